Source: an optimization exercise on an open RTL-to-GDS flow (aim: small area). Production flows keep margins and buffers that such runs may drop.
Only simulation tests tie the RTL to the original design; equivalence was not proved.
The runs stand in the order in which they began. Some may have run side by side, so a run need not build on the results above it, and the first need not be the original design.
The series may have gaps, and a smaller design here may also do less where the tests do not look.
Power and IR drop assume default switching activity.

==> flow/design.v <==
module param_register #(
	parameter BITNESS = 16,
	parameter synch_RESET = 1
)(
	input  wire 		  		CLK,
	input  wire 		  		EN,
	input  wire 		  		RST,
	input  wire	[BITNESS-1:0]	i_DATA,
	output reg	[BITNESS-1:0]	o_DATA
);
	if (synch_RESET == 0) begin
		always @(posedge CLK or posedge RST) begin
			if(RST) begin
				o_DATA <= 0;
			end else begin 
				if (EN) begin 
					o_DATA <= i_DATA;
				end
			end
		end
	end else begin 
		always @(posedge CLK) begin
			if(RST) begin
				o_DATA <= 0;
			end else begin 
				if (EN) begin 
					o_DATA <= i_DATA;
				end
			end
		end
	end
endmodule
module delay_unit #(
	parameter BITNESS = 16,
	parameter delay = 3,
	parameter synch_RESET = 1
)(
	input  wire 		  		CLK,
	input  wire 		  		EN,
	input  wire 		  		RST,
	input  wire	[BITNESS-1:0]	i_DATA,
	output wire	[BITNESS-1:0]	o_DATA
);
	wire [BITNESS-1:0] conections [delay:0];
	assign conections[0] 	= i_DATA;
	assign o_DATA 			= conections[delay];
	genvar i;
	generate
		for (i = 0; i < delay; i = i + 1) begin 
			param_register #(
			.BITNESS	(BITNESS		),
			.synch_RESET(synch_RESET	))
		param (
			.CLK		(CLK			),
			.EN			(EN				),
			.RST		(RST			),
			.i_DATA		(conections[i]	),
			.o_DATA		(conections[i+1])
		);
		end
	endgenerate
endmodule
module ring_shift_register #(
	parameter BITNESS = 16,
	parameter shLeft = 1,
	parameter RESET_VALUE = 1,
	parameter synch_RESET = 1
)(
	input  	wire 						CLK,
	input  	wire 						EN,
	input  	wire 						RST,
	output 	wire		[BITNESS-1:0]	o_DATA
);
	reg [BITNESS-1:0]	Q;
	assign o_DATA 	= Q;
	if (synch_RESET == 0) begin
		if (shLeft == 0) begin 
			always @(posedge CLK or posedge RST) begin
				if (RST) begin
					Q <= RESET_VALUE; 
				end else begin 
					if (EN)  begin
						Q <= { Q[0], Q[BITNESS-1:1]};
					end
				end
			end
		end else begin 
			always @(posedge CLK or posedge RST) begin
				if (RST) begin
					Q <= RESET_VALUE; 
				end else begin 
					if (EN)  begin
						Q <= {Q[BITNESS-2:0], Q[BITNESS-1]};
					end
				end
			end
		end
	end else begin 
		if (shLeft == 0) begin 
			always @(posedge CLK) begin
				if (RST) begin
					Q <= RESET_VALUE; 
				end else begin 
					if (EN)  begin
						Q <= { Q[0], Q[BITNESS-1:1]};
					end
				end
			end
		end else begin 
			always @(posedge CLK) begin
				if (RST) begin
					Q <= RESET_VALUE; 
				end else begin 
					if (EN)  begin
						Q <= {Q[BITNESS-2:0], Q[BITNESS-1]};
					end
				end
			end
		end
	end
endmodule
module dual_port_RAM_unit #(
	parameter DWL = 16,
	parameter AWL = 8,
	parameter INIT_FILE = "",
	parameter RAM_PERFORMANCE = "LOW_LATENCY"
)(
	input  wire 		  	CLK_A,
	input  wire 		  	WrE_A,
	input  wire 		  	EN_A,
	input  wire 		  	RST_A,
	input  wire	[DWL-1:0]	i_DATA_A,
	input  wire	[AWL-1:0]	i_ADDR_A,
	output wire	[DWL-1:0]	o_DATA_A,
	input  wire 		  	CLK_B,
	input  wire 		  	WrE_B,
	input  wire 		  	EN_B,
	input  wire 		  	RST_B,
	input  wire	[DWL-1:0]	i_DATA_B,
	input  wire	[AWL-1:0]	i_ADDR_B,
	output wire	[DWL-1:0]	o_DATA_B
);
	localparam RAM_DEPTH = 2**AWL;
	reg [DWL-1:0] RAM [RAM_DEPTH-1:0];
	reg [DWL-1:0] RAM_data_a;   
	reg [DWL-1:0] RAM_data_b;   
	always @(posedge CLK_A) begin
		if (EN_A) begin 
			if (WrE_A) begin
				RAM[i_ADDR_A] 	<=  i_DATA_A;
			end else begin 
				RAM_data_a 		<= RAM[i_ADDR_A];
			end
		end
	end
	always @(posedge CLK_B) begin
		if (EN_B) begin 
			if (WrE_B) begin
				RAM[i_ADDR_B] 	<=  i_DATA_B;
			end else begin 
				RAM_data_b 		<= RAM[i_ADDR_B];
			end
		end
	end
	generate 
		if (RAM_PERFORMANCE == "LOW_LATENCY") begin : no_output_register
			assign o_DATA_A =  RAM_data_a;
			assign o_DATA_B =  RAM_data_b;
		end else begin : output_register
			reg [DWL-1:0] dout_a_reg;  
			reg [DWL-1:0] dout_b_reg;  
			always @(posedge CLK_A) begin
				if (RST_A) begin 
					dout_a_reg <= {DWL{1'b0}};
				end else begin 
					dout_a_reg <= RAM_data_a;
				end 
			end
			always @(posedge CLK_B) begin
				if (RST_B) begin 
					dout_b_reg <= {DWL{1'b0}};
				end else begin 
					dout_b_reg <= RAM_data_b;
				end 
			end
			assign o_DATA_A =  dout_a_reg;
			assign o_DATA_B =  dout_b_reg;
		end
	endgenerate
endmodule
module in_fft_FIFO_unit #(
	parameter DWL 					= 16,
	parameter AWL 					= 8,
	parameter BIT_REVERS_WRITE 		= 1
)(
	input  wire 		  	CLK,
	input  wire 		  	RST,
	input  wire 		  	BLOCK,
	input  wire				R_INC,
	input  wire				WR_INC,
	output wire	[DWL-1:0]	R_DATA_1_R,
	output wire	[DWL-1:0]	R_DATA_1_I,
	output wire	[DWL-1:0]	R_DATA_2_R,
	output wire	[DWL-1:0]	R_DATA_2_I,
	input wire	[DWL-1:0]	WR_DATA_R,
	input wire	[DWL-1:0]	WR_DATA_I,
	output wire 			R_EMPTY,
	output wire 			WR_FULL
);
	wire 				WrE_A;	
	wire 				EN_A;
	wire 				EN_B;
	wire 	[AWL-1:0]	i_ADDR_A;
	wire 	[AWL-1:0] 	r_addr;
	wire 	[AWL-1:0] 	r_addr_2;
	reg 	[AWL-1:0] 	wr_addr;
	wire 	[AWL-1:0] 	normal_wr_addr;
	wire 	[AWL:0] 	r_ptr;
	wire 	[AWL:0] 	wr_ptr;
	wire         		full;
	wire         		empty;
	wire 		 		en_r;
	wire 		 		en_wr;
	assign en_r 	= R_INC & !empty;
	assign en_wr 	= WR_INC & !full;
	assign WrE_A 	= (BLOCK)?	1'b0 		: 1'b1;
	assign EN_A 	= (BLOCK)? 	en_r 		: en_wr;
	assign i_ADDR_A = (BLOCK)? 	r_addr_2 	: wr_addr;
	assign R_EMPTY 	= empty;
	assign WR_FULL 	= full;
	assign EN_B 	= en_r;
	generate
		if (BIT_REVERS_WRITE) begin 
			always @(normal_wr_addr) 
				wr_addr = BIT_REV(normal_wr_addr);
		end else begin 
			always @(normal_wr_addr) 
				wr_addr = normal_wr_addr;
		end
	endgenerate
	in_fft_FIFO_wptr_full #(
		.AWL		(AWL			)) 
	write_pointer_full_flag (
		.WR_CLK		(CLK			),
		.WR_RST		(RST			),
		.WR_INC		(WR_INC			),
		.BLOCK		(BLOCK			),
		.R_PTR_2	(r_ptr			),
		.WR_FULL	(full			),
		.WR_ADDR	(normal_wr_addr	),
		.WR_PTR		(wr_ptr			)
	);
	in_fft_FIFO_rptr_empty #(
		.AWL		(AWL			))
	read_pointer_empty_flagg(
		.R_CLK		(CLK			),
		.R_RST		(RST			),
		.R_INC		(R_INC			),
		.BLOCK		(BLOCK			),
		.WR_PTR_2	(wr_ptr			),
		.R_EMPTY	(empty			),
		.R_ADDR_2	(r_addr_2		),
		.R_ADDR		(r_addr			),
		.R_PTR		(r_ptr			)
	);
	in_fft_FIFO_dual_port_RAM_MEM_unit #(
		.DWL		(DWL			),
		.AWL		(AWL			)) 
	ram_unit_r (
		.CLK_A		(CLK			),
		.WrE_A		(WrE_A			),
		.EN_A		(EN_A			),
		.RST_A		(RST			),
		.i_DATA_A	(WR_DATA_R		),
		.i_ADDR_A	(i_ADDR_A		),
		.o_DATA_A	(R_DATA_2_R		),
		.CLK_B		(CLK			),
		.WrE_B		(1'b0			),
		.EN_B		(EN_B			),
		.RST_B		(RST			),
		.i_DATA_B	({DWL{1'b0}}	),
		.i_ADDR_B	(r_addr			),
		.o_DATA_B	(R_DATA_1_R		)
	);
	in_fft_FIFO_dual_port_RAM_MEM_unit #(
		.DWL		(DWL			),
		.AWL		(AWL			)) 
	ram_unit_i (
		.CLK_A		(CLK			),
		.WrE_A		(WrE_A			),
		.EN_A		(EN_A			),
		.RST_A		(RST			),
		.i_DATA_A	(WR_DATA_I		),
		.i_ADDR_A	(i_ADDR_A		),
		.o_DATA_A	(R_DATA_2_I		),
		.CLK_B		(CLK			),
		.WrE_B		(1'b0			),
		.EN_B		(EN_B			),
		.RST_B		(RST			),
		.i_DATA_B	({DWL{1'b0}}	),
		.i_ADDR_B	(r_addr			),
		.o_DATA_B	(R_DATA_1_I		)
	);
	function [AWL-1:0] BIT_REV(input [AWL-1:0] A);
		integer i;
		for (i = 0; i < AWL; i = i + 1) begin
			BIT_REV[i] = A[AWL-i-1];
		end 
	endfunction
endmodule
module in_fft_FIFO_wptr_full #(
	parameter AWL = 8
) (
	input 	wire 				WR_CLK,
	input 	wire 				WR_RST,
	input 	wire 				WR_INC,
	input 	wire 				BLOCK,
	input 	wire	[AWL:0]		R_PTR_2,
	output 	reg					WR_FULL,
	output 	wire	[AWL-1:0]	WR_ADDR,
	output 	wire	[AWL:0]		WR_PTR
);
	reg [AWL:0] wr_bin, wr_b_next;
	always @(posedge WR_CLK) begin
		if (WR_RST)begin 
			wr_bin <= 0;
		end else begin 
			wr_bin <= wr_b_next;
		end
	end
	always @(*) begin
		wr_b_next = (!WR_FULL & !BLOCK)? (wr_bin + WR_INC) : wr_bin;
	end
	assign WR_ADDR 	= wr_bin[AWL-1:0];
	assign WR_PTR 	= wr_b_next;
	always @(posedge WR_CLK) begin
		if (WR_RST) begin 
			WR_FULL <= 1'b0;
		end else begin 
			WR_FULL <= ((wr_b_next[AWL]     != R_PTR_2[AWL]  ) &&
						(wr_b_next[AWL-1:0] == R_PTR_2[AWL-1:0]));
		end
	end
endmodule
module in_fft_FIFO_rptr_empty #(
	parameter AWL = 8
) (
	input 	wire 				R_CLK,
	input 	wire 				R_RST,
	input 	wire 				BLOCK,
	input 	wire 				R_INC,
	input 	wire	[AWL:0]		WR_PTR_2,
	output 	reg					R_EMPTY,
	output 	wire	[AWL-1:0]	R_ADDR,
	output 	wire	[AWL-1:0]	R_ADDR_2,
	output 	wire	[AWL:0]		R_PTR
);
	reg [AWL:0] r_bin, r_b_next;
	always @(posedge R_CLK) begin
		if (R_RST)begin 
			r_bin <= 0;
		end else begin 
			if (R_INC) begin 
				r_bin <= r_b_next;
			end
		end
	end
	always @(*) begin
		r_b_next = (!R_EMPTY & BLOCK)? (r_bin + {R_INC, 1'b0}) : r_bin;
	end
	assign R_ADDR 		= r_bin[AWL-1:0];
	assign R_ADDR_2 	= r_bin[AWL-1:0] | 1;
	assign R_PTR 		= r_bin;
	always @(posedge R_CLK) begin
		if (R_RST) begin 
			R_EMPTY <= 1'b1;
		end else begin 
			R_EMPTY <= (r_b_next == WR_PTR_2);
		end
	end
endmodule
module in_fft_FIFO_dual_port_RAM_MEM_unit #(
	parameter DWL = 16,
	parameter AWL = 8,
	parameter INIT_FILE = "",
	parameter RAM_PERFORMANCE = "LOW_LATENCY"
)(
	input  wire 		  	CLK_A,
	input  wire 		  	WrE_A,
	input  wire 		  	EN_A,
	input  wire 		  	RST_A,
	input  wire	[DWL-1:0]	i_DATA_A,
	input  wire	[AWL-1:0]	i_ADDR_A,
	output wire	[DWL-1:0]	o_DATA_A,
	input  wire 		  	CLK_B,
	input  wire 		  	WrE_B,
	input  wire 		  	EN_B,
	input  wire 		  	RST_B,
	input  wire	[DWL-1:0]	i_DATA_B,
	input  wire	[AWL-1:0]	i_ADDR_B,
	output wire	[DWL-1:0]	o_DATA_B
);
	localparam RAM_DEPTH = 2**AWL;
	reg [DWL-1:0] RAM [RAM_DEPTH-1:0];
	reg [DWL-1:0] RAM_data_a;
	reg [DWL-1:0] RAM_data_b;
	always @(posedge CLK_A) begin
		if (EN_A) begin 
			if (WrE_A) begin
				RAM[i_ADDR_A] <=  i_DATA_A;
			end else begin 
				RAM_data_a <= RAM[i_ADDR_A];
			end
		end
	end
	always @(posedge CLK_B) begin
		if (EN_B) begin 
			if (WrE_B) begin
				RAM[i_ADDR_B] <=  i_DATA_B;
			end else begin 
				RAM_data_b <= RAM[i_ADDR_B];
			end
		end
	end
	generate 
		if (RAM_PERFORMANCE == "LOW_LATENCY") begin : no_output_register
			assign o_DATA_A =  RAM_data_a;
			assign o_DATA_B =  RAM_data_b;
		end else begin : output_register
			reg [DWL-1:0] dout_a_reg;
			reg [DWL-1:0] dout_b_reg;
			always @(posedge CLK_A) begin
				if (RST_A) begin 
					dout_a_reg <= {DWL{1'b0}};
				end else begin 
					dout_a_reg <= RAM_data_a;
				end 
			end
			always @(posedge CLK_B) begin
				if (RST_B) begin 
					dout_b_reg <= {DWL{1'b0}};
				end else begin 
					dout_b_reg <= RAM_data_b;
				end 
			end
			assign o_DATA_A =  dout_a_reg;
			assign o_DATA_B =  dout_b_reg;
		end
	endgenerate
endmodule
module out_fft_FIFO_unit #(
	parameter DWL 					= 16,
	parameter AWL 					= 8,
	parameter BIT_REVERS_RIDE 		= 1
)(
	input  wire 		  	CLK,
	input  wire 		  	RST,
	input  wire 		  	BLOCK,
	input  wire				R_INC,
	input  wire				WR_INC,
	output wire	[DWL-1:0]	R_DATA_R,
	output wire	[DWL-1:0]	R_DATA_I,
	input wire	[DWL-1:0]	WR_DATA_1_R,
	input wire	[DWL-1:0]	WR_DATA_1_I,
	input wire	[DWL-1:0]	WR_DATA_2_R,
	input wire	[DWL-1:0]	WR_DATA_2_I,
	output wire 			R_EMPTY,
	output wire 			WR_FULL
);
	wire 				WrE_A;	
	wire 				EN_A;
	wire 				EN_B;
	wire 	[AWL-1:0]	i_ADDR_B;
	reg 	[AWL-1:0] 	r_addr;
	wire 	[AWL-1:0] 	normal_r_addr;
	wire 	[AWL-1:0]	wr_addr;
	wire 	[AWL-1:0]	wr_addr_2;	
	wire	[AWL:0] 	r_ptr;
	wire 	[AWL:0] 	wr_ptr;
	wire         		full;
	wire         		empty;
	wire 		 		en_r;
	wire 		 		en_wr;
	assign en_r 	= R_INC & !empty;
	assign en_wr 	= WR_INC & !full;
	assign WrE_B 	= (BLOCK)?	1'b0 		: 1'b1;
	assign EN_B 	= (BLOCK)? 	en_r 		: en_wr;
	assign i_ADDR_B = (BLOCK)? 	r_addr 		: wr_addr_2;
	assign R_EMPTY 	= empty;
	assign WR_FULL 	= full;
	assign EN_A 	= en_wr;
	generate
		if (BIT_REVERS_RIDE) begin 
			always @(normal_r_addr) 
				r_addr = BIT_REV(normal_r_addr);
		end else begin 
			always @(normal_r_addr) 
				r_addr = normal_r_addr;
		end
	endgenerate
	out_fft_FIFO_wptr_full #(
		.AWL		(AWL			)) 
	write_pointer_full_flag (
		.WR_CLK		(CLK			),
		.WR_RST		(RST			),
		.WR_INC		(WR_INC			),
		.BLOCK		(BLOCK			),
		.R_PTR_2	(r_ptr			),
		.WR_FULL	(full			),
		.WR_ADDR	(wr_addr		),
		.WR_ADDR_2	(wr_addr_2		),
		.WR_PTR		(wr_ptr			)
	);
	out_fft_FIFO_rptr_empty #(
		.AWL		(AWL			))
	read_pointer_empty_flagg(
		.R_CLK		(CLK			),
		.R_RST		(RST			),
		.R_INC		(R_INC			),
		.BLOCK		(BLOCK			),
		.WR_PTR_2	(wr_ptr			),
		.R_EMPTY	(empty			),
		.R_ADDR		(normal_r_addr	),
		.R_PTR		(r_ptr			)
	);
	out_fft_FIFO_dual_port_RAM_MEM_unit #(
		.DWL		(DWL			),
		.AWL		(AWL			)) 
	ram_unit_r (
		.CLK_A		(CLK			),
		.WrE_A		(1'b1			),
		.EN_A		(EN_A			),
		.RST_A		(RST			),
		.i_DATA_A	(WR_DATA_1_R	),
		.i_ADDR_A	(wr_addr		),
		.CLK_B		(CLK			),
		.WrE_B		(WrE_B			),
		.EN_B		(EN_B			),
		.RST_B		(RST			),
		.i_DATA_B	(WR_DATA_2_R	),
		.i_ADDR_B	(i_ADDR_B		),
		.o_DATA_B	(R_DATA_R		)
	);
	out_fft_FIFO_dual_port_RAM_MEM_unit #(
		.DWL		(DWL			),
		.AWL		(AWL			)) 
	ram_unit_i (
		.CLK_A		(CLK			),
		.WrE_A		(1'b1			),
		.EN_A		(EN_A			),
		.RST_A		(RST			),
		.i_DATA_A	(WR_DATA_1_I	),
		.i_ADDR_A	(wr_addr		),
		.CLK_B		(CLK			),
		.WrE_B		(WrE_B			),
		.EN_B		(EN_B			),
		.RST_B		(RST			),
		.i_DATA_B	(WR_DATA_2_I	),
		.i_ADDR_B	(i_ADDR_B		),
		.o_DATA_B	(R_DATA_I		)
	);
	function [AWL-1:0] BIT_REV(input [AWL-1:0] A);
		integer i;
		for (i = 0; i < AWL; i = i + 1) begin
			BIT_REV[i] = A[AWL-i-1];
		end 
	endfunction
endmodule
module out_fft_FIFO_wptr_full #(
	parameter AWL = 8
) (
	input 	wire 				WR_CLK,
	input 	wire 				WR_RST,
	input 	wire 				WR_INC,
	input 	wire 				BLOCK,
	input 	wire	[AWL:0]		R_PTR_2,
	output 	reg					WR_FULL,
	output 	wire	[AWL-1:0]	WR_ADDR,
	output 	wire	[AWL-1:0]	WR_ADDR_2,
	output 	wire	[AWL:0]		WR_PTR
);
	reg [AWL-1:0] wr_bin, wr_b_next;
	always @(posedge WR_CLK) begin
		if (WR_RST)begin 
			wr_bin <= 0;
		end else begin 
			wr_bin <= wr_b_next;
		end
	end
	always @(*) begin
		wr_b_next = (!WR_FULL & !BLOCK)? (wr_bin + WR_INC) : wr_bin;
	end
	assign WR_ADDR = { 1'b0 , wr_bin[AWL-2:0]};
	assign WR_ADDR_2 = { 1'b1 ,wr_bin[AWL-2:0]};
	assign WR_PTR = {wr_b_next[AWL-1], 1'b0, wr_b_next[AWL-2:0]};
	always @(posedge WR_CLK) begin
		if (WR_RST) begin 
			WR_FULL <= 1'b0;
		end else begin 
			WR_FULL <= ((WR_PTR[AWL]     != R_PTR_2[AWL]  ) &&
						(WR_PTR[AWL-1:0] == R_PTR_2[AWL-1:0]));
		end
	end
endmodule
module out_fft_FIFO_rptr_empty #(
	parameter AWL = 8
) (
	input 	wire 				R_CLK,
	input 	wire 				R_RST,
	input 	wire 				BLOCK,
	input 	wire 				R_INC,
	input 	wire	[AWL:0]		WR_PTR_2,
	output 	reg					R_EMPTY,
	output 	wire	[AWL-1:0]	R_ADDR,
	output 	wire	[AWL:0]		R_PTR
);
	reg [AWL:0] r_bin, r_b_next;
	always @(posedge R_CLK) begin
		if (R_RST)begin 
			r_bin <= 0;
		end else begin 
			if (R_INC) begin 
				r_bin <= r_b_next;
			end
		end
	end
	always @(*) begin
		r_b_next = (!R_EMPTY & BLOCK)? (r_bin + R_INC) : r_bin;
	end
	assign R_ADDR = r_bin[AWL-1:0];
	assign R_PTR = r_bin;
	always @(posedge R_CLK) begin
		if (R_RST) begin 
			R_EMPTY <= 1'b1;
		end else begin 
			R_EMPTY <= (r_b_next == WR_PTR_2);
		end
	end
endmodule
module out_fft_FIFO_dual_port_RAM_MEM_unit #(
	parameter DWL = 16,
	parameter AWL = 8,
	parameter INIT_FILE = "",
	parameter RAM_PERFORMANCE = "LOW_LATENCY"
)(
	input  wire 		  	CLK_A,
	input  wire 		  	WrE_A,
	input  wire 		  	EN_A,
	input  wire 		  	RST_A,
	input  wire	[DWL-1:0]	i_DATA_A,
	input  wire	[AWL-1:0]	i_ADDR_A,
	output wire	[DWL-1:0]	o_DATA_A,
	input  wire 		  	CLK_B,
	input  wire 		  	WrE_B,
	input  wire 		  	EN_B,
	input  wire 		  	RST_B,
	input  wire	[DWL-1:0]	i_DATA_B,
	input  wire	[AWL-1:0]	i_ADDR_B,
	output wire	[DWL-1:0]	o_DATA_B
);
	localparam RAM_DEPTH = 2**AWL;
	reg [DWL-1:0] RAM [RAM_DEPTH-1:0];
	reg [DWL-1:0] RAM_data_a;
	reg [DWL-1:0] RAM_data_b;
	always @(posedge CLK_A) begin
		if (EN_A) begin 
			if (WrE_A) begin
				RAM[i_ADDR_A] <=  i_DATA_A;
			end else begin 
				RAM_data_a <= RAM[i_ADDR_A];
			end
		end
	end
	always @(posedge CLK_B) begin
		if (EN_B) begin 
			if (WrE_B) begin
				RAM[i_ADDR_B] <=  i_DATA_B;
			end else begin 
				RAM_data_b <= RAM[i_ADDR_B];
			end
		end
	end
	generate 
		if (RAM_PERFORMANCE == "LOW_LATENCY") begin : no_output_register
			assign o_DATA_A =  RAM_data_a;
			assign o_DATA_B =  RAM_data_b;
		end else begin : output_register
			reg [DWL-1:0] dout_a_reg;
			reg [DWL-1:0] dout_b_reg;
			always @(posedge CLK_A) begin
				if (RST_A) begin 
					dout_a_reg <= {DWL{1'b0}};
				end else begin 
					dout_a_reg <= RAM_data_a;
				end 
			end
			always @(posedge CLK_B) begin
				if (RST_B) begin 
					dout_b_reg <= {DWL{1'b0}};
				end else begin 
					dout_b_reg <= RAM_data_b;
				end 
			end
			assign o_DATA_A =  dout_a_reg;
			assign o_DATA_B =  dout_b_reg;
		end
	endgenerate
endmodule
module sin_table_unit #(
	parameter DWL = 16,
	parameter AWL = 4,
	parameter table_division = 2,
	parameter COS  =  0
)(
	input  wire	[AWL-1:0]	i_ADDR,
	output reg	[DWL-1:0]	o_DATA
);
	always @(*) begin
		if (COS) begin
			case (i_ADDR)
				4'd0:	o_DATA = 16'h7fff;
				4'd1:	o_DATA = 16'h7d8a;
				4'd2:	o_DATA = 16'h7641;
				4'd3:	o_DATA = 16'h6a6d;
				4'd4:	o_DATA = 16'h5a82;
				4'd5:	o_DATA = 16'h471c;
				4'd6:	o_DATA = 16'h30fb;
				4'd7:	o_DATA = 16'h18f8;
				4'd8:	o_DATA = 16'h0000;
				4'd9:	o_DATA = 16'he707;
				4'd10:	o_DATA = 16'hcf04;
				4'd11:	o_DATA = 16'hb8e3;
				4'd12:	o_DATA = 16'ha57d;
				4'd13:	o_DATA = 16'h9592;
				4'd14:	o_DATA = 16'h89be;
				4'd15:	o_DATA = 16'h8275;
				default: o_DATA = 16'h0000;
			endcase
		end else begin
			case (i_ADDR)
				4'd0:	o_DATA = 16'h0000;
				4'd1:	o_DATA = 16'h18f8;
				4'd2:	o_DATA = 16'h30fb;
				4'd3:	o_DATA = 16'h471c;
				4'd4:	o_DATA = 16'h5a82;
				4'd5:	o_DATA = 16'h6a6d;
				4'd6:	o_DATA = 16'h7641;
				4'd7:	o_DATA = 16'h7d8a;
				4'd8:	o_DATA = 16'h7fff;
				4'd9:	o_DATA = 16'h7d8a;
				4'd10:	o_DATA = 16'h7641;
				4'd11:	o_DATA = 16'h6a6d;
				4'd12:	o_DATA = 16'h5a82;
				4'd13:	o_DATA = 16'h471c;
				4'd14:	o_DATA = 16'h30fb;
				4'd15:	o_DATA = 16'h18f8;
				default: o_DATA = 16'h0000;
			endcase
		end
	end
endmodule
module butterfly_address_gen_unit #(
	parameter AWL = 5,
	parameter synch_RESET = 1
)(
	input wire 					CLK,
	input wire 					RST,
	input wire 					EN,
	input wire 					LAY_EN,
	output wire 	[AWL-1:0] 	A_ADDR,
	output wire 	[AWL-1:0]	B_ADDR
);
	localparam shLeft		= 1;
	localparam RESET_VALUE	= 1;
	wire 	[AWL-1:0] addr;
	reg 	[AWL-1:0] next_addr;
	wire 	[AWL-1:0] lay;
	reg 	[AWL-1:0] a;
	reg 	[AWL-1:0] b;
	assign A_ADDR = a;
	assign B_ADDR = b;	
	always @(*) begin
		a <= addr;
		b <= addr | lay;
	end
	always @(*) begin
		next_addr <= ~(lay) & (b + 1);
	end
	param_register #(
		.BITNESS		(AWL			),
		.synch_RESET	(synch_RESET	))
	addr_reg(
		.CLK			(CLK			),
		.EN				(EN				),
		.RST			(RST			),
		.i_DATA			(next_addr		),
		.o_DATA			(addr			)
	);
	ring_shift_register #(
		.BITNESS 		(AWL			),
		.shLeft			(shLeft			),
		.RESET_VALUE	(RESET_VALUE	),
		.synch_RESET	(synch_RESET	))
	ring_reg(
		.CLK			(CLK			),
		.EN				(LAY_EN			),
		.RST			(RST			),	
		.o_DATA			(lay			)
	);
endmodule
module w_address_gen_unit #(
	parameter AWL = 5,
	parameter synch_RESET = 1
)(
	input wire 					CLK,
	input wire 					RST,
	input wire 					EN,
	input wire 					LAY_EN,
	output wire 	[AWL-1:0] 	W_ADDR
);
	localparam shLeft		= 0;
	localparam RESET_VALUE	= {1'b1, {(AWL-1){1'b0}}};
	wire [AWL-1:0] addr;
	wire [AWL-1:0] next_addr;
	wire [AWL-1:0] lay;
	wire [AWL-1:0] mask;
	assign mask = {1'b0, {(AWL-1){1'b1}}};
	assign W_ADDR = addr & mask;
	assign next_addr = addr + lay;
	param_register #(
		.BITNESS		(AWL			),
		.synch_RESET	(synch_RESET	))
	addr_reg(
		.CLK			(CLK			),
		.EN				(EN				),
		.RST			(RST			),
		.i_DATA			(next_addr		),
		.o_DATA			(addr			)
	);
	ring_shift_register #(
		.BITNESS 		(AWL			),
		.shLeft			(shLeft			),
		.synch_RESET	(synch_RESET	),
		.RESET_VALUE	(RESET_VALUE	))
	ring_reg(
		.CLK			(CLK			),
		.EN				(LAY_EN			),
		.RST			(RST			),	
		.o_DATA			(lay			)
	);
endmodule
module complex_butterfly_pipe_3_clk_cycles #(
	parameter IWL1 				= 16,
	parameter IWL2 				= 16,
	parameter OWL 				= 16,
	parameter CONSTANT_SHIFT	= 1,
	parameter synch_RESET		= 1
)(
	input 	wire 				clk,
	input 	wire 				rst,
	input 	wire 				strb_in,
	input 	wire 	[IWL1-1:0]	din1_re,
	input 	wire 	[IWL1-1:0]	din1_im,
	input 	wire 	[IWL2-1:0]	din2_re,
	input 	wire 	[IWL2-1:0]	din2_im,
	input 	wire 	[IWL1-1:0]	din3_re,
	input 	wire 	[IWL1-1:0]	din3_im,
	output 	wire  	[OWL-1:0]	dout1_re,
	output 	wire  	[OWL-1:0]	dout1_im,
	output 	wire  	[OWL-1:0]	dout2_re,
	output 	wire  	[OWL-1:0]	dout2_im,
	output 	wire				strb_out
);
	localparam PROD_WL 	= IWL1 + IWL2;
	localparam AWL 		= OWL + 1 ;
	wire	signed	[IWL2-1:0]			MUL_1_din1;
	wire	signed	[IWL2-1:0]			MUL_1_din2;
	wire	signed	[IWL1-1:0]			MUL_2_din1;
	wire	signed	[IWL2-1:0]			MUL_2_din2;
	wire	signed	[IWL1-1:0]			MUL_3_din1;
	wire	signed	[IWL2-1:0]			MUL_3_din2;
	wire	signed	[IWL1-1:0]			MUL_4_din1;
	wire	signed	[IWL2-1:0]			MUL_4_din2;
	reg		signed	[PROD_WL-1:0]		tmp_mult_1;
	reg		signed	[PROD_WL-1:0]		tmp_mult_2;
	reg		signed	[PROD_WL-1:0]		tmp_mult_3;
	reg		signed	[PROD_WL-1:0]		tmp_mult_4;
	reg		signed	[AWL:0]				tmp_mult_out_1;
	reg		signed	[AWL:0]				tmp_mult_out_2;
	reg		signed	[AWL:0]				tmp_mult_out_3;
	reg		signed	[AWL:0]				tmp_mult_out_4;
	wire			[AWL:0]				mult_out_1;
	wire			[AWL:0]				mult_out_2;
	wire			[AWL:0]				mult_out_3;
	wire			[AWL:0]				mult_out_4;
	reg				[AWL:0]				mult_out_reg_1;
	reg				[AWL:0]				mult_out_reg_2;
	reg				[AWL:0]				mult_out_reg_3;
	reg				[AWL:0]				mult_out_reg_4;
	wire 			[AWL:0]				pre_sum_din3_re;
	wire 			[AWL:0]				pre_sum_din3_im;
	wire	signed	[AWL:0]				ADD_0_din1;
	wire	signed	[AWL:0]				ADD_0_din2;
	wire	signed	[AWL:0]				SUB_0_din1; 
	wire	signed	[AWL:0]				SUB_0_din2;
	reg				[AWL:0]				add_0_out;
	reg				[AWL:0]				sub_0_out;
	wire	signed	[AWL:0]				ADD_1_din1;
	wire	signed	[AWL:0]				ADD_1_din2;
	wire	signed	[AWL:0]				SUB_1_din1; 
	wire	signed	[AWL:0]				SUB_1_din2;
	reg		signed	[AWL:0]				tmp_add_1;
	reg		signed	[AWL:0]				tmp_sub_1;
	reg				[OWL-1:0]			add_1_out;
	reg				[OWL-1:0]			sub_1_out;
	wire	signed	[AWL:0]				ADD_2_din1;
	wire	signed	[AWL:0]				ADD_2_din2;
	wire	signed	[AWL:0]				SUB_2_din1;
	wire	signed	[AWL:0]				SUB_2_din2;
	reg		signed	[AWL:0]				tmp_add_2;
	reg		signed	[AWL:0]				tmp_sub_2;
	reg				[OWL-1:0]			add_2_out;
	reg				[OWL-1:0]			sub_2_out;
	reg				[AWL:0]				re_reg;
	reg				[AWL:0]				im_reg;
	assign strb_out		= 	strb_in;
	assign MUL_1_din1	=	din1_re;
	assign MUL_1_din2	=	din2_re;	
	assign MUL_2_din1	=	din1_im;
	assign MUL_2_din2	=	din2_im;	
	assign MUL_3_din1	=	din1_re;
	assign MUL_3_din2	=	din2_im;	
	assign MUL_4_din1	=	din1_im;
	assign MUL_4_din2	=	din2_re;
	always @(*) begin : mult_alw_1
		tmp_mult_1 = MUL_1_din1 * MUL_1_din2;
		tmp_mult_out_1 = tmp_mult_1[PROD_WL-1:PROD_WL-AWL-1];
	end
	always @(*) begin : mult_alw_2
		tmp_mult_2 = MUL_2_din1 * MUL_2_din2;
		tmp_mult_out_2 = tmp_mult_2[PROD_WL-1:PROD_WL-AWL-1];
	end
	always @(*) begin : mult_alw_3
		tmp_mult_3 = MUL_3_din1 * MUL_3_din2;
		tmp_mult_out_3 = tmp_mult_3[PROD_WL-1:PROD_WL-AWL-1];
	end
	always @(*) begin : mult_alw_4
		tmp_mult_4 = MUL_4_din1 * MUL_4_din2;
		tmp_mult_out_4 = tmp_mult_4[PROD_WL-1:PROD_WL-AWL-1];
	end
	assign mult_out_1 		= (CONSTANT_SHIFT == 0)? tmp_mult_out_1 :  tmp_mult_out_1 >>> 1;
	assign mult_out_2 		= (CONSTANT_SHIFT == 0)? tmp_mult_out_2 :  tmp_mult_out_2 >>> 1;
	assign mult_out_3 		= (CONSTANT_SHIFT == 0)? tmp_mult_out_3 :  tmp_mult_out_3 >>> 1;
	assign mult_out_4 		= (CONSTANT_SHIFT == 0)? tmp_mult_out_4 :  tmp_mult_out_4 >>> 1;
	assign pre_sum_din3_re 	= (CONSTANT_SHIFT == 0)? {din3_re[IWL1-1], din3_re, 1'b0}: {din3_re[IWL1-1], din3_re[IWL1-1], din3_re};
	assign pre_sum_din3_im 	= (CONSTANT_SHIFT == 0)? {din3_im[IWL1-1], din3_im, 1'b0}: {din3_im[IWL1-1], din3_im[IWL1-1], din3_im};
	assign ADD_0_din1 =	mult_out_reg_3;
	assign ADD_0_din2 =	mult_out_reg_4;
	always @* begin : add_0_alw
		add_0_out = ADD_0_din1 + ADD_0_din2; 
	end
	assign SUB_0_din1 =	mult_out_reg_1;
	assign SUB_0_din2 =	mult_out_reg_2;
	always @* begin : sub_0_alw
		sub_0_out = SUB_0_din1 - SUB_0_din2;
	end
	assign ADD_1_din1 =	pre_sum_din3_re;
	assign ADD_1_din2 =	re_reg;
	always @* begin : add_1_alw
		tmp_add_1 = ADD_1_din1 + ADD_1_din2 + 2'b01;
		if (tmp_add_1[AWL] == tmp_add_1[AWL-1]) begin 
			add_1_out = tmp_add_1[AWL-1: AWL-OWL];
		end else begin 
			add_1_out[OWL-1] = tmp_add_1[AWL];
			add_1_out[OWL-2:0] = {OWL-1{tmp_add_1[AWL-1]}};
		end 
	end
	assign SUB_1_din1 =	pre_sum_din3_re;
	assign SUB_1_din2 =	re_reg;
	always @* begin : sub_1_alw
		tmp_sub_1 = SUB_1_din1 - SUB_1_din2 + 2'b01;
		if (tmp_sub_1[AWL] == tmp_sub_1[AWL-1]) begin 
			sub_1_out = tmp_sub_1[AWL-1: AWL-OWL];
		end else begin 
			sub_1_out[OWL-1] = tmp_sub_1[AWL];
			sub_1_out[OWL-2:0] = {OWL-1{tmp_sub_1[AWL-1]}};
		end 
	end
	assign ADD_2_din1 = pre_sum_din3_im;
	assign ADD_2_din2 = im_reg; 
	always @* begin : add_2_alw
		tmp_add_2 = ADD_2_din1 + ADD_2_din2 + 2'b01;
		if (tmp_add_2[AWL] == tmp_add_2[AWL-1]) begin 
			add_2_out = tmp_add_2[AWL-1: AWL-OWL];
		end else begin 
			add_2_out[OWL-1] = tmp_add_2[AWL];
			add_2_out[OWL-2:0] = {OWL-1{tmp_add_2[AWL-1]}};
		end 
	end
	assign SUB_2_din1 = pre_sum_din3_im; 
	assign SUB_2_din2 = im_reg; 
	always @* begin : sub_2_alw
		tmp_sub_2 = SUB_2_din1 - SUB_2_din2 + 2'b01;
		if (tmp_sub_2[AWL] == tmp_sub_2[AWL-1]) begin 
			sub_2_out = tmp_sub_2[AWL-1: AWL-OWL];
		end else begin 
			sub_2_out[OWL-1] = tmp_sub_2[AWL];
			sub_2_out[OWL-2:0] = {OWL-1{tmp_sub_2[AWL-1]}};
		end 
	end
	always @(posedge clk) begin : pipe
		mult_out_reg_1 <= mult_out_1;
		mult_out_reg_2 <= mult_out_2;
		mult_out_reg_3 <= mult_out_3;
		mult_out_reg_4 <= mult_out_4;
	end
	always @(posedge clk) begin
		re_reg <= sub_0_out;
		im_reg <= add_0_out;
	end
	param_register #(
		.BITNESS		(OWL			),
		.synch_RESET	(synch_RESET	))
	reg_dout1_re(
		.CLK			(clk			),
		.EN				(strb_in		),
		.RST			(rst			),
		.i_DATA			(add_1_out		),
		.o_DATA			(dout1_re		)
	);
	param_register #(
		.BITNESS		(OWL			),
		.synch_RESET	(synch_RESET	))
	reg_dout1_im(
		.CLK			(clk			),
		.EN				(strb_in		),
		.RST			(rst			),
		.i_DATA			(add_2_out		),
		.o_DATA			(dout1_im		)
	);
	param_register #(
		.BITNESS		(OWL			),
		.synch_RESET	(synch_RESET	))
	reg_dout2_re(
		.CLK			(clk			),
		.EN				(strb_in		),
		.RST			(rst			),
		.i_DATA			(sub_1_out		),
		.o_DATA			(dout2_re		)
	);
	param_register #(
		.BITNESS		(OWL			),
		.synch_RESET	(synch_RESET	))
	reg_dout2_im(
		.CLK			(clk			),
		.EN				(strb_in		),
		.RST			(rst			),
		.i_DATA			(sub_2_out		),
		.o_DATA			(dout2_im		)
	);
endmodule 
module complex_butterfly_selection #(
	parameter IWL1 				= 16,
	parameter IWL2 				= 16,
	parameter OWL 				= 16,
	parameter CONSTANT_SHIFT	= 1,
	parameter BUT_CLK_CYCLE 	= 5,
	parameter synch_RESET		= 1
)(
	input 	wire 				clk,
	input 	wire 				rst,
	input 	wire 				strb_in,
	input 	wire 	[IWL1-1:0]	din1_re,
	input 	wire 	[IWL1-1:0]	din1_im,
	input 	wire 	[IWL2-1:0]	din2_re,
	input 	wire 	[IWL2-1:0]	din2_im,
	input 	wire 	[IWL1-1:0]	din3_re,
	input 	wire 	[IWL1-1:0]	din3_im,
	output 	wire  	[OWL-1:0]	dout1_re,
	output 	wire  	[OWL-1:0]	dout1_im,
	output 	wire  	[OWL-1:0]	dout2_re,
	output 	wire  	[OWL-1:0]	dout2_im,
	output 	wire				strb_out
);
	generate 
		if (BUT_CLK_CYCLE == 3) begin
			complex_butterfly_pipe_3_clk_cycles #(
				.IWL1			(IWL1			),
				.IWL2			(IWL2			),
				.OWL			(OWL			),
				.synch_RESET	(synch_RESET	),
				.CONSTANT_SHIFT	(CONSTANT_SHIFT	))
			cplx_but_4MUL_3ADD_3SUB(
				.clk 			(clk 			),	        
				.rst         	(rst         	),
				.strb_in 		(strb_in 		),	    
				.din1_re 		(din1_re 		),	 
				.din1_im     	(din1_im     	),
				.din2_re     	(din2_re     	),   
				.din2_im     	(din2_im     	),
				.din3_re		(din3_re		),   
				.din3_im		(din3_im		),
				.dout1_re     	(dout1_re     	),
				.dout1_im     	(dout1_im     	),
				.dout2_re     	(dout2_re     	),
				.dout2_im     	(dout2_im     	),
				.strb_out    	(strb_out    	)
			);
		end
	endgenerate
endmodule	
module control_unit_fft_iter_3_cyc_but #(
	parameter LAYERS 		= 5,
	parameter BUTTERFLYES 	= 16,
	parameter LayWL 		= 3,
	parameter ButtWL 		= 4
)(
	input 	wire					CLK,
	input 	wire					RST,
	input 	wire					EN,
	input 	wire					START,	
	output	wire					BUSY,
	output 	wire					BUT_STROB,
	output 	wire					LAY_EN,
	output 	wire					ADDR_EN,
	output 	wire					ADDR_RST,
	output 	wire					RAM_EN_R,
	output 	wire					RAM_EN_WR,
	output 	wire					Wr,
	output 	wire					LAST_LAY	
);
	localparam FSM_BITNESS = 2;
	localparam FSM_STATE_WAIT 		= 0;  
	localparam FSM_STATE_R_STROB 	= 1;  
	localparam FSM_STATE_DELAY	 	= 3;  
	localparam FSM_STATE_ADDRgen_WR = 2;  
	reg 	[FSM_BITNESS-1:0]	state;
	reg 	[FSM_BITNESS-1:0]	next_state;
	reg 	[ButtWL+LayWL-1:0] 	counter;
	wire 	[ButtWL-1:0]		butt_count;
	wire 	[LayWL-1:0]			lay_count;
	wire						tmp_last_lay_en;
	reg							tmp_last_lay;
	wire 						tmp_but_strob;
	wire 						tmp_addr_en;
	wire						tmp_end;
	wire						tmp_busy;
	wire						tmp_count_rst;
	wire						tmp_addr_rst;
	wire						tmp_lay_en;
	wire 						tmp_wr;
	wire 						tmp_ram_en_r;
	wire 						tmp_ram_en_wr;
	assign tmp_busy 		= 	(state != FSM_STATE_WAIT)		? 1'b1 : 1'b0;
	assign tmp_but_strob 	= 	(state == FSM_STATE_R_STROB)	? 1'b1 : 1'b0;
	assign tmp_addr_en 		=	(state == FSM_STATE_ADDRgen_WR)	? 1'b1 : 1'b0; 
	assign tmp_wr 			= 	(state == FSM_STATE_ADDRgen_WR)	? 1'b1 : 1'b0;
	assign tmp_addr_rst 	= 	(state == FSM_STATE_WAIT)		? 1'b1 : 1'b0;
	assign tmp_count_rst 	= 	(state == FSM_STATE_WAIT)		? 1'b1 : 1'b0;
	assign tmp_ram_en_r 	= 	(state == FSM_STATE_R_STROB) 	? 1'b1 : 1'b0;
	assign tmp_ram_en_wr 	= 	(state == FSM_STATE_ADDRgen_WR) ? 1'b1 : 1'b0;
	assign tmp_end		 	= 	((butt_count == 2)				&& 
								(lay_count == LAYERS))			? 1'b1 : 1'b0;
	assign tmp_last_lay_en	= 	((butt_count == 3)				&&  
								(lay_count == LAYERS-1))		? 1'b1 : 1'b0;
	assign tmp_lay_en 		= 	((butt_count == {ButtWL{1'b0}}) && 
								(state == FSM_STATE_ADDRgen_WR) && 
								(lay_count != {LayWL{1'b0}}))	? 1'b1 : 1'b0;
	assign butt_count 		= 	counter[ButtWL-1:0];
	assign lay_count		= 	counter[ButtWL+LayWL-1:ButtWL];
	assign LAY_EN			= 	tmp_lay_en;
	assign Wr				= 	tmp_wr;
	assign LAST_LAY			= 	tmp_last_lay;
	assign BUT_STROB 		= 	tmp_but_strob;
	assign ADDR_EN 			= 	tmp_addr_en;
	assign RAM_EN_R			=	tmp_ram_en_r ;
	assign RAM_EN_WR		=	tmp_ram_en_wr;
	assign ADDR_RST			=	tmp_addr_rst;
	assign BUSY 			=	tmp_busy;
	always @(*) begin
		case (state)
			FSM_STATE_WAIT:
				if(START == 1) begin
					next_state = FSM_STATE_R_STROB;
				end else begin
					next_state = state;
				end
			FSM_STATE_R_STROB:
				next_state = FSM_STATE_DELAY;
			FSM_STATE_DELAY:
				next_state = FSM_STATE_ADDRgen_WR;
			FSM_STATE_ADDRgen_WR:
				if(tmp_end == 1) begin
					next_state = FSM_STATE_WAIT;
				end else begin
					next_state = FSM_STATE_R_STROB;
				end
		endcase
	end
	always @(posedge CLK) begin
		if(tmp_count_rst) begin 
			counter <= 0;
		end else begin 
			if (tmp_but_strob) begin
				counter <= counter + 1;
			end
		end
	end
	always @(posedge CLK) begin
		if(tmp_count_rst) begin 
			tmp_last_lay <= 0;
		end else begin 
			if (tmp_last_lay_en) begin
				tmp_last_lay <= 1;
			end
		end
	end
	always @(posedge CLK) begin
		if(RST) begin 
			state <= FSM_STATE_WAIT;
		end else begin 
			if (EN) begin
				state <= next_state;
			end
		end
	end
endmodule
module control_unit_fft_iter_selection #(
	parameter LAYERS 		= 5,
	parameter BUTTERFLYES 	= 16,
	parameter LayWL 		= 3,
	parameter ButtWL 		= 4,
	parameter BUT_CLK_CYCLE = 5
)(
	input 	wire					CLK,
	input 	wire					RST,
	input 	wire					EN,
	input 	wire					START,	
	output	wire					BUSY,
	output 	wire					BUT_STROB,
	output 	wire					LAY_EN,
	output 	wire					ADDR_EN,
	output 	wire					ADDR_RST,
	output 	wire					RAM_EN_R,
	output 	wire					RAM_EN_WR,
	output 	wire					Wr,
	output 	wire					LAST_LAY
);
	generate
		if ((BUT_CLK_CYCLE == 3) || (BUT_CLK_CYCLE == 33)) begin
			control_unit_fft_iter_3_cyc_but #(
				.LAYERS 	(LAYERS			),
				.BUTTERFLYES(BUTTERFLYES	),
				.LayWL 		(LayWL			),
				.ButtWL 	(ButtWL			))	
			control_unit(
				.CLK		(CLK			),
				.RST		(RST			),
				.EN			(EN				),
				.START		(START			),
				.BUSY		(BUSY			),
				.BUT_STROB	(BUT_STROB		),
				.LAY_EN		(LAY_EN			),
				.ADDR_EN	(ADDR_EN		),
				.ADDR_RST	(ADDR_RST		),
				.RAM_EN_R	(RAM_EN_R		),
				.RAM_EN_WR	(RAM_EN_WR		),
				.Wr			(Wr				),
				.LAST_LAY	(LAST_LAY		));
		end
	endgenerate
endmodule
module top_fft_iter #(
	parameter DWL 					= 16,
	parameter W_DWL					= 16,
	parameter AWL 					= 5,
	parameter BIT_REVERS_WRITE 		= 1,
	parameter LayWL 				= 4,
	parameter INVERSE 				= 0,
	parameter BUT_CLK_CYCLE 		= 3,
	parameter synch_RESET			= 1
)(	
	input 	wire					CLK,
	input 	wire					RST,
	input 	wire					EN,
	input 	wire 		[DWL-1:0] 	i_DATA_R,
	input 	wire 		[DWL-1:0] 	i_DATA_I,
	input 	wire					i_WR_DATA,
	input	wire 					IN_FIFO_RST,		
	output 	wire					FULL,
	output 	wire 		[DWL-1:0] 	o_DATA_R,
	output 	wire 		[DWL-1:0] 	o_DATA_I,
	output 	wire					VALID
);
	localparam BUT_NUM 	= 2^(AWL-1);
	localparam a_b_address_delay 	= (BUT_CLK_CYCLE == 33) || (BUT_CLK_CYCLE == 3) || (BUT_CLK_CYCLE == 2) ? 3	: 2;
	localparam w_value_delay 		= (BUT_CLK_CYCLE == 33) || (BUT_CLK_CYCLE == 3) || (BUT_CLK_CYCLE == 2) ? 2	: 1;
	localparam butterfly_constant_shift = (INVERSE == 0)? 1'b1 : 1'b0;
	wire 	[DWL-1:0] 		a_value_r_mux;
	wire 	[DWL-1:0] 		b_value_r_mux;
	wire 	[DWL-1:0] 		a_value_i_mux;
	wire 	[DWL-1:0] 		b_value_i_mux;
	wire  	[DWL-1:0] 		reg_a_value_r;
	wire  	[DWL-1:0] 		reg_b_value_r;
	wire  	[DWL-1:0] 		reg_a_value_i;
	wire  	[DWL-1:0] 		reg_b_value_i;
	wire 	[DWL-1:0] 		x_value_r;
	wire 	[DWL-1:0] 		y_value_r;
	wire 	[DWL-1:0] 		x_value_i;
	wire 	[DWL-1:0] 		y_value_i;
	wire 	[AWL-1:0] 		a_addr_mux;
	wire 	[AWL-1:0] 		b_addr_mux;
	wire  	[AWL-1:0] 		wr_a_addr;
	wire  	[AWL-1:0] 		wr_b_addr;
	wire 	[AWL-1:0] 		r_a_addr;
	wire 	[AWL-1:0] 		r_b_addr;
	wire 	[DWL-1:0] 		RAM_a_value_r;
	wire 	[DWL-1:0] 		RAM_b_value_r;
	wire 	[DWL-1:0] 		RAM_a_value_i;
	wire 	[DWL-1:0] 		RAM_b_value_i;
	wire 	[DWL-1:0] 		in_FIFO_a_value_r;
	wire 	[DWL-1:0] 		in_FIFO_b_value_r;
	wire 	[DWL-1:0] 		in_FIFO_a_value_i;
	wire 	[DWL-1:0] 		in_FIFO_b_value_i;
	wire 					tmp_in_fifo_empty;
	wire 					tmp_in_fifo_full;
	wire					tmp_in_fifo_rst;
	wire					in_fifo_r_en;
	wire 					tmp_out_fifo_empty;
	wire 					tmp_out_fifo_full;
	wire 					tmp_out_fifo_block;
	wire					out_fifo_wr_en;
	wire 	[AWL-1:0] 		w_addr;
	wire 	[W_DWL-1:0] 	cos_value;
	wire 	[W_DWL-1:0] 	sin_value;
	wire 	[W_DWL-1:0] 	w_value_i;
	wire 	[W_DWL-1:0] 	w_value_r;
	wire 	[W_DWL-1:0] 	reg_w_value_i;
	wire 	[W_DWL-1:0] 	reg_w_value_r;
	wire					tmp_full;
	wire 					tmp_valid;
	wire 					first_lay;
	wire					first_reg;
	wire					first_reg_en;
	wire 					tmp_block_reg;
	wire 					tmp_block_rst;
	wire 					last_lay;
	wire					tmp_start;
	wire 					busy;
	wire 					addr_en;
	wire 					addr_rst;
	wire 					lay_en;
	wire 					wr;
	wire 					ram_en;
	wire 					ram_en_r;
	wire 					ram_en_wr;
	wire 					but_strob;
	wire 					strb_out;
	assign a_value_r_mux		= (first_lay )	? in_FIFO_a_value_r	: RAM_a_value_r;
	assign a_value_i_mux		= (first_lay )	? in_FIFO_a_value_i	: RAM_a_value_i;
	assign b_value_r_mux		= (first_lay )	? in_FIFO_b_value_r	: RAM_b_value_r;
	assign b_value_i_mux		= (first_lay )	? in_FIFO_b_value_i	: RAM_b_value_i;
	assign a_addr_mux			= (wr		)	? wr_a_addr			: r_a_addr;
	assign b_addr_mux			= (wr		)	? wr_b_addr			: r_b_addr;
	assign w_value_i 			= (INVERSE	)	? sin_value			: -sin_value;
	assign w_value_r 			= 				cos_value;
	assign ram_en 				= (last_lay )	? ram_en_r			: ram_en_r | ram_en_wr;
	assign in_fifo_r_en			= (first_lay	)	? ram_en_r			:	0;
	assign out_fifo_wr_en		= (last_lay	)	? ram_en_wr			:	0;
	assign tmp_start			= tmp_in_fifo_full & (~busy);
	assign tmp_in_fifo_rst		= RST || (IN_FIFO_RST && !tmp_block_reg);
	assign tmp_block_rst		= RST | (tmp_in_fifo_empty & addr_en);
	assign first_reg_en			= ((BUT_CLK_CYCLE == 4) || (BUT_CLK_CYCLE == 5) || (BUT_CLK_CYCLE == 6)) ? ram_en_r : but_strob;
	assign first_lay				= first_reg || tmp_block_reg;
	assign tmp_full				= first_lay || tmp_in_fifo_full;
	assign FULL					= tmp_full;
	assign VALID				= tmp_out_fifo_block & tmp_valid;
	in_fft_FIFO_unit #(
		.DWL			(DWL						),
		.AWL			(AWL						),
		.BIT_REVERS_WRITE(BIT_REVERS_WRITE			))
	in_fifo(
		.CLK			(CLK						),
		.RST			(tmp_in_fifo_rst			),
		.BLOCK			(tmp_full					),
		.R_INC			(in_fifo_r_en				),
		.WR_INC			(i_WR_DATA					),
		.R_DATA_1_R		(in_FIFO_a_value_r			),
		.R_DATA_1_I		(in_FIFO_a_value_i			),
		.R_DATA_2_R		(in_FIFO_b_value_r			),
		.R_DATA_2_I		(in_FIFO_b_value_i			),
		.WR_DATA_R		(i_DATA_R					),
		.WR_DATA_I		(i_DATA_I					),
		.R_EMPTY		(tmp_in_fifo_empty			),
		.WR_FULL		(tmp_in_fifo_full			)
	);
	param_register #(
		.BITNESS		(1							),
		.synch_RESET	(synch_RESET				))
	block_reg(
		.CLK			(CLK						),
		.EN				(tmp_start					),
		.RST			(tmp_block_rst				),
		.i_DATA			(1'b1						),
		.o_DATA			(tmp_block_reg				)
	);
	param_register #(
		.BITNESS		(1							),
		.synch_RESET	(synch_RESET				))
	firstss_reg(
		.CLK			(CLK						),
		.EN				(first_reg_en				),
		.RST			(RST						),
		.i_DATA			(tmp_block_reg				),
		.o_DATA			(first_reg					)
	);
	butterfly_address_gen_unit #(
		.AWL			(AWL						),
		.synch_RESET	(synch_RESET				))
	butterfly_address_gen(
		.CLK			(CLK						),
		.RST			(addr_rst					),
		.EN				(addr_en					),
		.LAY_EN			(lay_en						),
		.A_ADDR			(r_a_addr					),
		.B_ADDR			(r_b_addr					)
	);
	delay_unit #(
		.BITNESS		(AWL						),
		.delay			(a_b_address_delay			),
		.synch_RESET	(synch_RESET				))
	delay_address_A(
		.CLK			(CLK						),
		.EN				(but_strob					),
		.RST			(RST						),
		.i_DATA			(r_a_addr					),
		.o_DATA			(wr_a_addr					)
	);
	delay_unit #(
		.BITNESS		(AWL						),
		.delay			(a_b_address_delay			),
		.synch_RESET	(synch_RESET				))
	delay_address_B(
		.CLK			(CLK						),
		.EN				(but_strob					),
		.RST			(RST						),
		.i_DATA			(r_b_addr					),
		.o_DATA			(wr_b_addr					)
	);
	w_address_gen_unit #(
		.AWL 			(AWL						),
		.synch_RESET	(synch_RESET				))
	w_address_gen(
		.CLK			(CLK						),
		.RST			(addr_rst					),
		.EN				(addr_en					),
		.LAY_EN			(lay_en						),
		.W_ADDR			(w_addr						)
	);
	sin_table_unit #(
		.DWL			(DWL						),
		.AWL			(AWL-1						),
		.table_division	(2							)) 
	sin_table (
		.i_ADDR			(w_addr[AWL-2:0]			),
		.o_DATA			(sin_value					)
	);
	sin_table_unit #(
		.DWL			(DWL						),
		.AWL			(AWL-1						),
		.COS			(1							),
		.table_division	(2							)) 
	cos_table (
		.i_ADDR			(w_addr[AWL-2:0]			),
		.o_DATA			(cos_value					)
	);
	delay_unit #(
		.BITNESS		(W_DWL						),
		.delay			(w_value_delay				),
		.synch_RESET	(synch_RESET				))
	delay_value_w_r(
		.CLK			(CLK						),
		.EN				(but_strob					),
		.RST			(RST						),
		.i_DATA			(w_value_r					),
		.o_DATA			(reg_w_value_r				)
	);
	delay_unit #(
		.BITNESS		(W_DWL						),
		.delay			(w_value_delay				),
		.synch_RESET	(synch_RESET				))
	delay_value_w_i(
		.CLK			(CLK						),
		.EN				(but_strob					),
		.RST			(RST						),
		.i_DATA			(w_value_i					),
		.o_DATA			(reg_w_value_i				)
	);
	param_register #(
		.BITNESS		(DWL						),
		.synch_RESET	(synch_RESET				))
	a_r_reg(
		.CLK			(CLK						),
		.EN				(but_strob					),
		.RST			(RST						),
		.i_DATA			(a_value_r_mux				),
		.o_DATA			(reg_a_value_r				)
	);
	param_register #(
		.BITNESS		(DWL						),
		.synch_RESET	(synch_RESET				))
	a_i_reg(
		.CLK			(CLK						),
		.EN				(but_strob					),
		.RST			(RST						),
		.i_DATA			(a_value_i_mux				),
		.o_DATA			(reg_a_value_i				)
	);
	param_register #(
		.BITNESS		(DWL						),
		.synch_RESET	(synch_RESET				))
	b_r_reg(
		.CLK			(CLK						),
		.EN				(but_strob					),
		.RST			(RST						),
		.i_DATA			(b_value_r_mux				),
		.o_DATA			(reg_b_value_r				)
	);
	param_register #(
		.BITNESS		(DWL						),
		.synch_RESET	(synch_RESET				))
	b_i_reg(
		.CLK			(CLK						),
		.EN				(but_strob					),
		.RST			(RST						),
		.i_DATA			(b_value_i_mux				),
		.o_DATA			(reg_b_value_i				)
	);
	complex_butterfly_selection #(
		.IWL1			(DWL						),
		.IWL2			(W_DWL						),
		.OWL			(DWL						),
		.CONSTANT_SHIFT	(butterfly_constant_shift	),
		.synch_RESET	(synch_RESET				),
		.BUT_CLK_CYCLE	(BUT_CLK_CYCLE				)) 
	butterfly(
		.clk 			(CLK 						),	        
		.rst         	(RST         				),
		.strb_in 		(but_strob 					),	  
		.din1_re 		(reg_b_value_r				),	
		.din1_im     	(reg_b_value_i	   			),
		.din2_re     	(reg_w_value_r				),  
		.din2_im     	(reg_w_value_i				),
		.din3_re		(reg_a_value_r				),  
		.din3_im		(reg_a_value_i				),
		.dout1_re     	(x_value_r					),
		.dout1_im     	(x_value_i		   			),
		.dout2_re     	(y_value_r		 			),
		.dout2_im     	(y_value_i		   			),
		.strb_out    	(strb_out    				)
	);
	(* DONT_TOUCH = "yes" *) dual_port_RAM_unit #(
		.DWL			(DWL						),
		.AWL			(AWL						),
		.RAM_PERFORMANCE("NO"						)) 
	workt_ram_unit_r (
		.CLK_A			(CLK						),
		.WrE_A			(wr							),
		.EN_A			(ram_en						),
		.RST_A			(RST						),
		.i_DATA_A		(x_value_r					),
		.i_ADDR_A		(a_addr_mux					),
		.o_DATA_A		(RAM_a_value_r				),
		.CLK_B			(CLK						),
		.WrE_B			(wr							),
		.EN_B			(ram_en						),
		.RST_B			(RST						),
		.i_DATA_B		(y_value_r					),
		.i_ADDR_B		(b_addr_mux					),
		.o_DATA_B		(RAM_b_value_r				)
	);
	(* DONT_TOUCH = "yes" *) dual_port_RAM_unit #(
		.DWL			(DWL						),
		.AWL			(AWL						),
		.RAM_PERFORMANCE("NO"						)) 
	workt_ram_unit_i (
		.CLK_A			(CLK						),
		.WrE_A			(wr							),
		.EN_A			(ram_en						),
		.RST_A			(RST						),
		.i_DATA_A		(x_value_i					),
		.i_ADDR_A		(a_addr_mux					),
		.o_DATA_A		(RAM_a_value_i				),
		.CLK_B			(CLK						),
		.WrE_B			(wr							),
		.EN_B			(ram_en						),
		.RST_B			(RST						),
		.i_DATA_B		(y_value_i					),
		.i_ADDR_B		(b_addr_mux					),
		.o_DATA_B		(RAM_b_value_i				)
	);
	out_fft_FIFO_unit #(
		.DWL			(DWL						),
		.AWL			(AWL						),
		.BIT_REVERS_RIDE(0							))
	out_fifo(
		.CLK			(CLK						),
		.RST			(RST						),
		.BLOCK			(tmp_out_fifo_block			),
		.R_INC			(tmp_out_fifo_block			),
		.WR_INC			(out_fifo_wr_en				),
		.R_DATA_R		(o_DATA_R					),
		.R_DATA_I		(o_DATA_I					),
		.WR_DATA_1_R	(x_value_r					),
		.WR_DATA_1_I	(x_value_i					),
		.WR_DATA_2_R	(y_value_r					),
		.WR_DATA_2_I	(y_value_i					),
		.R_EMPTY		(tmp_out_fifo_empty			),
		.WR_FULL		(tmp_out_fifo_full			)
	);
	param_register #(
		.BITNESS		(1							),
		.synch_RESET	(synch_RESET				))
	out_fifo_block_reg(
		.CLK			(CLK						),
		.EN				(tmp_out_fifo_full			),
		.RST			(tmp_out_fifo_empty			),
		.i_DATA			(1'b1						),
		.o_DATA			(tmp_out_fifo_block			)
	);
	param_register #(
		.BITNESS		(1							),
		.synch_RESET	(synch_RESET				))
	valid_reg(
		.CLK			(CLK						),
		.EN				(EN							),
		.RST			(RST						),
		.i_DATA			(tmp_out_fifo_block			),
		.o_DATA			(tmp_valid					)
	);
	control_unit_fft_iter_selection #(
		.LAYERS 		(AWL						),
		.BUTTERFLYES	(BUT_NUM					),
		.LayWL 			(LayWL						),
		.ButtWL 		(AWL-1						),
		.BUT_CLK_CYCLE	(BUT_CLK_CYCLE				))	
	control_unit_selection(
		.CLK			(CLK						),
		.RST			(RST						),
		.EN				(EN							),
		.START			(first_lay					),
		.BUSY			(busy						),
		.BUT_STROB		(but_strob					),
		.LAY_EN			(lay_en						),
		.ADDR_EN		(addr_en					),
		.ADDR_RST		(addr_rst					),
		.RAM_EN_R		(ram_en_r					),
		.RAM_EN_WR		(ram_en_wr					),
		.Wr				(wr							),
		.LAST_LAY		(last_lay					)
	);
endmodule
==> flow/run.sh <==
#!/bin/bash
# synth_recipe.tcl (not shown) runs the flow's synth.tcl, then flattens the netlist and writes it again
# the make line also repeats each setting of config.mk as NAME=value (left out here)
make -C /OpenROAD-flow-scripts/flow DESIGN_CONFIG=/design/flow/config.mk WORK_HOME=/design/flow/orfs CLKGATE_MAP_FILE= SYNTH_SCRIPT=/design/flow/synth_recipe.tcl finish
==> flow/config.mk <==
export PLATFORM = sky130hd
export DESIGN_NAME = top_fft_iter
export DESIGN_NICKNAME = top_fft_iter
export VERILOG_FILES = /design/flow/design.v
export SDC_FILE = /design/flow/constraint.sdc
export NUM_CORES = 4
export LEC_CHECK = 0
export CAP_MARGIN = 20
export CORE_MARGIN = 2
export CORE_UTILIZATION = 40
export SLEW_MARGIN = 20
==> flow/constraint.sdc <==
create_clock -name core_clock -period 9.0 [get_ports {CLK}]
set_input_delay 1.8000 -clock core_clock [delete_from_list [all_inputs] [get_ports {CLK}]]
set_output_delay 1.8000 -clock core_clock [all_outputs]
set_load 0.01 [all_outputs]
==> impl_metrics.toml, run 1 <==
[status]
outcome = "finished clean"

[critical_path]
cp_common_cell = "fa_1"
slowest_stage = "fa_1"
critPathKind = "reg -> reg"
arrival_ns = 8.04
worst_ep_required_time_ns = 9.84
crit_family = "adder cells"
cp.buffers_inverters = 4
start_kind = "flip-flop"
endpoint_kind = "flip-flop"
worstPathMaxFanout = 17
max_stage_delay_ns = 0.89
crit_chain = "buf_4 -> nand2_1 -> inv_1 -> fa_1 -> fa_1 -> fa_1 -> fa_1 -> fa_1 -> inv_1 -> fa_1 -> inv_1 -> ha_1 -> a21o_1 -> a21o_1 -> a21o_1 -> a21o_1 -> nor3_1 -> a21oi_1 -> and2_1 -> a311o_1 -> xnor2_1"

[die]
start_util_pct = 40.13
rows = 265
die-area_um2 = 528100
core_um2 = 520600
die-width_um = 726.7
io_pins = 71
fp.dieH_um = 726.7

[drt]
route.detailed.drc = 0
first_pass_iters = 8
routed_wl_mm = 688.9
viasPerCell = 6.060
dr_total_vias = 134200
wl_per_cell_um = 31.10
drt_iter0_drc = 16650
ant_nets = 0

[global_route]
grt_antenna_before_repair = 47
grtUsageTotal_pct = 25.55
grt_max_degree = 143
grt_pass1_vias = 132900
grt_overflow_total = 0
grt_pass1_wl_mm = 986.1

[final_layout]
n_fill_cell = 46540
drive_above_1_share_pct = 22.92
fin_cells = 22150
areaGrowthSynthToFinish_pct = 10.73
nNetsFinal = 16400
finalInstanceArea_um2 = 231300

[sta]
setup_viol = 0
final.period_utilization_pct = 79.94
final_hold_viol_count = 0
setup_tns_ns = 0
skew_ns = 0.1203
drv_slew = 0
worst_pin_slew_ns = 1.282
rsz0062_at_grt = "no"
fmax_mhz = 139.0
finalCriticalPeriod_ns = 7.195
relSlewSlack_pct = 14.35

[clock_network]
postCtsSetupRepairBufs = 0
numCtsBuffers = 402
clkTransAtPathRegs_ns = 0.06
numClockSinks = 3697
htreeDepth = 5
clockRootBuffer = "clkbuf_16"
cts_tree = "built"
clk_latency_ns = 1.05
ctsResizeCount = 0
ctsHoldBuffers = 0
clock_path_buffers = 4

[logic_synthesis]
yosysSeqAreaShare_pct = 50.91
synth_most_common_cell = "edfxtp_1"
netlist_instances = 15200
synth_edf_count = 3232
ys_async_sr_fraction_pct = 0
synth_nets = 16780
synth_area_um2 = 208900
yosysTopAreaCell = "edfxtp_1"
syn_area_per_cell_um2 = 13.74
synth.distinct_cells = 89
ys_ff_latch = 3697
yosys_warnings = 22
synthDominantCellAreaShare_pct = 46.45
netlist_top_cells_count = "edfxtp_1 (3,232), nand2_1 (1,561), mux2_2 (1,282), inv_1 (1,264), fa_1 (1,051)"
ys_top_cells_by_area = "edfxtp_1 (46%), fa_1 (10%), mux4_2 (10%)"
synth_flop_cell = "edfxtp_1"

[placed_design]
io_buffer_count = 70
dp_hpwl_mm = 417.6
place_inst = 21360
place.gp.congestion = 0.8718
placed_area_um2 = 217900

[worst_hold_path]
hold_path.class = "reg -> reg"

[run]
cap_violations = 0
==> metal layers <==
metal / part of all wire (%) / wire length (um) / track usage (%) / vias up
met3: 10 / 69480 / 5.053 / 1497
li1: - / - / - / 54970
met1: 39 / 269000 / 34.61 / 69790
met2: 46 / 315100 / 40.05 / 7964
met4: 5.1 / 35260 / 11.25 / 14
met5: 0.012 / 86 / 0 / -
==> final timing paths <==
| kind | start | endpoint | slack, ns | depth (start not counted) |
|---|---|---|---|---|
| min | workt_ram_unit_r.RAM_data_b[6] | workt_ram_unit_r.output_register.dout_b_reg[6] | 0.40 | 1 |
| max reg2reg | delay_value_w_r.genblk1[1].param.o_DATA[2] | flip-flop | 1.81 | 21 |
| min reg2reg | workt_ram_unit_r.RAM_data_b[6] | workt_ram_unit_r.output_register.dout_b_reg[6] | 0.40 | 1 |
| max | delay_value_w_r.genblk1[1].param.o_DATA[2] | flip-flop | 1.81 | 21 |
==> per-stage QoR <==
stage               hold slack (ns)  util (%)  setup WS [ns]
floorplan                    0.3932         -          2.768
global placement             0.4372     41.85          1.602
detailed placement           0.4419     41.87          1.632
CTS                          0.4073     44.40          1.551
global route                 0.4235     44.43          1.350
finish                       0.4027     44.44          1.805
==> cell usage in the layout (no fill, tap or decap), types with 79 or more instances in the layout <==
| cell type | count |
|---|---|
| fa_1 | 1051 |
| mux2_2 | 1282 |
| and2_1 | 497 |
| mux2i_1 | 127 |
| buf_4 | 378 |
| clkbuf_1 | 112 |
| a221oi_1 | 227 |
| a21oi_1 | 150 |
| xnor2_1 | 157 |
| nand3_1 | 107 |
| edfxtp_1 | 3232 |
| dfxtp_1 | 394 |
| nor2_1 | 466 |
| mux4_2 | 928 |
| ha_1 | 487 |
| nand4_1 | 94 |
| a311oi_1 | 79 |
| inv_1 | 1256 |
| nor2b_1 | 96 |
| nand2_1 | 1537 |
| o21ai_0 | 158 |
| a22oi_1 | 402 |
| clkbuf_16 | 408 |
| o22ai_1 | 119 |
| a22o_1 | 252 |
==> worst reg2reg max path, delay by kind of cell, from the launching register on <==
| kind | cells | cell delay, ns |
|---|---|---|
| AO/OA/AOI/OAI | 6 | 1.18 |
| XOR/XNOR | 1 | 0.13 |
| adder cells (fa/ha/maj) | 7 | 3.81 |
| buffers and inverters | 4 | 0.62 |
| flip-flops | 1 | 0.86 |
| AND/OR/NAND/NOR | 3 | 0.46 |
==> cell type report <==
cell class              count  area, um^2  area share, %
diodes                     36       90.09        0.03894
clock buffers             549       11030          4.768
clock inverters           203        2177         0.9411
inverters                1269        4763          2.059
multi-input cells        8989       94200          40.72
flip-flops and latches   3697      106500          46.03
well taps                6942        8686          3.755
repair buffers            466        3916          1.693
==> cells by family after synthesis <==
group,Yosys count,share of synthesized area (%)
flip-flops,3697,50.91
adder cells (fa/ha/maj),1541,13.01
AND/OR/NAND/NOR,3165,6.917
multiplexers,2340,17.54
buffers and inverters,2517,4.597
XOR/XNOR,223,0.9349
AO/OA/AOI/OAI,1720,6.099
Power of run 1 is not shown: the default activity estimate is doubtful for this run.
==> run 2, diff against run 1 <==
==> flow/design.v (replaced) <==
module top_fft_iter (
	input  wire        CLK,
	input  wire        RST,
	input  wire        EN,
	input  wire [15:0] i_DATA_R,
	input  wire [15:0] i_DATA_I,
	input  wire        i_WR_DATA,
	input  wire        IN_FIFO_RST,
	output wire        FULL,
	output wire [15:0] o_DATA_R,
	output wire [15:0] o_DATA_I,
	output wire        VALID
);
	localparam S_WAIT = 2'd0, S_RD = 2'd1, S_DLY = 2'd3, S_WR = 2'd2;
	reg  [1:0] state;
	reg  [6:0] counter;
	reg        last_lay;
	wire       busy     = (state != S_WAIT);
	wire       st_rd    = (state == S_RD);
	wire       st_dly   = (state == S_DLY);
	wire       st_wr    = (state == S_WR);
	wire       first_lay;
	always @(posedge CLK) begin
		if (RST)
			state <= S_WAIT;
		else if (EN) begin
			case (state)
				S_WAIT: if (first_lay) state <= S_RD;
				S_RD:   state <= S_DLY;
				S_DLY:  state <= S_WR;
				default: state <= (counter == 7'd82) ? S_WAIT : S_RD;
			endcase
		end
	end
	always @(posedge CLK) begin
		if (!busy)
			counter <= 7'd0;
		else if (st_rd)
			counter <= counter + 7'd1;
	end
	always @(posedge CLK) begin
		if (!busy)
			last_lay <= 1'b0;
		else if (counter == 7'd67)
			last_lay <= 1'b1;
	end
	reg  [5:0] iw, ir;
	reg        ifull, iempty;
	reg        block_reg, first_reg;
	assign first_lay = first_reg | block_reg;
	wire   tmp_full  = first_lay | ifull;
	wire   in_rst    = RST | (IN_FIFO_RST & ~block_reg);
	wire   in_we     = i_WR_DATA & ~tmp_full;
	wire [5:0] iw_next = in_we ? iw + 6'd1 : iw;
	wire   ir_inc    = first_lay & st_rd & ~iempty;
	wire [5:0] ir_next = ir_inc ? ir + 6'd2 : ir;
	always @(posedge CLK) begin
		if (in_rst) begin
			iw     <= 6'd0;
			ir     <= 6'd0;
			ifull  <= 1'b0;
			iempty <= 1'b1;
		end else begin
			iw     <= iw_next;
			ir     <= ir_next;
			ifull  <= (iw_next[5] != ir[5]) && (iw_next[4:0] == ir[4:0]);
			iempty <= (ir_next == iw_next);
		end
	end
	always @(posedge CLK) begin
		if (RST | (iempty & st_wr))
			block_reg <= 1'b0;
		else if (ifull & ~busy)
			block_reg <= 1'b1;
	end
	always @(posedge CLK) begin
		if (RST)
			first_reg <= 1'b0;
		else if (st_rd)
			first_reg <= block_reg;
	end
	assign FULL = tmp_full;
	reg  [4:0] ow;
	reg  [5:0] orp;
	reg        ofull, oempty, oblock, valid_reg;
	wire       ow_inc   = last_lay & st_wr & ~ofull & ~oblock;
	wire [4:0] ow_next  = ow + {4'd0, ow_inc};
	wire [5:0] ow_ptr   = {ow_next[4], 1'b0, ow_next[3:0]};
	wire       o_rd     = oblock & ~oempty;
	wire [5:0] or_next  = orp + {5'd0, o_rd};
	always @(posedge CLK) begin
		if (RST) begin
			ow     <= 5'd0;
			orp    <= 6'd0;
			ofull  <= 1'b0;
			oempty <= 1'b1;
		end else begin
			ow     <= ow_next;
			orp    <= or_next;
			ofull  <= (ow_ptr[5] != orp[5]) && (ow_ptr[4:0] == orp[4:0]);
			oempty <= (or_next == ow_ptr);
		end
	end
	always @(posedge CLK) begin
		if (oempty)
			oblock <= 1'b0;
		else if (ofull)
			oblock <= 1'b1;
	end
	always @(posedge CLK) begin
		if (RST)
			valid_reg <= 1'b0;
		else if (EN)
			valid_reg <= oblock;
	end
	assign VALID = oblock & valid_reg;
	function [4:0] addr_a(input [6:0] s);
		begin
			case (s[6:4])
				3'd1:    addr_a = {s[3:1], 1'b0, s[0]};
				3'd2:    addr_a = {s[3:2], 1'b0, s[1:0]};
				3'd3:    addr_a = {s[3], 1'b0, s[2:0]};
				3'd4:    addr_a = {1'b0, s[3:0]};
				default: addr_a = {s[3:0], 1'b0};
			endcase
		end
	endfunction
	function [4:0] addr_b(input [6:0] s);
		begin
			case (s[6:4])
				3'd1:    addr_b = {s[3:1], 1'b1, s[0]};
				3'd2:    addr_b = {s[3:2], 1'b1, s[1:0]};
				3'd3:    addr_b = {s[3], 1'b1, s[2:0]};
				3'd4:    addr_b = {1'b1, s[3:0]};
				default: addr_b = {s[3:0], 1'b1};
			endcase
		end
	endfunction
	function [3:0] tw_idx(input [6:0] s);
		begin
			case (s[6:4])
				3'd1:    tw_idx = {s[0], 3'd0};
				3'd2:    tw_idx = {s[1:0], 2'd0};
				3'd3:    tw_idx = {s[2:0], 1'b0};
				3'd4:    tw_idx = s[3:0];
				default: tw_idx = 4'd0;
			endcase
		end
	endfunction
	function [15:0] cos_tab(input [3:0] i);
		begin
			case (i)
				4'd0:  cos_tab = 16'h7fff;
				4'd1:  cos_tab = 16'h7d8a;
				4'd2:  cos_tab = 16'h7641;
				4'd3:  cos_tab = 16'h6a6d;
				4'd4:  cos_tab = 16'h5a82;
				4'd5:  cos_tab = 16'h471c;
				4'd6:  cos_tab = 16'h30fb;
				4'd7:  cos_tab = 16'h18f8;
				4'd8:  cos_tab = 16'h0000;
				4'd9:  cos_tab = 16'he707;
				4'd10: cos_tab = 16'hcf04;
				4'd11: cos_tab = 16'hb8e3;
				4'd12: cos_tab = 16'ha57d;
				4'd13: cos_tab = 16'h9592;
				4'd14: cos_tab = 16'h89be;
				default: cos_tab = 16'h8275;
			endcase
		end
	endfunction
	function [15:0] nsin_tab(input [3:0] i);
		begin
			case (i)
				4'd0:  nsin_tab = 16'h0000;
				4'd1:  nsin_tab = 16'he708;
				4'd2:  nsin_tab = 16'hcf05;
				4'd3:  nsin_tab = 16'hb8e4;
				4'd4:  nsin_tab = 16'ha57e;
				4'd5:  nsin_tab = 16'h9593;
				4'd6:  nsin_tab = 16'h89bf;
				4'd7:  nsin_tab = 16'h8276;
				4'd8:  nsin_tab = 16'h8001;
				4'd9:  nsin_tab = 16'h8276;
				4'd10: nsin_tab = 16'h89bf;
				4'd11: nsin_tab = 16'h9593;
				4'd12: nsin_tab = 16'ha57e;
				4'd13: nsin_tab = 16'hb8e4;
				4'd14: nsin_tab = 16'hcf05;
				default: nsin_tab = 16'he708;
			endcase
		end
	endfunction
	function [15:0] sat_half(input [17:0] t);
		begin
			if (t[17] == t[16])
				sat_half = t[16:1];
			else
				sat_half = {t[17], {15{t[16]}}};
		end
	endfunction
	reg  [6:0]  h1, h2, h3;
	reg         selq;         
	reg         f0;           
	reg  [3:0]  irq;          
	reg  [31:0] ha, hb;       
	reg  [31:0] rb, ra;       
	reg  [16:0] rre, rim;     
	reg  [31:0] xr, yr;       
	wire        if_rd_now = st_rd & first_lay & ~iempty;
	always @(posedge CLK) begin
		if (RST) begin
			h1 <= 7'd127;
			h2 <= 7'd127;
			h3 <= 7'd127;
		end else if (st_rd) begin
			h1 <= counter;
			h2 <= h1;
			h3 <= h2;
		end
	end
	always @(posedge CLK) begin
		f0 <= if_rd_now;
		if (st_rd) begin
			selq <= block_reg | (counter == 7'd81);
			irq  <= ir[4:1];
		end
	end
	wire [4:0]  if_addr = f0 ? {irq, 1'b1} : ir[4:0];
	wire [4:0]  wr_addr = st_dly ? addr_b(h1) : addr_a(h1);
	wire [31:0] if_rd, wr_rd;
	wire [31:0] hb_d = f0 ? if_rd : hb;
	always @(posedge CLK) begin
		if (if_rd_now) ha <= if_rd;
		if (f0)        hb <= if_rd;
		if (st_dly)    rb <= selq ? hb_d : wr_rd;
		if (st_wr)     ra <= selq ? ha : wr_rd;
	end
	wire [3:0]  ti   = tw_idx(h1);
	wire [15:0] wre  = cos_tab(ti);
	wire [15:0] wim  = nsin_tab(ti);
	wire [15:0] m1w  = st_wr ? wre : wim;
	wire [15:0] m2w  = st_wr ? wim : wre;
	wire signed [15:0] b_re = rb[31:16];
	wire signed [15:0] b_im = rb[15:0];
	wire signed [15:0] w1   = m1w;
	wire signed [15:0] w2   = m2w;
	wire signed [31:0] p1 = b_re * w1;
	wire signed [31:0] p2 = b_im * w2;
	wire [16:0] q1 = p1[31:15];
	wire [16:0] q2 = p2[31:15];
	wire [16:0] pr = st_wr ? (q1 - q2) : (q1 + q2);
	always @(posedge CLK) begin
		if (st_wr) rre <= pr;
		if (st_rd) rim <= pr;
	end
	wire        ysel  = st_dly;
	wire [17:0] op_re = ysel ? ~{rre[16], rre} : {rre[16], rre};
	wire [17:0] op_im = ysel ? ~{rim[16], rim} : {rim[16], rim};
	wire [17:0] k12   = {16'd0, ysel, ~ysel};
	wire [17:0] s_re  = {{2{ra[31]}}, ra[31:16]} + op_re + k12;
	wire [17:0] s_im  = {{2{ra[15]}}, ra[15:0]}  + op_im + k12;
	wire [31:0] bf_o  = {sat_half(s_re), sat_half(s_im)};
	always @(posedge CLK) begin
		if (st_dly) yr <= bf_o;
		if (st_wr)  xr <= bf_o;
	end
	wire        h3_wr  = (h3 < 7'd64) | (h3 == 7'd81);
	wire        h3_out = (h3[6:4] == 3'd4);
	wire        wr_we  = h3_wr & ((st_dly & ~RST) | st_wr);
	wire [4:0]  wr_wa  = st_dly ? addr_b(h3) : addr_a(h3);
	wire [31:0] bf_wd  = st_dly ? yr : xr;
	wire [4:0]  in_wa = {iw[0], iw[1], iw[2], iw[3], iw[4]};
	reg  [31:0] ifm [0:31];
	reg  [31:0] wrm [0:31];
	always @(posedge CLK) if (in_we) ifm[in_wa] <= {i_DATA_R, i_DATA_I};
	always @(posedge CLK) if (wr_we) wrm[wr_wa] <= bf_wd;
	assign if_rd = ifm[if_addr];
	assign wr_rd = wrm[wr_addr];
	reg  [31:0] sx [0:15];
	reg  [31:0] sy [0:15];
	reg  [31:0] odata;
	wire        push_x = h3_out & st_wr;
	wire        push_y = h3_out & st_dly & ~RST;
	integer k;
	always @(posedge CLK) begin
		if (push_x | o_rd) begin
			odata <= sx[15];
			for (k = 15; k > 0; k = k - 1)
				sx[k] <= sx[k-1];
			sx[0] <= o_rd ? sy[15] : bf_wd;
		end
		if (push_y | o_rd) begin
			for (k = 15; k > 0; k = k - 1)
				sy[k] <= sy[k-1];
			sy[0] <= bf_wd;
		end
	end
	assign o_DATA_R = odata[31:16];
	assign o_DATA_I = odata[15:0];
endmodule
==> run 2 against run 1 <==
The layout now fails its checks (setup timing). Critical path depth grew 25. Sequential cell count shrank 300. Clock skew shrank 0.016 ns. Utilization grew 2.5 points. Register-to-register slack lost 2.9 ns. Count of clock-buffer cells in the layout shrank 124. Critical path type unchanged. Highest routed layer unchanged.
==> impl_metrics.toml, run 2 <==
[status]
outcome = "finished with violations"
so_faults = "setup timing"

[final_layout]
areaGrowthSynthToFinish_pct = 16.84
final_common_cell = "edfxtp_1"
largest_registers = "ifm x1024, wrm x1024"
nNetsFinal = 9823
drive_above_1_share_pct = 23.26
finalInstanceArea_um2 = 170100
n_fill_cell = 30540
final_cell_mix = "edfxtp_1 (3,303), inv_1 (653), buf_4 (615)"

[placed_design]
io_buffer_count = 70
dp_hpwl_mm = 203.0
placed_area_um2 = 156700
place.gp.congestion = 0.8571

[die]
core_um2 = 362200
fp.dieH_um = 607.4
rows = 221
die-width_um = 607.4
die-area_um2 = 368900
start_util_pct = 40.20
io_pins = 71

[critical_path]
start_kind = "flip-flop"
arrival_ns = 10.70
max_stage_delay_ns = 0.57
slowest_stage = "or4bb_4"
cp_common_cell = "fa_1"
worstPathMaxFanout = 9
cp.buffers_inverters = 12
endpoint_kind = "flip-flop"
worst_ep_required_time_ns = 9.63
crit_family = "adder cells"
critPathKind = "reg -> reg"

[sta]
final.period_utilization_pct = 111.9
fmax_mhz = 99.31
setup_viol = 22
finalWorstSetupSlack_ns = -1.069
relSlewSlack_pct = 25.92
finalCriticalPeriod_ns = 10.07
final_hold_viol_count = 0
skew_ns = 0.1045
rsz0062_at_grt = "yes"
worst_pin_slew_ns = 1.101
drv_slew = 0

[global_route]
grt_max_degree = 127
top_usage_layer = "met2"
grtUsageTotal_pct = 18.31
gr-usage-met3_pct = 2.380
grt_pass1_vias = 76990
grt.met2_usage_pct = 29.83
met1_usage_pct = 26.02
grt_overflow_total = 0
grt_antenna_before_repair = 26
grt_pass1_wl_mm = 504.1

[clock_network]
clk_latency_ns = 0.96
htreeDepth = 5
clockRootBuffer = "clkbuf_16"
clock_path_buffers = 4
ctsHoldBuffers = 0
numClockSinks = 3397
numCtsBuffers = 345
clkTransAtPathRegs_ns = 0.07
cts_tree = "built"

[drt]
route.detailed.drc = 0
routed_wl_mm = 341.9
viasPerCell = 5.272
first_pass_iters = 5
drt_iter0_drc = 7364
wl_per_cell_um = 24.28
dr_total_vias = 74240
ant_nets = 0

[logic_synthesis]
ys_top_cells_by_area = "edfxtp_1 (68%), mux4_2 (7.9%), fa_1 (7.2%)"
syn_area_per_cell_um2 = 17.68
synth_edf_count = 3303
netlist_instances = 8235
ys_async_sr_fraction_pct = 0
synth_nets = 9062
synth.distinct_cells = 82
synthDominantCellAreaShare_pct = 68.11
ys_ff_latch = 3397
netlist_top_cells_count = "edfxtp_1 (3,303), inv_1 (680), nand2_1 (618), fa_1 (525), mux4_2 (512)"
synth_area_um2 = 145600
synth_flop_cell = "edfxtp_1"
yosysTopAreaCell = "edfxtp_1"
yosys_warnings = 3
yosysSeqAreaShare_pct = 69.41
synth_most_common_cell = "edfxtp_1"

[worst_hold_path]
hold_path.class = "reg -> reg"

[run]
cap_violations = 0
==> run 2: through the flow <==
stage               setup TNS, ns  setup WS, ns  utilization (%)  hold WS, ns  std cells
finish                     -13.51        -1.069            46.97       0.3930      14080
global route               -22.40        -1.455            46.97       0.3972      14080
CTS                        -13.90        -1.057            46.70       0.3939      14050
detailed placement         -31.05        -1.755            43.25       0.3981      13380
global placement           -31.38        -1.785            43.24       0.3976      13380
floorplan                -3776.37        -6.066                -       0.3835       8235
==> run 2: cell families (layout without fill, tap and decap cells) <==
kind of cell	count (synthesis)	in the layout	synth area share, %
xor gates and xnor gates	167	167	1.004
other	0	10	0
adders and majority gates	790	790	9.495
buffers and inverters	1029	2071	2.677
muxes	697	697	9.277
DFF	3397	3397	69.41
and+or+nand+nor	1401	1401	4.559
AOI/OAI and AO/OA	754	754	3.581
==> run 2: routing by layer <==
metal / vias up / part of all wire [%]
met5: - / 0.0038
met1: 39250 / 44
met4: 2 / 2.5
met3: 486 / 5.7
met2: 2162 / 48
li1: 32340 / -
==> run 2: path summary, 6_finish.rpt <==
path         startpoint        end  slack [ns]  depth (start not counted)
max               h1[4]    rre[16]       -1.07                         46
min           sx[13][3]  sx[14][3]        0.39                          0
max reg2reg       h1[4]    rre[16]       -1.07                         46
min reg2reg   sx[13][3]  sx[14][3]        0.39                          0
==> run 2: area by class of cell <==
cell class,count,area [um^2],share of cell area [%]
well taps,4794,5998,3.525
multi-input cells,3809,42740,25.12
inverters,682,2567,1.509
clock inverters,203,2237,1.315
flip-flops and latches,3397,101100,59.41
clock buffers,425,8994,5.286
diodes,10,25.02,0.01471
repair buffers,761,6497,3.819
==> run 2: what timing repair did <==
action                     in CTS  in global routing
pin swaps                      75                119
setup endpoints to repair      31                 28
resized for setup             198                191
cloned                          4                  1
setup buffers                  41                 31
Power of run 2 is not shown: the default activity estimate is doubtful for this run.
==> run 3, diff against run 2 <==
--- a/flow/config.mk
+++ b/flow/config.mk
@@ -7,2 +7,3 @@
 export LEC_CHECK = 0
+export ABC_AREA = 1
 export CAP_MARGIN = 20
==> run 3 against run 2 <==
The layout still fails its checks (setup timing). Cell count increased by 21%. Clock skew increased by 0.020 ns. Routed wire length grew 14%. Worst hold slack gained 0.018 ns. Count of clock-buffer cells in the layout grew 17. Via count is 22% higher. Setup slack better by 0.82 ns. Global-route usage grew 2.2 points.
==> impl_metrics.toml, run 3 <==
[status]
outcome = "finished with violations"
so_faults = "setup timing"

[placed_design]
dp_hpwl_mm = 229.5
place.gp.congestion = 0.8930
io_buffer_count = 70
place_inst = 16220
post-place-ws_ns = -0.6912

[logic_synthesis]
synthXorXnorAreaFrac_pct = 0.8060
yosysSeqAreaShare_pct = 68.03
synth_flop_cell = "edfxtp_1"
ys_top_cells_by_area = "edfxtp_1 (67%), fa_1 (7.1%), nand2_1 (5.1%)"
synthMuxAreaShare_pct = 1.563
synth.distinct_cells = 61
synth_most_common_cell = "edfxtp_1"
synth-adder-area-share_pct = 9.307
synth_simple_gate_area_share_pct = 8.839
netlist_top_cells_count = "edfxtp_1 (3,303), nand2_1 (2,007), inv_1 (927), nor2_1 (879), fa_1 (525)"
synthDominantCellAreaShare_pct = 66.76
yosys_warnings = 3
ys_ff_latch = 3397
yosysTopAreaCell = "edfxtp_1"
synth_nets = 11900
netlist_instances = 11070
syn_area_per_cell_um2 = 13.42
ys_async_sr_fraction_pct = 0
synth_top_family_by_area = "adder cells"
synth_compound_area_share_pct = 7.576
synth_area_um2 = 148600
synth_edf_count = 3303

[sta]
finalCriticalPeriod_ns = 9.253
skew_ns = 0.1240
final_hold_viol_count = 0
drv_slew = 0
rsz0062_at_grt = "yes"
setup_viol = 11
fmax_mhz = 108.1
finalWorstSetupSlack_ns = -0.2532
worst_pin_slew_ns = 1.170
relSlewSlack_pct = 21.80
hold_slack_ns = 0.4105
final.period_utilization_pct = 102.8

[global_route]
grtUsageTotal_pct = 20.48
grt_max_degree = 197
grt_pass1_vias = 90480
grt_overflow_total = 0
grt_pass1_wl_mm = 578.9
grt_antenna_before_repair = 23

[critical_path]
timing.rr.end = "rre[16]"
crit-reg2reg-launch = "h1[4]"
ff2ff_setup_slack_ns = -0.25
worst_ep_required_time_ns = 9.73
endpoint_kind = "flip-flop"
slowest_stage = "fa_1"
critPathKind = "reg -> reg"
arrival_ns = 9.98
worstPathMaxFanout = 7
max_stage_delay_ns = 0.54
ff2ff_path_depth = 58
start_kind = "flip-flop"

[die]
rows = 223
core_um2 = 369400
die-area_um2 = 376300
fp.dieH_um = 613.4
start_util_pct = 40.21
io_pins = 71
die-width_um = 613.4

[drt]
highest_layer = "met5"
first_pass_iters = 6
viasPerCell = 5.328
drt_iter0_drc = 9677
dr_total_vias = 90700
route.detailed.drc = 0
drt-met1-wl_mm = 165.2
ant_nets = 0
dr_wl_met2_mm = 182.9
wl_met3_mm = 26.44
routed_wl_mm = 391.3
wl_per_cell_um = 22.98

[worst_hold_path]
hold_path.class = "reg -> reg"
min-delay-start = "sy[2][25]"
holdPathStages = 0
min_to = "sy[3][25]"

[clock_network]
ctsHoldBuffers = 0
clockRootBuffer = "clkbuf_16"
htreeDepth = 5
numClockSinks = 3397
clock_path_buffers = 4
clkTransAtPathRegs_ns = 0.06
numCtsBuffers = 352
cts_tree = "built"
clk_latency_ns = 0.98

[final_layout]
final_cell_mix = "edfxtp_1 (3,303), nand2_1 (1,914), inv_1 (861)"
nNetsFinal = 12620
areaGrowthSynthToFinish_pct = 17.45
fin_cells = 17020
drive_above_1_share_pct = 16.51
final_common_cell = "edfxtp_1"
largest_registers = "ifm x1024, wrm x1024"

[run]
cap_violations = 0
[run 3: cells by family after synthesis]
family,after synthesis
xor+xnor,135
fa+ha+maj,790
flops,3397
compound gates,1723
simple gates,3308
mux,216
buf+inv,1504
[run 3: layout make-up]
cell class	count	area, um^2
diodes	4	10.01
multi-input cells	6172	44540
repair buffers	921	7923
inverters	945	3608
clock inverters	192	1836
flip-flops and latches	3397	101100
fillers	32100	194900
well taps	4950	6193
clock buffers	442	9294
[run 3: repair_timing]
item,in CTS,in global routing
gates cloned,1,1
setup endpoints to repair,23,58
setup buffers,121,53
endpoints found under the hold margin,0,0
resized for setup,337,239
pin swaps,123,141
[run 3: critical path, delay by kind of cell (launching register included)]
kind / cells / cell delay, ns
AO/OA/AOI/OAI: 2 / 0.17
XOR/XNOR: 1 / 0.07
adder cells (fa/ha/maj): 9 / 3.77
buffers and inverters: 17 / 1.59
flip-flops: 1 / 0.36
AND/OR/NAND/NOR: 29 / 3.03
[run 3: metal layers]
metal  global-route usage (%)  vias up
met5                        0        -
met4                    8.257       20
met3                    2.862      801
met2                    32.94     3414
met1                    28.09    45630
li1                         -    40830
[run 3: metrics by stage]
step / util [%] / instance area [um^2] / TNS, ns
finish: 47.23 / 174500 / -1.385
global route: 47.23 / 174500 / -7.819
CTS: 46.86 / 173100 / -0.9206
detailed placement: 43.24 / 159700 / -9.497
global placement: 43.20 / 159600 / -8.921
floorplan: - / 148700 / -1520.84
[run 3: how the worst max path moves through the flow]
stage | startpoint | endpoint
after floorplan | RST | sy[0][0]
final | h1[4] | rre[16]
after detailed placement | h1[4] | rim[14]
after global placement | h1[4] | rre[15]
after CTS | h1[5] | rim[15]
after global routing | h1[4] | rre[16]
Power of run 3 is not shown: the default activity estimate is doubtful for this run.
==> run 4, diff against run 3 <==
--- a/flow/design.v
+++ b/flow/design.v
@@ -193,2 +193,24 @@
 	endfunction
+	function [31:0] bmul(input [15:0] x, input [15:0] y);
+		integer i;
+		reg b0, b1, b2, ng, one, two;
+		reg [17:0] xs, pp;
+		reg [31:0] acc;
+		begin
+			xs  = {{2{x[15]}}, x};
+			acc = 32'h55560000;    
+			for (i = 0; i < 8; i = i + 1) begin
+				b2  = y[2*i+1];
+				b1  = y[2*i];
+				b0  = (i == 0) ? 1'b0 : y[2*i-1];
+				ng  = b2 & ~(b1 & b0);
+				one = b1 ^ b0;
+				two = (b2 & ~b1 & ~b0) | (~b2 & b1 & b0);
+				pp  = ({18{one}} & xs) | ({18{two}} & {xs[16:0], 1'b0});
+				pp  = pp ^ {18{ng}};
+				acc = acc + ({{14{1'b0}}, ~pp[17], pp[16:0]} << (2*i)) + ({31'd0, ng} << (2*i));
+			end
+			bmul = acc;
+		end
+	endfunction
 	function [15:0] sat_half(input [17:0] t);
@@ -241,10 +263,14 @@
 	wire [15:0] wim  = nsin_tab(ti);
-	wire [15:0] m1w  = st_wr ? wre : wim;
-	wire [15:0] m2w  = st_wr ? wim : wre;
-	wire signed [15:0] b_re = rb[31:16];
-	wire signed [15:0] b_im = rb[15:0];
-	wire signed [15:0] w1   = m1w;
-	wire signed [15:0] w2   = m2w;
-	wire signed [31:0] p1 = b_re * w1;
-	wire signed [31:0] p2 = b_im * w2;
+	reg  [15:0] m1w, m2w;     
+	always @(posedge CLK) begin
+		if (st_dly) begin
+			m1w <= wre;
+			m2w <= wim;
+		end else if (st_wr) begin
+			m1w <= wim;
+			m2w <= wre;
+		end
+	end
+	wire [31:0] p1 = bmul(rb[31:16], m1w);
+	wire [31:0] p2 = bmul(rb[15:0], m2w);
 	wire [16:0] q1 = p1[31:15];
@@ -277,18 +303,29 @@
 	always @(posedge CLK) if (wr_we) wrm[wr_wa] <= bf_wd;
-	assign if_rd = ifm[if_addr];
-	assign wr_rd = wrm[wr_addr];
+	wire [31:0] if_sel = 32'd1 << if_addr;
+	wire [31:0] wr_sel = 32'd1 << wr_addr;
+	reg  [31:0] if_rd_r, wr_rd_r;
+	integer n;
+	always @(*) begin
+		if_rd_r = 32'd0;
+		wr_rd_r = 32'd0;
+		for (n = 0; n < 32; n = n + 1) begin
+			if_rd_r = if_rd_r | ({32{if_sel[n]}} & ifm[n]);
+			wr_rd_r = wr_rd_r | ({32{wr_sel[n]}} & wrm[n]);
+		end
+	end
+	assign if_rd = if_rd_r;
+	assign wr_rd = wr_rd_r;
 	reg  [31:0] sx [0:15];
 	reg  [31:0] sy [0:15];
-	reg  [31:0] odata;
 	wire        push_x = h3_out & st_wr;
 	wire        push_y = h3_out & st_dly & ~RST;
+	wire        pop    = o_rd & (orp[4:0] != 5'd0);
 	integer k;
 	always @(posedge CLK) begin
-		if (push_x | o_rd) begin
-			odata <= sx[15];
+		if (push_x | pop) begin
 			for (k = 15; k > 0; k = k - 1)
 				sx[k] <= sx[k-1];
-			sx[0] <= o_rd ? sy[15] : bf_wd;
+			sx[0] <= pop ? sy[15] : bf_wd;
 		end
-		if (push_y | o_rd) begin
+		if (push_y | pop) begin
 			for (k = 15; k > 0; k = k - 1)
@@ -298,4 +335,4 @@
 	end
-	assign o_DATA_R = odata[31:16];
-	assign o_DATA_I = odata[15:0];
+	assign o_DATA_R = sx[15][31:16];
+	assign o_DATA_I = sx[15][15:0];
 endmodule
--- a/flow/config.mk
+++ b/flow/config.mk
@@ -7,3 +7,2 @@
 export LEC_CHECK = 0
-export ABC_AREA = 1
 export CAP_MARGIN = 20
@@ -11,2 +10,3 @@
 export CORE_UTILIZATION = 40
+export CTS_BUF_LIST = sky130_fd_sc_hd__clkbuf_8
 export SLEW_MARGIN = 20
==> run 4 against run 3 <==
The run now finishes clean. Die area down 9.3%. Worst hold slack got worse by 0.025 ns. Register-to-register slack improved by 0.78 ns. Non-clock buffer count down 531. Utilization fell by 1.8 points. Area after synthesis fell by 9.4%.
==> impl_metrics.toml, run 4 <==
[status]
outcome = "finished clean"

[global_route]
grt_pass1_vias = 76790
grtUsageTotal_pct = 22.35
grt_overflow_total = 0
grt_antenna_before_repair = 31
grt_pass1_wl_mm = 550.6
grt_max_degree = 180

[sta]
relSlewSlack_pct = 20.02
final.period_utilization_pct = 94.16
setup_viol = 0
drv_slew = 0
finalCriticalPeriod_ns = 8.474
fmax_mhz = 118.0
skew_ns = 0.08936
worst_pin_slew_ns = 1.193
final_hold_viol_count = 0
rsz0062_at_grt = "no"

[critical_path]
critPathKind = "reg -> reg"
arrival_ns = 9.29
slowest_stage = "fa_1"
worstPathMaxFanout = 14
worst_ep_required_time_ns = 9.82
cp_common_cell = "xnor2_1"
max_stage_delay_ns = 0.55
start_kind = "flip-flop"
endpoint_kind = "flip-flop"
ff2ff_setup_slack_ns = 0.53

[drt]
dr_wl_met2_mm = 176.7
highest_layer = "met5"
viasPerCell = 5.859
first_pass_iters = 7
drt_iter0_drc = 10840
routed_wl_mm = 390.2
drt-met1-wl_mm = 155.3
dr_total_vias = 78350
route.detailed.drc = 0
wl_met3_mm = 42.84
ant_nets = 0
wl_per_cell_um = 29.18

[logic_synthesis]
netlist_instances = 8023
synthDominantCellAreaShare_pct = 73.67
netlist_top_cells_count = "edfxtp_1 (3,303), a22oi_1 (621), nand2_1 (367), clkbuf_1 (334), nor2_1 (302)"
ys_async_sr_fraction_pct = 0
ys_top_cells_by_area = "edfxtp_1 (74%), a22oi_1 (3.5%), fa_1 (2.7%)"
yosysTopAreaCell = "edfxtp_1"
ys_ff_latch = 3397
synth_nets = 8512
yosysSeqAreaShare_pct = 75.07
yosys_warnings = 3
synth_flop_cell = "edfxtp_1"
synth.distinct_cells = 87
syn_area_per_cell_um2 = 16.78
synth_most_common_cell = "edfxtp_1"
synth_edf_count = 3303
synth_area_um2 = 134600

[clock_network]
clockRootBuffer = "clkbuf_8"
clock_path_buffers = 4
cts_tree = "built"
htreeDepth = 6
clkTransAtPathRegs_ns = 0.06
numClockSinks = 3397
numCtsBuffers = 554
clk_latency_ns = 1.15

[die]
rows = 213
die-area_um2 = 341200
die-width_um = 584.1
io_pins = 71
start_util_pct = 40.09
fp.dieH_um = 584.1
core_um2 = 335800

[final_layout]
utilization_pct = 45.43
drive_above_1_share_pct = 14.04
final_cell_mix = "edfxtp_1 (3,303), a22oi_1 (621), clkbuf_8 (573)"
finalInstanceArea_um2 = 152500
areaGrowthSynthToFinish_pct = 13.31
nNetsFinal = 9031
largest_registers = "ifm x1024, wrm x1024"
final_common_cell = "edfxtp_1"

[placed_design]
io_buffer_count = 70
dp_hpwl_mm = 221.5
place.gp.congestion = 0.8552
placed_area_um2 = 142600

[run]
cap_violations = 0

[worst_hold_path]
hold_path.class = "reg -> reg"
## run 4: cell count changes after synthesis, sizes merged, moves of 200 or more
cell,before,now
a31oi,265,13
nand2,2017,367
inv,934,255
o21ai,377,177
a22oi,5,621
fa,525,183
a22o,0,224
a21oi,385,143
nor2,885,302
## run 4: cell type report
| class | count | area [um^2] |
|---|---|---|
| well taps | 4407 | 5514 |
| multi-input cells | 3941 | 31850 |
| fillers | 28880 | 183300 |
| flip-flops and latches | 3397 | 101100 |
| clock inverters | 391 | 2029 |
| diodes | 16 | 40.04 |
| inverters | 258 | 987.2 |
| clock buffers | 573 | 7886 |
| repair buffers | 390 | 3159 |
## run 4: final timing paths
check                  start          to  depth (start not counted)
setup / recovery      m2w[3]     rre[16]                         33
hold / removal    sy[12][28]  sy[13][28]                          0
setup reg to reg      m2w[3]     rre[16]                         33
hold reg to reg   sy[12][28]  sy[13][28]                          0
## run 4: what timing repair did
| action | 4_1_cts | 5_1_grt |
|---|---|---|
| hold buffers | 0 | 0 |
| gates resized for setup | 0 | 9 |
| setup endpoints to repair | 0 | 6 |
| buffers inserted | 0 | 0 |
## run 4: cell families after synthesis
logic type | count (synthesis) | synth area share (%)
XOR/XNOR | 386 | 2.511
AO/OA/AOI/OAI | 1772 | 9.897
AND/OR/NAND/NOR | 1170 | 4.075
buffers and inverters | 685 | 1.941
flip-flops | 3397 | 75.07
adder cells (fa/ha/maj) | 452 | 5.221
multiplexers | 161 | 1.283
## run 4: per-layer routing
metal	up-vias	track usage, %
met2	4753	34.85
met3	883	4.715
li1	32770	-
met5	-	0
met1	39940	30.87
met4	6	8.238
## run 4: through the flow
stage / instances / hold slack, ns / setup TNS, ns / setup WS [ns]
6_report: 13370 / 0.3854 / 0 / 0.5259
5_1_grt: 13360 / 0.3850 / 0 / 0.02179
4_1_cts: 13360 / 0.3862 / 0 / 0.3059
3_5_place_dp: 12390 / 0.4045 / 0 / 0.3436
3_3_place_gp: 12390 / 0.4004 / 0 / 0.4108
2_1_floorplan: 8023 / 0.3932 / -3268.70 / -6.063
## run 4: critical path: cells and delay by family (launching register included)
kind	cells	cell delay, ns
AOI/OAI and AO/OA	10	1.94
xor gates and xnor gates	6	1.01
adders and majority gates	7	2.90
buffers and inverters	4	0.52
DFF	1	0.48
and+or+nand+nor	6	1.36
Power of run 4 is not shown: the default activity estimate is doubtful for this run.
==> run 5, diff against run 4 <==
--- a/flow/config.mk
+++ b/flow/config.mk
@@ -10,3 +10,3 @@
 export CORE_UTILIZATION = 40
-export CTS_BUF_LIST = sky130_fd_sc_hd__clkbuf_8
+export CTS_BUF_LIST = sky130_fd_sc_hd__clkbuf_4
 export SLEW_MARGIN = 20
==> run 5 against run 4 <==
Still clean on timing, DRC and antenna. Count of clock-buffer cells in the layout grew 619. Non-clock buffer count is the same. Sequential cell count is the same. Setup slack lost 0.015 ns. Clock skew grew 0.13 ns. Register-to-register slack lost 0.02 ns. Routed wire length is essentially flat. Cell area grew 0.21%. Cell count grew 3.3%. Critical path type unchanged. Highest routed layer unchanged.
==> impl_metrics.toml, run 5 <==
[logic_synthesis]
netlist_top_cells_count = "edfxtp_1 (3,303), a22oi_1 (621), nand2_1 (367), clkbuf_1 (334), nor2_1 (302)"
ys_async_sr_fraction_pct = 0
ys_top_cells_by_area = "edfxtp_1 (74%), a22oi_1 (3.5%), fa_1 (2.7%)"
ys_ff_latch = 3397
synth_flop_cell = "edfxtp_1"
yosys_warnings = 3
netlist_instances = 8023
yosysSeqAreaShare_pct = 75.07
synthDominantCellAreaShare_pct = 73.67
synth.distinct_cells = 87
yosysTopAreaCell = "edfxtp_1"
synth_area_um2 = 134600
synth_edf_count = 3303
synth_most_common_cell = "edfxtp_1"
syn_area_per_cell_um2 = 16.78
synth_nets = 8512

[drt]
ant_nets = 0
dr_total_vias = 80130
routed_wl_mm = 390.2
route.detailed.drc = 0
first_pass_iters = 7
wl_per_cell_um = 28.24
drt_iter0_drc = 10720
viasPerCell = 5.799

[sta]
skew_ns = 0.2162
finalWorstSetupSlack_ns = 0.5107
final.period_utilization_pct = 94.33
hold_slack_ns = 0.3736
final_hold_viol_count = 0
relSlewSlack_pct = 20.47
finalCriticalPeriod_ns = 8.489
setup_viol = 0
worst_pin_slew_ns = 1.191
setup_tns_ns = 0
fmax_mhz = 117.8
drv_slew = 0
rsz0062_at_grt = "no"

[clock_network]
clkTransAtPathRegs_ns = 0.06
clk_latency_ns = 1.60
clockRootBuffer = "clkbuf_4"
numClockSinks = 3397
cts_tree = "built"
htreeDepth = 6
numCtsBuffers = 826
clock_path_buffers = 4

[critical_path]
ff2ff_path_depth = 31
max_stage_delay_ns = 0.55
worstPathMaxFanout = 14
start_kind = "flip-flop"
crit-reg2reg-launch = "m2w[3]"
worst_ep_required_time_ns = 10.13
slowest_stage = "fa_1"
timing.rr.end = "rre[16]"
arrival_ns = 9.62
critPathKind = "reg -> reg"
ff2ff_setup_slack_ns = 0.51
cp_common_cell = "xnor2_1"
endpoint_kind = "flip-flop"

[worst_hold_path]
holdPathStages = 0
min-delay-start = "sx[9][20]"
min_to = "sx[10][20]"
hold_path.class = "reg -> reg"

[final_layout]
final_cell_mix = "edfxtp_1 (3,303), clkbuf_4 (1,192), a22oi_1 (621)"
fin_cells = 13820
final_common_cell = "edfxtp_1"
nNetsFinal = 9303
drive_above_1_share_pct = 19.74
largest_registers = "ifm x1024, wrm x1024"
areaGrowthSynthToFinish_pct = 13.54

[placed_design]
post-place-ws_ns = 0.3436
place.gp.congestion = 0.8552
io_buffer_count = 70
place_inst = 12390
dp_hpwl_mm = 221.5

[global_route]
grt_antenna_before_repair = 36
grt_overflow_total = 0
grt_pass1_vias = 78820
grt_pass1_wl_mm = 552.4
grt_max_degree = 180
grtUsageTotal_pct = 22.39

[die]
core_um2 = 335800
die-width_um = 584.1
io_pins = 71
die-area_um2 = 341200
fp.dieH_um = 584.1
start_util_pct = 40.09
rows = 213

[status]
outcome = "finished clean"

[run]
cap_violations = 0
run 5: changes by cell type in the layout (fill, tap and decap cells not counted), sizes merged:
cell / change
buf: +1
bufinv: +6
clkbuf: +619
clkdlybuf4s50: -1
clkinv: +28
clkinvlp: -3
diode: +4
inv: -209
run 5: cell families (layout without fill, tap and decap cells):
kind of cell,after synthesis,count (layout),share of synthesized area [%]
compound gates,1772,1772,9.897
xor+xnor,386,386,2.511
fa+ha+maj,452,452,5.221
buf+inv,685,2053,1.941
flops,3397,3397,75.07
mux,161,161,1.283
other cells,0,20,0
simple gates,1170,1170,4.075
run 5: worst max-delay path by stage:
stage                     startpoint       end  slack [ns]  depth (start not counted)
final                         m2w[3]   rre[16]        0.51                         31
after global routing          m2w[5]   rre[16]       0.009                         36
after CTS                     m1w[7]   rre[15]        0.27                         31
after detailed placement      m1w[7]   rim[15]        0.34                         31
after global placement        m2w[7]   rim[16]        0.41                         36
after floorplan                  RST  sy[0][0]       -6.06                          2
run 5: cell type report:
cell class | instances | area, um^2
diodes | 20 | 50.05
clock buffers | 1192 | 8949
clock inverters | 213 | 1265
fillers | 29110 | 182900
inverters | 258 | 987.2
multi-input cells | 3941 | 31870
flip-flops and latches | 3397 | 101100
well taps | 4407 | 5514
repair buffers | 390 | 3154
run 5: critical path, delay by kind of cell (launching register included):
family	cells	cell delay, ns
adder cells (fa/ha/maj)	7	2.80
flip-flops	1	0.48
AO/OA/AOI/OAI	9	2.52
AND/OR/NAND/NOR	5	1.11
XOR/XNOR	6	0.80
buffers and inverters	4	0.45
run 5: routing by layer:
metal / vias up / routed length (um) / track usage [%]
li1: 33800 / - / -
met1: 40620 / 153600 / 30.46
met2: 4859 / 177700 / 34.90
met3: 848 / 43830 / 5.249
met4: 10 / 15040 / 8.576
met5: - / 53 / 0
run 5: per-stage QoR:
stage | area, um^2 | util, %
floorplan | 134700 | -
global placement | 142500 | 42.45
detailed placement | 142600 | 42.46
CTS | 152800 | 45.50
global route | 152800 | 45.51
finish | 152900 | 45.52
run 5: what timing repair did:
item / CTS / global route
setup buffers: 0 / 0
setup endpoints to repair: 0 / 6
gates resized for setup: 0 / 11
hold buffers: 0 / 0
Power of run 5 is not shown: the default activity estimate is doubtful for this run.
==> run 6, diff against run 5 <==
==> flow/flow/run.sh (new file) <==
#!/bin/bash
# The standard layout (standard.sh: the standard flow's synthesis, floorplan, placement,
# CTS, routing), with one change: clock tree synthesis inserts no dummy
# loads. Its arguments are otherwise ORFS's defaults for this design
# (sink clustering, clock net repair, clkbuf_4 as in config.mk).
set -euo pipefail
export CTS_ARGS="-sink_clustering_enable -repair_clock_nets -dont_use_dummy_load -buf_list sky130_fd_sc_hd__clkbuf_4"
bash standard.sh > standard.log 2>&1
==> flow/standard.sh (new file) <==
#!/bin/bash
# synth_recipe.tcl (not shown) runs the flow's synth.tcl, then flattens the netlist and writes it again
# the make line also repeats each setting of config.mk as NAME=value (left out here)
make -C /OpenROAD-flow-scripts/flow DESIGN_CONFIG=/design/flow/config.mk WORK_HOME=/design/flow/orfs CLKGATE_MAP_FILE= SYNTH_SCRIPT=/design/flow/synth_recipe.tcl "${@:-finish}"
removed: flow/run.sh
==> run 6 against run 5 <==
Non-clock buffer count unchanged. Setup slack worse by 0.028 ns. Critical path type unchanged. Register-to-register slack worse by 0.03 ns. Cell count shrank 4.2%. Via count is 1.6% lower. Area after synthesis unchanged. Sequential cell count stayed put. Count of clock-buffer cells in the layout shrank 366. Global-route usage fell by 0.089 points. Largest cell class unchanged. Worst hold slack worse by 0.020 ns.
==> impl_metrics.toml, run 6 <==
[status]
outcome = "finished clean"

[logic_synthesis]
synth_flop_cell = "edfxtp_1"
ys_ff_latch = 3397
yosysTopAreaCell = "edfxtp_1"
synthDominantCellAreaShare_pct = 73.67
yosysSeqAreaShare_pct = 75.07
yosys_warnings = 3
ys_top_cells_by_area = "edfxtp_1 (74%), a22oi_1 (3.5%), fa_1 (2.7%)"
ys_async_sr_fraction_pct = 0
synth_nets = 8512
netlist_instances = 8023
synth.distinct_cells = 87
syn_area_per_cell_um2 = 16.78
synth_most_common_cell = "edfxtp_1"
synth_edf_count = 3303
netlist_top_cells_count = "edfxtp_1 (3,303), a22oi_1 (621), nand2_1 (367), clkbuf_1 (334), nor2_1 (302)"
synth_area_um2 = 134600

[drt]
wl_per_cell_um = 29.33
viasPerCell = 5.959
first_pass_iters = 6
dr_total_vias = 78870
drt_iter0_drc = 10460
ant_nets = 0
route.detailed.drc = 0
routed_wl_mm = 388.1

[clock_network]
numCtsBuffers = 826
htreeDepth = 6
clk_latency_ns = 1.58
clock_path_buffers = 4
cts_tree = "built"
clockRootBuffer = "clkbuf_4"
clkTransAtPathRegs_ns = 0.06
numClockSinks = 3397
ctsHoldBuffers = 0

[sta]
final.period_utilization_pct = 94.64
skew_ns = 0.2273
finalWorstSetupSlack_ns = 0.4828
rsz0062_at_grt = "no"
fmax_mhz = 117.4
setup_viol = 0
final_hold_viol_count = 0
worst_pin_slew_ns = 1.250
drv_slew = 0
hold_slack_ns = 0.3532
finalCriticalPeriod_ns = 8.517
relSlewSlack_pct = 16.54

[run]
cap_violations = 0

[final_layout]
final_common_cell = "edfxtp_1"
drive_above_1_share_pct = 16.17
n_fill_cell = 29340
nNetsFinal = 9303
final_cell_mix = "edfxtp_1 (3,303), clkbuf_4 (826), a22oi_1 (621)"
largest_registers = "ifm x1024, wrm x1024"
areaGrowthSynthToFinish_pct = 10.56

[critical_path]
start_kind = "flip-flop"
worstPathMaxFanout = 14
endpoint_kind = "flip-flop"
critPathKind = "reg -> reg"
worst_ep_required_time_ns = 10.09
max_stage_delay_ns = 0.55
cp_common_cell = "xnor2_1"
slowest_stage = "fa_1"
arrival_ns = 9.61

[worst_hold_path]
hold_path.class = "reg -> reg"

[die]
die-area_um2 = 341200
rows = 213
fp.dieH_um = 584.1
start_util_pct = 40.09
io_pins = 71
die-width_um = 584.1
core_um2 = 335800

[global_route]
grtUsageTotal_pct = 22.30
grt_pass1_vias = 78020
grt_pass1_wl_mm = 549.2
grt_overflow_total = 0
grt_antenna_before_repair = 35
grt_max_degree = 180

[placed_design]
dp_hpwl_mm = 221.5
place.gp.congestion = 0.8552
post-place-ws_ns = 0.3436
io_buffer_count = 70
## run 6: cell counts after synthesis
No cell type changed its count.
## run 6: repair_timing
action,CTS,global route
gates resized for setup,0,12
buffers inserted,0,0
endpoints found under the setup margin,0,5
hold endpoints to repair,0,0
## run 6: critical path, delay by kind of cell (launching register included)
family	cells	cell delay [ns]
XOR/XNOR	6	0.91
adder cells (fa/ha/maj)	7	2.87
AO/OA/AOI/OAI	9	2.17
flip-flops	1	0.47
buffers and inverters	4	0.45
AND/OR/NAND/NOR	6	0.93
multiplexers	1	0.37
## run 6: final cells by class
class	instances	area [um^2]	area share [%]
multi-input combinational	3941	31870	21.41
antenna	17	42.54	0.02858
sequential	3397	101100	67.91
timing repair buffer	390	3159	2.122
clock buffer	826	6201	4.166
tap	4407	5514	3.704
inverter	258	987.2	0.6632
## run 6: per-stage QoR
stage / setup TNS, ns / cell area, um^2 / util (%) / cells
after detailed placement: 0 / 142600 / 42.46 / 12390
after global routing: 0 / 148800 / 44.32 / 13220
final: 0 / 148800 / 44.33 / 13240
after global placement: 0 / 142500 / 42.45 / 12390
after floorplan: -3268.70 / 134700 / - / 8023
after CTS: 0 / 148800 / 44.31 / 13220
## run 6: worst paths after layout
check	startpoint	to	slack (ns)	depth (start not counted)
setup / recovery	m2w[3]	rre[16]	0.48	33
hold / removal	sx[6][5]	sx[7][5]	0.35	0
setup reg to reg	m2w[3]	rre[16]	0.48	33
hold reg to reg	sx[6][5]	sx[7][5]	0.35	0
## run 6: cell families after synthesis
family / Yosys count / share of synthesized area, %
mux: 161 / 1.283
fa+ha+maj: 452 / 5.221
flops: 3397 / 75.07
simple gates: 1170 / 4.075
xor+xnor: 386 / 2.511
buf+inv: 685 / 1.941
compound gates: 1772 / 9.897
## run 6: per-layer routing
metal | part of all wire, % | wire (um) | global-route usage (%)
met5 | 0.011 | 41 | 0
met3 | 11 | 42560 | 5.189
met4 | 3.9 | 15210 | 8.604
met2 | 45 | 176400 | 34.66
met1 | 40 | 153900 | 30.43
Power of run 6 is not shown: the default activity estimate is doubtful for this run.
==> run 7, diff against run 6 <==
==> flow/run.sh (new file) <==
#!/bin/bash
# synth_recipe.tcl (not shown) runs the flow's synth.tcl, then flattens the netlist and writes it again
# the make line also repeats each setting of config.mk as NAME=value (left out here)
make -C /OpenROAD-flow-scripts/flow DESIGN_CONFIG=/design/flow/config.mk WORK_HOME=/design/flow/orfs CLKGATE_MAP_FILE= SYNTH_SCRIPT=/design/flow/synth_recipe.tcl finish
--- a/flow/config.mk
+++ b/flow/config.mk
@@ -10,3 +10,5 @@
 export CORE_UTILIZATION = 40
-export CTS_BUF_LIST = sky130_fd_sc_hd__clkbuf_4
+export CTS_BUF_LIST = sky130_fd_sc_hd__clkbuf_8
+export CTS_CLUSTER_DIAMETER = 60
+export CTS_CLUSTER_SIZE = 16
 export SLEW_MARGIN = 20
removed: flow/flow/run.sh
removed: flow/standard.sh
==> run 7 against run 6 <==
Worst hold slack better by 0.053 ns. Clock skew down 0.13 ns. First-iteration DRC count down 0.17%. Synthesized cell count unchanged.
==> impl_metrics.toml, run 7 <==
[status]
outcome = "finished clean"

[placed_design]
place.gp.congestion = 0.8552
io_buffer_count = 70
dp_hpwl_mm = 221.5

[drt]
routed_wl_mm = 384.4
viasPerCell = 5.950
route.detailed.drc = 0
first_pass_iters = 6
dr_total_vias = 76410
ant_nets = 0
drt_iter0_drc = 10440
wl_per_cell_um = 29.93

[critical_path]
cp_common_cell = "xnor2_1"
worst_ep_required_time_ns = 9.72
critPathKind = "reg -> reg"
slowest_stage = "fa_1"
max_stage_delay_ns = 0.55
endpoint_kind = "flip-flop"
start_kind = "flip-flop"
worstPathMaxFanout = 14
arrival_ns = 9.19

[clock_network]
htreeDepth = 5
ctsHoldBuffers = 0
clkTransAtPathRegs_ns = 0.09
numCtsBuffers = 279
cts_tree = "built"
clockRootBuffer = "clkbuf_8"
clk_latency_ns = 1.07
clock_path_buffers = 4
numClockSinks = 3397

[worst_hold_path]
hold_path.class = "reg -> reg"

[sta]
finalCriticalPeriod_ns = 8.472
worst_pin_slew_ns = 1.181
setup_viol = 0
relSlewSlack_pct = 21.14
final_hold_viol_count = 0
drv_slew = 0
rsz0062_at_grt = "no"
fmax_mhz = 118.0
final.period_utilization_pct = 94.14
skew_ns = 0.1011

[logic_synthesis]
synth_nets = 8512
synth_edf_count = 3303
yosysTopAreaCell = "edfxtp_1"
syn_area_per_cell_um2 = 16.78
synth_flop_cell = "edfxtp_1"
netlist_top_cells_count = "edfxtp_1 (3,303), a22oi_1 (621), nand2_1 (367), clkbuf_1 (334), nor2_1 (302)"
ys_async_sr_fraction_pct = 0
ys_ff_latch = 3397
synth.distinct_cells = 87
netlist_instances = 8023
synthDominantCellAreaShare_pct = 73.67
synth_most_common_cell = "edfxtp_1"
yosysSeqAreaShare_pct = 75.07
yosys_warnings = 3
synth_area_um2 = 134600
ys_top_cells_by_area = "edfxtp_1 (74%), a22oi_1 (3.5%), fa_1 (2.7%)"

[global_route]
grt_pass1_vias = 73960
grt_antenna_before_repair = 30
grtUsageTotal_pct = 22.02
grt_overflow_total = 0
grt_pass1_wl_mm = 541.0
grt_max_degree = 180

[final_layout]
final_common_cell = "edfxtp_1"
nNetsFinal = 8756
drive_above_1_share_pct = 11.63
utilization_pct = 44.05
areaGrowthSynthToFinish_pct = 9.872
final_cell_mix = "edfxtp_1 (3,303), a22oi_1 (621), nand2_1 (361)"
largest_registers = "ifm x1024, wrm x1024"

[die]
fp.dieH_um = 584.1
io_pins = 71
rows = 213
core_um2 = 335800
die-area_um2 = 341200
start_util_pct = 40.09
die-width_um = 584.1

[run]
cap_violations = 0
[run 7: timing repair]
action / in CTS / in global routing
gates resized for setup: 0 / 9
buffers inserted: 0 / 0
endpoints found under the setup margin: 0 / 6
[run 7: cell families after synthesis]
group | Yosys count | share of synthesized area [%]
XOR/XNOR | 386 | 2.511
buffers and inverters | 685 | 1.941
flip-flops | 3397 | 75.07
AO/OA/AOI/OAI | 1772 | 9.897
adder cells (fa/ha/maj) | 452 | 5.221
AND/OR/NAND/NOR | 1170 | 4.075
multiplexers | 161 | 1.283
[run 7: critical path, delay by kind of cell, from the launching register on]
kind            cells  cell delay (ns)
fa+ha+maj           7             2.91
compound gates     10             1.93
simple gates        6             1.34
xor+xnor            6             1.01
buf+inv             4             0.51
flops               1             0.49
[run 7: cell type report]
type / instances / area (um^2)
fill: 29100 / 187900
sequential: 3397 / 101100
multi-input combinational: 3941 / 31850
tap: 4407 / 5514
clock buffer: 295 / 4060
timing repair buffer: 390 / 3154
clock inverter: 130 / 1217
inverter: 258 / 987.2
antenna: 24 / 60.06
[run 7: per-layer routing]
layer	vias to the layer above	global-route usage, %	share of wire, %
met5	-	0	0.0044
met4	4	7.765	3.9
met3	787	4.309	11
met2	4348	34.28	45
met1	39330	30.86	40
li1	31940	-	-
[run 7: per-stage QoR]
stage                     hold WS, ns  cells  cell area, um^2  TNS (ns)  setup WS, ns
after global placement         0.4004  12390           142500         0        0.4108
after CTS                      0.4048  12820           147900         0        0.3140
final                          0.4061  12840           147900         0        0.5277
after global routing           0.4056  12820           147900         0      0.007450
after floorplan                0.3932   8023           134700  -3268.70        -6.063
after detailed placement       0.4045  12390           142600         0        0.3436
[run 7: path summary, 6_finish.rpt]
kind,from,to,slack [ns],cells past startpoint
setup / recovery,m2w[3],rre[16],0.53,33
hold / removal,sx[8][27],sx[9][27],0.41,0
setup reg to reg,m2w[3],rre[16],0.53,33
hold reg to reg,sx[8][27],sx[9][27],0.41,0
Power of run 7 is not shown: the default activity estimate is doubtful for this run.
==> run 8, diff against run 7 <==
==> flow/flow/run.sh (new file) <==
#!/bin/bash
# The standard layout (standard.sh: the standard flow's synthesis, floorplan, placement,
# CTS, routing), with one change: clock tree synthesis inserts no dummy
# loads and uses the clustering given here.
set -euo pipefail
export CTS_ARGS="-sink_clustering_enable -repair_clock_nets -dont_use_dummy_load -sink_clustering_size 16 -sink_clustering_max_diameter 60 -buf_list sky130_fd_sc_hd__clkbuf_8"
bash standard.sh > standard.log 2>&1
==> flow/standard.sh (new file) <==
#!/bin/bash
# synth_recipe.tcl (not shown) runs the flow's synth.tcl, then flattens the netlist and writes it again
# the make line also repeats each setting of config.mk as NAME=value (left out here)
make -C /OpenROAD-flow-scripts/flow DESIGN_CONFIG=/design/flow/config.mk WORK_HOME=/design/flow/orfs CLKGATE_MAP_FILE= SYNTH_SCRIPT=/design/flow/synth_recipe.tcl "${@:-finish}"
removed: flow/run.sh
==> run 8 against run 7 <==
Clock skew increased by 0.044 ns. Register-to-register slack lost 0.03 ns. Count of clock-buffer cells in the layout fell by 16. Die area stayed put. Global-route usage about the same. Routed wire length about the same. Still clean. Area after synthesis unchanged. First-iteration DRC count grew 0.53%. Via count about the same.
==> impl_metrics.toml, run 8 <==
[logic_synthesis]
ys_top_cells_by_area = "edfxtp_1 (74%), a22oi_1 (3.5%), fa_1 (2.7%)"
synth_flop_cell = "edfxtp_1"
netlist_instances = 8023
yosysSeqAreaShare_pct = 75.07
synthDominantCellAreaShare_pct = 73.67
yosysTopAreaCell = "edfxtp_1"
syn_area_per_cell_um2 = 16.78
ys_ff_latch = 3397
ys_async_sr_fraction_pct = 0
synth_area_um2 = 134600
netlist_top_cells_count = "edfxtp_1 (3,303), a22oi_1 (621), nand2_1 (367), clkbuf_1 (334), nor2_1 (302)"
synth_nets = 8512
synth.distinct_cells = 87
synth_most_common_cell = "edfxtp_1"
yosys_warnings = 3
synth_edf_count = 3303

[drt]
wl_per_cell_um = 30.26
dr_total_vias = 76390
viasPerCell = 6.018
first_pass_iters = 6
ant_nets = 0
route.detailed.drc = 0
routed_wl_mm = 384.1
drt_iter0_drc = 10500

[global_route]
grt_max_degree = 180
grt_pass1_wl_mm = 539.8
grt_antenna_before_repair = 31
grt_pass1_vias = 73670
grtUsageTotal_pct = 21.99
grt_overflow_total = 0

[clock_network]
clock_path_buffers = 4
clockRootBuffer = "clkbuf_8"
cts_tree = "built"
clk_latency_ns = 1.08
clkTransAtPathRegs_ns = 0.09
numCtsBuffers = 279
htreeDepth = 5
numClockSinks = 3397

[final_layout]
n_fill_cell = 29200
largest_registers = "ifm x1024, wrm x1024"
drive_above_1_share_pct = 10.60
fin_cells = 12690
final_common_cell = "edfxtp_1"
areaGrowthSynthToFinish_pct = 8.799
nNetsFinal = 8756
final_cell_mix = "edfxtp_1 (3,303), a22oi_1 (621), nand2_1 (361)"

[die]
die-area_um2 = 341200
rows = 213
core_um2 = 335800
io_pins = 71
die-width_um = 584.1
start_util_pct = 40.09
fp.dieH_um = 584.1

[sta]
finalCriticalPeriod_ns = 8.506
skew_ns = 0.1451
setup_tns_ns = 0
drv_slew = 0
final_hold_viol_count = 0
rsz0062_at_grt = "no"
fmax_mhz = 117.6
setup_viol = 0
finalWorstSetupSlack_ns = 0.4938
relSlewSlack_pct = 20.00
final.period_utilization_pct = 94.51
worst_pin_slew_ns = 1.198

[run]
cap_violations = 0

[status]
outcome = "finished clean"

[placed_design]
place_inst = 12390
io_buffer_count = 70
dp_hpwl_mm = 221.5
place.gp.congestion = 0.8552
post-place-ws_ns = 0.3436

[worst_hold_path]
hold_path.class = "reg -> reg"

[critical_path]
worst_ep_required_time_ns = 9.76
slowest_stage = "fa_1"
arrival_ns = 9.26
max_stage_delay_ns = 0.53
start_kind = "flip-flop"
critPathKind = "reg -> reg"
cp_common_cell = "o21ai_0"
endpoint_kind = "flip-flop"
worstPathMaxFanout = 7
## run 8: cell counts after synthesis
No cell type changed its count.
## run 8: worst max-delay path, delay by kind of cell (launching register included)
family / cells / cell delay (ns)
adder cells (fa/ha/maj): 8 / 3.11
AO/OA/AOI/OAI: 10 / 2.43
buffers and inverters: 6 / 0.79
AND/OR/NAND/NOR: 7 / 0.87
flip-flops: 1 / 0.47
XOR/XNOR: 3 / 0.57
## run 8: metal layers
metal	vias to the layer above	part of all wire (%)	routed length (um)	global-route usage [%]
met2	4350	45	173800	34.26
met4	4	4.0	15190	7.626
met1	39450	40	154000	30.71
met3	801	11	40980	4.478
li1	31780	-	-	-
met5	-	0.0044	17	0
## run 8: layout make-up
type / count / area, um^2 / share of cell area [%]
clock buffers: 279 / 3840 / 2.622
well taps: 4407 / 5514 / 3.765
inverters: 258 / 987.2 / 0.6740
repair buffers: 390 / 3154 / 2.154
diodes: 21 / 52.55 / 0.03588
flip-flops and latches: 3397 / 101100 / 69.01
multi-input cells: 3941 / 31850 / 21.74
## run 8: metrics by stage
step | hold WS [ns] | util, % | cell area (um^2)
floorplan | 0.3932 | - | 134700
global placement | 0.4004 | 42.45 | 142500
detailed placement | 0.4045 | 42.46 | 142600
CTS | 0.3692 | 43.60 | 146400
global route | 0.3650 | 43.61 | 146400
finish | 0.3676 | 43.62 | 146500
## run 8: path summary, 6_finish.rpt
| check | endpoint | cells after the start | from | slack [ns] |
|---|---|---|---|---|
| max | rre[15] | 34 | m2w[7] | 0.49 |
| min | sx[9][27] | 0 | sx[8][27] | 0.37 |
| max reg2reg | rre[15] | 34 | m2w[7] | 0.49 |
| min reg2reg | sx[9][27] | 0 | sx[8][27] | 0.37 |
## run 8: logic make-up after synthesis
| kind of cell | count (synthesis) | synth area share (%) |
|---|---|---|
| DFF | 3397 | 75.07 |
| AOI/OAI and AO/OA | 1772 | 9.897 |
| and+or+nand+nor | 1170 | 4.075 |
| buffers and inverters | 685 | 1.941 |
| adders and majority gates | 452 | 5.221 |
| xor gates and xnor gates | 386 | 2.511 |
| muxes | 161 | 1.283 |
## run 8: what timing repair did
action / 4_1_cts / 5_1_grt
gates resized for setup: 0 / 8
setup buffers: 0 / 0
setup endpoints to repair: 0 / 6
hold buffers: 0 / 0
Power of run 8 is not shown: the default activity estimate is doubtful for this run.
==> run 9, diff against run 8 <==
--- a/flow/config.mk
+++ b/flow/config.mk
@@ -7,5 +7,5 @@
 export LEC_CHECK = 0
-export CAP_MARGIN = 20
+export CAP_MARGIN = 10
 export CORE_MARGIN = 2
-export CORE_UTILIZATION = 40
+export CORE_UTILIZATION = 50
 export CTS_BUF_LIST = sky130_fd_sc_hd__clkbuf_8
@@ -13,2 +13,2 @@
 export CTS_CLUSTER_SIZE = 16
-export SLEW_MARGIN = 20
+export SLEW_MARGIN = 10
==> run 9 against run 8 <==
Via count is 0.23% lower. Non-clock buffer count fell by 3. Sequential cell count is the same. Worst hold slack lost 0.013 ns. Maximum frequency grew 0.59%. First-iteration DRC count increased by 15%. Sequential share of layout area is 0.60 points higher. Area after synthesis is the same.
==> impl_metrics.toml, run 9 <==
[drt]
routed_wl_mm = 384.8
wl_per_cell_um = 32.57
dr_total_vias = 76210
first_pass_iters = 6
drt_iter0_drc = 12050
viasPerCell = 6.452
ant_nets = 0
route.detailed.drc = 0

[final_layout]
utilization_pct = 54.20
register_area_um2 = 101100
drive_above_1_share_pct = 10.30
final_common_cell = "edfxtp_1"
areaGrowthSynthToFinish_pct = 7.867
n_fill_cell = 21080
nNetsFinal = 8742
largest_registers = "ifm x1024, wrm x1024"
final_cell_mix = "edfxtp_1 (3,303), a22oi_1 (621), nand2_1 (363)"
multi_input_area_um2 = 31880

[global_route]
grtUsageTotal_pct = 27.70
grt.met2_usage_pct = 41.44
grt_pass1_vias = 72280
gr-usage-met3_pct = 5.573
grt_max_degree = 195
met1_usage_pct = 41.19
top_usage_layer = "met2"
grt_pass1_wl_mm = 537.2
grt_overflow_total = 0
grt_antenna_before_repair = 31

[critical_path]
slowest_stage = "fa_1"
cp_common_cell = "xnor2_1"
crit-reg2reg-launch = "m2w[5]"
worstPathMaxFanout = 9
worst_ep_required_time_ns = 9.73
arrival_ns = 9.18
endpoint_kind = "flip-flop"
ff2ff_setup_slack_ns = 0.54
max_stage_delay_ns = 0.58
critPathKind = "reg -> reg"
start_kind = "flip-flop"
timing.rr.end = "rre[16]"
ff2ff_path_depth = 30

[sta]
relSlewSlack_pct = 14.36
skew_ns = 0.1582
fmax_mhz = 118.3
setup_tns_ns = 0
setup_viol = 0
hold_slack_ns = 0.3550
drv_slew = 0
final_hold_viol_count = 0
final.period_utilization_pct = 93.96
finalCriticalPeriod_ns = 8.456
worst_pin_slew_ns = 1.281

[die]
io_pins = 71
start_util_pct = 50.25
die-width_um = 522.9
die-area_um2 = 273400
core_um2 = 267900
fp.dieH_um = 522.9
rows = 190

[logic_synthesis]
ys_ff_latch = 3397
synth.distinct_cells = 87
synth_most_common_cell = "edfxtp_1"
yosysTopAreaCell = "edfxtp_1"
ys_async_sr_fraction_pct = 0
yosys_warnings = 3
synth_edf_count = 3303
ys_top_cells_by_area = "edfxtp_1 (74%), a22oi_1 (3.5%), fa_1 (2.7%)"
synth_nets = 8512
netlist_top_cells_count = "edfxtp_1 (3,303), a22oi_1 (621), nand2_1 (367), clkbuf_1 (334), nor2_1 (302)"
syn_area_per_cell_um2 = 16.78
synth_area_um2 = 134600
netlist_instances = 8023
synth_flop_cell = "edfxtp_1"
synthDominantCellAreaShare_pct = 73.67
yosysSeqAreaShare_pct = 75.07

[worst_hold_path]
min_to = "sy[1][30]"
hold_path.class = "reg -> reg"
min-delay-start = "sy[0][30]"
holdPathStages = 0

[placed_design]
io_buffer_count = 70
dp_hpwl_mm = 225.2
place.gp.congestion = 0.8570

[clock_network]
clk_latency_ns = 1.10
clock_path_buffers = 4
clockRootBuffer = "clkbuf_8"
numClockSinks = 3397
clkTransAtPathRegs_ns = 0.09
numCtsBuffers = 268
htreeDepth = 5
cts_tree = "built"

[run]
cap_violations = 0

[status]
outcome = "finished clean"
run 9: cell count changes in the layout (fill, tap and decap cells not counted), moves of 4 or more:
cell             delta
buf_2               -9
clkbuf_8           -11
clkdlybuf4s50_1     +9
diode_2            -12
nor2_2              -4
run 9: cell families (layout without fill, tap and decap cells):
group           Yosys count  count (layout)  synth area share (%)
flops                  3397            3397                 75.07
compound gates         1772            1772                 9.897
simple gates           1170            1170                 4.075
buf+inv                 685             913                 1.941
fa+ha+maj               452             452                 5.221
xor+xnor                386             386                 2.511
mux                     161             161                 1.283
other cells               0               9                     0
run 9: layout make-up:
class                   count  area share, %
flip-flops and latches   3397          69.60
clock buffers             268          2.540
multi-input cells        3941          21.95
repair buffers            387          2.154
diodes                      9        0.01551
well taps                3552          3.060
inverters                 258         0.6738
run 9: worst max-delay path: cells and delay by family, from the launching register on:
| family | cells | cell delay, ns |
|---|---|---|
| AND/OR/NAND/NOR | 6 | 1.39 |
| buffers and inverters | 3 | 0.46 |
| AO/OA/AOI/OAI | 8 | 1.97 |
| XOR/XNOR | 6 | 0.91 |
| flip-flops | 1 | 0.47 |
| adder cells (fa/ha/maj) | 7 | 3.00 |
run 9: worst max-delay path by stage:
| stage | startpoint | endpoint | slack, ns |
|---|---|---|---|
| 3_5_place_dp | m2w[5] | rre[16] | 0.33 |
| 5_1_grt | m2w[3] | rre[16] | -0.005 |
| 6_report | m2w[5] | rre[16] | 0.54 |
| 2_1_floorplan | RST | sy[0][0] | -6.06 |
| 3_3_place_gp | m2w[5] | rim[16] | 0.34 |
| 4_1_cts | m2w[5] | rre[16] | 0.29 |
run 9: layer usage:
| layer | vias to the layer above | wire length, um |
|---|---|---|
| met5 | - | 57 |
| met4 | 10 | 13350 |
| met3 | 804 | 45190 |
| met2 | 4608 | 170200 |
| met1 | 39040 | 156000 |
| li1 | 31750 | - |
run 9: what timing repair did:
item / CTS / global route
setup buffers: 0 / 2
resized for setup: 0 / 11
setup endpoints to repair: 0 / 9
hold buffers: 0 / 0
run 9: metrics by stage:
stage               setup slack [ns]  std cells  area, um^2
floorplan                     -6.063       8023      134700
global placement              0.3449      11530      141400
detailed placement            0.3256      11530      141400
CTS                           0.2892      11800      145100
global route               -0.004820      11810      145200
finish                        0.5436      11810      145200
Power of run 9 is not shown: the default activity estimate is doubtful for this run.
==> run 10, diff against run 9 <==
--- a/flow/design.v
+++ b/flow/design.v
@@ -298,8 +298,15 @@
 	wire [31:0] bf_wd  = st_dly ? yr : xr;
-	wire [4:0]  in_wa = {iw[0], iw[1], iw[2], iw[3], iw[4]};
 	reg  [31:0] ifm [0:31];
+	integer m;
 	reg  [31:0] wrm [0:31];
-	always @(posedge CLK) if (in_we) ifm[in_wa] <= {i_DATA_R, i_DATA_I};
+	always @(posedge CLK) begin
+		if (in_we) begin
+			for (m = 31; m > 0; m = m - 1)
+				ifm[m] <= ifm[m-1];
+			ifm[0] <= {i_DATA_R, i_DATA_I};
+		end
+	end
 	always @(posedge CLK) if (wr_we) wrm[wr_wa] <= bf_wd;
-	wire [31:0] if_sel = 32'd1 << if_addr;
+	wire [4:0]  if_pos = ~{if_addr[0], if_addr[1], if_addr[2], if_addr[3], if_addr[4]};
+	wire [31:0] if_sel = 32'd1 << if_pos;
 	wire [31:0] wr_sel = 32'd1 << wr_addr;
--- a/flow/config.mk
+++ b/flow/config.mk
@@ -7,5 +7,5 @@
 export LEC_CHECK = 0
-export CAP_MARGIN = 10
+export CAP_MARGIN = 20
 export CORE_MARGIN = 2
-export CORE_UTILIZATION = 50
+export CORE_UTILIZATION = 40
 export CTS_BUF_LIST = sky130_fd_sc_hd__clkbuf_8
@@ -13,2 +13,2 @@
 export CTS_CLUSTER_SIZE = 16
-export SLEW_MARGIN = 10
+export SLEW_MARGIN = 20
==> run 10 against run 9 <==
Global-route usage down 6.6 points. Synthesized cell count decreased by 1.3%. Count of clock-buffer cells in the layout decreased by 2. Utilization is 11 points lower. Still clean on timing, DRC and antenna. Via count down 2.1%. Setup slack worse by 0.037 ns. Sequential share of layout area fell by 0.27 points. Non-clock buffer count up 7. Die area up 25%. Routed wire length shrank 4.0%. Sequential cell count stayed put.
==> impl_metrics.toml, run 10 <==
[status]
outcome = "finished clean"

[critical_path]
worstPathMaxFanout = 9
slowest_stage = "fa_1"
max_stage_delay_ns = 0.55
worst_ep_required_time_ns = 9.67
start_kind = "flip-flop"
endpoint_kind = "flip-flop"
critPathKind = "reg -> reg"
crit_start = "m2w[4]"
arrival_ns = 9.16
crit-reg2reg-launch = "m2w[4]"

[power]
irDropWorstVdd_uv = 123.8
switching_share_pct = 19.77
p_leak_uw = 0.04766
powerDensity_nw_per_um2 = 172.5
power_switching_uw = 4970
p_comb_share_pct = 0.7
p_clk_share_pct = 29.2
p_seq_share_pct = 70.1
intPower_uw = 20170

[global_route]
gr-usage-met3_pct = 3.943
grt.met2_usage_pct = 32.29
grt_pass1_vias = 71940
top_usage_layer = "met2"
grt_antenna_before_repair = 18
grt_overflow_total = 0
grt_max_degree = 201
grtUsageTotal_pct = 21.06
met1_usage_pct = 30.25
grt_pass1_wl_mm = 520.1

[die]
die-area_um2 = 340400
die-width_um = 583.5
core_um2 = 334000
fp.dieH_um = 583.5
start_util_pct = 40.22
rows = 212
io_pins = 71

[clock_network]
numClockSinks = 3397
numCtsBuffers = 266
clk_latency_ns = 1.04
htreeDepth = 5
clock_path_buffers = 4
clockRootBuffer = "clkbuf_8"
cts_tree = "built"
clkTransAtPathRegs_ns = 0.09
ctsHoldBuffers = 0

[worst_hold_path]
hold_path.class = "reg -> reg"
min-delay-start = "sx[6][4]"

[sta]
final_hold_viol_count = 0
finalCriticalPeriod_ns = 8.494
setup_tns_ns = 0
setup_viol = 0
rsz0062_at_grt = "no"
relSlewSlack_pct = 14.95
final.period_utilization_pct = 94.37
skew_ns = 0.1764
worst_pin_slew_ns = 1.266
fmax_mhz = 117.7
drv_slew = 0

[logic_synthesis]
synth_edf_count = 3303
netlist_instances = 7915
synth_nets = 8399
ys_async_sr_fraction_pct = 0
synth-adder-area-share_pct = 5.187
synth_most_common_cell = "edfxtp_1"
synth_simple_gate_area_share_pct = 3.981
synth_flop_cell = "edfxtp_1"
yosysSeqAreaShare_pct = 75.25
yosys_warnings = 4
yosysTopAreaCell = "edfxtp_1"
syn_area_per_cell_um2 = 16.97
ys_ff_latch = 3397
synth_compound_area_share_pct = 10.01
synth_top_family_by_area = "compound AO/OA/AOI/OAI gates"
synth_area_um2 = 134300
synthDominantCellAreaShare_pct = 73.85
synthMuxAreaShare_pct = 0.9130
synth.distinct_cells = 103
netlist_top_cells_count = "edfxtp_1 (3,303), a22oi_1 (636), nand2_1 (381), clkbuf_1 (321), ha_1 (264)"
synthXorXnorAreaFrac_pct = 2.641
ys_top_cells_by_area = "edfxtp_1 (74%), a22oi_1 (3.6%), fa_1 (2.7%)"

[placed_design]
io_buffer_count = 70
dp_hpwl_mm = 220.2
place.gp.congestion = 0.8744

[drt]
ant_nets = 0
first_pass_iters = 9
routed_wl_mm = 369.3
drt_iter0_drc = 11750
route.detailed.drc = 0
viasPerCell = 5.946
wl_per_cell_um = 29.43
dr_total_vias = 74630

[final_layout]
final_cell_mix = "edfxtp_1 (3,303), a22oi_1 (636), nand2_1 (380)"
utilization_pct = 43.65
largest_registers = "ifm x1024, wrm x1024"
areaGrowthSynthToFinish_pct = 8.531
final_common_cell = "edfxtp_1"
nNetsFinal = 8636
drive_above_1_share_pct = 10.52

[run]
cap_violations = 0
[run 10: changes by cell type after synthesis, sizes merged, moves of 15 or more]
cell / before / now
nand3: 142 / 81
a222oi: 45 / 95
mux2i: 90 / 41
nor2: 302 / 271
o21ai: 177 / 154
o21a: 81 / 59
a22o: 224 / 204
nand3b: 12 / 30
or3: 14 / 32
a22oi: 621 / 637
nand2: 367 / 383
nor3: 61 / 46
[run 10: through the flow]
stage | total power, uW | worst slack, ns | cells | instance area [um^2] | hold WS [ns]
floorplan | 18110 | -10.12 | 7915 | 134400 | 0.3932
global placement | 18140 | 0.1074 | 12260 | 141900 | 0.4002
detailed placement | 18160 | 0.1450 | 12260 | 141900 | 0.4045
CTS | 25360 | 0.1142 | 12530 | 145600 | 0.3678
global route | 25890 | 0.005164 | 12540 | 145700 | 0.3754
finish | 25140 | 0.5064 | 12550 | 145800 | 0.3796
[run 10: layout make-up]
| cell class | instances | area, um^2 |
|---|---|---|
| sequential | 3397 | 101100 |
| fill | 28750 | 188200 |
| timing repair buffer | 394 | 3281 |
| tap | 4387 | 5489 |
| inverter | 260 | 997.2 |
| antenna | 15 | 37.54 |
| clock buffer | 266 | 3661 |
| multi-input combinational | 3833 | 31230 |
[run 10: critical path, delay by kind of cell, from the launching register on]
| kind | cells | cell delay [ns] |
|---|---|---|
| adder cells (fa/ha/maj) | 8 | 3.62 |
| XOR/XNOR | 6 | 0.98 |
| AO/OA/AOI/OAI | 10 | 2.21 |
| AND/OR/NAND/NOR | 5 | 0.66 |
| buffers and inverters | 5 | 0.37 |
| flip-flops | 1 | 0.43 |
[run 10: worst paths after layout]
| check | to | slack [ns] | cells past startpoint |
|---|---|---|---|
| worst min-delay path | sx[7][4] | 0.38 | 0 |
| worst min register to register | sx[7][4] | 0.38 | 0 |
| worst max register to register | rre[16] | 0.51 | 34 |
| worst max-delay path | rre[16] | 0.51 | 34 |
[run 10: timing repair]
item,4_1_cts,5_1_grt
buffers inserted,0,7
gates resized for setup,0,23
setup endpoints to repair,0,10
[run 10: routing by layer]
metal	routed length, um	vias up
met4	13590	4
met1	151200	38060
met3	39350	699
met2	165200	4389
li1	-	31480
met5	27	-
[run 10: logic make-up after synthesis]
group,after synthesis
xor+xnor,402
fa+ha+maj,447
buf+inv,685
compound gates,1766
simple gates,1106
flops,3397
mux,112
[run 10: power groups by stage]
stage	Sequential [uW]	Clock [uW]	Combinational (uW)
after detailed placement	18000	0	182
after global placement	18000	0	176
final	17600	7330	181
after floorplan	18000	0	100
after global routing	17700	8040	193
after CTS	17600	7560	182
==> run 11, diff against run 10 <==
--- a/flow/config.mk
+++ b/flow/config.mk
@@ -7,5 +7,5 @@
 export LEC_CHECK = 0
-export CAP_MARGIN = 20
+export CAP_MARGIN = 10
 export CORE_MARGIN = 2
-export CORE_UTILIZATION = 40
+export CORE_UTILIZATION = 50
 export CTS_BUF_LIST = sky130_fd_sc_hd__clkbuf_8
@@ -13,2 +13,2 @@
 export CTS_CLUSTER_SIZE = 16
-export SLEW_MARGIN = 20
+export SLEW_MARGIN = 10
==> run 11 against run 10 <==
Utilization up 10 points. Cell area down 1.0%. Cell count down 7.0%. Critical path type unchanged. Clock skew down 0.014 ns.
==> impl_metrics.toml, run 11 <==
[logic_synthesis]
synthDominantCellAreaShare_pct = 73.85
yosysTopAreaCell = "edfxtp_1"
synth_area_um2 = 134300
yosys_warnings = 4
ys_top_cells_by_area = "edfxtp_1 (74%), a22oi_1 (3.6%), fa_1 (2.7%)"
ys_ff_latch = 3397
synth_edf_count = 3303
synth_flop_cell = "edfxtp_1"
syn_area_per_cell_um2 = 16.97
ys_async_sr_fraction_pct = 0
synth_most_common_cell = "edfxtp_1"
synth.distinct_cells = 103
netlist_top_cells_count = "edfxtp_1 (3,303), a22oi_1 (636), nand2_1 (381), clkbuf_1 (321), ha_1 (264)"
yosysSeqAreaShare_pct = 75.25
synth_nets = 8399
netlist_instances = 7915

[global_route]
top_usage_layer = "met1"
grt.met2_usage_pct = 37.97
grt_overflow_total = 0
grtUsageTotal_pct = 26.13
gr-usage-met3_pct = 6.132
met1_usage_pct = 39.00
grt_pass1_wl_mm = 513.7
grt_max_degree = 201
grt_pass1_vias = 71470
grt_antenna_before_repair = 20

[sta]
skew_ns = 0.1628
finalWorstSetupSlack_ns = 0.5102
setup_tns_ns = 0
setup_viol = 0
hold_slack_ns = 0.3114
fmax_mhz = 117.8
finalCriticalPeriod_ns = 8.490
worst_pin_slew_ns = 1.271
final.period_utilization_pct = 94.33
relSlewSlack_pct = 15.19
drv_slew = 0
rsz0062_at_grt = "no"
final_hold_viol_count = 0

[die]
start_util_pct = 50.17
fp.dieH_um = 522.3
io_pins = 71
core_um2 = 267700
die-area_um2 = 272800
rows = 190
die-width_um = 522.3

[final_layout]
largest_registers = "ifm x1024, wrm x1024"
nNetsFinal = 8599
utilization_pct = 53.89
n_fill_cell = 21200
finalInstanceArea_um2 = 144200
areaGrowthSynthToFinish_pct = 7.396
register_area_um2 = 101100
final_common_cell = "edfxtp_1"
final_cell_mix = "edfxtp_1 (3,303), a22oi_1 (636), nand2_1 (380)"
drive_above_1_share_pct = 10.01
multi_input_area_um2 = 31200

[critical_path]
cp_common_cell = "xnor2_1"
worst_ep_required_time_ns = 9.71
arrival_ns = 9.20
critPathKind = "reg -> reg"
max_stage_delay_ns = 0.58
worstPathMaxFanout = 12
start_kind = "flip-flop"
crit_start = "m2w[1]"
slowest_stage = "fa_1"
crit-reg2reg-launch = "m2w[1]"
endpoint_kind = "flip-flop"

[clock_network]
clock_path_buffers = 4
clkTransAtPathRegs_ns = 0.10
clk_latency_ns = 1.12
htreeDepth = 4
clockRootBuffer = "clkbuf_8"
numClockSinks = 3397
numCtsBuffers = 247
cts_tree = "built"

[drt]
dr_total_vias = 74380
first_pass_iters = 7
routed_wl_mm = 363.0
viasPerCell = 6.372
route.detailed.drc = 0
ant_nets = 0
drt_iter0_drc = 11530
wl_per_cell_um = 31.10

[status]
outcome = "finished clean"

[placed_design]
dp_hpwl_mm = 218.2
io_buffer_count = 70
placed_area_um2 = 140700
place.gp.congestion = 0.8772
post-place-ws_ns = 0.2332

[power]
powerDensity_nw_per_um2 = 172.2
irDropWorstVdd_uv = 152.4
p_leak_uw = 0.04742

[run]
cap_violations = 0

[worst_hold_path]
hold_path.class = "reg -> reg"
min-delay-start = "sx[1][27]"
==> run 11: cell types whose count changed in the layout (fill, tap and decap cells not counted), sizes merged, moves of 2 or more <==
cell,delta
diode,-7
clkbuf,-19
clkinv,+2
buf,-17
==> run 11: cell families after synthesis <==
| kind of cell | count (synthesis) | synth area share [%] |
|---|---|---|
| buf+inv | 685 | 2.014 |
| simple gates | 1106 | 3.981 |
| xor+xnor | 402 | 2.641 |
| fa+ha+maj | 447 | 5.187 |
| flops | 3397 | 75.25 |
| compound gates | 1766 | 10.01 |
| mux | 112 | 0.9130 |
==> run 11: routing by layer <==
layer / part of all wire, % / up-vias / routed length [um]
li1: - / 31370 / -
met1: 41 / 37800 / 149300
met4: 3.7 / 14 / 13400
met3: 12 / 714 / 43630
met5: 0.019 / - / 70
met2: 43 / 4478 / 156600
==> run 11: layout make-up <==
type	instances	share of cell area [%]
Clock buffer	247	2.357
Multi-Input combinational cell	3833	21.63
Antenna cell	8	0.01388
Tap cell	3552	3.081
Sequential cell	3397	70.07
Inverter	260	0.6879
Timing Repair Buffer	376	2.158
==> run 11: timing repair <==
item / in CTS / in global routing
hold buffers: 0 / 0
endpoints found under the hold margin: 0 / 0
resized for setup: 0 / 14
buffers inserted: 0 / 3
endpoints found under the setup margin: 0 / 10
==> run 11: through the flow <==
step	std cells	total power, uW
2_1_floorplan	7915	18110
3_3_place_gp	11420	18140
3_5_place_dp	11420	18150
4_1_cts	11660	25020
5_1_grt	11670	25560
6_report	11670	24840
==> run 11: worst max-delay path, delay by kind of cell (launching register included) <==
| kind | cells | cell delay [ns] |
|---|---|---|
| AO/OA/AOI/OAI | 8 | 1.65 |
| XOR/XNOR | 6 | 1.11 |
| adder cells (fa/ha/maj) | 7 | 2.91 |
| flip-flops | 1 | 0.45 |
| buffers and inverters | 3 | 0.51 |
| AND/OR/NAND/NOR | 7 | 1.53 |
==> run 11: where the power goes <==
part	switching, uW	leakage (uW)	internal, uW
sequential	159	0.0313	17500
clock	4610	0.00178	2440
combinational	130	0.0144	43.6
==> run 11: worst paths after layout <==
path	endpoint	cells past startpoint	slack, ns
min	sx[2][27]	0	0.31
min reg2reg	sx[2][27]	0	0.31
max reg2reg	rim[16]	31	0.51
max	rim[16]	31	0.51
==> run 12, diff against run 11 <==
==> flow/flow/run.sh (replaced) <==
#!/bin/bash
# The standard layout (standard.sh: the standard flow's synthesis, floorplan, placement,
# CTS, routing), with one change: clock tree synthesis inserts no dummy
# loads and uses the clustering given here.
set -euo pipefail
export CTS_ARGS="-sink_clustering_enable -repair_clock_nets -dont_use_dummy_load -sink_clustering_size 18 -sink_clustering_max_diameter 50 -buf_list sky130_fd_sc_hd__clkbuf_8"
bash standard.sh > standard.log 2>&1
--- a/flow/config.mk
+++ b/flow/config.mk
@@ -7,8 +7,8 @@
 export LEC_CHECK = 0
-export CAP_MARGIN = 10
+export CAP_MARGIN = 20
 export CORE_MARGIN = 2
-export CORE_UTILIZATION = 50
+export CORE_UTILIZATION = 40
 export CTS_BUF_LIST = sky130_fd_sc_hd__clkbuf_8
-export CTS_CLUSTER_DIAMETER = 60
-export CTS_CLUSTER_SIZE = 16
-export SLEW_MARGIN = 10
+export CTS_CLUSTER_DIAMETER = 50
+export CTS_CLUSTER_SIZE = 18
+export SLEW_MARGIN = 20
==> run 12 against run 11 <==
Clock skew shrank 0.0068 ns. Non-clock buffer count grew 17. First-iteration DRC count grew 0.94%. Maximum frequency grew 0.28%.
==> impl_metrics.toml, run 12 <==
[status]
outcome = "finished clean"

[worst_hold_path]
hold_path.class = "reg -> reg"
min-delay-start = "sx[13][28]"

[logic_synthesis]
synth_most_common_cell = "edfxtp_1"
synth_nets = 8399
netlist_instances = 7915
ys_async_sr_fraction_pct = 0
syn_area_per_cell_um2 = 16.97
synth_area_um2 = 134300
ys_top_cells_by_area = "edfxtp_1 (74%), a22oi_1 (3.6%), fa_1 (2.7%)"
synth_edf_count = 3303
yosysTopAreaCell = "edfxtp_1"
synth.distinct_cells = 103
netlist_top_cells_count = "edfxtp_1 (3,303), a22oi_1 (636), nand2_1 (381), clkbuf_1 (321), ha_1 (264)"
synth_flop_cell = "edfxtp_1"
ys_ff_latch = 3397
yosysSeqAreaShare_pct = 75.25
yosys_warnings = 4
synthDominantCellAreaShare_pct = 73.85

[power]
intPower_uw = 20470
powerDensity_nw_per_um2 = 174.4
p_clk_share_pct = 30.2
power_switching_uw = 5038
irDropWorstVdd_uv = 119.2
switching_share_pct = 19.75
p_leak_uw = 0.04788
p_seq_share_pct = 69.1
p_comb_share_pct = 0.7
p_total_uw = 25510

[global_route]
grtUsageTotal_pct = 21.05
grt_overflow_total = 0
grt_pass1_wl_mm = 519.9
grt_antenna_before_repair = 22
grt_pass1_vias = 72220
grt_max_degree = 201

[sta]
finalCriticalPeriod_ns = 8.466
worst_pin_slew_ns = 1.169
fmax_mhz = 118.1
final_hold_viol_count = 0
drv_slew = 0
skew_ns = 0.1560
setup_tns_ns = 0
setup_viol = 0
final.period_utilization_pct = 94.06
relSlewSlack_pct = 21.99

[run]
cap_violations = 0

[drt]
drt_iter0_drc = 11630
routed_wl_mm = 369.8
route.detailed.drc = 0
viasPerCell = 5.937
ant_nets = 0
wl_per_cell_um = 29.39
first_pass_iters = 7
dr_total_vias = 74710

[die]
start_util_pct = 40.22
die-area_um2 = 340400
die-width_um = 583.5
io_pins = 71
rows = 212
fp.dieH_um = 583.5
core_um2 = 334000

[final_layout]
drive_above_1_share_pct = 10.87
areaGrowthSynthToFinish_pct = 8.858
final_common_cell = "edfxtp_1"
largest_registers = "ifm x1024, wrm x1024"
final_cell_mix = "edfxtp_1 (3,303), a22oi_1 (636), nand2_1 (380)"
nNetsFinal = 8666

[clock_network]
clk_latency_ns = 1.04
ctsHoldBuffers = 0
clock_path_buffers = 4
clkTransAtPathRegs_ns = 0.07
clockRootBuffer = "clkbuf_8"
cts_tree = "built"
htreeDepth = 5
numCtsBuffers = 297
numClockSinks = 3397

[placed_design]
place.gp.congestion = 0.8744
dp_hpwl_mm = 220.2
io_buffer_count = 70

[critical_path]
worst_ep_required_time_ns = 9.66
slowest_stage = "fa_1"
endpoint_kind = "flip-flop"
worstPathMaxFanout = 5
max_stage_delay_ns = 0.58
arrival_ns = 9.13
crit-reg2reg-launch = "m2w[1]"
start_kind = "flip-flop"
critPathKind = "reg -> reg"
crit_start = "m2w[1]"
-- run 12: cell counts after synthesis --
No cell type changed its count.
-- run 12: repair_timing --
action | CTS | global route
setup endpoints to repair | 0 | 10
resized for setup | 0 | 27
buffers inserted | 0 | 6
-- run 12: area by class of cell --
cell class / instances / area, um^2
antenna: 15 / 37.54
clock buffer: 297 / 4088
fill: 28690 / 187800
inverter: 260 / 999.7
multi-input combinational: 3833 / 31250
sequential: 3397 / 101100
tap: 4387 / 5489
timing repair buffer: 393 / 3273
-- run 12: metrics by stage --
| stage | util, % | cells | cell area, um^2 | setup WS, ns | hold slack, ns |
|---|---|---|---|---|---|
| 2_1_floorplan | - | 7915 | 134400 | -10.12 | 0.3932 |
| 3_3_place_gp | 42.49 | 12260 | 141900 | 0.1074 | 0.4002 |
| 3_5_place_dp | 42.50 | 12260 | 141900 | 0.1450 | 0.4045 |
| 4_1_cts | 43.72 | 12560 | 146000 | 0.07503 | 0.3514 |
| 5_1_grt | 43.77 | 12570 | 146200 | -0.02273 | 0.3561 |
| 6_report | 43.78 | 12580 | 146200 | 0.5342 | 0.3408 |
-- run 12: final timing paths --
check,end,slack [ns],cells after the start
max,rim[16],0.53,34
min,sx[14][28],0.34,0
max reg2reg,rim[16],0.53,34
min reg2reg,sx[14][28],0.34,0
-- run 12: cell families (layout without fill, tap and decap cells) --
kind of cell               count (synthesis)  in the layout  synth area share (%)
adders and majority gates                447            447                 5.187
buffers and inverters                    685            950                 2.014
xor gates and xnor gates                 402            402                 2.641
other                                      0             15                     0
and+or+nand+nor                         1106           1106                 3.981
AOI/OAI and AO/OA                       1766           1766                 10.01
DFF                                     3397           3397                 75.25
muxes                                    112            112                0.9130
-- run 12: layer usage --
metal | track usage [%] | vias up | wire [um]
li1 | - | 31530 | -
met1 | 29.89 | 37850 | 149600
met2 | 32.05 | 4566 | 163900
met3 | 4.439 | 763 | 41590
met4 | 7.419 | 4 | 14640
met5 | 0 | - | 27
-- run 12: power by group through the flow --
stage               Clock [uW]  Combinational [uW]  Sequential [uW]
finish                    7690                 181            17600
global route              8390                 193            17700
CTS                       7890                 182            17600
detailed placement           0                 182            18000
global placement             0                 176            18000
floorplan                    0                 100            18000
-- run 12: critical path: cells and delay by family, from the launching register on --
| kind | cells | cell delay (ns) |
|---|---|---|
| xor gates and xnor gates | 6 | 0.92 |
| buffers and inverters | 5 | 0.39 |
| AOI/OAI and AO/OA | 10 | 2.24 |
| and+or+nand+nor | 5 | 0.65 |
| DFF | 1 | 0.42 |
| adders and majority gates | 8 | 3.57 |
==> run 13, diff against run 12 <==
--- a/flow/config.mk
+++ b/flow/config.mk
@@ -7,5 +7,5 @@
 export LEC_CHECK = 0
-export CAP_MARGIN = 20
+export CAP_MARGIN = 10
 export CORE_MARGIN = 2
-export CORE_UTILIZATION = 40
+export CORE_UTILIZATION = 50
 export CTS_BUF_LIST = sky130_fd_sc_hd__clkbuf_8
@@ -13,2 +13,2 @@
 export CTS_CLUSTER_SIZE = 18
-export SLEW_MARGIN = 20
+export SLEW_MARGIN = 10
==> run 13 against run 12 <==
Critical endpoint is now rre[16]. Utilization grew 10 points. First-iteration DRC count shrank 0.43%. Setup slack lost 0.039 ns. Count of clock-buffer cells in the layout grew 24. Cell area shrank 0.65%. Critical path depth shrank 3. Largest cell class unchanged. Still clean on timing, DRC and antenna. Sequential cell count is the same. Synthesized cell count is the same. Clock power grew 3.3%. Sequential share of layout area grew 0.45 points. Highest routed layer unchanged.
==> impl_metrics.toml, run 13 <==
[status]
outcome = "finished clean"

[logic_synthesis]
netlist_instances = 7915
synth_nets = 8399
yosysSeqAreaShare_pct = 75.25
synth_edf_count = 3303
syn_area_per_cell_um2 = 16.97
synth_most_common_cell = "edfxtp_1"
netlist_top_cells_count = "edfxtp_1 (3,303), a22oi_1 (636), nand2_1 (381), clkbuf_1 (321), ha_1 (264)"
ys_ff_latch = 3397
synthDominantCellAreaShare_pct = 73.85
yosys_warnings = 4
yosysTopAreaCell = "edfxtp_1"
synth_area_um2 = 134300
synth.distinct_cells = 103
synth_flop_cell = "edfxtp_1"
ys_top_cells_by_area = "edfxtp_1 (74%), a22oi_1 (3.6%), fa_1 (2.7%)"
ys_async_sr_fraction_pct = 0

[sta]
relSlewSlack_pct = 14.42
hold_slack_ns = 0.3604
worst_pin_slew_ns = 1.280
setup_viol = 0
fmax_mhz = 117.6
skew_ns = 0.1347
drv_slew = 0
finalCriticalPeriod_ns = 8.505
final.period_utilization_pct = 94.50
final_hold_viol_count = 0

[critical_path]
critPathKind = "reg -> reg"
endpoint_kind = "flip-flop"
endpoint = "rre[16]"
worstPathMaxFanout = 9
start_kind = "flip-flop"
worst_ep_required_time_ns = 9.66
cp_common_cell = "xnor2_1"
arrival_ns = 9.16
crit_start = "m1w[5]"
ff2ff_setup_slack_ns = 0.49
timing.rr.end = "rre[16]"
max_stage_delay_ns = 0.64
crit-reg2reg-launch = "m1w[5]"
slowest_stage = "o31ai_1"
ff2ff_path_depth = 31

[placed_design]
place.gp.congestion = 0.8772
io_buffer_count = 70
dp_hpwl_mm = 218.2
place_inst = 11420

[drt]
ant_nets = 0
dr_total_vias = 74850
wl_per_cell_um = 30.99
drt_iter0_drc = 11580
first_pass_iters = 9
viasPerCell = 6.370
routed_wl_mm = 364.1
route.detailed.drc = 0

[final_layout]
fin_cells = 11750
utilization_pct = 54.26
nNetsFinal = 8673
final_common_cell = "edfxtp_1"
drive_above_1_share_pct = 10.81
areaGrowthSynthToFinish_pct = 8.150
final_cell_mix = "edfxtp_1 (3,303), a22oi_1 (636), nand2_1 (380)"
largest_registers = "ifm x1024, wrm x1024"

[die]
fp.dieH_um = 522.3
core_um2 = 267700
start_util_pct = 50.17
io_pins = 71
die-area_um2 = 272800
rows = 190
die-width_um = 522.3

[global_route]
grt_max_degree = 201
grt_overflow_total = 0
grtUsageTotal_pct = 26.18
grt_pass1_vias = 72190
grt_pass1_wl_mm = 514.9
grt_antenna_before_repair = 20

[power]
p_leak_uw = 0.04795
powerDensity_nw_per_um2 = 177.3
irDropWorstVdd_uv = 168.8
p_total_uw = 25750

[clock_network]
clock_path_buffers = 4
clockRootBuffer = "clkbuf_8"
numCtsBuffers = 321
htreeDepth = 5
clkTransAtPathRegs_ns = 0.10
numClockSinks = 3397
cts_tree = "built"
clk_latency_ns = 1.02

[worst_hold_path]
hold_path.class = "reg -> reg"
holdPathStages = 0

[run]
cap_violations = 0
-- run 13: cell counts after synthesis --
No cell type changed its count.
-- run 13: worst min path at each step --
| stage | startpoint | endpoint | slack, ns |
|---|---|---|---|
| final | sy[6][25] | sy[7][25] | 0.36 |
| after global routing | sy[10][4] | sy[11][4] | 0.33 |
| after CTS | sx[2][22] | sx[3][22] | 0.33 |
| after detailed placement | sx[9][5] | sx[10][5] | 0.40 |
| after global placement | sx[12][25] | sx[13][25] | 0.40 |
| after floorplan | oempty | oblock | 0.39 |
-- run 13: critical path: cells and delay by family (launching register included) --
kind / cells / cell delay [ns]
AND/OR/NAND/NOR: 5 / 1.05
buffers and inverters: 2 / 0.29
AO/OA/AOI/OAI: 11 / 2.91
adder cells (fa/ha/maj): 7 / 2.58
XOR/XNOR: 6 / 0.88
flip-flops: 1 / 0.48
-- run 13: layer usage --
| metal | track usage, % | wire length [um] | vias up |
|---|---|---|---|
| li1 | - | - | 31530 |
| met1 | 38.81 | 149300 | 38090 |
| met2 | 37.98 | 157300 | 4486 |
| met3 | 6.488 | 44030 | 733 |
| met4 | 8.690 | 13290 | 10 |
| met5 | 0 | 216 | - |
-- run 13: where the power goes --
group | internal, uW | total, uW | switching [uW]
clock | 3180 | 7940 | 4760
combinational | 43.6 | 175 | 131
sequential | 17500 | 17600 | 159
-- run 13: stage by stage --
step                      setup WS, ns  instance area, um^2   TNS, ns
final                           0.4948               145300         0
after global placement          0.2306               140700         0
after CTS                       0.1390               145200         0
after global routing          -0.01633               145200  -0.03265
after detailed placement        0.2332               140700         0
after floorplan                 -10.12               134400         -
-- run 13: kinds of logic after synthesis --
logic type | after synthesis | synth area share (%)
XOR/XNOR | 402 | 2.641
buffers and inverters | 685 | 2.014
AND/OR/NAND/NOR | 1106 | 3.981
multiplexers | 112 | 0.9130
flip-flops | 3397 | 75.25
adder cells (fa/ha/maj) | 447 | 5.187
AO/OA/AOI/OAI | 1766 | 10.01
-- run 13: area by class of cell --
class | count | area [um^2]
fillers | 21110 | 122400
flip-flops and latches | 3397 | 101100
multi-input cells | 3833 | 31190
well taps | 3552 | 4444
clock buffers | 321 | 4418
repair buffers | 376 | 3113
inverters | 260 | 992.2
diodes | 11 | 27.53
-- run 13: repair_timing --
action	in CTS	in global routing
hold buffers	0	0
gates resized for setup	0	12
buffers inserted	0	3
setup endpoints to repair	0	10
==> run 14, diff against run 13 <==
--- a/flow/design.v
+++ b/flow/design.v
@@ -263,11 +263,6 @@
 	wire [15:0] wim  = nsin_tab(ti);
-	reg  [15:0] m1w, m2w;     
+	reg  [15:0] m1w, m2w;
 	always @(posedge CLK) begin
-		if (st_dly) begin
-			m1w <= wre;
-			m2w <= wim;
-		end else if (st_wr) begin
-			m1w <= wim;
-			m2w <= wre;
-		end
+		m1w <= st_dly ? wre : wim;
+		m2w <= st_dly ? wim : wre;
 	end
==> flow/flow/run.sh (replaced) <==
#!/bin/bash
# The standard layout (standard.sh: the standard flow's synthesis, floorplan, placement,
# CTS, routing), with one change: clock tree synthesis inserts no dummy
# loads and uses the clustering given here.
set -euo pipefail
export CTS_ARGS="-sink_clustering_enable -repair_clock_nets -dont_use_dummy_load -sink_clustering_size 28 -sink_clustering_max_diameter 60 -buf_list sky130_fd_sc_hd__clkbuf_16"
bash standard.sh > standard.log 2>&1
--- a/flow/config.mk
+++ b/flow/config.mk
@@ -10,5 +10,5 @@
 export CORE_UTILIZATION = 50
-export CTS_BUF_LIST = sky130_fd_sc_hd__clkbuf_8
-export CTS_CLUSTER_DIAMETER = 50
-export CTS_CLUSTER_SIZE = 18
+export CTS_BUF_LIST = sky130_fd_sc_hd__clkbuf_16
+export CTS_CLUSTER_DIAMETER = 60
+export CTS_CLUSTER_SIZE = 28
 export SLEW_MARGIN = 10
==> run 14 against run 13 <==
Still clean on timing, DRC and antenna. Count of clock-buffer cells in the layout shrank 110. Cell count shrank 1.1%. Clock power grew 13%. Worst hold slack gained 0.010 ns. Routed wire length grew 1.4%. Power grew 4.0%. Die area is essentially flat. Via count shrank 0.11%. Utilization grew 0.20 points. Sequential cell count is the same. Critical endpoint unchanged. Highest routed layer unchanged.
==> impl_metrics.toml, run 14 <==
[die]
io_pins = 71
die-width_um = 522.3
die-area_um2 = 272800
start_util_pct = 50.18
rows = 190
fp.dieH_um = 522.3
core_um2 = 267700

[logic_synthesis]
ys_async_sr_fraction_pct = 0
synthMuxAreaShare_pct = 1.010
synth_flop_cell = "edfxtp_1"
netlist_instances = 7938
synth_compound_area_share_pct = 10.04
synth_area_um2 = 134300
ys_top_cells_by_area = "edfxtp_1 (73%), a22oi_1 (4.1%), fa_1 (2.7%)"
synth_most_common_cell = "edfxtp_1"
synthXorXnorAreaFrac_pct = 2.581
synth_edf_count = 3271
synth_nets = 8422
synth.distinct_cells = 103
yosys_warnings = 4
netlist_top_cells_count = "edfxtp_1 (3,271), a22oi_1 (731), nand2_1 (319), clkbuf_1 (285), nor2_1 (278)"
yosysTopAreaCell = "edfxtp_1"
ys_ff_latch = 3397
synth_top_family_by_area = "compound AO/OA/AOI/OAI gates"
yosysSeqAreaShare_pct = 75.01
syn_area_per_cell_um2 = 16.92
synthDominantCellAreaShare_pct = 73.13
synth-adder-area-share_pct = 5.187
synth_simple_gate_area_share_pct = 4.106

[global_route]
grt_overflow_total = 0
grt_max_degree = 193
grt_antenna_before_repair = 22
grt_pass1_vias = 71950
grtUsageTotal_pct = 26.59
grt_pass1_wl_mm = 522.1

[final_layout]
final_cell_mix = "edfxtp_1 (3,271), a22oi_1 (731), nand2_1 (318)"
areaGrowthSynthToFinish_pct = 8.532
final_common_cell = "edfxtp_1"
largest_registers = "ifm x1024, wrm x1024"
nNetsFinal = 8549
multi_input_area_um2 = 31410
drive_above_1_share_pct = 9.016
register_area_um2 = 100700
n_fill_cell = 21050

[critical_path]
worstPathMaxFanout = 8
start_kind = "flip-flop"
ff2ff_path_depth = 31
endpoint_kind = "flip-flop"
worst_ep_required_time_ns = 9.58
crit-reg2reg-launch = "m2w[7]"
ff2ff_setup_slack_ns = 0.51
slowest_stage = "o21ai_1"
critPathKind = "reg -> reg"
arrival_ns = 9.07
max_stage_delay_ns = 0.58
timing.rr.end = "rre[16]"
crit_start = "m2w[7]"

[clock_network]
clock_path_buffers = 4
clockRootBuffer = "clkbuf_16"
ctsHoldBuffers = 0
clk_latency_ns = 0.94
htreeDepth = 4
numCtsBuffers = 211
cts_tree = "built"
numClockSinks = 3397
clkTransAtPathRegs_ns = 0.10

[drt]
routed_wl_mm = 369.1
first_pass_iters = 9
dr_total_vias = 74760
ant_nets = 0
drt_iter0_drc = 12080
route.detailed.drc = 0
viasPerCell = 6.433
wl_per_cell_um = 31.76

[sta]
worst_pin_slew_ns = 1.285
relSlewSlack_pct = 13.97
setup_tns_ns = 0
final_hold_viol_count = 0
final.period_utilization_pct = 94.36
setup_viol = 0
skew_ns = 0.1312
rsz0062_at_grt = "no"
drv_slew = 0
fmax_mhz = 117.8
finalWorstSetupSlack_ns = 0.5080
finalCriticalPeriod_ns = 8.492

[status]
outcome = "finished clean"

[worst_hold_path]
hold_path.class = "reg -> reg"
holdPathStages = 0
min_to = "sy[1][19]"
min-delay-start = "sy[0][19]"

[power]
powerDensity_nw_per_um2 = 183.7
irDropWorstVdd_uv = 161.1
p_leak_uw = 0.04779

[placed_design]
dp_hpwl_mm = 219.2
post-place-ws_ns = 0.5787
place.gp.congestion = 0.8725
io_buffer_count = 70

[run]
cap_violations = 0
-- run 14: cell types whose count changed after synthesis, sizes merged, moves of 22 or more --
cell / before / now
edfxtp: 3303 / 3271
nand2: 383 / 325
a222oi: 95 / 63
nand3: 81 / 142
clkbuf: 321 / 285
a22o: 204 / 182
a22oi: 637 / 733
nor2: 271 / 300
dfxtp: 94 / 126
buf: 104 / 138
-- run 14: report_power, final --
part           switching, uW  total (uW)  internal (uW)
clock network           4840        8970           4140
logic                    141         185           43.4
registers                164       17600          17400
total                   5140       26800          21600
-- run 14: final cells by class --
cell class                 instances  share of cell area, %
sequential                      3397                  69.11
tap                             3552                  3.049
multi-input combinational       3868                  21.55
antenna                            6                0.01030
clock buffer                     211                  3.622
timing repair buffer             337                  2.003
inverter                         250                 0.6557
-- run 14: worst max-delay path by stage --
stage	endpoint	slack, ns	cells after the start
finish	rre[16]	0.51	31
floorplan	iempty	-9.87	6
global placement	rre[16]	0.68	34
CTS	rre[16]	0.58	34
global route	rre[16]	0.006	31
detailed placement	rre[16]	0.58	34
-- run 14: per-stage QoR --
| step | hold slack, ns | area, um^2 | total power, uW | std cells | util (%) |
|---|---|---|---|---|---|
| 3_3_place_gp | 0.4001 | 140400 | 18130 | 11400 | 52.45 |
| 5_1_grt | 0.3653 | 145800 | 27480 | 11620 | 54.45 |
| 2_1_floorplan | 0.3932 | 134400 | 18090 | 7938 | - |
| 4_1_cts | 0.3568 | 145700 | 26940 | 11610 | 54.42 |
| 3_5_place_dp | 0.4045 | 140400 | 18140 | 11400 | 52.45 |
| 6_report | 0.3709 | 145800 | 26770 | 11620 | 54.46 |
-- run 14: what timing repair did --
action / 4_1_cts / 5_1_grt
buffers inserted: 0 / 0
gates resized for setup: 0 / 1
hold endpoints to repair: 0 / 0
endpoints found under the setup margin: 0 / 2
-- run 14: logic make-up (layout without fill, tap and decap cells) --
kind of cell | Yosys count | in the layout
adder cells (fa/ha/maj) | 447 | 447
AO/OA/AOI/OAI | 1786 | 1786
buffers and inverters | 673 | 798
flip-flops | 3397 | 3397
other | 0 | 6
AND/OR/NAND/NOR | 1118 | 1118
multiplexers | 122 | 122
XOR/XNOR | 395 | 395
-- run 14: per-layer routing --
layer	wire length, um	up-vias	GRT usage [%]
met1	149600	38300	38.83
met3	42800	684	5.950
li1	-	31350	-
met4	12660	20	8.210
met2	163800	4413	39.96
met5	171	-	0
-- run 14: critical path, delay by kind of cell, from the launching register on --
kind            cells  cell delay, ns
compound gates     11            2.75
xor+xnor            4            0.61
fa+ha+maj           6            2.54
buf+inv             2            0.10
flops               1            0.42
simple gates        8            1.80
==> run 15, diff against run 14 <==
==> flow/flow/run.sh (replaced) <==
#!/bin/bash
# The standard layout (standard.sh: the standard flow's synthesis, floorplan, placement,
# CTS, routing), with one change: clock tree synthesis inserts no dummy
# loads and uses the clustering given here.
set -euo pipefail
export CTS_ARGS="-sink_clustering_enable -repair_clock_nets -dont_use_dummy_load -sink_clustering_size 16 -sink_clustering_max_diameter 60 -buf_list sky130_fd_sc_hd__clkbuf_8"
bash standard.sh > standard.log 2>&1
--- a/flow/config.mk
+++ b/flow/config.mk
@@ -7,8 +7,8 @@
 export LEC_CHECK = 0
-export CAP_MARGIN = 10
+export CAP_MARGIN = 20
 export CORE_MARGIN = 2
 export CORE_UTILIZATION = 50
-export CTS_BUF_LIST = sky130_fd_sc_hd__clkbuf_16
+export CTS_BUF_LIST = sky130_fd_sc_hd__clkbuf_8
 export CTS_CLUSTER_DIAMETER = 60
-export CTS_CLUSTER_SIZE = 28
-export SLEW_MARGIN = 10
+export CTS_CLUSTER_SIZE = 16
+export SLEW_MARGIN = 20
==> run 15 against run 14 <==
Sequential cell count stayed put. Cell count is 0.49% higher. Non-clock buffer count is 3 lower. Cell area is 1.1% lower. Sequential power hardly changed. Global-route usage is 0.088 points higher. Maximum frequency is 0.89% higher. Register-to-register slack better by 0.08 ns. Largest cell class unchanged.
==> impl_metrics.toml, run 15 <==
[critical_path]
cp.buffers_inverters = 3
ff2ff_setup_slack_ns = 0.58
max_stage_delay_ns = 0.53
slowest_stage = "fa_1"
arrival_ns = 9.13
start_kind = "flip-flop"
critPathKind = "reg -> reg"
worstPathMaxFanout = 11
crit-reg2reg-launch = "m2w[7]"
crit_start = "m2w[7]"
crit_family = "adder cells"
worst_ep_required_time_ns = 9.71
endpoint_kind = "flip-flop"
ff2ff_path_depth = 31
timing.rr.end = "rre[16]"

[die]
die-area_um2 = 272800
rows = 190
die-width_um = 522.3
io_pins = 71
start_util_pct = 50.18
fp.dieH_um = 522.3
core_um2 = 267700

[worst_hold_path]
hold_path.class = "reg -> reg"
holdPathStages = 0
min-delay-start = "sy[2][24]"
min_to = "sy[3][24]"

[logic_synthesis]
netlist_instances = 7938
synth_edf_count = 3271
synth_nets = 8422
synth-adder-area-share_pct = 5.187
yosys_warnings = 4
synthDominantCellAreaShare_pct = 73.13
synth_top_family_by_area = "compound AO/OA/AOI/OAI gates"
synth_area_um2 = 134300
synth_compound_area_share_pct = 10.04
yosysTopAreaCell = "edfxtp_1"
synth.distinct_cells = 103
synthXorXnorAreaFrac_pct = 2.581
synth_flop_cell = "edfxtp_1"
yosysSeqAreaShare_pct = 75.01
ys_top_cells_by_area = "edfxtp_1 (73%), a22oi_1 (4.1%), fa_1 (2.7%)"
synthMuxAreaShare_pct = 1.010
netlist_top_cells_count = "edfxtp_1 (3,271), a22oi_1 (731), nand2_1 (319), clkbuf_1 (285), nor2_1 (278)"
synth_simple_gate_area_share_pct = 4.106
synth_most_common_cell = "edfxtp_1"
ys_async_sr_fraction_pct = 0
ys_ff_latch = 3397
syn_area_per_cell_um2 = 16.92

[sta]
relSlewSlack_pct = 19.99
rsz0062_at_grt = "no"
setup_tns_ns = 0
worst_pin_slew_ns = 1.199
final_hold_viol_count = 0
finalCriticalPeriod_ns = 8.417
skew_ns = 0.1092
drv_slew = 0
setup_viol = 0
fmax_mhz = 118.8
hold_slack_ns = 0.3807
final.period_utilization_pct = 93.52

[clock_network]
cts_tree = "built"
clockRootBuffer = "clkbuf_8"
ctsHoldBuffers = 0
clock_path_buffers = 4
postCtsSetupRepairBufs = 0
clkTransAtPathRegs_ns = 0.10
numCtsBuffers = 272
numClockSinks = 3397
clk_latency_ns = 1.03
htreeDepth = 5

[final_layout]
nNetsFinal = 8607
largest_registers = "ifm x1024, wrm x1024"
drive_above_1_share_pct = 9.777
final_common_cell = "edfxtp_1"
multi_input_area_um2 = 31450
areaGrowthSynthToFinish_pct = 7.371
register_area_um2 = 100700
final_cell_mix = "edfxtp_1 (3,271), a22oi_1 (731), nand2_1 (312)"
n_fill_cell = 21170

[run]
cap_violations = 0

[drt]
routed_wl_mm = 370.4
ant_nets = 0
drt_iter0_drc = 11540
dr_total_vias = 74990
viasPerCell = 6.421
route.detailed.drc = 0
wl_per_cell_um = 31.72
first_pass_iters = 8

[placed_design]
place.gp.congestion = 0.8725
dp_hpwl_mm = 219.5
io_buffer_count = 70

[status]
outcome = "finished clean"

[global_route]
grt_pass1_vias = 72270
grt_max_degree = 193
grt_antenna_before_repair = 28
grt_overflow_total = 0
grt_pass1_wl_mm = 523.0
grtUsageTotal_pct = 26.68

[power]
p_leak_uw = 0.04712
irDropWorstVdd_uv = 105.9
powerDensity_nw_per_um2 = 175.2
p_total_uw = 25260
run 15: final cells by class:
type                    count  share of cell area, %
flip-flops and latches   3397                  69.86
repair buffers            334                  1.987
multi-input cells        3868                  21.81
inverters                 250                 0.6628
diodes                      5               0.008676
clock buffers             272                  2.596
well taps                3552                  3.082
run 15: logic make-up after synthesis:
logic type | count (synthesis)
flip-flops | 3397
XOR/XNOR | 395
adder cells (fa/ha/maj) | 447
AND/OR/NAND/NOR | 1118
AO/OA/AOI/OAI | 1786
multiplexers | 122
buffers and inverters | 673
run 15: per-layer routing:
layer,global-route usage [%],wire [um],up-vias
met5,0,146,-
met4,8.175,12690,20
met3,6.082,43890,766
met2,39.92,163200,4513
met1,39.08,150500,38290
li1,-,-,31400
run 15: worst max-delay path by stage:
stage	cells past startpoint	slack, ns	endpoint
floorplan	6	-9.87	iempty
global placement	34	0.68	rre[16]
detailed placement	34	0.55	rre[16]
CTS	31	0.55	rre[16]
global route	33	0.01	rre[16]
finish	31	0.58	rre[16]
run 15: what timing repair did:
| item | in CTS | in global routing |
|---|---|---|
| setup endpoints to repair | 0 | 2 |
| gates resized for setup | 0 | 4 |
| endpoints found under the hold margin | 0 | 0 |
run 15: stage by stage:
| stage | util, % | instances | worst slack (ns) | area [um^2] |
|---|---|---|---|---|
| finish | 53.88 | 11680 | 0.5831 | 144200 |
| floorplan | - | 7938 | -9.868 | 134400 |
| CTS | 53.86 | 11670 | 0.5487 | 144200 |
| global route | 53.87 | 11670 | 0.01022 | 144200 |
| detailed placement | 52.46 | 11400 | 0.5458 | 140400 |
| global placement | 52.45 | 11400 | 0.6769 | 140400 |
run 15: where the power goes:
group,internal [uW],switching (uW)
clock,2720,4740
sequential,17400,165
combinational,43.4,141
run 15: worst register-to-register path: cells and delay by family (launching register included):
family | cells | cell delay [ns]
fa+ha+maj | 7 | 2.73
compound gates | 9 | 2.05
simple gates | 8 | 1.85
xor+xnor | 4 | 0.62
buf+inv | 3 | 0.56
flops | 1 | 0.37

==> what the ideal ports hide <==
The results above use ideal ports. As a check the final layouts listed here were re-extracted and re-timed, cells and wires unchanged.
Step 1 sets driving cells, clkbuf_16 on the clock port and buf_2 on the other inputs (assumed; they add their load-dependent delay and slew).
Step 2 times the ports against the registers' clock, not the clock port: input delays grow and output delays shrink by t, the midpoint of the rising clock arrivals with the driver on.
Slacks: ideal ports / drivers / drivers and shift; pairs: ideal ports / drivers.
run	t, ns	setup WS [ns]	hold slack, ns	slew at the worst register clock pin (ns)	pins driven straight from the clock port
run 1	1.104	1.805 / 1.805 / 1.805	0.403 / 0.403 / 0.403	0.07 / 0.07	1
run 2	1.007	-1.069 / -1.069 / -1.069	0.393 / 0.393 / 0.393	0.07 / 0.07	1
run 3	1.028	-0.253 / -0.253 / -0.253	0.411 / 0.411 / 0.411	0.07 / 0.07	1
run 4	1.221	0.526 / 0.526 / 0.526	0.385 / 0.385 / 0.385	0.08 / 0.08	1
run 5	1.593	0.511 / 0.511 / 0.511	0.374 / 0.374 / 0.374	0.08 / 0.08	1
run 6	1.565	0.483 / 0.483 / 0.483	0.353 / 0.353 / 0.353	0.07 / 0.07	1
run 7	1.134	0.528 / 0.528 / 0.528	0.406 / 0.406 / 0.406	0.11 / 0.11	1
run 8	1.110	0.494 / 0.494 / 0.494	0.368 / 0.368 / 0.368	0.11 / 0.11	1
run 9	1.097	0.544 / 0.544 / 0.544	0.355 / 0.355 / 0.355	0.11 / 0.11	1
run 10	1.043	0.506 / 0.506 / 0.506	0.380 / 0.380 / 0.380	0.11 / 0.11	1
run 11	1.140	0.510 / 0.510 / 0.510	0.311 / 0.311 / 0.311	0.11 / 0.11	1
run 12	1.055	0.534 / 0.534 / 0.534	0.341 / 0.341 / 0.341	0.12 / 0.12	1
run 13	1.060	0.495 / 0.495 / 0.495	0.360 / 0.360 / 0.360	0.11 / 0.11	1
run 14	0.962	0.508 / 0.508 / 0.508	0.371 / 0.371 / 0.371	0.11 / 0.11	1
run 15	1.048	0.583 / 0.583 / 0.583	0.381 / 0.381 / 0.381	0.11 / 0.11	1
